This is an optimization exercise on Yosys and OpenROAD, whose aim is a short achievable clock period and few clock cycles, not a production implementation.
Where RTL was checked, it was by simulation tests only, not by an equivalence proof against the original.
Runs are listed by start time; runs that overlapped did not see each other's results, and the first one shown may already differ from the original design.
Not every run is shown, and edits may drop behaviour that the tests do not exercise.
No functional check of the RTL was part of run 4.
Power is estimated from default activity; no workload was simulated.

[flow/design.v]
module Decoder_3_to_8
	(
	 input [2:0] select_bits,
	 input enable_bit,
	 output reg [7:0] out
	);
	always @*
		case({enable_bit, select_bits})
			4'b0000, 4'b0001, 4'b0010, 4'b0011, 4'b0100, 4'b0101, 4'b0110, 4'b0111: out = 8'h00;
			4'b1000: out = 8'h01;
			4'b1001: out = 8'h02;
			4'b1010: out = 8'h04;
			4'b1011: out = 8'h08;
			4'b1100: out = 8'h10;
			4'b1101: out = 8'h20;
			4'b1110: out = 8'h40;
			4'b1111: out = 8'h80;
		endcase
endmodule
module Decoder_4_to_16
	(
	 input [3:0] select_bits,
	 input enable_bit,
	 output reg [15:0] out
	);
	always @*
		case({enable_bit, select_bits})
			5'b00000, 5'b00001, 5'b00010, 5'b00011, 5'b00100, 5'b00101, 5'b00110,
				5'b00111, 5'b01000, 5'b01001, 5'b01010, 5'b01011, 5'b01100,
				5'b01101, 5'b01110, 5'b01111: out = 16'h0000;
			5'b10000: out = 16'h0001;
			5'b10001: out = 16'h0002;
			5'b10010: out = 16'h0004;
			5'b10011: out = 16'h0008;
			5'b10100: out = 16'h0010;
			5'b10101: out = 16'h0020;
			5'b10110: out = 16'h0040;
			5'b10111: out = 16'h0080;
			5'b11000: out = 16'h0100;
			5'b11001: out = 16'h0200;
			5'b11010: out = 16'h0400;
			5'b11011: out = 16'h0800;
			5'b11100: out = 16'h1000;
			5'b11101: out = 16'h2000;
			5'b11110: out = 16'h4000;
			5'b11111: out = 16'h8000;
		endcase
endmodule
module Mux_16(
	input [15:0] i1,
	input [15:0] i2,
	input [15:0] i3,
	input [15:0] i4,
	input [15:0] i5,
	input [15:0] i6,
	input [15:0] i7,
	input [15:0] i8,
	input [15:0] i9,
	input [15:0] i10,
	input [15:0] i11,
	input [15:0] i12,
	input [15:0] i13,
	input [15:0] i14,
	input [15:0] i15,
	input [15:0] i16,
	input [3:0] selector,
	output reg [15:0] o
	);
	always @* 
		case ({selector})
			4'h0: o = i1;
			4'h1: o = i2;
			4'h2: o = i3;
			4'h3: o = i4;
			4'h4: o = i5;
			4'h5: o = i6;
			4'h6: o = i7;
			4'h7: o = i8;
			4'h8: o = i9;
			4'h9: o = i10;
			4'ha: o = i11;
			4'hb: o = i12;
			4'hc: o = i13;
			4'hd: o = i14;
			4'he: o = i15;
			4'hf: o = i16;
		endcase
endmodule
module ALU(
	input [15:0] a,
	input [15:0] b,
	input [3:0] Imm,
	input [1:0] Alu_Control,
	output reg [15:0] Result
	);
 reg [15:0] extended_Imm;
 integer i;
 always @* 
	begin 
		extended_Imm [0]= Imm[0];
		extended_Imm [1]= Imm[1];
		extended_Imm [2]= Imm[2];
		extended_Imm [3]= Imm[3];
		for( i=4 ; i<16; i=i+1 )
			extended_Imm[i] = Imm[3];
		if( Alu_Control[0] == 0 & Alu_Control[1] == 0)
			Result = a & b;
		else if(Alu_Control[0] == 0 & Alu_Control[1] == 1)
			Result = a & extended_Imm;
		else if(Alu_Control[0] == 1 & Alu_Control[1] == 0)
			Result = a + b;
		else begin
			if(Imm[3] == 1) begin
				extended_Imm = ~extended_Imm + 1;
				Result = a - extended_Imm;
			end
			else
				Result = a + extended_Imm;
		end
	end
endmodule 
module Comparator(
		input [15:0] a,
		input [15:0] b,
		input compareSignal,
		input Clock,
		input Reset,
		output reg zf,cf
	);
	always @(posedge Clock)
		begin
			if (Reset) begin
				zf <= 1'b0;
				cf <= 1'b0;
			end
			else if (compareSignal) begin
				zf <= (a == b);
				cf <= (a < b);
			end
		end
endmodule
module Jump_Condition_Checker
	(
	 input [2:0] jump_signal,
	 input zf, cf, jumpCondCheck,
	 output reg jump_condition_result
	);
	wire [7:0] decoder_result;
	reg je, ja, jb, jbe, jae;
	Decoder_3_to_8 decoder(jump_signal, 1'b1, decoder_result);
	always @*
	begin
		je = (zf & ~cf) & decoder_result[0] & jumpCondCheck;
		ja = (~zf & ~cf) & decoder_result[1] & jumpCondCheck;
		jb = (~zf & cf) & decoder_result[2] & jumpCondCheck;
		jbe = ((~zf & cf) | (zf & ~cf)) & decoder_result[3] & jumpCondCheck;
		jae = ((~zf & ~cf) | (zf & ~cf)) & decoder_result[4] & jumpCondCheck;
		jump_condition_result = je | ja | jb | jbe | jae;
	end
endmodule
module Register_File
	(
	 input [15:0] data_to_write,
	 input regWrite,
	 input [3:0] register_to_write,
	 input [3:0] output_a_selector,
	 input [3:0] output_b_selector,
	 output reg [15:0] output_a,
	 output reg [15:0] output_b,
	 input Clock
	);
	reg [15:0] reg1, reg2, reg3, reg4, reg5, reg6, reg7, reg8, reg9, reg10, reg11,
			   reg12, reg13, reg14, reg15, reg16;
	wire [15:0] decoded_value;
	integer i;
	Decoder_4_to_16 decoder(register_to_write, 1'b1, decoded_value);
	always @(posedge Clock) begin
		if(decoded_value[0] & regWrite)
			reg1 <= data_to_write;
		else if(decoded_value[1] & regWrite)
			reg2 <= data_to_write;
		else if(decoded_value[2] & regWrite)
			reg3 <= data_to_write;
		else if(decoded_value[3] & regWrite)
			reg4 <= data_to_write;
		else if(decoded_value[4] & regWrite)
			reg5 <= data_to_write;
		else if(decoded_value[5] & regWrite)
			reg6 <= data_to_write;
		else if(decoded_value[6] & regWrite)
			reg7 <= data_to_write;
		else if(decoded_value[7] & regWrite)
			reg8 <= data_to_write;
		else if(decoded_value[8] & regWrite)
			reg9 <= data_to_write;
		else if(decoded_value[9] & regWrite)
			reg10 <= data_to_write;
		else if(decoded_value[10] & regWrite)
			reg11 <= data_to_write;
		else if(decoded_value[11] & regWrite)
			reg12 <= data_to_write;
		else if(decoded_value[12] & regWrite)
			reg13 <= data_to_write;
		else if(decoded_value[13] & regWrite)
			reg14 <= data_to_write;
		else if(decoded_value[14] & regWrite)
			reg15 <= data_to_write;
		else if(decoded_value[15] & regWrite)
			reg16 <= data_to_write;
	end
	wire [15:0] a, b;
	Mux_16 a_mux(reg1, reg2, reg3, reg4, reg5, reg6, reg7, reg8, reg9, reg10, reg11,
			   reg12, reg13, reg14, reg15, reg16, output_a_selector, a);
	Mux_16 b_mux(reg1, reg2, reg3, reg4, reg5, reg6, reg7, reg8, reg9, reg10, reg11,
			   reg12, reg13, reg14, reg15, reg16, output_b_selector, b);
	always @* begin
		output_a <= a;
		output_b <= b;
	end
endmodule
module Control_Unit(
		input [3:0] opcode,
		input Clock,
		input Reset,
		output reg pcReadsignal,
		output reg instRead,
		output reg loadData,
		output reg regWrite,
		output reg pcWrite,
		output reg changePc,
		output reg [2:0] jumpSignal,
		output reg [1:0] aluControl,
		output reg dataMemRead,
		output reg memWrite,
		output reg jumpCondCheck,
		output reg compareSignal
	);
	reg [2:0] state,stateNext;
	reg changePcReg;
	always @(state, opcode)
		begin
			pcReadsignal <= ((~state[0]) & (~state[1]) & (~state[2]));
			instRead <= (state[0] & ~state[1] & ~state[2]);
			loadData <= (~state[0] & state[1] & ~state[2] & ~opcode[2] & ~opcode[3]);
			regWrite <= (~state[0] & state[1] & ~state[2] & ~opcode[2] & ~opcode[3]) | (~state[0] & state[1] & ~state[2] & opcode[0] & ~opcode[1] & opcode[2] & ~opcode[3]);
			pcWrite <= state[2];
			changePcReg <= (state[0] & state[1] & ~state[2] & opcode[0] & opcode[1] & opcode[2] & ~opcode[3]) | (state[0] & state[1] & ~state[2] & opcode[3]);
			jumpSignal[0] <= opcode[0] ;  jumpSignal[1] <= opcode[1] ;  jumpSignal[2] <= opcode[2] ; 
			aluControl[0] <= opcode[0] ;  aluControl[1] <= opcode[1] ;
			dataMemRead <= (~state[0] & state[1] & ~state[2] & opcode[0] & ~opcode[1] & opcode[2] & ~opcode[3]);
			memWrite <= (~state[0] & state[1] & ~state[2] & ~opcode[0] & opcode[1] & opcode[2] & ~opcode[3]);
			jumpCondCheck <= opcode[3];
			compareSignal <= (~state[0] & state[1] & ~state[2] & ~opcode[0] & ~opcode[1] & opcode[2] & ~opcode[3]);
			stateNext[0] <= (~state[0] & ~state[1] & ~state[2]) | (~state[0] & state[1] & ~state[2]);
			stateNext[1] <= (state[0] & ~state[1] & ~state[2])  | (~state[0] & state[1] & ~state[2]);
			stateNext[2] <= (state[0] & state[1] & ~state[2]);
		end
	always @(posedge Clock) 
		begin
			if (Reset) begin
				state <= 3'b000;
				changePc <= 1'b0;
			end
			else begin
				state <= stateNext;
				changePc <= changePcReg;
			end
		end
endmodule
module cpu(
	input clk,
	input rst,
	output [11:0] imem_addr,
	input [15:0] imem_rdata,
	output [7:0] dmem_addr,
	output [15:0] dmem_wdata,
	output dmem_we,
	input [15:0] dmem_rdata
);
wire Clock = clk;
reg [3:0] opcode;
wire pcReadsignal;
wire instRead;
wire loadData;
wire regWrite;
wire pcWrite;
wire changePc;
wire [2:0] jumpSignal;
wire [1:0] aluControl;
wire dataMemRead;
wire memWrite;
wire jumpCondCheck;
wire compareSignal;
reg [15:0] data_to_write;
reg [3:0] register_to_write;
reg [3:0] output_a_selector;
reg [3:0] output_b_selector;
wire [15:0] output_a;
wire [15:0] output_b;
reg [15:0] alu_register1;
reg [15:0] alu_register2;
reg [3:0] alu_imm;
wire [15:0] alu_result;
reg [7:0] data_store_address;
reg [15:0] registor_to_data_memory;
wire [15:0] data_memory;
wire [15:0] instruction_memory;
wire zf, cf;
reg jump_condition_result;
wire jump_condition_result_temp;
reg [11:0] program_counter;
reg first_mux_output;
reg [11:0] second_mux_output;
Control_Unit c_u(opcode, Clock, rst, pcReadsignal, instRead, loadData, regWrite, pcWrite, changePc, 
				jumpSignal, aluControl, dataMemRead, memWrite, jumpCondCheck, compareSignal);
assign imem_addr = program_counter;
assign instruction_memory = imem_rdata;
assign dmem_addr = data_store_address;
assign dmem_wdata = registor_to_data_memory;
assign dmem_we = memWrite;
assign data_memory = dmem_rdata;
Register_File register_file(data_to_write, regWrite, register_to_write, output_a_selector, output_b_selector, output_a, output_b, Clock);
ALU alu(alu_register1, alu_register2, alu_imm, aluControl, alu_result);
Comparator comparator(output_a, output_b, compareSignal, Clock, rst, zf, cf);
Jump_Condition_Checker jump_condition_checker(jumpSignal, zf, cf, jumpCondCheck, jump_condition_result_temp);
always @* begin
	if(loadData == 0)
		data_to_write <= data_memory;
	else
		data_to_write <= alu_result;
	opcode[0] <= instruction_memory[12];
	opcode[1] <= instruction_memory[13];
	opcode[2] <= instruction_memory[14];
	opcode[3] <= instruction_memory[15];
	register_to_write[0] <= instruction_memory[8];
	register_to_write[1] <= instruction_memory[9];
	register_to_write[2] <= instruction_memory[10];
	register_to_write[3] <= instruction_memory[11];
	if(~instruction_memory[12] & instruction_memory[13] & instruction_memory[14] & ~instruction_memory[15]) begin
		output_a_selector[0] <= instruction_memory[8];
		output_a_selector[1] <= instruction_memory[9];
		output_a_selector[2] <= instruction_memory[10];
		output_a_selector[3] <= instruction_memory[11];
	end
	else begin
		output_a_selector[0] <= instruction_memory[4];
		output_a_selector[1] <= instruction_memory[5];
		output_a_selector[2] <= instruction_memory[6];
		output_a_selector[3] <= instruction_memory[7];
	end
	output_b_selector[0] <= instruction_memory[0];
	output_b_selector[1] <= instruction_memory[1];
	output_b_selector[2] <= instruction_memory[2];
	output_b_selector[3] <= instruction_memory[3];
	alu_imm[0] <= instruction_memory[0];
	alu_imm[1] <= instruction_memory[1];
	alu_imm[2] <= instruction_memory[2];
	alu_imm[3] <= instruction_memory[3];
	data_store_address[0] <= instruction_memory[0];
	data_store_address[1] <= instruction_memory[1];
	data_store_address[2] <= instruction_memory[2];
	data_store_address[3] <= instruction_memory[3];
	data_store_address[4] <= instruction_memory[4];
	data_store_address[5] <= instruction_memory[5];
	data_store_address[6] <= instruction_memory[6];
	data_store_address[7] <= instruction_memory[7];
	jump_condition_result <= jump_condition_result_temp | ~instruction_memory[15];
	registor_to_data_memory <= output_a;
	alu_register1 <= output_a;
	alu_register2 <= output_b;
	if(changePc == 1)
		first_mux_output = jump_condition_result;
	else
		first_mux_output = 0;
	if(first_mux_output == 1)
		second_mux_output = instruction_memory[11:0];
	else
		second_mux_output = 12'h001;
end
always @(posedge Clock) begin
	if(rst)
		program_counter <= 12'h000;
	else if(pcWrite == 1)
		program_counter <= second_mux_output + program_counter;
end
endmodule
[flow/run.sh]
#!/bin/bash
# synth_recipe.tcl (not shown) runs the flow's synth.tcl, then flattens the netlist and writes it again
# the make line also repeats each setting of config.mk as NAME=value (left out here)
make -C /OpenROAD-flow-scripts/flow DESIGN_CONFIG=/design/flow/config.mk WORK_HOME=/design/flow/orfs CLKGATE_MAP_FILE= SYNTH_SCRIPT=/design/flow/synth_recipe.tcl finish
[flow/config.mk]
export PLATFORM = sky130hd
export DESIGN_NAME = cpu
export DESIGN_NICKNAME = cpu
export VERILOG_FILES = /design/flow/design.v
export SDC_FILE = /design/flow/constraint.sdc
export NUM_CORES = 4
export LEC_CHECK = 0
export CAP_MARGIN = 20
export CORE_MARGIN = 2
export CORE_UTILIZATION = 40
export SLEW_MARGIN = 20
[flow/constraint.sdc]
create_clock -name core_clock -period 10.0 [get_ports {clk}]
set_input_delay 2.0000 -clock core_clock [delete_from_list [all_inputs] [get_ports {clk}]]
set_output_delay 2.0000 -clock core_clock [all_outputs]
set_load 0.01 [all_outputs]
==> results of run 1 <==
==> synth_stat cells, drive strengths merged (15+ instances only) <==
library cell,n,area (um^2)
buf,42,255
nand4,16,100
a22o,20,175
a22oi,76,571
ha,65,813
nand3,43,215
edfxtp,256,7690
mux2i,35,400
xnor2,17,149
o21ai,64,320
a21oi,90,450
nand2b,15,93.8
nor2,108,415
a31oi,20,125
inv,41,154
mux2,28,319
clkbuf,44,165
dfxtp,18,360
nand2,136,510
mux4,17,383
o21a,18,135
a221oi,25,225
nor3,49,255
==> cell usage in the layout (no fill, tap or decap), types with 11 or more instances in the layout <==
cell             Yosys  routed
edfxtp_1           256     256
nand2_1            136     136
nor2_1             104      92
a21oi_1             90      90
a22oi_1             76      76
clkdlybuf4s50_1      0      69
ha_1                65      65
o21ai_0             62      60
buf_4               10      60
nand3_1             43      43
inv_1               41      41
nor3_1              47      39
mux2i_1             31      31
clkbuf_16            0      31
mux2_2              27      27
a221oi_1            24      24
a31oi_1             20      20
a22o_1              20      20
o21a_1              18      18
dfxtp_1             18      18
mux4_2              17      17
xnor2_1             17      17
nand4_1             16      16
nand2b_1            15      15
a32oi_1             14      14
o22ai_1             14      14
nor2_2               4      12
a222oi_1            12      12
and2_1              11      11
==> path summary, 6_finish.rpt <==
| check | slack [ns] | to | cells after the start | start |
|---|---|---|---|---|
| max | 1.25 | dmem_wdata[11] | 10 | imem_rdata[13] |
| min | 0.48 | comparator.zf | 2 | comparator.zf |
| max reg2reg | 5.17 | register_file.reg14[10] | 12 | register_file.reg10[2] |
| min reg2reg | 0.48 | comparator.zf | 2 | comparator.zf |
==> cell families (layout without fill, tap and decap cells) <==
| family | after synthesis | in the layout | synth area share |
|---|---|---|---|
| DFF | 274 | 274 | 0.506 |
| muxes | 80 | 80 | 0.0693 |
| xor gates and xnor gates | 25 | 25 | 0.0138 |
| AOI/OAI and AO/OA | 438 | 438 | 0.192 |
| adders and majority gates | 68 | 68 | 0.0549 |
| buffers and inverters | 127 | 228 | 0.0361 |
| and+or+nand+nor | 429 | 429 | 0.128 |
==> stage by stage <==
step / util / setup slack [ns] / cell area (um^2) / hold slack, ns / cells
6_report: 0.468 / 1.25 / 18500 / 0.483 / 2067
5_1_grt: 0.468 / 1.24 / 18500 / 0.523 / 2067
4_1_cts: 0.468 / 1.49 / 18500 / 0.487 / 2067
3_5_place_dp: 0.441 / 1.46 / 17400 / 0.479 / 2010
3_3_place_gp: 0.441 / 1.59 / 17400 / 0.462 / 2010
2_1_floorplan: - / 3.07 / 15900 / 0.449 / 1441
==> layer usage <==
metal	vias up	track usage	wire length (um)
met2	1009	0.454	27400
met3	209	0.0678	7410
met4	4	0.146	3360
met1	6743	0.419	25800
li1	5805	-	-
met5	-	0	22
==> power breakdown <==
| group | internal [mW] | switching [mW] |
|---|---|---|
| clock | 0.725 | 0.478 |
| combinational | 0.231 | 0.381 |
| sequential | 1.27 | 0.00411 |
==> state kept, by name, indices dropped and copies added, names as in the netlist <==
register,count
register_file.reg12,16
register_file.reg7,16
c_u.changePc,1
register_file.reg3,16
register_file.reg1,16
register_file.reg4,16
register_file.reg9,16
register_file.reg16,16
register_file.reg6,16
c_u.state,3
register_file.reg10,16
comparator.zf,1
register_file.reg5,16
comparator.cf,1
register_file.reg11,16
program_counter,12
register_file.reg14,16
register_file.reg2,16
register_file.reg13,16
register_file.reg15,16
register_file.reg8,16
==> critical path: stages <==
cell and delay [ns]:
clkdlybuf4s50_1 0.46, buf_4 0.33, and4bb_4 0.48, mux2i_4 0.91, nor2_1 0.40, o2bb2ai_1 0.23
a22o_1 0.20, a2111oi_0 0.71, a21oi_1 0.39, clkdlybuf4s50_1 0.58
==> cell type report <==
cell class / count / area, um^2 / area share
sequential: 274 / 8050 / 0.436
multi-input combinational: 1040 / 7380 / 0.400
timing repair buffer: 130 / 1150 / 0.0621
clock buffer: 33 / 783 / 0.0424
tap: 525 / 657 / 0.0356
clock inverter: 24 / 297 / 0.0161
inverter: 41 / 154 / 0.00834
==> impl_metrics.ini, run 1 <==
[outcome]
run_status = no timing/DRC/antenna violations

[final_layout]
synthToLayoutAreaGrowth_pct = 16.1
share_of_cells_above_drive_strength_1 = 0.128
antenna_cells = 0
layout.filler_cells = 3626
final_nets = 1620

[sta]
maxSlewHeadroom = 0.286
timing.final.hold_violations = 0
finalSetupTns_ns = 0
fmax_mhz = 114
post-route-min-period_ns = 8.75
timing.clock.skew_ns = 0.0123
layout_worst_path_cycle_share = 0.875
grt_setup_unrepaired = no
worst_margin_pin_slew_ns = 1.05
final_number_of_setup_violating_endpoints = 0
report.final.slew_viol_count = 0

[synth]
synth_seq_area_share = 0.506
synthFlopType = edfxtp_1
postSynthNetCount = 1543
synth_seq_cells = 274
synth.yosys.warnings = 9
netlist_area_um2 = 15900
average_instance_area_after_synthesis_um2 = 11.0
number_of_distinct_library_cells_after_synthesis = 75
synthArstFlopShare = 0
synth_edf_count = 256
synth_cells = 1441

[cts]
cts_max_level = 1
post_cts_setup_buffer_count = 0
clock-sinks = 274
path_clk_slew_ns = 0.06
insertion_delay_ns = 0.57
postCtsResizedCells = 0
tritoncts.num_buffers = 31
hold_buffers_post_cts = 0
cts-root-buf = clkbuf_16
cts_buffer_depth = 3
tritoncts = yes

[critical_path]
crit_fanout = 24
cp_data_arrival_time_ns = 6.75
worst_ep_required_time_ns = 8.00
crit_path_start_kind = input pin
setup.worst_path.end_class = output pin
path_class = input pin to output pin

[routing]
routed_wire_length_per_instance_um = 30.9
drt_drc_violations_left = 0
via_count = 13800
wl_um = 64000
avgViaCountPerCell = 6.66
drt_first_iter_violations = 1925
route.antenna.remaining_nets = 0
drt-pass1-iter-count = 8

[floorplanning]
die_area_um2 = 41300
floorplan.io_pins = 71
start_util = 0.403
dieWidth_um = 203
row_count = 73
die_h_um = 203
coreArea_um2 = 39500

[place]
gp_congestion = 1.01
dp_hpwl_um = 44500
buffer_ports.inserted = 70

[pwr]
power.density_cell_area_nw_per_um2 = 167
vdd_ir_drop_max_mv = 0.135
leakage_nw = 6.32
power_mw = 3.08

[global_route]
grt.total_usage = 0.304
grt_antenna_before_repair = 2
overflow = 0
number_of_global_route_vias_before_repair = 13000
grt_start_max_net_pins = 37
grt_pass1_wl_um = 91500

[min_path]
min-delay-path-class = flop to flop

[flow_run]
drv.max_cap_violation_count = 0
Testbench counts, summed over its fixed seeds: cycles 224,953.
==> inputs of run 2 (changes only) <==
--- a/flow/design.v
+++ b/flow/design.v
@@ -277,110 +277,96 @@
 	output dmem_we,
 	input [15:0] dmem_rdata
 );
-wire Clock = clk;
-reg [3:0] opcode;
-wire pcReadsignal;
-wire instRead;
-wire loadData;
-wire regWrite;
-wire pcWrite;
-wire changePc;
-wire [2:0] jumpSignal;
-wire [1:0] aluControl;
-wire dataMemRead;
-wire memWrite;
-wire jumpCondCheck;
-wire compareSignal;
-reg [15:0] data_to_write;
-reg [3:0] register_to_write;
-reg [3:0] output_a_selector;
-reg [3:0] output_b_selector;
-wire [15:0] output_a;
-wire [15:0] output_b;
-reg [15:0] alu_register1;
-reg [15:0] alu_register2;
-reg [3:0] alu_imm;
-wire [15:0] alu_result;
-reg [7:0] data_store_address;
-reg [15:0] registor_to_data_memory;
-wire [15:0] data_memory;
-wire [15:0] instruction_memory;
-wire zf, cf;
-reg jump_condition_result;
-wire jump_condition_result_temp;
-reg [11:0] program_counter;
-reg first_mux_output;
-reg [11:0] second_mux_output;
-Control_Unit c_u(opcode, Clock, rst, pcReadsignal, instRead, loadData, regWrite, pcWrite, changePc, 
-				jumpSignal, aluControl, dataMemRead, memWrite, jumpCondCheck, compareSignal);
-assign imem_addr = program_counter;
-assign instruction_memory = imem_rdata;
-assign dmem_addr = data_store_address;
-assign dmem_wdata = registor_to_data_memory;
-assign dmem_we = memWrite;
-assign data_memory = dmem_rdata;
-Register_File register_file(data_to_write, regWrite, register_to_write, output_a_selector, output_b_selector, output_a, output_b, Clock);
-ALU alu(alu_register1, alu_register2, alu_imm, aluControl, alu_result);
-Comparator comparator(output_a, output_b, compareSignal, Clock, rst, zf, cf);
-Jump_Condition_Checker jump_condition_checker(jumpSignal, zf, cf, jumpCondCheck, jump_condition_result_temp);
-always @* begin
-	if(loadData == 0)
-		data_to_write <= data_memory;
+reg [11:0] pc;
+wire [15:0] ins = imem_rdata;
+wire [3:0] fop = ins[15:12];
+wire f_jmp = (fop == 4'h7);
+wire f_jcc = ins[15] & ~(ins[14] & (ins[13] | ins[12]));    
+wire f_pred = ins[11] | (fop == 4'hB) | (fop == 4'hC);
+wire f_pt = f_jmp | (f_jcc & f_pred);
+wire [11:0] pc_inc = pc + 12'd1;
+wire [11:0] pc_tgt = pc + ins[11:0];
+wire [11:0] f_next = f_pt ? pc_tgt : pc_inc;
+wire [11:0] f_alt = f_pt ? pc_inc : pc_tgt;
+reg        vR;
+reg        r_jcc, r_pred;
+reg        r_je, r_ja, r_jb, r_jbe, r_jae;
+reg [11:0] r_alt;
+reg [3:0]  r_asel, r_bsel, r_dsel;
+reg [7:0]  r_addr;
+reg        r_wr, r_ld, r_st, r_cmp, r_and, r_imm;
+reg [15:0] eA, eB;
+reg [3:0]  e_d;
+reg        e_wr, e_ld, e_and, e_cmp;
+reg        st_we;
+reg [7:0]  daddr;
+reg [15:0] sdata;
+reg        zf, cf;
+reg [15:0] rf [0:15];
+wire [15:0] e_alu = e_and ? (eA & eB) : (eA + eB);
+wire [15:0] e_res = e_ld ? dmem_rdata : e_alu;
+wire zf_n = (eA == eB);
+wire cf_n = (eA < eB);
+wire zf_u = e_cmp ? zf_n : zf;
+wire cf_u = e_cmp ? cf_n : cf;
+wire r_take = (r_je & zf_u) | (r_ja & ~zf_u & ~cf_u) | (r_jb & cf_u) |
+              (r_jbe & (zf_u | cf_u)) | (r_jae & ~cf_u);
+wire mispred = vR & r_jcc & (r_take ^ r_pred);
+wire fwdA = e_wr & (e_d == r_asel);
+wire fwdB = e_wr & (e_d == r_bsel);
+wire [15:0] opA = fwdA ? e_res : rf[r_asel];
+wire [15:0] opB = r_imm ? {{12{r_bsel[3]}}, r_bsel} : (fwdB ? e_res : rf[r_bsel]);
+always @(posedge clk) begin
+	if (rst)
+		pc <= 12'h000;
+	else if (mispred)
+		pc <= r_alt;
 	else
-		data_to_write <= alu_result;
-	opcode[0] <= instruction_memory[12];
-	opcode[1] <= instruction_memory[13];
-	opcode[2] <= instruction_memory[14];
-	opcode[3] <= instruction_memory[15];
-	register_to_write[0] <= instruction_memory[8];
-	register_to_write[1] <= instruction_memory[9];
-	register_to_write[2] <= instruction_memory[10];
-	register_to_write[3] <= instruction_memory[11];
-	if(~instruction_memory[12] & instruction_memory[13] & instruction_memory[14] & ~instruction_memory[15]) begin
-		output_a_selector[0] <= instruction_memory[8];
-		output_a_selector[1] <= instruction_memory[9];
-		output_a_selector[2] <= instruction_memory[10];
-		output_a_selector[3] <= instruction_memory[11];
+		pc <= f_next;
+	vR <= ~rst & ~mispred;
+	r_jcc <= f_jcc;
+	r_pred <= f_pred;
+	r_je  <= (fop == 4'h8);
+	r_ja  <= (fop == 4'h9);
+	r_jb  <= (fop == 4'hA);
+	r_jbe <= (fop == 4'hB);
+	r_jae <= (fop == 4'hC);
+	r_alt <= f_alt;
+	r_asel <= (fop == 4'h6) ? ins[11:8] : ins[7:4];
+	r_bsel <= ins[3:0];
+	r_dsel <= ins[11:8];
+	r_addr <= ins[7:0];
+	r_wr  <= ~fop[3] & ~fop[2] | (fop == 4'h5);
+	r_ld  <= (fop == 4'h5);
+	r_st  <= (fop == 4'h6);
+	r_cmp <= (fop == 4'h4);
+	r_and <= (fop == 4'h0) | (fop == 4'h2);
+	r_imm <= (fop == 4'h2) | (fop == 4'h3);
+	eA <= opA;
+	eB <= opB;
+	e_d <= r_dsel;
+	e_wr <= ~rst & vR & r_wr;
+	e_ld <= r_ld;
+	e_and <= r_and;
+	e_cmp <= ~rst & vR & r_cmp;
+	st_we <= ~rst & vR & r_st;
+	if (vR & (r_ld | r_st))
+		daddr <= r_addr;
+	if (vR & r_st)
+		sdata <= opA;
+	if (e_wr)
+		rf[e_d] <= e_res;
+	if (rst) begin
+		zf <= 1'b0;
+		cf <= 1'b0;
 	end
-	else begin
-		output_a_selector[0] <= instruction_memory[4];
-		output_a_selector[1] <= instruction_memory[5];
-		output_a_selector[2] <= instruction_memory[6];
-		output_a_selector[3] <= instruction_memory[7];
+	else if (e_cmp) begin
+		zf <= zf_n;
+		cf <= cf_n;
 	end
-	output_b_selector[0] <= instruction_memory[0];
-	output_b_selector[1] <= instruction_memory[1];
-	output_b_selector[2] <= instruction_memory[2];
-	output_b_selector[3] <= instruction_memory[3];
-	alu_imm[0] <= instruction_memory[0];
-	alu_imm[1] <= instruction_memory[1];
-	alu_imm[2] <= instruction_memory[2];
-	alu_imm[3] <= instruction_memory[3];
-	data_store_address[0] <= instruction_memory[0];
-	data_store_address[1] <= instruction_memory[1];
-	data_store_address[2] <= instruction_memory[2];
-	data_store_address[3] <= instruction_memory[3];
-	data_store_address[4] <= instruction_memory[4];
-	data_store_address[5] <= instruction_memory[5];
-	data_store_address[6] <= instruction_memory[6];
-	data_store_address[7] <= instruction_memory[7];
-	jump_condition_result <= jump_condition_result_temp | ~instruction_memory[15];
-	registor_to_data_memory <= output_a;
-	alu_register1 <= output_a;
-	alu_register2 <= output_b;
-	if(changePc == 1)
-		first_mux_output = jump_condition_result;
-	else
-		first_mux_output = 0;
-	if(first_mux_output == 1)
-		second_mux_output = instruction_memory[11:0];
-	else
-		second_mux_output = 12'h001;
-end
-always @(posedge Clock) begin
-	if(rst)
-		program_counter <= 12'h000;
-	else if(pcWrite == 1)
-		program_counter <= second_mux_output + program_counter;
 end
+assign imem_addr = pc;
+assign dmem_addr = daddr;
+assign dmem_wdata = sdata;
+assign dmem_we = st_we;
 endmodule
--- a/flow/config.mk
+++ b/flow/config.mk
@@ -5,6 +5,7 @@
 export SDC_FILE = /design/flow/constraint.sdc
 export NUM_CORES = 4
 export LEC_CHECK = 0
+export ABC_CLOCK_PERIOD_IN_PS = 2000
 export CAP_MARGIN = 20
 export CORE_MARGIN = 2
 export CORE_UTILIZATION = 40
==> impl_metrics.ini, run 2 <==
[cts]
cts_max_level = 2
postCtsResizedCells = 0
cts-root-buf = clkbuf_16
tritoncts = yes
insertion_delay_ns = 0.55
clock-sinks = 377
post_cts_setup_buffer_count = 0
cts_buffer_depth = 3
path_clk_slew_ns = 0.06
tritoncts.num_buffers = 41
hold_buffers_post_cts = 0

[critical_path]
crit_fanout = 3
worst_ep_required_time_ns = 10.41
path_class = input pin to flop
critPathMostFrequentCell = mux2i_1
crit_path_start_kind = input pin
worst_path_max_delay_cell = a2111oi_0
worst_path_largest_cell_delay_ns = 0.66
setup.worst_path.end_class = flop
crit_chain = clkdlybuf4s50_1 > ha_1 > a211oi_1 > o21ai_0 > a2111oi_0 > o31ai_1 > xnor2_1 > mux2i_1 > mux2i_1 > nor2_1
cp_data_arrival_time_ns = 4.67

[global_route]
grt_start_max_net_pins = 57
grt_pass1_wl_um = 65800
overflow = 0
grt.total_usage = 0.191
number_of_global_route_vias_before_repair = 10600
grt_antenna_before_repair = 0

[sta]
setup_slack_ns = 5.75
maxSlewHeadroom = 0.361
timing.clock.skew_ns = 0.0187
layout_worst_path_cycle_share = 0.425
worst_margin_pin_slew_ns = 0.959
fmax_mhz = 235
final_number_of_setup_violating_endpoints = 0
report.final.slew_viol_count = 0
finalSetupTns_ns = 0
post-route-min-period_ns = 4.25
timing.final.hold_violations = 0
grt_setup_unrepaired = no

[pwr]
net_sw_frac = 0.266
power.share.clock = 0.368
power.switching_mw = 1.10
power.share.combinational = 0.170
leakage_nw = 6.95
internal_power_mw = 3.05
seqPwrFrac = 0.462
vdd_ir_drop_max_mv = 0.137
power.density_cell_area_nw_per_um2 = 201

[floorplanning]
die_area_um2 = 46000
coreArea_um2 = 43900
dieWidth_um = 214
row_count = 77
floorplan.io_pins = 71
die_h_um = 214
start_util = 0.403

[routing]
routed_wire_length_per_instance_um = 23.9
route.antenna.remaining_nets = 0
avgViaCountPerCell = 5.62
via_count = 10200
wl_um = 43300
drt_first_iter_violations = 1004
drt-pass1-iter-count = 5
drt_drc_violations_left = 0

[synth]
synth_largest_type_area_fraction = 0.475
synthArstFlopShare = 0
synth.yosys.warnings = 1
netlist_top_cells_area = edfxtp_1 47%, mux4_2 20%, dfxtp_1 11%, ha_1 3.1%, mux2i_1 1.8%
synth_cells = 1091
average_instance_area_after_synthesis_um2 = 16.2
yosys-top-cells-count = 280 x edfxtp_1, 159 x mux4_2, 97 x dfxtp_1, 53 x nor2_1, 44 x ha_1
number_of_distinct_library_cells_after_synthesis = 68
synth_edf_count = 280
postSynthNetCount = 1171
synth_seq_area_share = 0.584
synthFlopType = edfxtp_1
netlist_area_um2 = 17700
yosys.cell_count.top_type = edfxtp_1
synth_seq_cells = 377
post-synth-top-area-cell = edfxtp_1

[flow_run]
drv.max_cap_violation_count = 0

[place]
buffer_ports.inserted = 70
gp_congestion = 0.868
dp_hpwl_um = 27000
placement.setup.worst_slack_ns = 4.96

[final_layout]
share_of_cells_above_drive_strength_1 = 0.277
final_common_cell = edfxtp_1
largest-register = rf
antenna_cells = 0
largest_register_ffs = 256
synthToLayoutAreaGrowth_pct = 16.7
final_nets = 1264
most_used_cells_in_the_layout_excluding_fill_and_tap_cells = 280 x edfxtp_1, 159 x mux4_2, 93 x dfxtp_1
layout.filler_cells = 3769

[min_path]
min-delay-path-class = flop to flop

[outcome]
run_status = no timing/DRC/antenna violations
run 2: cell types whose count changed in the layout (fill, tap and decap cells not counted), sizes merged, moves of 26 or more:
cell,before,now
nor2,108,53
nand3,43,8
a21oi,90,41
mux4,17,159
nand2,136,41
o21ai,64,33
dfxtp,18,97
buf,61,35
nor3,49,16
a22oi,76,0
run 2: through the flow:
| stage | hold slack, ns | utilization | instances | instance area, um^2 | power [mW] |
|---|---|---|---|---|---|
| after floorplan | 0.310 | - | 1091 | 17700 | 2.39 |
| after global placement | 0.315 | 0.439 | 1732 | 19300 | 2.64 |
| after detailed placement | 0.314 | 0.439 | 1732 | 19300 | 2.65 |
| after CTS | 0.327 | 0.470 | 1808 | 20700 | 4.18 |
| after global routing | 0.333 | 0.471 | 1809 | 20700 | 4.31 |
| final | 0.327 | 0.471 | 1809 | 20700 | 4.15 |
run 2: worst max-delay path, delay by kind of cell:
kind	cells	cell delay, ns
AOI/OAI and AO/OA	4	1.39
adders and majority gates	1	0.25
xor gates and xnor gates	1	0.24
muxes	2	0.26
buffers and inverters	1	0.50
and+or+nand+nor	1	0.05
run 2: logic make-up after synthesis:
kind of cell | count (synthesis) | share of synthesized area
adder cells (fa/ha/maj) | 46 | 0.0333
multiplexers | 214 | 0.235
AND/OR/NAND/NOR | 178 | 0.0511
XOR/XNOR | 37 | 0.0183
AO/OA/AOI/OAI | 144 | 0.0567
flip-flops | 377 | 0.584
buffers and inverters | 95 | 0.0215
run 2: worst paths after layout:
kind	start	end	slack, ns	cells past startpoint
worst max-delay path	imem_rdata[1]	pc[11]	5.75	10
worst min-delay path	r_dsel[1]	e_d[1]	0.33	0
worst max register to register	eB[0]	sdata[14]	6.45	12
worst min register to register	r_dsel[1]	e_d[1]	0.33	0
run 2: power by group through the flow:
stage          registers, mW  logic (mW)  clock network (mW)
6_report                1.92       0.704                1.53
5_1_grt                 1.93       0.773                1.61
4_1_cts                 1.92       0.705                1.56
3_5_place_dp            1.95       0.703                   0
3_3_place_gp            1.95       0.693                   0
2_1_floorplan           1.94       0.457                   0
run 2: final cells by class:
class | instances | area [um^2] | area share
sequential | 377 | 10400 | 0.501
multi-input combinational | 619 | 7080 | 0.342
clock buffer | 52 | 1170 | 0.0566
timing repair buffer | 106 | 977 | 0.0473
tap | 592 | 741 | 0.0358
clock inverter | 24 | 206 | 0.00998
inverter | 39 | 146 | 0.00708
run 2: metal layers:
metal	routed length, um	vias to the layer above	global-route usage
li1	-	4558	-
met1	18700	5242	0.259
met2	21100	297	0.320
met3	2600	74	0.0313
met4	907	0	0.0530
met5	0	-	0
Testbench counts for the RTL of run 2, summed over its fixed seeds: cycles 46,774.
==> inputs of run 3 (changes only) <==
==> flow/flow/run.sh (new file) <==
#!/bin/bash
# Standard ORFS layout, with timing repair aiming well below the 10 ns constraint.
set -euo pipefail
bash standard.sh SETUP_SLACK_MARGIN=7.5 finish > flow_make.log 2>&1
==> flow/standard.sh (new file) <==
#!/bin/bash
# synth_recipe.tcl (not shown) runs the flow's synth.tcl, then flattens the netlist and writes it again
# the make line also repeats each setting of config.mk as NAME=value (left out here)
make -C /OpenROAD-flow-scripts/flow DESIGN_CONFIG=/design/flow/config.mk WORK_HOME=/design/flow/orfs CLKGATE_MAP_FILE= SYNTH_SCRIPT=/design/flow/synth_recipe.tcl "${@:-finish}"
removed: flow/run.sh
==> impl_metrics.ini, run 3 <==
[sta]
grt_setup_unrepaired = yes
maxSlewHeadroom = 0.313
fmax_mhz = 274
report.final.slew_viol_count = 0
final_number_of_setup_violating_endpoints = 0
timing.clock.skew_ns = 0.0133
timing.final.hold_violations = 0
worst_margin_pin_slew_ns = 1.03
post-route-min-period_ns = 3.65
finalSetupTns_ns = 0
layout_worst_path_cycle_share = 0.365
whs_ns = 0.326

[synth]
synth_seq_area_share = 0.584
yosys.cell_count.top_type = edfxtp_1
average_instance_area_after_synthesis_um2 = 16.2
synth_largest_type_area_fraction = 0.475
synthArstFlopShare = 0
synthFlopType = edfxtp_1
number_of_distinct_library_cells_after_synthesis = 68
synth_cells = 1091
yosys-top-cells-count = 280 x edfxtp_1, 159 x mux4_2, 97 x dfxtp_1, 53 x nor2_1, 44 x ha_1
postSynthNetCount = 1171
synth_seq_cells = 377
netlist_top_cells_area = edfxtp_1 47%, mux4_2 20%, dfxtp_1 11%, ha_1 3.1%, mux2i_1 1.8%
synth.yosys.warnings = 1
synth_edf_count = 280
netlist_area_um2 = 17700
post-synth-top-area-cell = edfxtp_1

[global_route]
grt_antenna_before_repair = 0
grt_start_max_net_pins = 67
grt_pass1_wl_um = 70500
overflow = 0
grt.total_usage = 0.205
number_of_global_route_vias_before_repair = 11100

[routing]
drt_drc_violations_left = 0
routed_wire_length_per_instance_um = 25.0
route.antenna.remaining_nets = 0
avgViaCountPerCell = 5.68
drt-pass1-iter-count = 5
wl_um = 47600
via_count = 10800
drt_first_iter_violations = 934

[min_path]
min-delay-path-class = flop to flop
hold-path-cell-count = 0

[critical_path]
worst_path_max_delay_cell = o31a_1
crit_path_buffers_inverters = 2
critPathMostFrequentCell = o31a_1
setup.worst_path.end_class = flop
crit_chain = buf_6 > ha_4 > inv_2 > fa_2 > nor2b_2 > o31a_1 > o31a_1 > o211ai_1 > a21boi_1 > o21a_1 > o31a_1 > a211oi_2
worst_path_largest_cell_delay_ns = 0.31
cp.depth = 12
worst_path_dominant_cell_family = compound AO/OA/AOI/OAI gates
path_class = input pin to flop
crit_path_start_kind = input pin
worstRegToRegCells = 12
crit_fanout = 2
cp_data_arrival_time_ns = 4.10
worst_ep_required_time_ns = 10.45

[cts]
insertion_delay_ns = 0.54
tritoncts = yes
cts-root-buf = clkbuf_16
clock-sinks = 377
path_clk_slew_ns = 0.06
cts_max_level = 2
tritoncts.num_buffers = 39
hold_buffers_post_cts = 0
cts_buffer_depth = 3

[final_layout]
antenna_cells = 0
final_nets = 1368
largest-register = rf
share_of_cells_above_drive_strength_1 = 0.494
final_cell_count_no_fill = 1909
most_used_cells_in_the_layout_excluding_fill_and_tap_cells = 280 x edfxtp_1, 159 x mux4_2, 81 x buf_4
final_common_cell = edfxtp_1
largest_register_ffs = 256
synthToLayoutAreaGrowth_pct = 31.7

[pwr]
net_sw_frac = 0.272
power.share.combinational = 0.270
vdd_ir_drop_max_mv = 0.102
power_mw = 4.60
power.switching_mw = 1.25
power.share.clock = 0.313
power.density_cell_area_nw_per_um2 = 197
seqPwrFrac = 0.417
leakage_nw = 8.04
internal_power_mw = 3.35

[place]
buffer_ports.inserted = 70
gp_congestion = 0.834
dp_hpwl_um = 27700
dp_cells = 1722

[floorplanning]
start_util = 0.403
floorplan.io_pins = 71
die_h_um = 214
dieWidth_um = 214
die_area_um2 = 46000
row_count = 77
coreArea_um2 = 43900

[flow_run]
drv.max_cap_violation_count = 0

[outcome]
run_status = no timing/DRC/antenna violations
[run 3: changes by cell type in the layout (fill, tap and decap cells not counted), moves of 23 or more]
cell / previous run / this run
ha_1: 44 / 18
buf_4: 35 / 81
clkdlybuf4s50_1: 70 / 6
ha_4: 0 / 26
buf_2: 0 / 27
mux2_2: 24 / 1
dfxtp_1: 93 / 69
mux2_4: 0 / 23
buf_6: 0 / 45
[run 3: worst paths after layout]
path                                     from         to  slack (ns)
worst min-delay path                    r_and      e_and        0.33
worst max register to register          eB[6]  sdata[13]        7.08
worst max-delay path            imem_rdata[0]     pc[10]        6.35
worst min register to register          r_and      e_and        0.33
[run 3: layer usage]
| metal | GRT usage | routed length (um) | vias up |
|---|---|---|---|
| li1 | - | - | 4786 |
| met1 | 0.267 | 19600 | 5660 |
| met2 | 0.357 | 24300 | 318 |
| met3 | 0.0309 | 2570 | 78 |
| met4 | 0.0563 | 1170 | 0 |
| met5 | 0 | 0 | - |
[run 3: kinds of logic (layout without fill, tap and decap cells)]
| family | after synthesis | count (layout) | share of synthesized area |
|---|---|---|---|
| multiplexers | 214 | 214 | 0.235 |
| AND/OR/NAND/NOR | 178 | 178 | 0.0511 |
| XOR/XNOR | 37 | 37 | 0.0183 |
| AO/OA/AOI/OAI | 144 | 144 | 0.0567 |
| adder cells (fa/ha/maj) | 46 | 46 | 0.0333 |
| buffers and inverters | 95 | 321 | 0.0215 |
| flip-flops | 377 | 377 | 0.584 |
[run 3: metrics by stage]
step | setup slack, ns | instance area [um^2] | utilization
final | 6.35 | 23300 | 0.531
after global routing | 6.28 | 23300 | 0.531
after CTS | 6.42 | 22600 | 0.515
after detailed placement | 5.38 | 19800 | 0.451
after global placement | 5.43 | 19800 | 0.451
after floorplan | 6.05 | 18400 | -
[run 3: worst reg2reg max path, delay by kind of cell (launching register included)]
| family | cells | cell delay [ns] |
|---|---|---|
| mux | 1 | 0.34 |
| xor+xnor | 1 | 0.20 |
| simple gates | 2 | 0.44 |
| compound gates | 4 | 0.74 |
| flops | 1 | 0.33 |
| fa+ha+maj | 1 | 0.25 |
| buf+inv | 3 | 0.37 |
[run 3: layout make-up]
cell class              count  area, um^2
multi-input cells         619        8510
well taps                 592         741
fillers                  3483       20600
clock buffers              54        1140
inverters                  39         158
clock inverters            16         128
flip-flops and latches    377       10400
repair buffers            212        2240
[run 3: timing repair]
item                       in CTS  in global routing
resized for setup             416                 83
setup endpoints to repair     366                292
pin swaps                      68                 52
gates cloned                    8                  2
setup buffers                  77                 30
[run 3: power by group through the flow]
stage	registers [mW]	clock network (mW)	logic (mW)
finish	1.92	1.44	1.24
global route	1.92	1.53	1.32
CTS	1.91	1.47	1.09
detailed placement	1.96	0	0.751
global placement	1.96	0	0.739
floorplan	1.94	0	0.537
==> inputs of run 4 (changes only) <==
--- a/flow/design.v
+++ b/flow/design.v
@@ -277,6 +277,61 @@
 	output dmem_we,
 	input [15:0] dmem_rdata
 );
+function [11:0] add12;
+	input [11:0] a, b;
+	reg [11:0] g, p, p0;
+	integer i, d;
+	begin
+		g = a & b;
+		p = a ^ b;
+		p0 = p;
+		for (d = 1; d < 12; d = d * 2)
+			for (i = 11; i >= d; i = i - 1) begin
+				g[i] = g[i] | (p[i] & g[i-d]);
+				p[i] = p[i] & p[i-d];
+			end
+		add12 = p0 ^ {g[10:0], 1'b0};
+	end
+endfunction
+function [15:0] add16;
+	input [15:0] a, b;
+	reg [15:0] g, p, p0;
+	integer i, d;
+	begin
+		g = a & b;
+		p = a ^ b;
+		p0 = p;
+		for (d = 1; d < 16; d = d * 2)
+			for (i = 15; i >= d; i = i - 1) begin
+				g[i] = g[i] | (p[i] & g[i-d]);
+				p[i] = p[i] & p[i-d];
+			end
+		add16 = p0 ^ {g[14:0], 1'b0};
+	end
+endfunction
+function [11:0] inc12;
+	input [11:0] a;
+	integer i;
+	begin
+		for (i = 0; i < 12; i = i + 1)
+			inc12[i] = a[i] ^ (&(a | ~((12'd1 << i) - 12'd1)));
+	end
+endfunction
+function less16;
+	input [15:0] a, b;
+	reg [15:0] lt, eq;
+	integer i, d;
+	begin
+		lt = ~a & b;
+		eq = ~(a ^ b);
+		for (d = 1; d < 16; d = d * 2)
+			for (i = 15; i >= d; i = i - 1) begin
+				lt[i] = lt[i] | (eq[i] & lt[i-d]);
+				eq[i] = eq[i] & eq[i-d];
+			end
+		less16 = lt[15];
+	end
+endfunction
 reg [11:0] pc;
 wire [15:0] ins = imem_rdata;
 wire [3:0] fop = ins[15:12];
@@ -284,8 +339,8 @@
 wire f_jcc = ins[15] & ~(ins[14] & (ins[13] | ins[12]));    
 wire f_pred = ins[11] | (fop == 4'hB) | (fop == 4'hC);
 wire f_pt = f_jmp | (f_jcc & f_pred);
-wire [11:0] pc_inc = pc + 12'd1;
-wire [11:0] pc_tgt = pc + ins[11:0];
+wire [11:0] pc_inc = inc12(pc);
+wire [11:0] pc_tgt = add12(pc, ins[11:0]);
 wire [11:0] f_next = f_pt ? pc_tgt : pc_inc;
 wire [11:0] f_alt = f_pt ? pc_inc : pc_tgt;
 reg        vR;
@@ -303,10 +358,10 @@
 reg [15:0] sdata;
 reg        zf, cf;
 reg [15:0] rf [0:15];
-wire [15:0] e_alu = e_and ? (eA & eB) : (eA + eB);
+wire [15:0] e_alu = e_and ? (eA & eB) : add16(eA, eB);
 wire [15:0] e_res = e_ld ? dmem_rdata : e_alu;
 wire zf_n = (eA == eB);
-wire cf_n = (eA < eB);
+wire cf_n = less16(eA, eB);
 wire zf_u = e_cmp ? zf_n : zf;
 wire cf_u = e_cmp ? cf_n : cf;
 wire r_take = (r_je & zf_u) | (r_ja & ~zf_u & ~cf_u) | (r_jb & cf_u) |
==> impl_metrics.ini, run 4 <==
[flow_run]
drv.max_cap_violation_count = 0

[sta]
final_number_of_setup_violating_endpoints = 0
report.final.slew_viol_count = 0
worst_margin_pin_slew_ns = 0.946
grt_setup_unrepaired = yes
whs_ns = 0.328
setup_slack_ns = 6.38
timing.clock.skew_ns = 0.0195
fmax_mhz = 276
maxSlewHeadroom = 0.369
finalSetupTns_ns = 0
layout_worst_path_cycle_share = 0.362
post-route-min-period_ns = 3.62
timing.final.hold_violations = 0

[synth]
synthFlopType = edfxtp_1
netlist_area_um2 = 17700
synth_seq_cells = 377
synth_cells = 1108
synth_edf_count = 280
synth_seq_area_share = 0.584
number_of_distinct_library_cells_after_synthesis = 69
yosys-top-cells-count = 280 x edfxtp_1, 159 x mux4_2, 97 x dfxtp_1, 58 x nor2_1, 57 x nand2_1
synth_largest_type_area_fraction = 0.474
average_instance_area_after_synthesis_um2 = 16.0
post-synth-top-area-cell = edfxtp_1
postSynthNetCount = 1191
synth.yosys.warnings = 1
synthArstFlopShare = 0
yosys.cell_count.top_type = edfxtp_1
netlist_top_cells_area = edfxtp_1 47%, mux4_2 20%, dfxtp_1 11%, ha_1 3.3%, mux2_2 1.6%

[floorplanning]
die_h_um = 215
dieWidth_um = 215
row_count = 77
coreArea_um2 = 44000
floorplan.io_pins = 71
start_util = 0.403
die_area_um2 = 46000

[final_layout]
layout.filler_cells = 3500
final_common_cell = edfxtp_1
final_core_util = 0.526
final_cell_count_no_fill = 1932
antenna_cells = 0
post-route-cell-area_um2 = 23200
most_used_cells_in_the_layout_excluding_fill_and_tap_cells = 280 x edfxtp_1, 159 x mux4_2, 94 x buf_4
synthToLayoutAreaGrowth_pct = 30.7
share_of_cells_above_drive_strength_1 = 0.492
largest_register_ffs = 256
largest-register = rf
final_nets = 1394

[pwr]
leakage_nw = 8.06
power.density_cell_area_nw_per_um2 = 193
power_mw = 4.47
vdd_ir_drop_max_mv = 0.104

[cts]
path_clk_slew_ns = 0.06
tritoncts = yes
cts_max_level = 2
cts-root-buf = clkbuf_16
insertion_delay_ns = 0.54
clock-sinks = 377
hold_buffers_post_cts = 0
tritoncts.num_buffers = 39
cts_buffer_depth = 3

[critical_path]
setup.worst_path.end_class = flop
path_class = input pin to flop
worst_path_max_delay_cell = o41a_1
crit_fanout = 2
cp_data_arrival_time_ns = 4.09
worst_path_largest_cell_delay_ns = 0.37
crit_chain = buf_6 > ha_4 > inv_2 > fa_2 > nor2b_2 > o21ai_2 > a21boi_2 > o31a_1 > o41a_1 > mux2_4 > a31o_4 > a21oi_2
crit_path_start_kind = input pin
crit_path_buffers_inverters = 2
worst_path_dominant_cell_family = compound AO/OA/AOI/OAI gates
worst_ep_required_time_ns = 10.47

[global_route]
number_of_global_route_vias_before_repair = 11300
grt.total_usage = 0.203
grt_start_max_net_pins = 66
overflow = 0
grt_antenna_before_repair = 0
grt_pass1_wl_um = 69900

[routing]
drt_first_iter_violations = 1089
wl_um = 47600
drt-pass1-iter-count = 5
routed_wire_length_per_instance_um = 24.6
avgViaCountPerCell = 5.63
route.antenna.remaining_nets = 0
via_count = 10900
drt_drc_violations_left = 0

[outcome]
run_status = no timing/DRC/antenna violations

[place]
detailed_place.area_um2 = 19600
buffer_ports.inserted = 70
dp_cells = 1736
gp_congestion = 0.871
dp_hpwl_um = 27300
placement.setup.worst_slack_ns = 5.26

[min_path]
min-delay-path-class = flop to flop
-- run 4: cell types whose count changed in the layout (fill, tap and decap cells not counted), sizes merged, moves of 5 or more --
cell and change:
o21ai +7, inv -6, nor2b +5, a211oi -5
dlygate4sd2 +7, xnor2 -7, nor3b +6, nand2 +16
nor3 +5, a21oi +5, nor2 +5
-- run 4: routing by layer --
| metal | share of wire | track usage | up-vias | wire length [um] |
|---|---|---|---|---|
| met4 | 0.024 | 0.0662 | 0 | 1170 |
| li1 | - | - | 4818 | - |
| met3 | 0.061 | 0.0383 | 71 | 2920 |
| met1 | 0.40 | 0.256 | 5650 | 19000 |
| met5 | 0 | 0 | - | 0 |
| met2 | 0.51 | 0.355 | 338 | 24500 |
-- run 4: final cells by class --
class	instances	area, um^2	share of cell area
flip-flops and latches	377	10400	0.450
multi-input cells	641	8420	0.364
repair buffers	220	2200	0.0951
clock buffers	52	1130	0.0489
well taps	592	741	0.0320
inverters	32	128	0.00551
clock inverters	18	114	0.00491
-- run 4: final timing paths --
check	startpoint	endpoint	cells past startpoint	slack [ns]
worst max-delay path	imem_rdata[0]	pc[10]	12	6.38
worst min register to register	r_dsel[2]	e_d[2]	0	0.33
worst min-delay path	r_dsel[2]	e_d[2]	0	0.33
worst max register to register	eA[0]	sdata[14]	11	7.09
-- run 4: cells by family after synthesis --
kind of cell | Yosys count | synth area share
AO/OA/AOI/OAI | 136 | 0.0505
XOR/XNOR | 32 | 0.0158
adder cells (fa/ha/maj) | 49 | 0.0354
buffers and inverters | 92 | 0.0212
flip-flops | 377 | 0.584
multiplexers | 211 | 0.234
AND/OR/NAND/NOR | 211 | 0.0596
-- run 4: timing repair --
item | CTS | global route
gates cloned | 3 | 3
pin swaps | 64 | 39
endpoints found under the setup margin | 372 | 249
buffers inserted | 97 | 22
endpoints found under the hold margin | 0 | 0
gates resized for setup | 423 | 75
-- run 4: power breakdown --
part / switching [mW] / total, mW / internal [mW] / leakage [nW]
combinational: 0.578 / 1.15 / 0.575 / 4.10
clock: 0.586 / 1.41 / 0.822 / 0.619
sequential: 0.0409 / 1.91 / 1.87 / 3.34
==> inputs of run 5 (changes only) <==
--- a/flow/design.v
+++ b/flow/design.v
@@ -335,24 +335,14 @@
 reg [11:0] pc;
 wire [15:0] ins = imem_rdata;
 wire [3:0] fop = ins[15:12];
-wire f_jmp = (fop == 4'h7);
-wire f_jcc = ins[15] & ~(ins[14] & (ins[13] | ins[12]));    
-wire f_pred = ins[11] | (fop == 4'hB) | (fop == 4'hC);
-wire f_pt = f_jmp | (f_jcc & f_pred);
 wire [11:0] pc_inc = inc12(pc);
 wire [11:0] pc_tgt = add12(pc, ins[11:0]);
-wire [11:0] f_next = f_pt ? pc_tgt : pc_inc;
-wire [11:0] f_alt = f_pt ? pc_inc : pc_tgt;
-reg        vR;
-reg        r_jcc, r_pred;
-reg        r_je, r_ja, r_jb, r_jbe, r_jae;
-reg [11:0] r_alt;
 reg [3:0]  r_asel, r_bsel, r_dsel;
 reg [7:0]  r_addr;
 reg        r_wr, r_ld, r_st, r_cmp, r_and, r_imm;
 reg [15:0] eA, eB;
 reg [3:0]  e_d;
-reg        e_wr, e_ld, e_and, e_cmp;
+reg        e_wr, e_ld, e_and;
 reg        st_we;
 reg [7:0]  daddr;
 reg [15:0] sdata;
@@ -360,54 +350,47 @@
 reg [15:0] rf [0:15];
 wire [15:0] e_alu = e_and ? (eA & eB) : add16(eA, eB);
 wire [15:0] e_res = e_ld ? dmem_rdata : e_alu;
-wire zf_n = (eA == eB);
-wire cf_n = less16(eA, eB);
-wire zf_u = e_cmp ? zf_n : zf;
-wire cf_u = e_cmp ? cf_n : cf;
-wire r_take = (r_je & zf_u) | (r_ja & ~zf_u & ~cf_u) | (r_jb & cf_u) |
-              (r_jbe & (zf_u | cf_u)) | (r_jae & ~cf_u);
-wire mispred = vR & r_jcc & (r_take ^ r_pred);
 wire fwdA = e_wr & (e_d == r_asel);
 wire fwdB = e_wr & (e_d == r_bsel);
 wire [15:0] opA = fwdA ? e_res : rf[r_asel];
 wire [15:0] opB = r_imm ? {{12{r_bsel[3]}}, r_bsel} : (fwdB ? e_res : rf[r_bsel]);
+wire zf_r = (opA == opB);
+wire cf_r = less16(opA, opB);
+wire zf_u = r_cmp ? zf_r : zf;
+wire cf_u = r_cmp ? cf_r : cf;
+wire f_take = ((fop == 4'h7)) |
+              ((fop == 4'h8) & zf_u) |
+              ((fop == 4'h9) & ~zf_u & ~cf_u) |
+              ((fop == 4'hA) & cf_u) |
+              ((fop == 4'hB) & (zf_u | cf_u)) |
+              ((fop == 4'hC) & ~cf_u);
 always @(posedge clk) begin
 	if (rst)
 		pc <= 12'h000;
-	else if (mispred)
-		pc <= r_alt;
+	else if (f_take)
+		pc <= pc_tgt;
 	else
-		pc <= f_next;
-	vR <= ~rst & ~mispred;
-	r_jcc <= f_jcc;
-	r_pred <= f_pred;
-	r_je  <= (fop == 4'h8);
-	r_ja  <= (fop == 4'h9);
-	r_jb  <= (fop == 4'hA);
-	r_jbe <= (fop == 4'hB);
-	r_jae <= (fop == 4'hC);
-	r_alt <= f_alt;
+		pc <= pc_inc;
 	r_asel <= (fop == 4'h6) ? ins[11:8] : ins[7:4];
 	r_bsel <= ins[3:0];
 	r_dsel <= ins[11:8];
 	r_addr <= ins[7:0];
-	r_wr  <= ~fop[3] & ~fop[2] | (fop == 4'h5);
+	r_wr  <= ~rst & (~fop[3] & ~fop[2] | (fop == 4'h5));
 	r_ld  <= (fop == 4'h5);
-	r_st  <= (fop == 4'h6);
-	r_cmp <= (fop == 4'h4);
+	r_st  <= ~rst & (fop == 4'h6);
+	r_cmp <= ~rst & (fop == 4'h4);
 	r_and <= (fop == 4'h0) | (fop == 4'h2);
 	r_imm <= (fop == 4'h2) | (fop == 4'h3);
 	eA <= opA;
 	eB <= opB;
 	e_d <= r_dsel;
-	e_wr <= ~rst & vR & r_wr;
+	e_wr <= ~rst & r_wr;
 	e_ld <= r_ld;
 	e_and <= r_and;
-	e_cmp <= ~rst & vR & r_cmp;
-	st_we <= ~rst & vR & r_st;
-	if (vR & (r_ld | r_st))
+	st_we <= ~rst & r_st;
+	if (r_ld | r_st)
 		daddr <= r_addr;
-	if (vR & r_st)
+	if (r_st)
 		sdata <= opA;
 	if (e_wr)
 		rf[e_d] <= e_res;
@@ -415,9 +398,9 @@
 		zf <= 1'b0;
 		cf <= 1'b0;
 	end
-	else if (e_cmp) begin
-		zf <= zf_n;
-		cf <= cf_n;
+	else if (r_cmp) begin
+		zf <= zf_r;
+		cf <= cf_r;
 	end
 end
 assign imem_addr = pc;
==> impl_metrics.ini, run 5 <==
[routing]
route.antenna.remaining_nets = 0
routed_wire_length_per_instance_um = 25.2
avgViaCountPerCell = 5.77
via_count = 10300
drt_drc_violations_left = 0
drt-pass1-iter-count = 5
wl_um = 45100
drt_first_iter_violations = 820

[sta]
maxSlewHeadroom = 0.375
post-route-min-period_ns = 4.91
fmax_mhz = 204
grt_setup_unrepaired = yes
report.final.slew_viol_count = 0
final_number_of_setup_violating_endpoints = 0
layout_worst_path_cycle_share = 0.491
timing.clock.skew_ns = 0.0210
timing.final.hold_violations = 0
finalSetupTns_ns = 0
worst_margin_pin_slew_ns = 0.937

[final_layout]
sequential_cell_area_in_the_final_layout_um2 = 9970
multi_input_comb_area_um2 = 7390
most_used_cells_in_the_layout_excluding_fill_and_tap_cells = 280 x edfxtp_1, 155 x mux4_2, 77 x buf_4
post-route-cell-area_um2 = 21400
antenna_cells = 0
final_nets = 1304
final_common_cell = edfxtp_1
synthToLayoutAreaGrowth_pct = 26.3
layout.filler_cells = 3436
largest_register_ffs = 256
share_of_cells_above_drive_strength_1 = 0.426
largest-register = rf

[floorplanning]
row_count = 75
dieWidth_um = 210
coreArea_um2 = 41900
die_h_um = 210
floorplan.io_pins = 71
start_util = 0.405
die_area_um2 = 44000

[synth]
synth_cells = 1039
synth.yosys.warnings = 1
yosys-top-cells-count = 280 x edfxtp_1, 155 x mux4_2, 76 x dfxtp_1, 52 x a21oi_1, 48 x nand2_1
netlist_top_cells_area = edfxtp_1 50%, mux4_2 21%, dfxtp_1 9.0%, ha_1 3.5%, mux2i_1 2.3%
postSynthNetCount = 1122
post-synth-top-area-cell = edfxtp_1
synth_largest_type_area_fraction = 0.497
synthArstFlopShare = 0
synth_edf_count = 280
yosys.cell_count.top_type = edfxtp_1
synthFlopType = edfxtp_1
average_instance_area_after_synthesis_um2 = 16.3
synth_seq_area_share = 0.587
synth_seq_cells = 356
number_of_distinct_library_cells_after_synthesis = 58
netlist_area_um2 = 16900

[critical_path]
cp_data_arrival_time_ns = 5.37
ff_to_ff_setup_slack_ns = 5.09
crit_fanout = 6
path_class = flop to flop
crit_path_start_kind = flop
worst_ep_required_time_ns = 10.46
setup.worst_path.end_class = flop

[cts]
cts-root-buf = clkbuf_16
clock-sinks = 356
cts_buffer_depth = 3
tritoncts.num_buffers = 39
hold_buffers_post_cts = 0
insertion_delay_ns = 0.54
cts_max_level = 2
path_clk_slew_ns = 0.06
tritoncts = yes

[global_route]
overflow = 0
grt_start_max_net_pins = 46
grt_antenna_before_repair = 0
globalRouteMet2Util = 0.347
grt_met3_use = 0.0389
number_of_global_route_vias_before_repair = 10700
gr-usage-met1 = 0.278
globalRoute.busiestLayer = met2
grt_pass1_wl_um = 67300
grt.total_usage = 0.209

[place]
gp_congestion = 0.830
buffer_ports.inserted = 70
detailed_place.area_um2 = 18700
dp_hpwl_um = 26500

[pwr]
internal_power_mw = 3.07
leakage_nw = 7.51
power.switching_mw = 1.12
seqPwrFrac = 0.426
power.share.combinational = 0.242
net_sw_frac = 0.267
vdd_ir_drop_max_mv = 0.0870
power.density_cell_area_nw_per_um2 = 196
power.share.clock = 0.332

[min_path]
min-delay-path-class = flop to flop

[flow_run]
drv.max_cap_violation_count = 0

[outcome]
run_status = no timing/DRC/antenna violations
-- run 5: power groups by stage --
stage / clock network (mW) / logic, mW / registers, mW
finish: 1.39 / 1.01 / 1.78
global route: 1.48 / 1.08 / 1.79
CTS: 1.42 / 0.916 / 1.78
detailed placement: 0 / 0.649 / 1.82
global placement: 0 / 0.638 / 1.82
floorplan: 0 / 0.448 / 1.81
-- run 5: kinds of logic (layout without fill, tap and decap cells) --
logic type	Yosys count	count (layout)	synth area share
flip-flops	356	356	0.587
AND/OR/NAND/NOR	166	166	0.0483
AO/OA/AOI/OAI	136	136	0.0506
XOR/XNOR	31	31	0.0160
adder cells (fa/ha/maj)	49	49	0.0371
multiplexers	210	210	0.240
buffers and inverters	91	303	0.0217
-- run 5: what timing repair did --
action | in CTS | in global routing
buffers inserted | 74 | 21
pin swaps | 47 | 32
endpoints found under the setup margin | 365 | 234
gates resized for setup | 330 | 70
gates cloned | 5 | 1
-- run 5: area by class of cell --
cell class,instances,share of cell area
tap,539,0.0315
sequential,356,0.466
inverter,35,0.00843
timing repair buffer,197,0.0906
clock inverter,23,0.00907
clock buffer,48,0.0482
multi-input combinational,592,0.346
-- run 5: per-stage QoR --
step / util / power, mW / worst slack [ns] / hold WS (ns) / cells
final: 0.511 / 4.19 / 5.09 / 0.326 / 1790
after global routing: 0.511 / 4.35 / 4.86 / 0.332 / 1790
after global placement: 0.446 / 2.46 / 3.71 / 0.313 / 1618
after detailed placement: 0.447 / 2.47 / 3.59 / 0.315 / 1618
after floorplan: - / 2.25 / 5.24 / 0.310 / 1039
after CTS: 0.501 / 4.12 / 5.16 / 0.330 / 1768
-- run 5: final timing paths --
kind | startpoint | end | depth (start not counted)
max | eB[0] | pc[3] | 23
min | r_dsel[0] | e_d[0] | 0
max reg2reg | eB[0] | pc[3] | 23
min reg2reg | r_dsel[0] | e_d[0] | 0
-- run 5: per-layer routing --
metal	routed length (um)	share of wire	vias up
met2	22000	0.49	327
met5	0	0	-
met4	1420	0.032	0
met1	18600	0.41	5329
met3	2950	0.065	95
li1	-	-	4572
-- run 5: worst max-delay path: stages, from the launching register on --
cell      delay (ns)
dfxtp_2         0.33
ha_4            0.16
inv_2           0.05
fa_2            0.22
nor2b_4         0.05
o21ai_2         0.15
a21boi_2        0.09
o31a_1          0.34
o41ai_2         0.32
xnor2_1         0.10
a221o_2         0.38
a221o_1         0.38
ha_4            0.29
nand4_1         0.14
nor4_2          0.40
a222oi_1        0.17
a31oi_1         0.19
buf_4           0.16
mux2i_4         0.24
nor3_4          0.06
buf_12          0.16
buf_8           0.13
mux2_2          0.26
nor2_1          0.08
Testbench counts for the RTL of run 5, summed over its fixed seeds: cycles 45,221.
==> inputs of run 6 (changes only) <==
--- a/flow/design.v
+++ b/flow/design.v
@@ -333,67 +333,140 @@
 	end
 endfunction
 reg [11:0] pc;
-wire [15:0] ins = imem_rdata;
-wire [3:0] fop = ins[15:12];
-wire [11:0] pc_inc = inc12(pc);
-wire [11:0] pc_tgt = add12(pc, ins[11:0]);
-reg [3:0]  r_asel, r_bsel, r_dsel;
-reg [7:0]  r_addr;
-reg        r_wr, r_ld, r_st, r_cmp, r_and, r_imm;
-reg [15:0] eA, eB;
-reg [3:0]  e_d;
-reg        e_wr, e_ld, e_and;
+wire [15:0] i0 = imem_rdata;
+wire [3:0] op0 = i0[15:12];
+wire [11:0] pc1 = inc12(pc);
+wire [11:0] pc2 = inc12(pc1);
+wire [11:0] tgt0 = add12(pc, i0[11:0]);
+reg [15:0] c_ins [0:15];
+reg [7:0]  c_tag [0:15];
+reg [15:0] c_v;
+wire [15:0] i1 = c_ins[pc1[3:0]];
+wire hit1 = c_v[pc1[3:0]] & (c_tag[pc1[3:0]] == pc1[11:4]);
+wire [3:0] op1 = i1[15:12];
+wire [11:0] tgt1 = add12(pc1, i1[11:0]);
+reg [3:0]  r_asel0, r_bsel0, r_dsel0, r_asel1, r_bsel1, r_dsel1;
+reg [7:0]  r_addr0, r_addr1;
+reg        r_wr0, r_ld0, r_st0, r_cmp0, r_and0, r_imm0;
+reg        r_wr1, r_ld1, r_st1, r_cmp1, r_and1, r_imm1;
+reg [15:0] eA0, eB0, eA1, eB1;
+reg [3:0]  e_d0, e_d1;
+reg        e_wr0, e_ld0, e_and0, e_wr1, e_ld1, e_and1;
 reg        st_we;
 reg [7:0]  daddr;
 reg [15:0] sdata;
 reg        zf, cf;
 reg [15:0] rf [0:15];
-wire [15:0] e_alu = e_and ? (eA & eB) : add16(eA, eB);
-wire [15:0] e_res = e_ld ? dmem_rdata : e_alu;
-wire fwdA = e_wr & (e_d == r_asel);
-wire fwdB = e_wr & (e_d == r_bsel);
-wire [15:0] opA = fwdA ? e_res : rf[r_asel];
-wire [15:0] opB = r_imm ? {{12{r_bsel[3]}}, r_bsel} : (fwdB ? e_res : rf[r_bsel]);
-wire zf_r = (opA == opB);
-wire cf_r = less16(opA, opB);
+wire [15:0] e_res0 = e_ld0 ? dmem_rdata : (e_and0 ? (eA0 & eB0) : add16(eA0, eB0));
+wire [15:0] e_res1 = e_ld1 ? dmem_rdata : (e_and1 ? (eA1 & eB1) : add16(eA1, eB1));
+function [15:0] operand;
+	input [3:0] sel;
+	input wr0, wr1;
+	input [3:0] d0, d1;
+	input [15:0] res0, res1, regv;
+	begin
+		if (wr0 & (d0 == sel))
+			operand = res0;
+		else if (wr1 & (d1 == sel))
+			operand = res1;
+		else
+			operand = regv;
+	end
+endfunction
+wire [15:0] opA0 = operand(r_asel0, e_wr0, e_wr1, e_d0, e_d1, e_res0, e_res1, rf[r_asel0]);
+wire [15:0] opB0 = r_imm0 ? {{12{r_bsel0[3]}}, r_bsel0} :
+                   operand(r_bsel0, e_wr0, e_wr1, e_d0, e_d1, e_res0, e_res1, rf[r_bsel0]);
+wire [15:0] opA1 = operand(r_asel1, e_wr0, e_wr1, e_d0, e_d1, e_res0, e_res1, rf[r_asel1]);
+wire [15:0] opB1 = r_imm1 ? {{12{r_bsel1[3]}}, r_bsel1} :
+                   operand(r_bsel1, e_wr0, e_wr1, e_d0, e_d1, e_res0, e_res1, rf[r_bsel1]);
+wire zf_r = r_cmp1 ? (opA1 == opB1) : (opA0 == opB0);
+wire cf_r = r_cmp1 ? less16(opA1, opB1) : less16(opA0, opB0);
+wire r_cmp = r_cmp0 | r_cmp1;
 wire zf_u = r_cmp ? zf_r : zf;
 wire cf_u = r_cmp ? cf_r : cf;
-wire f_take = ((fop == 4'h7)) |
-              ((fop == 4'h8) & zf_u) |
-              ((fop == 4'h9) & ~zf_u & ~cf_u) |
-              ((fop == 4'hA) & cf_u) |
-              ((fop == 4'hB) & (zf_u | cf_u)) |
-              ((fop == 4'hC) & ~cf_u);
+wire take0 = (op0 == 4'h7) |
+             ((op0 == 4'h8) & zf_u) |
+             ((op0 == 4'h9) & ~zf_u & ~cf_u) |
+             ((op0 == 4'hA) & cf_u) |
+             ((op0 == 4'hB) & (zf_u | cf_u)) |
+             ((op0 == 4'hC) & ~cf_u);
+wire wr0 = ~op0[3] & ~op0[2] | (op0 == 4'h5);
+wire wr1 = ~op1[3] & ~op1[2] | (op1 == 4'h5);
+wire mem0 = (op0 == 4'h5) | (op0 == 4'h6);
+wire mem1 = (op1 == 4'h5) | (op1 == 4'h6);
+wire jcc1 = op1[3] & ~(op1[2] & (op1[1] | op1[0]));
+wire rda1 = ~op1[3] & (~op1[2] | ~op1[1] & ~op1[0]);         
+wire rdb1 = ~op1[3] & ~op1[1] & (~op1[2] | ~op1[0]);         
+wire rdd1 = (op1 == 4'h6);
+wire raw = wr0 & ((rda1 & (i1[7:4] == i0[11:8])) |
+                  (rdb1 & (i1[3:0] == i0[11:8])) |
+                  (rdd1 & (i1[11:8] == i0[11:8])));
+wire waw = wr0 & wr1 & (i1[11:8] == i0[11:8]);
+wire pair = hit1 & ~take0 & ~jcc1 & ~(mem0 & mem1) & ~raw & ~waw &
+            ~((op0 == 4'h4) & (op1 == 4'h4));
+wire take1 = (op1 == 4'h7);
 always @(posedge clk) begin
 	if (rst)
 		pc <= 12'h000;
-	else if (f_take)
-		pc <= pc_tgt;
+	else if (take0)
+		pc <= tgt0;
+	else if (pair & take1)
+		pc <= tgt1;
+	else if (pair)
+		pc <= pc2;
+	else
+		pc <= pc1;
+	if (rst)
+		c_v <= 16'h0000;
 	else
-		pc <= pc_inc;
-	r_asel <= (fop == 4'h6) ? ins[11:8] : ins[7:4];
-	r_bsel <= ins[3:0];
-	r_dsel <= ins[11:8];
-	r_addr <= ins[7:0];
-	r_wr  <= ~rst & (~fop[3] & ~fop[2] | (fop == 4'h5));
-	r_ld  <= (fop == 4'h5);
-	r_st  <= ~rst & (fop == 4'h6);
-	r_cmp <= ~rst & (fop == 4'h4);
-	r_and <= (fop == 4'h0) | (fop == 4'h2);
-	r_imm <= (fop == 4'h2) | (fop == 4'h3);
-	eA <= opA;
-	eB <= opB;
-	e_d <= r_dsel;
-	e_wr <= ~rst & r_wr;
-	e_ld <= r_ld;
-	e_and <= r_and;
-	st_we <= ~rst & r_st;
-	if (r_ld | r_st)
-		daddr <= r_addr;
-	if (r_st)
-		sdata <= opA;
-	if (e_wr)
-		rf[e_d] <= e_res;
+		c_v[pc[3:0]] <= 1'b1;
+	c_ins[pc[3:0]] <= i0;
+	c_tag[pc[3:0]] <= pc[11:4];
+	r_asel0 <= (op0 == 4'h6) ? i0[11:8] : i0[7:4];
+	r_bsel0 <= i0[3:0];
+	r_dsel0 <= i0[11:8];
+	r_addr0 <= i0[7:0];
+	r_wr0  <= ~rst & wr0;
+	r_ld0  <= (op0 == 4'h5);
+	r_st0  <= ~rst & (op0 == 4'h6);
+	r_cmp0 <= ~rst & (op0 == 4'h4);
+	r_and0 <= (op0 == 4'h0) | (op0 == 4'h2);
+	r_imm0 <= (op0 == 4'h2) | (op0 == 4'h3);
+	r_asel1 <= (op1 == 4'h6) ? i1[11:8] : i1[7:4];
+	r_bsel1 <= i1[3:0];
+	r_dsel1 <= i1[11:8];
+	r_addr1 <= i1[7:0];
+	r_wr1  <= ~rst & pair & wr1;
+	r_ld1  <= (op1 == 4'h5);
+	r_st1  <= ~rst & pair & (op1 == 4'h6);
+	r_cmp1 <= ~rst & pair & (op1 == 4'h4);
+	r_and1 <= (op1 == 4'h0) | (op1 == 4'h2);
+	r_imm1 <= (op1 == 4'h2) | (op1 == 4'h3);
+	eA0 <= opA0;
+	eB0 <= opB0;
+	eA1 <= opA1;
+	eB1 <= opB1;
+	e_d0 <= r_dsel0;
+	e_d1 <= r_dsel1;
+	e_wr0 <= ~rst & r_wr0;
+	e_wr1 <= ~rst & r_wr1;
+	e_ld0 <= r_ld0;
+	e_ld1 <= r_ld1;
+	e_and0 <= r_and0;
+	e_and1 <= r_and1;
+	st_we <= ~rst & (r_st0 | r_st1);
+	if (r_ld1 & r_wr1 | r_st1)
+		daddr <= r_addr1;
+	else if (r_ld0 | r_st0)
+		daddr <= r_addr0;
+	if (r_st1)
+		sdata <= opA1;
+	else if (r_st0)
+		sdata <= opA0;
+	if (e_wr0)
+		rf[e_d0] <= e_res0;
+	if (e_wr1)
+		rf[e_d1] <= e_res1;
 	if (rst) begin
 		zf <= 1'b0;
 		cf <= 1'b0;
--- a/flow/config.mk
+++ b/flow/config.mk
@@ -5,7 +5,7 @@
 export SDC_FILE = /design/flow/constraint.sdc
 export NUM_CORES = 4
 export LEC_CHECK = 0
-export ABC_CLOCK_PERIOD_IN_PS = 2000
+export ABC_CLOCK_PERIOD_IN_PS = 200
 export CAP_MARGIN = 20
 export CORE_MARGIN = 2
 export CORE_UTILIZATION = 40
==> impl_metrics.ini, run 6 <==
[outcome]
run_status = aborted with a tool error
failing_step = 5_1_grt
flow.first_error = [ERROR GRT-0232] Routing congestion too high. Check the congestion heatmap in the GUI.

[synth]
netlist_area_um2 = 44500
postSynthNetCount = 3416
synthArstFlopShare = 0
yosys.cell_count.top_type = edfxtp_1
synth_edf_count = 664
synth_largest_type_area_fraction = 0.448
average_instance_area_after_synthesis_um2 = 13.6
synth_seq_cells = 817
synth_seq_area_share = 0.517
synth.yosys.warnings = 1
yosys-top-cells-count = 664 x edfxtp_1, 408 x mux4_2, 396 x nand2_1, 370 x o21ai_0, 206 x clkbuf_1
synthFlopType = edfxtp_1
post-synth-top-area-cell = edfxtp_1
number_of_distinct_library_cells_after_synthesis = 82
synth_cells = 3280
netlist_top_cells_area = edfxtp_1 45%, mux4_2 21%, dfxtp_1 6.9%, o21ai_0 4.2%, nand2_1 3.3%

[cts]
tritoncts.num_buffers = 90
cts_buffer_depth = 3
clock-sinks = 817
cts_max_level = 3
hold_buffers_post_cts = 0
cts-root-buf = clkbuf_16

[place]
dp_hpwl_um = 92200
buffer_ports.inserted = 70
detailed_place.area_um2 = 47300
gp_congestion = 0.937

[floorplanning]
row_count = 122
dieWidth_um = 337
floorplan.io_pins = 71
start_util = 0.402
die_h_um = 337

[global_route]
grt_start_max_net_pins = 49
grt.total_usage = 0.292
overflow = 1
## run 6: what timing repair did
| item | CTS |
|---|---|
| setup endpoints to repair | 714 |
| cloned | 55 |
| pin swaps | 114 |
| setup buffers | 186 |
| endpoints found under the hold margin | 0 |
| resized for setup | 700 |
## run 6: kinds of logic after synthesis
kind of cell | count (synthesis) | share of synthesized area
flops | 817 | 0.517
simple gates | 725 | 0.0729
compound gates | 639 | 0.0826
mux | 552 | 0.246
buf+inv | 348 | 0.0324
fa+ha+maj | 102 | 0.0294
xor+xnor | 97 | 0.0191
## run 6: routing by layer
layer	GRT overflow	track usage
met4	0	0.166
met2	1	0.425
met1	0	0.398
met5	0	0
met3	0	0.0738
## run 6: how the worst max path moves through the flow
| stage | slack, ns | depth (start not counted) | startpoint | end |
|---|---|---|---|---|
| 2_1_floorplan | 4.84 | 18 | dmem_rdata[1] | pc[3] |
| 4_1_cts | 4.58 | 28 | eB1[0] | pc[9] |
| 3_5_place_dp | 2.73 | 16 | dmem_rdata[14] | pc[6] |
| 3_3_place_gp | 2.80 | 16 | dmem_rdata[14] | pc[5] |
## run 6: per-stage QoR
step                      instances  worst slack, ns  hold WS (ns)  power (mW)
after floorplan                3280             4.84         0.310        8.99
after global placement         4658             2.80         0.311        10.5
after detailed placement       4658             2.73         0.314        10.5
after CTS                      5069             4.58         0.309        16.7
## run 6: power groups by stage
stage,registers (mW),clock network (mW),logic (mW)
CTS,4.32,3.48,8.94
detailed placement,4.48,0,6.04
global placement,4.48,0,6.01
floorplan,4.24,0,4.75
Testbench counts for the RTL of run 6, summed over its fixed seeds: cycles 39,213.
==> inputs of run 7 (changes only) <==
--- a/flow/design.v
+++ b/flow/design.v
@@ -344,14 +344,18 @@
 wire [15:0] i1 = c_ins[pc1[3:0]];
 wire hit1 = c_v[pc1[3:0]] & (c_tag[pc1[3:0]] == pc1[11:4]);
 wire [3:0] op1 = i1[15:12];
-wire [11:0] tgt1 = add12(pc1, i1[11:0]);
 reg [3:0]  r_asel0, r_bsel0, r_dsel0, r_asel1, r_bsel1, r_dsel1;
 reg [7:0]  r_addr0, r_addr1;
 reg        r_wr0, r_ld0, r_st0, r_cmp0, r_and0, r_imm0;
 reg        r_wr1, r_ld1, r_st1, r_cmp1, r_and1, r_imm1;
+reg        r_jcc, r_pred;
+reg [4:0]  r_cond;
+reg [11:0] r_alt;
 reg [15:0] eA0, eB0, eA1, eB1;
 reg [3:0]  e_d0, e_d1;
 reg        e_wr0, e_ld0, e_and0, e_wr1, e_ld1, e_and1;
+reg [15:0] cA, cB;
+reg        e_cmp;
 reg        st_we;
 reg [7:0]  daddr;
 reg [15:0] sdata;
@@ -359,6 +363,10 @@
 reg [15:0] rf [0:15];
 wire [15:0] e_res0 = e_ld0 ? dmem_rdata : (e_and0 ? (eA0 & eB0) : add16(eA0, eB0));
 wire [15:0] e_res1 = e_ld1 ? dmem_rdata : (e_and1 ? (eA1 & eB1) : add16(eA1, eB1));
+wire zf_e = (cA == cB);
+wire cf_e = less16(cA, cB);
+wire zf_x = e_cmp ? zf_e : zf;
+wire cf_x = e_cmp ? cf_e : cf;
 function [15:0] operand;
 	input [3:0] sel;
 	input wr0, wr1;
@@ -373,28 +381,28 @@
 			operand = regv;
 	end
 endfunction
+function cond;
+	input [4:0] c;
+	input z, f;
+	cond = (c[0] & z) | (c[1] & ~z & ~f) | (c[2] & f) | (c[3] & (z | f)) | (c[4] & ~f);
+endfunction
 wire [15:0] opA0 = operand(r_asel0, e_wr0, e_wr1, e_d0, e_d1, e_res0, e_res1, rf[r_asel0]);
 wire [15:0] opB0 = r_imm0 ? {{12{r_bsel0[3]}}, r_bsel0} :
                    operand(r_bsel0, e_wr0, e_wr1, e_d0, e_d1, e_res0, e_res1, rf[r_bsel0]);
 wire [15:0] opA1 = operand(r_asel1, e_wr0, e_wr1, e_d0, e_d1, e_res0, e_res1, rf[r_asel1]);
 wire [15:0] opB1 = r_imm1 ? {{12{r_bsel1[3]}}, r_bsel1} :
                    operand(r_bsel1, e_wr0, e_wr1, e_d0, e_d1, e_res0, e_res1, rf[r_bsel1]);
-wire zf_r = r_cmp1 ? (opA1 == opB1) : (opA0 == opB0);
-wire cf_r = r_cmp1 ? less16(opA1, opB1) : less16(opA0, opB0);
 wire r_cmp = r_cmp0 | r_cmp1;
-wire zf_u = r_cmp ? zf_r : zf;
-wire cf_u = r_cmp ? cf_r : cf;
-wire take0 = (op0 == 4'h7) |
-             ((op0 == 4'h8) & zf_u) |
-             ((op0 == 4'h9) & ~zf_u & ~cf_u) |
-             ((op0 == 4'hA) & cf_u) |
-             ((op0 == 4'hB) & (zf_u | cf_u)) |
-             ((op0 == 4'hC) & ~cf_u);
+wire mispred = r_jcc & (cond(r_cond, zf_x, cf_x) ^ r_pred);
+wire [4:0] cond0 = {op0 == 4'hC, op0 == 4'hB, op0 == 4'hA, op0 == 4'h9, op0 == 4'h8};
+wire jcc0 = |cond0;
+wire pred0 = i0[11] | cond0[3] | cond0[4];
+wire take0 = (op0 == 4'h7) | jcc0 & pred0;
 wire wr0 = ~op0[3] & ~op0[2] | (op0 == 4'h5);
 wire wr1 = ~op1[3] & ~op1[2] | (op1 == 4'h5);
 wire mem0 = (op0 == 4'h5) | (op0 == 4'h6);
 wire mem1 = (op1 == 4'h5) | (op1 == 4'h6);
-wire jcc1 = op1[3] & ~(op1[2] & (op1[1] | op1[0]));
+wire jmp1 = op1[3] & ~(op1[2] & (op1[1] | op1[0])) | (op1 == 4'h7);    
 wire rda1 = ~op1[3] & (~op1[2] | ~op1[1] & ~op1[0]);         
 wire rdb1 = ~op1[3] & ~op1[1] & (~op1[2] | ~op1[0]);         
 wire rdd1 = (op1 == 4'h6);
@@ -402,16 +410,16 @@
                   (rdb1 & (i1[3:0] == i0[11:8])) |
                   (rdd1 & (i1[11:8] == i0[11:8])));
 wire waw = wr0 & wr1 & (i1[11:8] == i0[11:8]);
-wire pair = hit1 & ~take0 & ~jcc1 & ~(mem0 & mem1) & ~raw & ~waw &
+wire pair = hit1 & ~jcc0 & (op0 != 4'h7) & ~jmp1 & ~(mem0 & mem1) & ~raw & ~waw &
             ~((op0 == 4'h4) & (op1 == 4'h4));
-wire take1 = (op1 == 4'h7);
+wire kill = rst | mispred;
 always @(posedge clk) begin
 	if (rst)
 		pc <= 12'h000;
+	else if (mispred)
+		pc <= r_alt;
 	else if (take0)
 		pc <= tgt0;
-	else if (pair & take1)
-		pc <= tgt1;
 	else if (pair)
 		pc <= pc2;
 	else
@@ -422,24 +430,28 @@
 		c_v[pc[3:0]] <= 1'b1;
 	c_ins[pc[3:0]] <= i0;
 	c_tag[pc[3:0]] <= pc[11:4];
+	r_jcc <= ~kill & jcc0;
+	r_pred <= pred0;
+	r_cond <= cond0;
+	r_alt <= pred0 ? pc1 : tgt0;
 	r_asel0 <= (op0 == 4'h6) ? i0[11:8] : i0[7:4];
 	r_bsel0 <= i0[3:0];
 	r_dsel0 <= i0[11:8];
 	r_addr0 <= i0[7:0];
-	r_wr0  <= ~rst & wr0;
+	r_wr0  <= ~kill & wr0;
 	r_ld0  <= (op0 == 4'h5);
-	r_st0  <= ~rst & (op0 == 4'h6);
-	r_cmp0 <= ~rst & (op0 == 4'h4);
+	r_st0  <= ~kill & (op0 == 4'h6);
+	r_cmp0 <= ~kill & (op0 == 4'h4);
 	r_and0 <= (op0 == 4'h0) | (op0 == 4'h2);
 	r_imm0 <= (op0 == 4'h2) | (op0 == 4'h3);
 	r_asel1 <= (op1 == 4'h6) ? i1[11:8] : i1[7:4];
 	r_bsel1 <= i1[3:0];
 	r_dsel1 <= i1[11:8];
 	r_addr1 <= i1[7:0];
-	r_wr1  <= ~rst & pair & wr1;
+	r_wr1  <= ~kill & pair & wr1;
 	r_ld1  <= (op1 == 4'h5);
-	r_st1  <= ~rst & pair & (op1 == 4'h6);
-	r_cmp1 <= ~rst & pair & (op1 == 4'h4);
+	r_st1  <= ~kill & pair & (op1 == 4'h6);
+	r_cmp1 <= ~kill & pair & (op1 == 4'h4);
 	r_and1 <= (op1 == 4'h0) | (op1 == 4'h2);
 	r_imm1 <= (op1 == 4'h2) | (op1 == 4'h3);
 	eA0 <= opA0;
@@ -454,6 +466,11 @@
 	e_ld1 <= r_ld1;
 	e_and0 <= r_and0;
 	e_and1 <= r_and1;
+	e_cmp <= ~rst & r_cmp;
+	if (r_cmp) begin
+		cA <= r_cmp1 ? opA1 : opA0;
+		cB <= r_cmp1 ? opB1 : opB0;
+	end
 	st_we <= ~rst & (r_st0 | r_st1);
 	if (r_ld1 & r_wr1 | r_st1)
 		daddr <= r_addr1;
@@ -471,9 +488,9 @@
 		zf <= 1'b0;
 		cf <= 1'b0;
 	end
-	else if (r_cmp) begin
-		zf <= zf_r;
-		cf <= cf_r;
+	else if (e_cmp) begin
+		zf <= zf_e;
+		cf <= cf_e;
 	end
 end
 assign imem_addr = pc;
==> flow/flow/run.sh (replaced) <==
#!/bin/bash
# Standard ORFS layout (standard synthesis), with timing repair aiming well
# below the 10 ns constraint, free resizing across cell footprints, and
# port buffers of a normal drive strength.
set -euo pipefail
bash standard.sh SETUP_SLACK_MARGIN=7.5 MATCH_CELL_FOOTPRINT=0 \
  'BUFFER_PORTS_ARGS=-buffer_cell sky130_fd_sc_hd__buf_4' finish > flow_make.log 2>&1
--- a/flow/config.mk
+++ b/flow/config.mk
@@ -8,5 +8,5 @@
 export ABC_CLOCK_PERIOD_IN_PS = 200
 export CAP_MARGIN = 20
 export CORE_MARGIN = 2
-export CORE_UTILIZATION = 40
+export CORE_UTILIZATION = 30
 export SLEW_MARGIN = 20
==> impl_metrics.ini, run 7 <==
[floorplanning]
dieWidth_um = 396
coreArea_um2 = 152000
start_util = 0.303
die_area_um2 = 157000
row_count = 143
die_h_um = 396
floorplan.io_pins = 71

[sta]
whs_ns = 0.325
worst_margin_pin_slew_ns = 2.08
fmax_mhz = 255
timing.clock.skew_ns = 0.0530
timing.final.hold_violations = 0
grt_setup_unrepaired = yes
report.final.slew_viol_count = 4
finalSetupTns_ns = 0
maxSlewHeadroom = -0.393
post-route-min-period_ns = 3.93
layout_worst_path_cycle_share = 0.393
final_number_of_setup_violating_endpoints = 0

[global_route]
grt_antenna_before_repair = 10
globalRouteMet2Util = 0.329
overflow = 0
globalRoute.busiestLayer = met2
gr-usage-met1 = 0.276
grt_start_max_net_pins = 43
number_of_global_route_vias_before_repair = 33800
grt_met3_use = 0.0701
grt.total_usage = 0.220
grt_pass1_wl_um = 248000

[outcome]
failed_checks = max-capacitance violations, max-slew violations
run_status = complete, but fails checks

[synth]
synth_largest_type_area_fraction = 0.452
post-synth-top-area-cell = edfxtp_1
synth_seq_area_share = 0.527
synthFlopType = edfxtp_1
synth_cells = 3435
yosys-top-cells-count = 696 x edfxtp_1, 416 x nand2_1, 402 x mux4_2, 337 x o21ai_0, 193 x clkbuf_1
synth_seq_cells = 869
synth_edf_count = 696
postSynthNetCount = 3543
average_instance_area_after_synthesis_um2 = 13.4
netlist_top_cells_area = edfxtp_1 45%, mux4_2 20%, dfxtp_1 7.5%, o21ai_0 3.7%, nand2_1 3.4%
synthArstFlopShare = 0
yosys.cell_count.top_type = edfxtp_1
synth.yosys.warnings = 1
number_of_distinct_library_cells_after_synthesis = 87
netlist_area_um2 = 46200

[critical_path]
worstSetupEndpoint = r_cmp1
destination_of_the_worst_register_to_register_timing_path = r_cmp1
cp_data_arrival_time_ns = 4.52
path_class = input pin to flop
crit_fanout = 26
crit_path_start_kind = input pin
setup.worst_path.end_class = flop
worstRegToRegCells = 13
regToRegStartpoint = pc[0]
worst_ep_required_time_ns = 10.59
ff_to_ff_setup_slack_ns = 6.08
start_point_of_the_critical_path = imem_rdata[15]

[cts]
cts_max_level = 3
cts_buffer_depth = 3
path_clk_slew_ns = 0.06
cts-root-buf = clkbuf_16
insertion_delay_ns = 0.73
tritoncts = yes
tritoncts.num_buffers = 89
hold_buffers_post_cts = 0
clock-sinks = 869

[pwr]
leakage_nw = 20.9
power.density_cell_area_nw_per_um2 = 293
vdd_ir_drop_max_mv = 0.250

[routing]
routed_wire_length_per_instance_um = 30.8
drt_drc_violations_left = 0
route.antenna.remaining_nets = 0
via_count = 35600
wl_um = 182000
avgViaCountPerCell = 6.02
drt_first_iter_violations = 5694
drt-pass1-iter-count = 10

[place]
buffer_ports.inserted = 70
dp_hpwl_um = 92700
gp_congestion = 0.904

[min_path]
min-delay-path-class = flop to flop

[final_layout]
layout.filler_cells = 13700
share_of_cells_above_drive_strength_1 = 0.464
final_nets = 3911
final_common_cell = edfxtp_1
final_core_util = 0.403
most_used_cells_in_the_layout_excluding_fill_and_tap_cells = 696 x edfxtp_1, 402 x mux4_2, 316 x nand2_1
synthToLayoutAreaGrowth_pct = 33.0

[flow_run]
drv.max_cap_violation_count = 1
-- run 7: cell types whose count changed after synthesis, sizes merged, moves of 14 or more --
| cell | change |
|---|---|
| a21oi | +18 |
| mux4 | -17 |
| inv | +21 |
| dfxtp | +20 |
| o21ai | -32 |
| clkbuf | -14 |
| nor2 | +18 |
| ha | -27 |
| edfxtp | +32 |
| mux2i | +55 |
| nand2 | +20 |
-- run 7: cell type report --
class	instances	area [um^2]	area share
Multi-Input combinational cell	2242	24500	0.399
Sequential cell	869	24500	0.398
Timing Repair Buffer	513	6270	0.102
Tap cell	2030	2540	0.0413
Clock buffer	102	2360	0.0384
Clock inverter	66	901	0.0147
Inverter	88	403	0.00656
Antenna cell	3	7.51	0.000122
-- run 7: power breakdown --
| part | total [mW] | switching, mW | internal [mW] |
|---|---|---|---|
| combinational | 9.72 | 5.37 | 4.35 |
| clock | 3.72 | 1.58 | 2.14 |
| sequential | 4.55 | 0.209 | 4.34 |
-- run 7: worst max-delay path, cell delays in order --
cell	delay, ns
buf_6	0.21
or4b_4	0.22
nor2_1	0.05
nand3_1	0.12
o311ai_4	0.16
a2111oi_4	0.42
buf_4	0.17
nand4_1	0.08
nor4_1	0.47
nand2_1	0.20
nor4bb_2	0.39
-- run 7: how the worst min path moves through the flow --
stage,startpoint,to,depth (start not counted)
after floorplan,r_and0,e_and0,0
after global placement,r_and0,e_and0,0
after detailed placement,r_and1,e_and1,0
final,r_and1,e_and1,0
after CTS,r_and1,e_and1,0
after global routing,r_and1,e_and1,0
-- run 7: cells by family after synthesis --
group	Yosys count	synth area share
xor gates and xnor gates	91	0.0174
muxes	599	0.242
buffers and inverters	362	0.0326
and+or+nand+nor	783	0.0756
DFF	869	0.527
AOI/OAI and AO/OA	657	0.0842
adders and majority gates	74	0.0205
-- run 7: timing repair --
item                       4_1_cts  5_1_grt
pin swaps                      163      159
setup endpoints to repair      597      594
gates cloned                    68       11
resized for setup              573      380
buffers inserted               219      118
-- run 7: routing by layer --
layer | up-vias | share of wire
met5 | - | 0.00037
met4 | 10 | 0.079
met3 | 735 | 0.13
met2 | 3007 | 0.43
met1 | 17600 | 0.35
li1 | 14200 | -
-- run 7: metrics by stage --
step                area [um^2]  total power, mW  std cells  worst slack [ns]
floorplan                 47200             8.90       3435              5.82
global placement          49600             10.1       5323              4.38
detailed placement        49600             10.1       5324              4.25
CTS                       58400             16.3       5779              6.27
global route              61400             18.4       5911              6.04
finish                    61400             18.0       5913              6.07
Testbench counts for the RTL of run 7, summed over its fixed seeds: cycles 41,397.
==> inputs of run 8 (changes only) <==
--- a/flow/design.v
+++ b/flow/design.v
@@ -341,8 +341,10 @@
 reg [15:0] c_ins [0:15];
 reg [7:0]  c_tag [0:15];
 reg [15:0] c_v;
-wire [15:0] i1 = c_ins[pc1[3:0]];
-wire hit1 = c_v[pc1[3:0]] & (c_tag[pc1[3:0]] == pc1[11:4]);
+wire [3:0] c_wi = pc[3:0] - 4'd1;
+wire [7:0] pc1_hi = (&pc[3:0]) ? pc[11:4] + 8'd1 : pc[11:4];
+wire [15:0] i1 = c_ins[pc[3:0]];
+wire hit1 = c_v[pc[3:0]] & (c_tag[pc[3:0]] == pc1_hi);
 wire [3:0] op1 = i1[15:12];
 reg [3:0]  r_asel0, r_bsel0, r_dsel0, r_asel1, r_bsel1, r_dsel1;
 reg [7:0]  r_addr0, r_addr1;
@@ -427,9 +429,9 @@
 	if (rst)
 		c_v <= 16'h0000;
 	else
-		c_v[pc[3:0]] <= 1'b1;
-	c_ins[pc[3:0]] <= i0;
-	c_tag[pc[3:0]] <= pc[11:4];
+		c_v[c_wi] <= 1'b1;
+	c_ins[c_wi] <= i0;
+	c_tag[c_wi] <= pc[11:4];
 	r_jcc <= ~kill & jcc0;
 	r_pred <= pred0;
 	r_cond <= cond0;
==> impl_metrics.ini, run 8 <==
[outcome]
run_status = no timing/DRC/antenna violations

[place]
gp_congestion = 0.881
placement.setup.worst_slack_ns = 5.01
buffer_ports.inserted = 70
dp_hpwl_um = 94100

[min_path]
min_to = e_d0[0]
min-delay-path-class = flop to flop
hold-path-cell-count = 0
holdCritStartpoint = r_dsel0[0]

[critical_path]
worst_path_dominant_cell_family = compound AO/OA/AOI/OAI gates
crit_chain = buf_4 > buf_6 > clkbuf_16 > buf_4 > mux4_2 > a22o_1 > a221oi_2 > xnor2_1 > nand4_1 > nor4_4 > buf_6 > and4_4 > nand2_1 > a311o_1 > a21oi_1
path_class = flop to flop
regToRegStartpoint = pc[0]
crit_fanout = 7
worst_path_largest_cell_delay_ns = 0.49
crit_path_start_kind = flop
worst_path_max_delay_cell = mux4_2
destination_of_the_worst_register_to_register_timing_path = pc[4]
ff_to_ff_setup_slack_ns = 6.36
cp_data_arrival_time_ns = 4.29
crit_path_buffers_inverters = 5
setup.worst_path.end_class = flop
worst_ep_required_time_ns = 10.65
worstRegToRegCells = 15

[cts]
hold_buffers_post_cts = 0
tritoncts.num_buffers = 91
cts_buffer_depth = 3
cts-root-buf = clkbuf_16
insertion_delay_ns = 0.74
path_clk_slew_ns = 0.07
clock-sinks = 869
tritoncts = yes
cts_max_level = 3

[final_layout]
multi_input_comb_area_um2 = 24900
layout.filler_cells = 13500
final_common_cell = edfxtp_1
sequential_cell_area_in_the_final_layout_um2 = 24500
final_nets = 3947
share_of_cells_above_drive_strength_1 = 0.495
most_used_cells_in_the_layout_excluding_fill_and_tap_cells = 696 x edfxtp_1, 408 x mux4_2, 308 x nand2_1
synthToLayoutAreaGrowth_pct = 36.2

[floorplanning]
dieWidth_um = 396
die_area_um2 = 156000
start_util = 0.302
die_h_um = 396
coreArea_um2 = 152000
floorplan.io_pins = 71
row_count = 143

[sta]
layout_worst_path_cycle_share = 0.364
post-route-min-period_ns = 3.64
final_number_of_setup_violating_endpoints = 0
grt_setup_unrepaired = yes
fmax_mhz = 275
maxSlewHeadroom = 0.227
timing.final.hold_violations = 0
report.final.slew_viol_count = 0
setup_slack_ns = 6.36
finalSetupTns_ns = 0
timing.clock.skew_ns = 0.0651
worst_margin_pin_slew_ns = 1.16

[global_route]
grt.total_usage = 0.223
grt_antenna_before_repair = 3
grt_start_max_net_pins = 46
overflow = 0
grt_pass1_wl_um = 251000
number_of_global_route_vias_before_repair = 33700

[routing]
via_count = 36200
wl_um = 187000
drt_first_iter_violations = 5194
route.antenna.remaining_nets = 0
avgViaCountPerCell = 6.09
drt-pass1-iter-count = 8
routed_wire_length_per_instance_um = 31.5
drt_drc_violations_left = 0

[synth]
synth_seq_area_share = 0.530
synth_edf_count = 696
synthFlopType = edfxtp_1
post-synth-top-area-cell = edfxtp_1
synth.yosys.warnings = 1
yosys.cell_count.top_type = edfxtp_1
netlist_top_cells_area = edfxtp_1 45%, mux4_2 20%, dfxtp_1 7.5%, o21ai_0 3.9%, nand2_1 3.2%
synth_seq_cells = 869
synth_cells = 3365
synth_largest_type_area_fraction = 0.454
yosys-top-cells-count = 696 x edfxtp_1, 405 x mux4_2, 396 x nand2_1, 354 x o21ai_0, 208 x clkbuf_1
postSynthNetCount = 3476
number_of_distinct_library_cells_after_synthesis = 85
synthArstFlopShare = 0
average_instance_area_after_synthesis_um2 = 13.7
netlist_area_um2 = 46000

[pwr]
power.density_cell_area_nw_per_um2 = 278
power_mw = 17.4
vdd_ir_drop_max_mv = 0.249
leakage_nw = 21.6

[flow_run]
drv.max_cap_violation_count = 0
-- run 8: cell count changes after synthesis, sizes merged, moves of 12 or more --
cell / delta
clkbuf: +15
nand2: -21
inv: -12
and2: -20
o21ai: +19
a21oi: -26
mux4: +20
nand3: +15
and3: +15
mux2i: -55
-- run 8: repair_timing --
item	CTS	global route
resized for setup	632	469
buffers inserted	281	135
pin swaps	153	215
endpoints found under the setup margin	1045	970
gates cloned	68	26
-- run 8: final cells by class --
| type | instances | share of cell area |
|---|---|---|
| inverter | 76 | 0.00523 |
| sequential | 869 | 0.391 |
| clock inverter | 57 | 0.00953 |
| clock buffer | 114 | 0.0396 |
| timing repair buffer | 608 | 0.118 |
| timing repair inverter | 1 | 0.000120 |
| tap | 2030 | 0.0405 |
| multi-input combinational | 2189 | 0.397 |
| antenna | 1 | 0.0000399 |
-- run 8: cells by family after synthesis --
group | after synthesis | synth area share
DFF | 869 | 0.530
buffers and inverters | 355 | 0.0323
adders and majority gates | 77 | 0.0214
AOI/OAI and AO/OA | 641 | 0.0829
and+or+nand+nor | 774 | 0.0751
xor gates and xnor gates | 88 | 0.0168
muxes | 561 | 0.242
-- run 8: worst max-delay path by stage --
stage                              start             to  slack, ns  cells after the start
after global routing               pc[0]          pc[4]       6.32                     15
after CTS                       sdata[5]  dmem_wdata[5]       6.47                      1
after floorplan           imem_rdata[13]          pc[2]       6.12                     12
after global placement             pc[0]         pc[11]       5.09                     11
final                              pc[0]          pc[4]       6.36                     15
after detailed placement           pc[0]          pc[3]       5.01                     11
-- run 8: routing by layer --
layer  vias to the layer above  global-route usage  wire length, um
li1                      14300                   -                -
met1                     18200               0.287            66600
met2                      2977               0.339            82100
met3                       784              0.0606            24200
met4                         4               0.124            14600
met5                         -                   0               22
-- run 8: where the power goes --
group,switching (mW),internal (mW)
registers,0.209,4.39
clock network,1.59,1.94
logic,5.09,4.22
-- run 8: per-stage QoR --
stage / cells / instance area (um^2) / utilization / hold WS [ns]
2_1_floorplan: 3365 / 47400 / - / 0.310
3_3_place_gp: 5263 / 49500 / 0.326 / 0.310
3_5_place_dp: 5263 / 49500 / 0.326 / 0.312
4_1_cts: 5783 / 59100 / 0.389 / 0.324
5_1_grt: 5944 / 62600 / 0.412 / 0.322
6_report: 5945 / 62600 / 0.412 / 0.322
Testbench counts for the RTL of run 8, summed over its fixed seeds: cycles 41,397.
==> inputs of run 9 (changes only) <==
--- a/flow/design.v
+++ b/flow/design.v
@@ -337,14 +337,26 @@
 wire [3:0] op0 = i0[15:12];
 wire [11:0] pc1 = inc12(pc);
 wire [11:0] pc2 = inc12(pc1);
-wire [11:0] tgt0 = add12(pc, i0[11:0]);
-reg [15:0] c_ins [0:15];
-reg [7:0]  c_tag [0:15];
+wire [11:0] tgt0;
+adder12 u_tgt(.a(pc), .b(i0[11:0]), .s(tgt0));
+wire [15:0] tgt0_oh = 16'd1 << tgt0[3:0];
+reg [255:0] c_ins;
+reg [127:0] c_tag;
 reg [15:0] c_v;
-wire [3:0] c_wi = pc[3:0] - 4'd1;
-wire [7:0] pc1_hi = (&pc[3:0]) ? pc[11:4] + 8'd1 : pc[11:4];
-wire [15:0] i1 = c_ins[pc[3:0]];
-wire hit1 = c_v[pc[3:0]] & (c_tag[pc[3:0]] == pc1_hi);
+reg [15:0] pc_oh;
+wire [7:0] pc_hi1 = pc[11:4] + 8'd1;
+reg [15:0] i1;
+reg [15:0] c_match;
+integer j;
+always @* begin
+	i1 = 16'h0000;
+	for (j = 0; j < 16; j = j + 1) begin
+		i1 = i1 | ({16{pc_oh[j]}} & c_ins[16*j +: 16]);
+		c_match[j] = c_v[j] & (c_tag[8*j +: 8] == ((j == 15) ? pc_hi1 : pc[11:4]));
+	end
+end
+wire hit1 = |(pc_oh & c_match);
+wire [15:0] c_we = {pc_oh[0], pc_oh[15:1]};    
 wire [3:0] op1 = i1[15:12];
 reg [3:0]  r_asel0, r_bsel0, r_dsel0, r_asel1, r_bsel1, r_dsel1;
 reg [7:0]  r_addr0, r_addr1;
@@ -353,6 +365,7 @@
 reg        r_jcc, r_pred;
 reg [4:0]  r_cond;
 reg [11:0] r_alt;
+reg [15:0] r_alt_oh;
 reg [15:0] eA0, eB0, eA1, eB1;
 reg [3:0]  e_d0, e_d1;
 reg        e_wr0, e_ld0, e_and0, e_wr1, e_ld1, e_and1;
@@ -408,34 +421,48 @@
 wire rda1 = ~op1[3] & (~op1[2] | ~op1[1] & ~op1[0]);         
 wire rdb1 = ~op1[3] & ~op1[1] & (~op1[2] | ~op1[0]);         
 wire rdd1 = (op1 == 4'h6);
-wire raw = wr0 & ((rda1 & (i1[7:4] == i0[11:8])) |
-                  (rdb1 & (i1[3:0] == i0[11:8])) |
-                  (rdd1 & (i1[11:8] == i0[11:8])));
-wire waw = wr0 & wr1 & (i1[11:8] == i0[11:8]);
-wire pair = hit1 & ~jcc0 & (op0 != 4'h7) & ~jmp1 & ~(mem0 & mem1) & ~raw & ~waw &
+wire [15:0] use1 = ({16{rda1}} & (16'd1 << i1[7:4])) |
+                   ({16{rdb1}} & (16'd1 << i1[3:0])) |
+                   ({16{rdd1 | wr1}} & (16'd1 << i1[11:8]));
+wire ok1 = hit1 & ~jmp1;
+wire pair = ok1 & ~jcc0 & (op0 != 4'h7) & ~(mem0 & mem1) & ~(wr0 & use1[i0[11:8]]) &
             ~((op0 == 4'h4) & (op1 == 4'h4));
 wire kill = rst | mispred;
 always @(posedge clk) begin
 	if (rst)
 		pc <= 12'h000;
+	else if (pair & ~mispred)
+		pc <= pc2;
 	else if (mispred)
 		pc <= r_alt;
 	else if (take0)
 		pc <= tgt0;
-	else if (pair)
-		pc <= pc2;
 	else
 		pc <= pc1;
 	if (rst)
+		pc_oh <= 16'h0001;
+	else if (pair & ~mispred)
+		pc_oh <= {pc_oh[13:0], pc_oh[15:14]};
+	else if (mispred)
+		pc_oh <= r_alt_oh;
+	else if (take0)
+		pc_oh <= tgt0_oh;
+	else
+		pc_oh <= {pc_oh[14:0], pc_oh[15]};
+	for (j = 0; j < 16; j = j + 1)
+		if (c_we[j]) begin
+			c_ins[16*j +: 16] <= i0;
+			c_tag[8*j +: 8] <= pc[11:4];
+		end
+	if (rst)
 		c_v <= 16'h0000;
 	else
-		c_v[c_wi] <= 1'b1;
-	c_ins[c_wi] <= i0;
-	c_tag[c_wi] <= pc[11:4];
+		c_v <= c_v | c_we;
 	r_jcc <= ~kill & jcc0;
 	r_pred <= pred0;
 	r_cond <= cond0;
 	r_alt <= pred0 ? pc1 : tgt0;
+	r_alt_oh <= pred0 ? {pc_oh[14:0], pc_oh[15]} : tgt0_oh;
 	r_asel0 <= (op0 == 4'h6) ? i0[11:8] : i0[7:4];
 	r_bsel0 <= i0[3:0];
 	r_dsel0 <= i0[11:8];
@@ -474,14 +501,8 @@
 		cB <= r_cmp1 ? opB1 : opB0;
 	end
 	st_we <= ~rst & (r_st0 | r_st1);
-	if (r_ld1 & r_wr1 | r_st1)
-		daddr <= r_addr1;
-	else if (r_ld0 | r_st0)
-		daddr <= r_addr0;
-	if (r_st1)
-		sdata <= opA1;
-	else if (r_st0)
-		sdata <= opA0;
+	daddr <= (r_ld1 & r_wr1 | r_st1) ? r_addr1 : r_addr0;
+	sdata <= r_st1 ? opA1 : opA0;
 	if (e_wr0)
 		rf[e_d0] <= e_res0;
 	if (e_wr1)
@@ -500,3 +521,22 @@
 assign dmem_wdata = sdata;
 assign dmem_we = st_we;
 endmodule
+module adder12(
+	input [11:0] a,
+	input [11:0] b,
+	output [11:0] s
+);
+	reg [11:0] g, p, p0;
+	integer i, d;
+	always @* begin
+		g = a & b;
+		p = a ^ b;
+		p0 = p;
+		for (d = 1; d < 12; d = d * 2)
+			for (i = 11; i >= d; i = i - 1) begin
+				g[i] = g[i] | (p[i] & g[i-d]);
+				p[i] = p[i] & p[i-d];
+			end
+	end
+	assign s = p0 ^ {g[10:0], 1'b0};
+endmodule
==> flow/flow/run.sh (replaced) <==
#!/bin/bash
# Standard ORFS layout (standard synthesis), with timing repair aiming well
# below the 10 ns constraint, free resizing across cell footprints, port
# buffers of a normal drive strength, and no gate cloning (its clones were
# left with slow input nets after routing).
set -euo pipefail
bash standard.sh SETUP_SLACK_MARGIN=7.5 MATCH_CELL_FOOTPRINT=0 SKIP_GATE_CLONING=1 \
  'BUFFER_PORTS_ARGS=-buffer_cell sky130_fd_sc_hd__buf_4' finish > flow_make.log 2>&1
--- a/flow/config.mk
+++ b/flow/config.mk
@@ -6,7 +6,8 @@
 export NUM_CORES = 4
 export LEC_CHECK = 0
 export ABC_CLOCK_PERIOD_IN_PS = 200
-export CAP_MARGIN = 20
+export CAP_MARGIN = 30
 export CORE_MARGIN = 2
 export CORE_UTILIZATION = 30
-export SLEW_MARGIN = 20
+export SLEW_MARGIN = 30
+export SYNTH_HIERARCHICAL = 1
==> impl_metrics.ini, run 9 <==
[outcome]
run_status = no timing/DRC/antenna violations

[cts]
hold_buffers_post_cts = 0
cts_buffer_depth = 3
tritoncts.num_buffers = 93
cts_max_level = 3
path_clk_slew_ns = 0.07
tritoncts = yes
clock-sinks = 901
insertion_delay_ns = 0.72
cts-root-buf = clkbuf_16

[sta]
finalSetupTns_ns = 0
timing.clock.skew_ns = 0.0279
timing.final.hold_violations = 0
worst_margin_pin_slew_ns = 0.953
report.final.slew_viol_count = 0
grt_setup_unrepaired = yes
maxSlewHeadroom = 0.363
whs_ns = 0.326
post-route-min-period_ns = 3.46
layout_worst_path_cycle_share = 0.346
fmax_mhz = 289
final_number_of_setup_violating_endpoints = 0
setup_slack_ns = 6.54

[global_route]
grt_pass1_wl_um = 259000
number_of_global_route_vias_before_repair = 35500
grt.total_usage = 0.220
overflow = 0
grt_start_max_net_pins = 46
grt_antenna_before_repair = 4

[synth]
synth.yosys.warnings = 8
synth_edf_count = 672
synth_largest_type_area_fraction = 0.425
synth_cells = 3677
synth_seq_cells = 901
average_instance_area_after_synthesis_um2 = 12.9
synthFlopType = edfxtp_1
number_of_distinct_library_cells_after_synthesis = 96
yosys-top-cells-count = 672 x edfxtp_1, 349 x nand2_1, 320 x mux4_2, 275 x o21ai_0, 229 x dfxtp_1
yosys.cell_count.top_type = edfxtp_1
post-synth-top-area-cell = edfxtp_1
netlist_top_cells_area = edfxtp_1 43%, mux4_2 15%, dfxtp_1 9.7%, o21ai_0 2.9%, mux2i_1 2.8%
synthArstFlopShare = 0
postSynthNetCount = 3783
synth_seq_area_share = 0.522
netlist_area_um2 = 47500

[pwr]
leakage_nw = 22.8
vdd_ir_drop_max_mv = 0.305
power.density_cell_area_nw_per_um2 = 263

[routing]
avgViaCountPerCell = 5.95
route.antenna.remaining_nets = 0
wl_um = 188000
drt-pass1-iter-count = 8
drt_first_iter_violations = 4988
routed_wire_length_per_instance_um = 29.9
drt_drc_violations_left = 0
via_count = 37400

[critical_path]
crit_path_start_kind = flop
worstRegToRegCells = 15
worst_ep_required_time_ns = 10.59
setup.worst_path.end_class = flop
regToRegStartpoint = pc_oh[3]
crit_fanout = 7
ff_to_ff_setup_slack_ns = 6.54
cp_data_arrival_time_ns = 4.05
path_class = flop to flop
destination_of_the_worst_register_to_register_timing_path = pc_oh[0]

[floorplanning]
coreArea_um2 = 157000
die_area_um2 = 161000
floorplan.io_pins = 71
dieWidth_um = 402
die_h_um = 402
row_count = 145
start_util = 0.303

[min_path]
min-delay-path-class = flop to flop
holdCritStartpoint = r_and0
min_to = e_and0
hold-path-cell-count = 0

[final_layout]
final_common_cell = edfxtp_1
final_nets = 4252
share_of_cells_above_drive_strength_1 = 0.476
synthToLayoutAreaGrowth_pct = 36.9
layout.filler_cells = 14100
most_used_cells_in_the_layout_excluding_fill_and_tap_cells = 672 x edfxtp_1, 320 x mux4_2, 300 x buf_4

[place]
gp_congestion = 0.879
dp_hpwl_um = 95100
placement.setup.worst_slack_ns = 5.37
buffer_ports.inserted = 70

[flow_run]
drv.max_cap_violation_count = 0
==> run 9: per-module statistics from Yosys, one instance, submodules excluded <==
module   area (um^2)  cells  flops+latches  copies in the design
cpu            47000   3613            901                     1
adder12          484     64              0                     1
==> run 9: report_power, final <==
group | switching, mW | leakage [nW] | internal, mW
Clock | 1.59 | 1.52 | 2.01
Combinational | 4.78 | 13.2 | 4.08
Sequential | 0.167 | 8.08 | 4.46
Total | 6.54 | 22.8 | 10.6
==> run 9: logic make-up (layout without fill, tap and decap cells) <==
kind of cell | count (synthesis) | count (layout) | share of synthesized area
other | 0 | 1 | 0
buffers and inverters | 405 | 952 | 0.0382
XOR/XNOR | 202 | 202 | 0.0373
AO/OA/AOI/OAI | 728 | 728 | 0.104
multiplexers | 522 | 522 | 0.196
AND/OR/NAND/NOR | 846 | 846 | 0.0828
flip-flops | 901 | 901 | 0.522
adder cells (fa/ha/maj) | 73 | 73 | 0.0197
==> run 9: area by class of cell <==
class                      instances  area (um^2)  share of cell area
multi-input combinational       2371        25200               0.387
tap                             2058         2570              0.0396
timing repair buffer             692         8820               0.136
inverter                          87          359             0.00553
clock inverter                    44          448             0.00689
antenna                            1         2.50           0.0000385
clock buffer                     129         2670              0.0411
sequential                       901        24900               0.384
==> run 9: worst max path at each step <==
stage,depth (start not counted),slack [ns],from,endpoint
after global placement,13,5.38,cA[3],pc[2]
final,15,6.54,pc_oh[3],pc_oh[0]
after floorplan,13,6.17,imem_rdata[0],pc[10]
after global routing,14,6.47,pc_oh[8],pc_oh[0]
after CTS,15,6.67,cA[3],pc[11]
after detailed placement,12,5.37,cB[3],pc_oh[1]
==> run 9: critical path, cell delays in order, from the launching register on <==
cell and delay, ns:
dfxtp_4 0.38, buf_16 0.17, buf_4 0.16, a22oi_2 0.17, nand2_2 0.08, nor4_4 0.36, buf_4 0.18, o2111ai_2 0.17
o311ai_2 0.36, a211oi_1 0.11, nor3_2 0.30, buf_4 0.18, o311ai_4 0.09, buf_12 0.16, buf_12 0.13, a311o_1 0.33
==> run 9: what timing repair did <==
item / CTS / global route
gates resized for setup: 780 / 376
pin swaps: 179 / 114
buffers inserted: 372 / 140
setup endpoints to repair: 560 / 440
==> run 9: through the flow <==
step,cells,instance area [um^2],power (mW),util
6_report,6283,65000,17.1,0.415
5_1_grt,6282,65000,17.5,0.415
4_1_cts,6141,62100,15.9,0.396
3_5_place_dp,5596,51600,9.53,0.329
3_3_place_gp,5582,51300,9.46,0.327
2_1_floorplan,3677,49100,8.43,-
==> run 9: layer usage <==
layer	up-vias	routed length, um	track usage
met5	-	39	0
met4	6	14200	0.132
met3	675	21000	0.0505
met2	2606	84700	0.340
met1	18900	68300	0.281
li1	15200	-	-
Testbench counts for the RTL of run 9, summed over its fixed seeds: cycles 41,397.
==> inputs of run 10 (changes only) <==
--- a/flow/design.v
+++ b/flow/design.v
@@ -277,38 +277,6 @@
 	output dmem_we,
 	input [15:0] dmem_rdata
 );
-function [11:0] add12;
-	input [11:0] a, b;
-	reg [11:0] g, p, p0;
-	integer i, d;
-	begin
-		g = a & b;
-		p = a ^ b;
-		p0 = p;
-		for (d = 1; d < 12; d = d * 2)
-			for (i = 11; i >= d; i = i - 1) begin
-				g[i] = g[i] | (p[i] & g[i-d]);
-				p[i] = p[i] & p[i-d];
-			end
-		add12 = p0 ^ {g[10:0], 1'b0};
-	end
-endfunction
-function [15:0] add16;
-	input [15:0] a, b;
-	reg [15:0] g, p, p0;
-	integer i, d;
-	begin
-		g = a & b;
-		p = a ^ b;
-		p0 = p;
-		for (d = 1; d < 16; d = d * 2)
-			for (i = 15; i >= d; i = i - 1) begin
-				g[i] = g[i] | (p[i] & g[i-d]);
-				p[i] = p[i] & p[i-d];
-			end
-		add16 = p0 ^ {g[14:0], 1'b0};
-	end
-endfunction
 function [11:0] inc12;
 	input [11:0] a;
 	integer i;
@@ -345,18 +313,22 @@
 reg [15:0] c_v;
 reg [15:0] pc_oh;
 wire [7:0] pc_hi1 = pc[11:4] + 8'd1;
-reg [15:0] i1;
-reg [15:0] c_match;
+wire [15:0] c_we = {pc_oh[0], pc_oh[15:1]};    
+reg [15:0] i0c, i1;
+reg [15:0] c_match0, c_match1;
 integer j;
 always @* begin
+	i0c = 16'h0000;
 	i1 = 16'h0000;
 	for (j = 0; j < 16; j = j + 1) begin
+		i0c = i0c | ({16{c_we[j]}} & c_ins[16*j +: 16]);
 		i1 = i1 | ({16{pc_oh[j]}} & c_ins[16*j +: 16]);
-		c_match[j] = c_v[j] & (c_tag[8*j +: 8] == ((j == 15) ? pc_hi1 : pc[11:4]));
+		c_match0[j] = c_v[j] & (c_tag[8*j +: 8] == pc[11:4]);
+		c_match1[j] = c_v[j] & (c_tag[8*j +: 8] == ((j == 15) ? pc_hi1 : pc[11:4]));
 	end
 end
-wire hit1 = |(pc_oh & c_match);
-wire [15:0] c_we = {pc_oh[0], pc_oh[15:1]};    
+wire hit0 = |(c_we & c_match0);
+wire hit1 = |(pc_oh & c_match1);
 wire [3:0] op1 = i1[15:12];
 reg [3:0]  r_asel0, r_bsel0, r_dsel0, r_asel1, r_bsel1, r_dsel1;
 reg [7:0]  r_addr0, r_addr1;
@@ -376,8 +348,11 @@
 reg [15:0] sdata;
 reg        zf, cf;
 reg [15:0] rf [0:15];
-wire [15:0] e_res0 = e_ld0 ? dmem_rdata : (e_and0 ? (eA0 & eB0) : add16(eA0, eB0));
-wire [15:0] e_res1 = e_ld1 ? dmem_rdata : (e_and1 ? (eA1 & eB1) : add16(eA1, eB1));
+wire [15:0] sum0, sum1;
+adder16 u_add0(.a(eA0), .b(eB0), .s(sum0));
+adder16 u_add1(.a(eA1), .b(eB1), .s(sum1));
+wire [15:0] e_res0 = e_ld0 ? dmem_rdata : (e_and0 ? (eA0 & eB0) : sum0);
+wire [15:0] e_res1 = e_ld1 ? dmem_rdata : (e_and1 ? (eA1 & eB1) : sum1);
 wire zf_e = (cA == cB);
 wire cf_e = less16(cA, cB);
 wire zf_x = e_cmp ? zf_e : zf;
@@ -415,7 +390,9 @@
 wire take0 = (op0 == 4'h7) | jcc0 & pred0;
 wire wr0 = ~op0[3] & ~op0[2] | (op0 == 4'h5);
 wire wr1 = ~op1[3] & ~op1[2] | (op1 == 4'h5);
-wire mem0 = (op0 == 4'h5) | (op0 == 4'h6);
+wire [3:0] op0c = i0c[15:12];
+wire wr0c = ~op0c[3] & ~op0c[2] | (op0c == 4'h5);
+wire mem0c = (op0c == 4'h5) | (op0c == 4'h6);
 wire mem1 = (op1 == 4'h5) | (op1 == 4'h6);
 wire jmp1 = op1[3] & ~(op1[2] & (op1[1] | op1[0])) | (op1 == 4'h7);    
 wire rda1 = ~op1[3] & (~op1[2] | ~op1[1] & ~op1[0]);         
@@ -424,31 +401,24 @@
 wire [15:0] use1 = ({16{rda1}} & (16'd1 << i1[7:4])) |
                    ({16{rdb1}} & (16'd1 << i1[3:0])) |
                    ({16{rdd1 | wr1}} & (16'd1 << i1[11:8]));
-wire ok1 = hit1 & ~jmp1;
-wire pair = ok1 & ~jcc0 & (op0 != 4'h7) & ~(mem0 & mem1) & ~(wr0 & use1[i0[11:8]]) &
-            ~((op0 == 4'h4) & (op1 == 4'h4));
+wire pair = hit0 & hit1 & ~jmp1 & ~(op0c[3] & ~(op0c[2] & (op0c[1] | op0c[0]))) & (op0c != 4'h7) &
+            ~(mem0c & mem1) & ~(wr0c & use1[i0c[11:8]]) & ~((op0c == 4'h4) & (op1 == 4'h4));
 wire kill = rst | mispred;
+wire take_now = take0 & ~mispred;
+wire [11:0] pc_other = mispred ? r_alt : (pair ? pc2 : pc1);
+wire [11:0] pc_next = take_now ? tgt0 : pc_other;
+wire [15:0] pc_oh_other = mispred ? r_alt_oh :
+                          (pair ? {pc_oh[13:0], pc_oh[15:14]} : {pc_oh[14:0], pc_oh[15]});
+wire [15:0] pc_oh_next = take_now ? tgt0_oh : pc_oh_other;
 always @(posedge clk) begin
 	if (rst)
 		pc <= 12'h000;
-	else if (pair & ~mispred)
-		pc <= pc2;
-	else if (mispred)
-		pc <= r_alt;
-	else if (take0)
-		pc <= tgt0;
 	else
-		pc <= pc1;
+		pc <= pc_next;
 	if (rst)
 		pc_oh <= 16'h0001;
-	else if (pair & ~mispred)
-		pc_oh <= {pc_oh[13:0], pc_oh[15:14]};
-	else if (mispred)
-		pc_oh <= r_alt_oh;
-	else if (take0)
-		pc_oh <= tgt0_oh;
 	else
-		pc_oh <= {pc_oh[14:0], pc_oh[15]};
+		pc_oh <= pc_oh_next;
 	for (j = 0; j < 16; j = j + 1)
 		if (c_we[j]) begin
 			c_ins[16*j +: 16] <= i0;
@@ -540,3 +510,22 @@
 	end
 	assign s = p0 ^ {g[10:0], 1'b0};
 endmodule
+module adder16(
+	input [15:0] a,
+	input [15:0] b,
+	output [15:0] s
+);
+	reg [15:0] g, p, p0;
+	integer i, d;
+	always @* begin
+		g = a & b;
+		p = a ^ b;
+		p0 = p;
+		for (d = 1; d < 16; d = d * 2)
+			for (i = 15; i >= d; i = i - 1) begin
+				g[i] = g[i] | (p[i] & g[i-d]);
+				p[i] = p[i] & p[i-d];
+			end
+	end
+	assign s = p0 ^ {g[14:0], 1'b0};
+endmodule
==> impl_metrics.ini, run 10 <==
[outcome]
run_status = no timing/DRC/antenna violations

[critical_path]
crit_path_start_kind = flop
worstRegToRegCells = 16
destination_of_the_worst_register_to_register_timing_path = cB[12]
regToRegStartpoint = eB1[0]
crit_fanout = 4
worst_ep_required_time_ns = 10.45
setup.worst_path.end_class = flop
ff_to_ff_setup_slack_ns = 6.33
path_class = flop to flop
cp_data_arrival_time_ns = 4.12

[sta]
post-route-min-period_ns = 3.67
timing.final.hold_violations = 0
layout_worst_path_cycle_share = 0.367
finalSetupTns_ns = 0
worst_margin_pin_slew_ns = 0.990
maxSlewHeadroom = 0.339
timing.clock.skew_ns = 0.0412
grt_setup_unrepaired = yes
report.final.slew_viol_count = 0
fmax_mhz = 272
final_number_of_setup_violating_endpoints = 0

[global_route]
grt.total_usage = 0.221
number_of_global_route_vias_before_repair = 37100
grt_pass1_wl_um = 263000
grt_start_max_net_pins = 52
overflow = 0
gr-usage-met1 = 0.293
globalRoute.busiestLayer = met2
grt_antenna_before_repair = 6
globalRouteMet2Util = 0.335
grt_met3_use = 0.0565

[synth]
netlist_top_cells_area = edfxtp_1 42%, mux4_2 15%, dfxtp_1 9.5%, o21ai_0 3.4%, nand2_1 3.0%
combinational_family_with_the_most_area_after_synthesis = multiplexers
yosys.cell_count.top_type = edfxtp_1
synth_simple_gate_area_share = 0.0821
number_of_distinct_library_cells_after_synthesis = 88
synthArstFlopShare = 0
average_instance_area_after_synthesis_um2 = 12.6
synth_edf_count = 672
yosys-top-cells-count = 672 x edfxtp_1, 390 x nand2_1, 325 x o21ai_0, 320 x mux4_2, 229 x dfxtp_1
synth_seq_area_share = 0.513
synth.area.mux_share = 0.186
synth.yosys.warnings = 9
netlist_area_um2 = 48300
postSynthNetCount = 3924
post-synth-top-area-cell = edfxtp_1
synth_seq_cells = 901
synthFlopType = edfxtp_1
synth_largest_type_area_fraction = 0.418
synth_cells = 3820
yosys.area_share.adder = 0.0186
synth_xor_area_frac = 0.0399
post_synthesis_compound_gate_area_fraction = 0.123

[pwr]
power.density_cell_area_nw_per_um2 = 286
leakage_nw = 22.9
vdd_ir_drop_max_mv = 0.272

[min_path]
min-delay-path-class = flop to flop
holdCritStartpoint = r_ld0
min_to = e_ld0
hold-path-cell-count = 0

[cts]
insertion_delay_ns = 0.73
cts_buffer_depth = 3
clock-sinks = 901
hold_buffers_post_cts = 0
path_clk_slew_ns = 0.06
cts_max_level = 3
tritoncts = yes
cts-root-buf = clkbuf_16
tritoncts.num_buffers = 93

[final_layout]
share_of_cells_above_drive_strength_1 = 0.459
sequential_cell_area_in_the_final_layout_um2 = 25000
synthToLayoutAreaGrowth_pct = 37.9
post-route-cell-area_um2 = 66600
most_used_cells_in_the_layout_excluding_fill_and_tap_cells = 672 x edfxtp_1, 320 x mux4_2, 308 x buf_4
final_nets = 4425
final_common_cell = edfxtp_1
multi_input_comb_area_um2 = 26700
layout.filler_cells = 14200

[place]
gp_congestion = 0.909
detailed_place.area_um2 = 52700
dp_hpwl_um = 98200
buffer_ports.inserted = 70

[floorplanning]
die_h_um = 405
dieWidth_um = 405
floorplan.io_pins = 71
die_area_um2 = 164000
row_count = 147
start_util = 0.301
coreArea_um2 = 160000

[routing]
via_count = 38600
drt-pass1-iter-count = 9
drt_drc_violations_left = 0
avgViaCountPerCell = 5.89
wl_um = 190000
routed_wire_length_per_instance_um = 29.0
drt_first_iter_violations = 5764
route.antenna.remaining_nets = 0

[flow_run]
drv.max_cap_violation_count = 0
==> run 10: logic make-up after synthesis <==
group / Yosys count
fa+ha+maj: 70
simple gates: 840
buf+inv: 402
xor+xnor: 218
flops: 901
compound gates: 896
mux: 493
==> run 10: modules after synthesis, one instance, submodules excluded <==
module | times used | flip-flops and latches | cell area (um^2)
cpu | 1 | 901 | 46400
adder16 | 2 | 0 | 706
adder12 | 1 | 0 | 484
==> run 10: where the power goes <==
group	total, mW	internal (mW)	switching, mW	leakage [nW]
logic	10.7	5.24	5.44	13.4
registers	4.75	4.48	0.263	8.06
clock network	3.64	2.04	1.60	1.51
total	19.1	11.8	7.30	22.9
==> run 10: worst max-delay path by stage <==
stage	startpoint	endpoint	slack, ns	depth (start not counted)
2_1_floorplan	imem_rdata[1]	pc_oh[0]	6.23	10
3_5_place_dp	pc_oh[8]	pc_oh[0]	5.20	12
6_report	eB1[0]	cB[12]	6.33	16
3_3_place_gp	pc_oh[8]	pc_oh[0]	5.19	12
5_1_grt	eB1[0]	cB[12]	6.33	16
4_1_cts	eB1[0]	cB[10]	6.57	15
==> run 10: critical path, cell delays in order, from the launching register on <==
cell,delay (ns)
dfxtp_2,0.34
ha_4,0.18
fa_2,0.38
a21oi_4,0.21
o221ai_4,0.19
a31oi_4,0.32
buf_6,0.15
o31ai_4,0.05
xor2_1,0.14
nor2b_4,0.14
a31oi_4,0.28
o21ai_4,0.11
mux2i_1,0.22
nor2_2,0.09
a21oi_4,0.20
o21ai_2,0.11
mux2_4,0.31
==> run 10: timing repair <==
| item | in CTS | in global routing |
|---|---|---|
| endpoints found under the setup margin | 497 | 461 |
| gates resized for setup | 758 | 478 |
| setup buffers | 388 | 160 |
| pin swaps | 151 | 132 |
==> run 10: layout make-up <==
class,instances,share of cell area
Clock inverter,53,0.00975
Antenna cell,1,0.0000376
Multi-Input combinational cell,2517,0.400
Sequential cell,901,0.375
Clock buffer,120,0.0374
Timing Repair Buffer,712,0.131
Tap cell,2160,0.0406
Inverter,96,0.00558
==> run 10: metal layers <==
layer,up-vias,part of all wire
met3,630,0.12
met5,-,0.00037
met2,2768,0.44
met1,19400,0.37
li1,15800,-
met4,4,0.059
==> run 10: stage by stage <==
stage                     worst slack (ns)  total power [mW]  hold slack (ns)  std cells   util
after floorplan                       6.23              9.11            0.310       3820      -
after global placement                5.19              10.5            0.311       5822  0.327
after detailed placement              5.20              10.5            0.312       5836  0.329
after CTS                             6.57              16.6            0.326       6397  0.395
after global routing                  6.33              19.6            0.331       6559  0.416
final                                 6.33              19.1            0.325       6560  0.416
Testbench counts for the RTL of run 10, summed over its fixed seeds: cycles 41,644.
==> inputs of run 11 (changes only) <==
--- a/flow/design.v
+++ b/flow/design.v
@@ -301,6 +301,7 @@
 	end
 endfunction
 reg [11:0] pc;
+reg [11:0] pc_out_n;
 wire [15:0] i0 = imem_rdata;
 wire [3:0] op0 = i0[15:12];
 wire [11:0] pc1 = inc12(pc);
@@ -314,21 +315,44 @@
 reg [15:0] pc_oh;
 wire [7:0] pc_hi1 = pc[11:4] + 8'd1;
 wire [15:0] c_we = {pc_oh[0], pc_oh[15:1]};    
-reg [15:0] i0c, i1;
+wire [15:0] we_m1 = {pc_oh[1:0], pc_oh[15:2]};
+reg [15:0] i1, im1;
 reg [15:0] c_match0, c_match1;
 integer j;
 always @* begin
-	i0c = 16'h0000;
 	i1 = 16'h0000;
+	im1 = 16'h0000;
 	for (j = 0; j < 16; j = j + 1) begin
-		i0c = i0c | ({16{c_we[j]}} & c_ins[16*j +: 16]);
 		i1 = i1 | ({16{pc_oh[j]}} & c_ins[16*j +: 16]);
+		im1 = im1 | ({16{we_m1[j]}} & c_ins[16*j +: 16]);
 		c_match0[j] = c_v[j] & (c_tag[8*j +: 8] == pc[11:4]);
 		c_match1[j] = c_v[j] & (c_tag[8*j +: 8] == ((j == 15) ? pc_hi1 : pc[11:4]));
 	end
 end
 wire hit0 = |(c_we & c_match0);
 wire hit1 = |(pc_oh & c_match1);
+function pairable;
+	input [15:0] x, y;
+	reg [3:0] ox, oy;
+	reg wrx, wry, memx, memy, rda, rdb, rdd, u;
+	begin
+		ox = x[15:12];
+		oy = y[15:12];
+		wrx = ~ox[3] & ~ox[2] | (ox == 4'h5);
+		wry = ~oy[3] & ~oy[2] | (oy == 4'h5);
+		memx = (ox == 4'h5) | (ox == 4'h6);
+		memy = (oy == 4'h5) | (oy == 4'h6);
+		rda = ~oy[3] & (~oy[2] | ~oy[1] & ~oy[0]);         
+		rdb = ~oy[3] & ~oy[1] & (~oy[2] | ~oy[0]);         
+		rdd = (oy == 4'h6);
+		u = (rda & (y[7:4] == x[11:8])) | (rdb & (y[3:0] == x[11:8])) |
+		    ((rdd | wry) & (y[11:8] == x[11:8]));
+		pairable = ~(ox[3] & ~(ox[2] & (ox[1] | ox[0]))) & (ox != 4'h7) &    
+		           ~(oy[3] & ~(oy[2] & (oy[1] | oy[0]))) & (oy != 4'h7) &    
+		           ~(memx & memy) & ~(wrx & u) & ~((ox == 4'h4) & (oy == 4'h4));
+	end
+endfunction
+reg [15:0] c_pb;
 wire [3:0] op1 = i1[15:12];
 reg [3:0]  r_asel0, r_bsel0, r_dsel0, r_asel1, r_bsel1, r_dsel1;
 reg [7:0]  r_addr0, r_addr1;
@@ -388,21 +412,8 @@
 wire jcc0 = |cond0;
 wire pred0 = i0[11] | cond0[3] | cond0[4];
 wire take0 = (op0 == 4'h7) | jcc0 & pred0;
-wire wr0 = ~op0[3] & ~op0[2] | (op0 == 4'h5);
 wire wr1 = ~op1[3] & ~op1[2] | (op1 == 4'h5);
-wire [3:0] op0c = i0c[15:12];
-wire wr0c = ~op0c[3] & ~op0c[2] | (op0c == 4'h5);
-wire mem0c = (op0c == 4'h5) | (op0c == 4'h6);
-wire mem1 = (op1 == 4'h5) | (op1 == 4'h6);
-wire jmp1 = op1[3] & ~(op1[2] & (op1[1] | op1[0])) | (op1 == 4'h7);    
-wire rda1 = ~op1[3] & (~op1[2] | ~op1[1] & ~op1[0]);         
-wire rdb1 = ~op1[3] & ~op1[1] & (~op1[2] | ~op1[0]);         
-wire rdd1 = (op1 == 4'h6);
-wire [15:0] use1 = ({16{rda1}} & (16'd1 << i1[7:4])) |
-                   ({16{rdb1}} & (16'd1 << i1[3:0])) |
-                   ({16{rdd1 | wr1}} & (16'd1 << i1[11:8]));
-wire pair = hit0 & hit1 & ~jmp1 & ~(op0c[3] & ~(op0c[2] & (op0c[1] | op0c[0]))) & (op0c != 4'h7) &
-            ~(mem0c & mem1) & ~(wr0c & use1[i0c[11:8]]) & ~((op0c == 4'h4) & (op1 == 4'h4));
+wire pair = hit0 & hit1 & (|(c_we & c_pb));
 wire kill = rst | mispred;
 wire take_now = take0 & ~mispred;
 wire [11:0] pc_other = mispred ? r_alt : (pair ? pc2 : pc1);
@@ -416,6 +427,10 @@
 	else
 		pc <= pc_next;
 	if (rst)
+		pc_out_n <= 12'hfff;
+	else
+		pc_out_n <= ~pc_next;
+	if (rst)
 		pc_oh <= 16'h0001;
 	else
 		pc_oh <= pc_oh_next;
@@ -424,6 +439,11 @@
 			c_ins[16*j +: 16] <= i0;
 			c_tag[8*j +: 8] <= pc[11:4];
 		end
+	for (j = 0; j < 16; j = j + 1)
+		if (c_we[j])
+			c_pb[j] <= pairable(i0, i1);
+		else if (we_m1[j])
+			c_pb[j] <= pairable(im1, i0);
 	if (rst)
 		c_v <= 16'h0000;
 	else
@@ -437,7 +457,7 @@
 	r_bsel0 <= i0[3:0];
 	r_dsel0 <= i0[11:8];
 	r_addr0 <= i0[7:0];
-	r_wr0  <= ~kill & wr0;
+	r_wr0  <= ~kill & (~op0[3] & ~op0[2] | (op0 == 4'h5));
 	r_ld0  <= (op0 == 4'h5);
 	r_st0  <= ~kill & (op0 == 4'h6);
 	r_cmp0 <= ~kill & (op0 == 4'h4);
@@ -486,7 +506,7 @@
 		cf <= cf_e;
 	end
 end
-assign imem_addr = pc;
+assign imem_addr = ~pc_out_n;
 assign dmem_addr = daddr;
 assign dmem_wdata = sdata;
 assign dmem_we = st_we;
==> impl_metrics.ini, run 11 <==
[cts]
cts_max_level = 3
clock-sinks = 929
hold_buffers_post_cts = 0
cts_buffer_depth = 3
path_clk_slew_ns = 0.07
insertion_delay_ns = 0.75
cts-root-buf = clkbuf_16
tritoncts.num_buffers = 93
tritoncts = yes

[final_layout]
layout.filler_cells = 14500
synthToLayoutAreaGrowth_pct = 36.8
most_used_cells_in_the_layout_excluding_fill_and_tap_cells = 688 x edfxtp_1, 320 x mux4_2, 265 x nand2_1
final_nets = 4381
share_of_cells_above_drive_strength_1 = 0.464
final_common_cell = edfxtp_1

[synth]
netlist_top_cells_area = edfxtp_1 42%, mux4_2 15%, dfxtp_1 9.9%, o21ai_0 3.9%, nand2_1 3.3%
number_of_distinct_library_cells_after_synthesis = 85
average_instance_area_after_synthesis_um2 = 12.7
synth_seq_area_share = 0.521
synthArstFlopShare = 0
synth.yosys.warnings = 9
synthFlopType = edfxtp_1
synth_largest_type_area_fraction = 0.422
post-synth-top-area-cell = edfxtp_1
netlist_area_um2 = 48900
synth_seq_cells = 929
yosys.cell_count.top_type = edfxtp_1
postSynthNetCount = 3965
synth_edf_count = 688
yosys-top-cells-count = 688 x edfxtp_1, 431 x nand2_1, 381 x o21ai_0, 320 x mux4_2, 241 x dfxtp_1
synth_cells = 3861

[pwr]
power.density_cell_area_nw_per_um2 = 270
power_mw = 18.1
vdd_ir_drop_max_mv = 0.207
leakage_nw = 22.9

[min_path]
min-delay-path-class = flop to flop
holdCritStartpoint = r_dsel0[0]
min_to = e_d0[0]
hold-path-cell-count = 0

[routing]
routed_wire_length_per_instance_um = 29.6
route.antenna.remaining_nets = 0
drt_drc_violations_left = 0
via_count = 39100
drt-pass1-iter-count = 6
wl_um = 194000
drt_first_iter_violations = 5511
avgViaCountPerCell = 5.99

[global_route]
grt.total_usage = 0.218
grt_start_max_net_pins = 56
number_of_global_route_vias_before_repair = 37000
overflow = 0
grt_antenna_before_repair = 6
grt_pass1_wl_um = 265000

[sta]
post-route-min-period_ns = 3.51
timing.clock.skew_ns = 0.0502
fmax_mhz = 285
layout_worst_path_cycle_share = 0.351
final_number_of_setup_violating_endpoints = 0
worst_margin_pin_slew_ns = 0.867
grt_setup_unrepaired = yes
timing.final.hold_violations = 0
report.final.slew_viol_count = 0
finalSetupTns_ns = 0
maxSlewHeadroom = 0.420

[floorplanning]
floorplan.io_pins = 71
start_util = 0.301
dieWidth_um = 408
coreArea_um2 = 162000
die_h_um = 408
die_area_um2 = 166000
row_count = 148

[place]
dp_hpwl_um = 103000
gp_congestion = 0.901
buffer_ports.inserted = 70

[critical_path]
cp_data_arrival_time_ns = 4.13
destination_of_the_worst_register_to_register_timing_path = pc[6]
regToRegStartpoint = cB[15]
setup.worst_path.end_class = flop
crit_path_start_kind = flop
worstRegToRegCells = 14
crit_fanout = 7
worst_ep_required_time_ns = 10.62
path_class = flop to flop
ff_to_ff_setup_slack_ns = 6.49

[flow_run]
drv.max_cap_violation_count = 0

[outcome]
run_status = no timing/DRC/antenna violations
-- run 11: cell types whose count changed after synthesis, moves of 39 or more --
cell,change
a21oi_1,-45
inv_1,-39
mux2_2,+44
mux2i_1,-49
nand2_1,+41
o21ai_0,+56
xnor2_1,+60
xor2_1,-42
-- run 11: Yosys stat by module, one instance, submodules excluded --
module	cells inside	cell area [um^2]	copies in the design
adder12	64	484	1
adder16	87	682	2
cpu	3623	47100	1
-- run 11: area by class of cell --
| cell class | count | area (um^2) | share of cell area |
|---|---|---|---|
| antenna | 3 | 7.51 | 0.000112 |
| clock buffer | 121 | 2630 | 0.0393 |
| clock inverter | 52 | 623 | 0.00931 |
| inverter | 54 | 210 | 0.00314 |
| multi-input combinational | 2564 | 26900 | 0.401 |
| sequential | 929 | 25700 | 0.384 |
| tap | 2175 | 2720 | 0.0406 |
| timing repair buffer | 635 | 8190 | 0.122 |
-- run 11: worst max-delay path by stage --
stage                  startpoint           end  slack (ns)
floorplan           imem_rdata[0]  pc_out_n[10]        6.23
global placement    imem_rdata[0]  pc_out_n[10]        5.70
detailed placement  imem_rdata[0]  pc_out_n[10]        5.68
CTS                        eB1[0]        cB[12]        6.70
global route               cB[15]         pc[6]        6.40
finish                     cB[15]         pc[6]        6.49
-- run 11: worst max-delay path, cell delays in order, from the launching register on --
cell      delay (ns)
edfxtp_1        0.45
ha_4            0.32
nand4_1         0.20
nor4_4          0.38
buf_4           0.19
a31oi_4         0.16
a21o_1          0.25
mux2i_1         0.16
nand3_1         0.12
mux2_4          0.34
buf_6           0.12
buf_8           0.13
buf_12          0.14
buf_12          0.15
a311oi_2        0.30
-- run 11: cell families after synthesis --
kind of cell | share of synthesized area
compound gates | 0.120
xor+xnor | 0.0422
fa+ha+maj | 0.0184
buf+inv | 0.0328
flops | 0.521
mux | 0.184
simple gates | 0.0821
-- run 11: where the power goes --
part / internal, mW / total, mW / switching [mW]
combinational: 4.56 / 9.37 / 4.81
sequential: 4.66 / 4.96 / 0.304
clock: 2.12 / 3.78 / 1.66
total: 11.3 / 18.1 / 6.77
-- run 11: per-stage QoR --
step	hold slack (ns)	worst slack, ns	instance area (um^2)	std cells	util
final	0.322	6.49	67000	6533	0.412
after global routing	0.335	6.40	67000	6531	0.412
after CTS	0.323	6.70	63800	6362	0.393
after detailed placement	0.312	5.68	53400	5884	0.329
after global placement	0.311	5.70	53100	5867	0.327
after floorplan	0.310	6.23	50700	3861	-
-- run 11: metal layers --
metal  global-route usage  wire (um)
met1                0.285      72100
met2                0.328      84400
met3               0.0696      26100
met4               0.0987      11100
met5                    0         49
-- run 11: what timing repair did --
action | 4_1_cts | 5_1_grt
buffers inserted | 305 | 167
resized for setup | 867 | 442
setup endpoints to repair | 488 | 491
pin swaps | 198 | 149
Testbench counts for the RTL of run 11, summed over its fixed seeds: cycles 41,644.
==> inputs of run 12 (changes only) <==
--- a/flow/design.v
+++ b/flow/design.v
@@ -365,8 +365,7 @@
 reg [15:0] eA0, eB0, eA1, eB1;
 reg [3:0]  e_d0, e_d1;
 reg        e_wr0, e_ld0, e_and0, e_wr1, e_ld1, e_and1;
-reg [15:0] cA, cB;
-reg        e_cmp;
+reg        e_cmp, e_cmp1;
 reg        st_we;
 reg [7:0]  daddr;
 reg [15:0] sdata;
@@ -377,22 +376,32 @@
 adder16 u_add1(.a(eA1), .b(eB1), .s(sum1));
 wire [15:0] e_res0 = e_ld0 ? dmem_rdata : (e_and0 ? (eA0 & eB0) : sum0);
 wire [15:0] e_res1 = e_ld1 ? dmem_rdata : (e_and1 ? (eA1 & eB1) : sum1);
-wire zf_e = (cA == cB);
-wire cf_e = less16(cA, cB);
+wire [15:0] e_oth0 = e_ld0 ? dmem_rdata : (eA0 & eB0);
+wire [15:0] e_oth1 = e_ld1 ? dmem_rdata : (eA1 & eB1);
+wire e_add0 = ~e_ld0 & ~e_and0;
+wire e_add1 = ~e_ld1 & ~e_and1;
+wire zf_e = e_cmp1 ? (eA1 == eB1) : (eA0 == eB0);
+wire cf_e = e_cmp1 ? less16(eA1, eB1) : less16(eA0, eB0);
 wire zf_x = e_cmp ? zf_e : zf;
 wire cf_x = e_cmp ? cf_e : cf;
 function [15:0] operand;
 	input [3:0] sel;
 	input wr0, wr1;
 	input [3:0] d0, d1;
-	input [15:0] res0, res1, regv;
+	input add0, add1;
+	input [15:0] sum0, sum1, oth0, oth1, regv;
+	reg f0, f1;
+	reg [15:0] early;
 	begin
-		if (wr0 & (d0 == sel))
-			operand = res0;
-		else if (wr1 & (d1 == sel))
-			operand = res1;
+		f0 = wr0 & (d0 == sel);
+		f1 = wr1 & (d1 == sel);
+		early = f0 ? oth0 : (f1 ? oth1 : regv);
+		if (f0 & add0)
+			operand = sum0;
+		else if (~f0 & f1 & add1)
+			operand = sum1;
 		else
-			operand = regv;
+			operand = early;
 	end
 endfunction
 function cond;
@@ -400,12 +409,12 @@
 	input z, f;
 	cond = (c[0] & z) | (c[1] & ~z & ~f) | (c[2] & f) | (c[3] & (z | f)) | (c[4] & ~f);
 endfunction
-wire [15:0] opA0 = operand(r_asel0, e_wr0, e_wr1, e_d0, e_d1, e_res0, e_res1, rf[r_asel0]);
+wire [15:0] opA0 = operand(r_asel0, e_wr0, e_wr1, e_d0, e_d1, e_add0, e_add1, sum0, sum1, e_oth0, e_oth1, rf[r_asel0]);
 wire [15:0] opB0 = r_imm0 ? {{12{r_bsel0[3]}}, r_bsel0} :
-                   operand(r_bsel0, e_wr0, e_wr1, e_d0, e_d1, e_res0, e_res1, rf[r_bsel0]);
-wire [15:0] opA1 = operand(r_asel1, e_wr0, e_wr1, e_d0, e_d1, e_res0, e_res1, rf[r_asel1]);
+                   operand(r_bsel0, e_wr0, e_wr1, e_d0, e_d1, e_add0, e_add1, sum0, sum1, e_oth0, e_oth1, rf[r_bsel0]);
+wire [15:0] opA1 = operand(r_asel1, e_wr0, e_wr1, e_d0, e_d1, e_add0, e_add1, sum0, sum1, e_oth0, e_oth1, rf[r_asel1]);
 wire [15:0] opB1 = r_imm1 ? {{12{r_bsel1[3]}}, r_bsel1} :
-                   operand(r_bsel1, e_wr0, e_wr1, e_d0, e_d1, e_res0, e_res1, rf[r_bsel1]);
+                   operand(r_bsel1, e_wr0, e_wr1, e_d0, e_d1, e_add0, e_add1, sum0, sum1, e_oth0, e_oth1, rf[r_bsel1]);
 wire r_cmp = r_cmp0 | r_cmp1;
 wire mispred = r_jcc & (cond(r_cond, zf_x, cf_x) ^ r_pred);
 wire [4:0] cond0 = {op0 == 4'hC, op0 == 4'hB, op0 == 4'hA, op0 == 4'h9, op0 == 4'h8};
@@ -486,10 +495,7 @@
 	e_and0 <= r_and0;
 	e_and1 <= r_and1;
 	e_cmp <= ~rst & r_cmp;
-	if (r_cmp) begin
-		cA <= r_cmp1 ? opA1 : opA0;
-		cB <= r_cmp1 ? opB1 : opB0;
-	end
+	e_cmp1 <= r_cmp1;
 	st_we <= ~rst & (r_st0 | r_st1);
 	daddr <= (r_ld1 & r_wr1 | r_st1) ? r_addr1 : r_addr0;
 	sdata <= r_st1 ? opA1 : opA0;
==> impl_metrics.ini, run 12 <==
[synth]
synth.yosys.warnings = 9
synth_seq_area_share = 0.507
synthFlopType = edfxtp_1
yosys.cell_count.top_type = edfxtp_1
synth_cells = 3920
number_of_distinct_library_cells_after_synthesis = 78
synth_edf_count = 656
post-synth-top-area-cell = edfxtp_1
netlist_area_um2 = 48400
synthArstFlopShare = 0
yosys-top-cells-count = 656 x edfxtp_1, 472 x nand2_1, 406 x o21ai_0, 320 x mux4_2, 242 x dfxtp_1
netlist_top_cells_area = edfxtp_1 41%, mux4_2 15%, dfxtp_1 10%, o21ai_0 4.2%, nand2_1 3.7%
average_instance_area_after_synthesis_um2 = 12.3
synth_largest_type_area_fraction = 0.407
synth_seq_cells = 898
postSynthNetCount = 4072

[pwr]
power.share.clock = 0.217
power.switching_mw = 6.50
power_mw = 16.8
net_sw_frac = 0.387
internal_power_mw = 10.3
vdd_ir_drop_max_mv = 0.244
power.density_cell_area_nw_per_um2 = 264
power.share.combinational = 0.498
leakage_nw = 22.8
seqPwrFrac = 0.285

[global_route]
number_of_global_route_vias_before_repair = 35300
grt_pass1_wl_um = 245000
grt_start_max_net_pins = 57
overflow = 0
grt_antenna_before_repair = 5
grt.total_usage = 0.203

[sta]
timing.final.hold_violations = 0
fmax_mhz = 301
setup_slack_ns = 6.68
worst_margin_pin_slew_ns = 1.08
timing.clock.skew_ns = 0.0756
layout_worst_path_cycle_share = 0.332
grt_setup_unrepaired = yes
final_number_of_setup_violating_endpoints = 0
finalSetupTns_ns = 0
maxSlewHeadroom = 0.278
post-route-min-period_ns = 3.32
report.final.slew_viol_count = 0

[final_layout]
share_of_cells_above_drive_strength_1 = 0.427
synthToLayoutAreaGrowth_pct = 31.6
final_nets = 4368
layout.filler_cells = 14800
final_common_cell = edfxtp_1
multi_input_comb_area_um2 = 26100
most_used_cells_in_the_layout_excluding_fill_and_tap_cells = 656 x edfxtp_1, 320 x mux4_2, 300 x nand2_1
sequential_cell_area_in_the_final_layout_um2 = 24800

[place]
gp_congestion = 0.865
placement.setup.worst_slack_ns = 5.53
dp_hpwl_um = 94000
buffer_ports.inserted = 70

[cts]
tritoncts.num_buffers = 97
insertion_delay_ns = 0.77
path_clk_slew_ns = 0.06
cts-root-buf = clkbuf_16
cts_buffer_depth = 3
clock-sinks = 898
tritoncts = yes
cts_max_level = 3

[floorplanning]
dieWidth_um = 406
start_util = 0.302
die_h_um = 406
die_area_um2 = 165000
coreArea_um2 = 160000
row_count = 147
floorplan.io_pins = 71

[critical_path]
worstRegToRegCells = 16
path_class = input pin to flop
ff_to_ff_setup_slack_ns = 6.68
crit_fanout = 3
regToRegStartpoint = eA0[3]
cp_data_arrival_time_ns = 3.97
setup.worst_path.end_class = flop
worst_ep_required_time_ns = 10.65
crit_path_start_kind = input pin
destination_of_the_worst_register_to_register_timing_path = pc_oh[7]

[outcome]
run_status = no timing/DRC/antenna violations

[routing]
wl_um = 177000
avgViaCountPerCell = 5.84
via_count = 37700
routed_wire_length_per_instance_um = 27.5
drt_first_iter_violations = 4481
drt_drc_violations_left = 0
drt-pass1-iter-count = 5
route.antenna.remaining_nets = 0

[flow_run]
drv.max_cap_violation_count = 0

[min_path]
min_to = e_d0[2]
holdCritStartpoint = r_dsel0[2]
min-delay-path-class = flop to flop
hold-path-cell-count = 0
-- run 12: changes by cell type in the layout (fill, tap and decap cells not counted), sizes merged, moves of 16 or more --
cell	before	now
nand3	64	83
nor2b	42	12
edfxtp	688	656
a31oi	49	10
inv	63	79
xnor2	150	69
xor2	85	170
nand2	431	472
buf	624	531
mux2i	86	114
ha	67	115
mux2	82	53
-- run 12: worst max path at each step --
stage                     to      startpoint
6_report              pc[10]   imem_rdata[0]
4_1_cts        dmem_wdata[2]        sdata[2]
3_5_place_dp     pc_out_n[1]           pc[5]
3_3_place_gp         c_pb[0]  imem_rdata[15]
5_1_grt             pc_oh[7]          eA0[7]
2_1_floorplan    pc_out_n[6]   imem_rdata[0]
-- run 12: Yosys stat by module (local to each module, per instance) --
module,times used,area (um^2),flip-flops and latches,cells
adder12,1,484,0,64
adder16,2,682,0,87
cpu,1,46500,898,3682
-- run 12: per-layer routing --
metal / wire [um] / global-route usage / up-vias
li1: - / - / 15700
met1: 68800 / 0.281 / 19100
met2: 79700 / 0.309 / 2423
met3: 20800 / 0.0427 / 510
met4: 8150 / 0.0805 / 4
met5: 27 / 0 / -
-- run 12: what timing repair did --
item	in CTS	in global routing
setup endpoints to repair	414	472
hold buffers	0	0
resized for setup	669	490
pin swaps	122	180
buffers inserted	247	128
-- run 12: layout make-up --
cell class                 count  share of cell area
antenna                        1           0.0000393
clock buffer                 134              0.0427
clock inverter                49             0.00733
inverter                      73             0.00434
multi-input combinational   2608               0.409
sequential                   898               0.389
tap                         2160              0.0424
timing repair buffer         538               0.105
-- run 12: critical path, stage by stage --
cell,delay [ns]
buf_16,0.10
ha_4,0.14
inv_2,0.04
fa_2,0.35
nor2b_2,0.16
o31a_1,0.22
o21a_1,0.23
buf_4,0.15
o221ai_2,0.10
xnor2_2,0.16
nand2_2,0.09
nand2_4,0.06
o21a_1,0.17
-- run 12: logic make-up after synthesis --
logic type               Yosys count  share of synthesized area
AO/OA/AOI/OAI                    866                      0.115
XOR/XNOR                         239                     0.0433
adder cells (fa/ha/maj)          118                     0.0310
buffers and inverters            414                     0.0354
flip-flops                       898                      0.507
multiplexers                     487                      0.185
AND/OR/NAND/NOR                  898                     0.0834
-- run 12: per-stage QoR --
| step | cell area, um^2 | std cells | util | hold WS (ns) |
|---|---|---|---|---|
| after floorplan | 49900 | 3920 | - | 0.310 |
| after global placement | 52100 | 5902 | 0.325 | 0.310 |
| after detailed placement | 52200 | 5902 | 0.325 | 0.312 |
| after CTS | 60500 | 6332 | 0.377 | 0.324 |
| after global routing | 63700 | 6461 | 0.397 | 0.327 |
| final | 63700 | 6461 | 0.397 | 0.323 |
-- run 12: power by group through the flow --
stage | Combinational (mW) | Sequential, mW | Clock (mW)
3_5_place_dp | 4.84 | 4.93 | 0
2_1_floorplan | 3.91 | 4.74 | 0
4_1_cts | 6.40 | 4.80 | 3.68
6_report | 8.36 | 4.79 | 3.65
3_3_place_gp | 4.76 | 4.92 | 0
5_1_grt | 8.75 | 4.81 | 3.83
Testbench counts for the RTL of run 12, summed over its fixed seeds: cycles 41,644.
==> inputs of run 13 (changes only) <==
--- a/flow/design.v
+++ b/flow/design.v
@@ -311,19 +311,23 @@
 wire [15:0] tgt0_oh = 16'd1 << tgt0[3:0];
 reg [255:0] c_ins;
 reg [127:0] c_tag;
+reg [191:0] c_tgt;    
 reg [15:0] c_v;
 reg [15:0] pc_oh;
 wire [7:0] pc_hi1 = pc[11:4] + 8'd1;
 wire [15:0] c_we = {pc_oh[0], pc_oh[15:1]};    
 wire [15:0] we_m1 = {pc_oh[1:0], pc_oh[15:2]};
 reg [15:0] i1, im1;
+reg [11:0] tgt1;
 reg [15:0] c_match0, c_match1;
 integer j;
 always @* begin
 	i1 = 16'h0000;
 	im1 = 16'h0000;
+	tgt1 = 12'h000;
 	for (j = 0; j < 16; j = j + 1) begin
 		i1 = i1 | ({16{pc_oh[j]}} & c_ins[16*j +: 16]);
+		tgt1 = tgt1 | ({12{pc_oh[j]}} & c_tgt[12*j +: 12]);
 		im1 = im1 | ({16{we_m1[j]}} & c_ins[16*j +: 16]);
 		c_match0[j] = c_v[j] & (c_tag[8*j +: 8] == pc[11:4]);
 		c_match1[j] = c_v[j] & (c_tag[8*j +: 8] == ((j == 15) ? pc_hi1 : pc[11:4]));
@@ -348,7 +352,6 @@
 		u = (rda & (y[7:4] == x[11:8])) | (rdb & (y[3:0] == x[11:8])) |
 		    ((rdd | wry) & (y[11:8] == x[11:8]));
 		pairable = ~(ox[3] & ~(ox[2] & (ox[1] | ox[0]))) & (ox != 4'h7) &    
-		           ~(oy[3] & ~(oy[2] & (oy[1] | oy[0]))) & (oy != 4'h7) &    
 		           ~(memx & memy) & ~(wrx & u) & ~((ox == 4'h4) & (oy == 4'h4));
 	end
 endfunction
@@ -358,14 +361,18 @@
 reg [7:0]  r_addr0, r_addr1;
 reg        r_wr0, r_ld0, r_st0, r_cmp0, r_and0, r_imm0;
 reg        r_wr1, r_ld1, r_st1, r_cmp1, r_and1, r_imm1;
-reg        r_jcc, r_pred;
-reg [4:0]  r_cond;
-reg [11:0] r_alt;
-reg [15:0] r_alt_oh;
+reg        r_jcc0, r_pred0, r_jcc1, r_pred1;
+reg [4:0]  r_cond0, r_cond1;
+reg [11:0] r_alt0, r_alt1;
+reg [15:0] r_alt0_oh, r_alt1_oh;
 reg [15:0] eA0, eB0, eA1, eB1;
 reg [3:0]  e_d0, e_d1;
 reg        e_wr0, e_ld0, e_and0, e_wr1, e_ld1, e_and1;
 reg        e_cmp, e_cmp1;
+reg        e_jcc1, e_pred1;
+reg [4:0]  e_cond1;
+reg [11:0] e_alt1;
+reg [15:0] e_alt1_oh;
 reg        st_we;
 reg [7:0]  daddr;
 reg [15:0] sdata;
@@ -416,19 +423,29 @@
 wire [15:0] opB1 = r_imm1 ? {{12{r_bsel1[3]}}, r_bsel1} :
                    operand(r_bsel1, e_wr0, e_wr1, e_d0, e_d1, e_add0, e_add1, sum0, sum1, e_oth0, e_oth1, rf[r_bsel1]);
 wire r_cmp = r_cmp0 | r_cmp1;
-wire mispred = r_jcc & (cond(r_cond, zf_x, cf_x) ^ r_pred);
+wire mispred_e = e_jcc1 & (cond(e_cond1, zf_x, cf_x) ^ e_pred1);
+wire mispred_r = r_jcc0 & (cond(r_cond0, zf_x, cf_x) ^ r_pred0);
+wire mispred = mispred_e | mispred_r;
+wire [11:0] alt = mispred_e ? e_alt1 : r_alt0;
+wire [15:0] alt_oh = mispred_e ? e_alt1_oh : r_alt0_oh;
 wire [4:0] cond0 = {op0 == 4'hC, op0 == 4'hB, op0 == 4'hA, op0 == 4'h9, op0 == 4'h8};
 wire jcc0 = |cond0;
 wire pred0 = i0[11] | cond0[3] | cond0[4];
 wire take0 = (op0 == 4'h7) | jcc0 & pred0;
 wire wr1 = ~op1[3] & ~op1[2] | (op1 == 4'h5);
+wire [4:0] cond1 = {op1 == 4'hC, op1 == 4'hB, op1 == 4'hA, op1 == 4'h9, op1 == 4'h8};
+wire jcc1 = |cond1;
+wire pred1 = i1[11] | cond1[3] | cond1[4];
+wire take1 = (op1 == 4'h7) | jcc1 & pred1;
+wire [15:0] tgt1_oh = 16'd1 << tgt1[3:0];
 wire pair = hit0 & hit1 & (|(c_we & c_pb));
 wire kill = rst | mispred;
 wire take_now = take0 & ~mispred;
-wire [11:0] pc_other = mispred ? r_alt : (pair ? pc2 : pc1);
+wire [11:0] pc_other = mispred ? alt : (pair ? (take1 ? tgt1 : pc2) : pc1);
 wire [11:0] pc_next = take_now ? tgt0 : pc_other;
-wire [15:0] pc_oh_other = mispred ? r_alt_oh :
-                          (pair ? {pc_oh[13:0], pc_oh[15:14]} : {pc_oh[14:0], pc_oh[15]});
+wire [15:0] pc_oh_other = mispred ? alt_oh :
+                          (pair ? (take1 ? tgt1_oh : {pc_oh[13:0], pc_oh[15:14]}) :
+                                  {pc_oh[14:0], pc_oh[15]});
 wire [15:0] pc_oh_next = take_now ? tgt0_oh : pc_oh_other;
 always @(posedge clk) begin
 	if (rst)
@@ -447,6 +464,7 @@
 		if (c_we[j]) begin
 			c_ins[16*j +: 16] <= i0;
 			c_tag[8*j +: 8] <= pc[11:4];
+			c_tgt[12*j +: 12] <= tgt0;
 		end
 	for (j = 0; j < 16; j = j + 1)
 		if (c_we[j])
@@ -457,11 +475,16 @@
 		c_v <= 16'h0000;
 	else
 		c_v <= c_v | c_we;
-	r_jcc <= ~kill & jcc0;
-	r_pred <= pred0;
-	r_cond <= cond0;
-	r_alt <= pred0 ? pc1 : tgt0;
-	r_alt_oh <= pred0 ? {pc_oh[14:0], pc_oh[15]} : tgt0_oh;
+	r_jcc0 <= ~kill & jcc0;
+	r_pred0 <= pred0;
+	r_cond0 <= cond0;
+	r_alt0 <= pred0 ? pc1 : tgt0;
+	r_alt0_oh <= pred0 ? {pc_oh[14:0], pc_oh[15]} : tgt0_oh;
+	r_jcc1 <= ~kill & pair & jcc1;
+	r_pred1 <= pred1;
+	r_cond1 <= cond1;
+	r_alt1 <= pred1 ? pc2 : tgt1;
+	r_alt1_oh <= pred1 ? {pc_oh[13:0], pc_oh[15:14]} : tgt1_oh;
 	r_asel0 <= (op0 == 4'h6) ? i0[11:8] : i0[7:4];
 	r_bsel0 <= i0[3:0];
 	r_dsel0 <= i0[11:8];
@@ -488,15 +511,20 @@
 	eB1 <= opB1;
 	e_d0 <= r_dsel0;
 	e_d1 <= r_dsel1;
-	e_wr0 <= ~rst & r_wr0;
-	e_wr1 <= ~rst & r_wr1;
+	e_wr0 <= ~rst & ~mispred_e & r_wr0;
+	e_wr1 <= ~rst & ~mispred_e & r_wr1;
 	e_ld0 <= r_ld0;
 	e_ld1 <= r_ld1;
 	e_and0 <= r_and0;
 	e_and1 <= r_and1;
-	e_cmp <= ~rst & r_cmp;
+	e_cmp <= ~rst & ~mispred_e & r_cmp;
 	e_cmp1 <= r_cmp1;
-	st_we <= ~rst & (r_st0 | r_st1);
+	st_we <= ~rst & ~mispred_e & (r_st0 | r_st1);
+	e_jcc1 <= ~rst & ~mispred_e & r_jcc1;
+	e_pred1 <= r_pred1;
+	e_cond1 <= r_cond1;
+	e_alt1 <= r_alt1;
+	e_alt1_oh <= r_alt1_oh;
 	daddr <= (r_ld1 & r_wr1 | r_st1) ? r_addr1 : r_addr0;
 	sdata <= r_st1 ? opA1 : opA0;
 	if (e_wr0)
==> impl_metrics.ini, run 13 <==
[place]
buffer_ports.inserted = 70
dp_hpwl_um = 112000
dp_cells = 6833
placement.setup.worst_slack_ns = 5.24
gp_congestion = 0.852
detailed_place.area_um2 = 62600

[global_route]
grt_antenna_before_repair = 9
grt_pass1_wl_um = 323000
overflow = 0
grt_start_max_net_pins = 51
grt.total_usage = 0.226
number_of_global_route_vias_before_repair = 44600

[pwr]
power.share.combinational = 0.471
net_sw_frac = 0.382
internal_power_mw = 12.7
seqPwrFrac = 0.304
power.density_cell_area_nw_per_um2 = 256
leakage_nw = 28.3
power_mw = 20.6
vdd_ir_drop_max_mv = 0.261
power.share.clock = 0.225
power.switching_mw = 7.86

[critical_path]
crit_fanout = 3
destination_of_the_worst_register_to_register_timing_path = pc_oh[8]
path_class = input pin to flop
regToRegStartpoint = eA0[11]
cp_data_arrival_time_ns = 4.21
ff_to_ff_setup_slack_ns = 6.49
setup.worst_path.end_class = flop
worstRegToRegCells = 15
crit_path_start_kind = input pin
worst_ep_required_time_ns = 10.66

[sta]
maxSlewHeadroom = 0.339
finalSetupTns_ns = 0
fmax_mhz = 282
layout_worst_path_cycle_share = 0.354
final_number_of_setup_violating_endpoints = 0
setup_slack_ns = 6.46
worst_margin_pin_slew_ns = 0.991
timing.final.hold_violations = 0
grt_setup_unrepaired = yes
timing.clock.skew_ns = 0.0876
report.final.slew_viol_count = 0
post-route-min-period_ns = 3.54
whs_ns = 0.312

[cts]
insertion_delay_ns = 0.81
path_clk_slew_ns = 0.06
cts-root-buf = clkbuf_16
tritoncts = yes
cts_max_level = 3
tritoncts.num_buffers = 118
cts_buffer_depth = 3
clock-sinks = 1160
hold_buffers_post_cts = 0

[routing]
routed_wire_length_per_instance_um = 30.8
avgViaCountPerCell = 6.00
route.antenna.remaining_nets = 0
wl_um = 238000
via_count = 46400
drt-pass1-iter-count = 7
drt_first_iter_violations = 6447
drt_drc_violations_left = 0

[floorplanning]
die_area_um2 = 196000
coreArea_um2 = 192000
dieWidth_um = 443
die_h_um = 443
start_util = 0.301
floorplan.io_pins = 71
row_count = 161

[synth]
synthArstFlopShare = 0
synth_largest_type_area_fraction = 0.441
netlist_top_cells_area = edfxtp_1 44%, mux4_2 12%, dfxtp_1 11%, o21ai_0 3.6%, nand2_1 3.1%
synthFlopType = edfxtp_1
yosys.cell_count.top_type = edfxtp_1
yosys-top-cells-count = 848 x edfxtp_1, 480 x nand2_1, 418 x o21ai_0, 320 x mux4_2, 312 x dfxtp_1
synth_cells = 4508
synth.yosys.warnings = 9
post-synth-top-area-cell = edfxtp_1
average_instance_area_after_synthesis_um2 = 12.8
synth_seq_cells = 1160
netlist_area_um2 = 57800
synth_edf_count = 848
number_of_distinct_library_cells_after_synthesis = 94
postSynthNetCount = 4660
synth_seq_area_share = 0.549

[final_layout]
post-route-cell-area_um2 = 80400
final_nets = 5240
synthToLayoutAreaGrowth_pct = 39.1
share_of_cells_above_drive_strength_1 = 0.464
final_common_cell = edfxtp_1
final_core_util = 0.419
final_cell_count_no_fill = 7728
most_used_cells_in_the_layout_excluding_fill_and_tap_cells = 848 x edfxtp_1, 336 x buf_4, 320 x mux4_2

[min_path]
hold-path-cell-count = 0
min_to = e_alt1_oh[15]
min-delay-path-class = flop to flop
holdCritStartpoint = r_alt1_oh[15]

[outcome]
run_status = no timing/DRC/antenna violations

[flow_run]
drv.max_cap_violation_count = 0
[run 13: critical path, cell delays in order]
cell and delay, ns:
buf_16 0.09, ha_4 0.14, inv_2 0.04, fa_2 0.38, nor2b_2 0.19, o31a_1 0.22
o21a_1 0.24, o221ai_4 0.16, xnor2_4 0.23, nor2_1 0.08, o211ai_1 0.27, o311ai_1 0.17
[run 13: worst max-delay path by stage]
stage                             start             to
after floorplan           imem_rdata[0]    pc_out_n[8]
after global placement    imem_rdata[0]    pc_out_n[8]
after detailed placement  imem_rdata[0]    pc_out_n[8]
after CTS                  pc_out_n[11]  imem_addr[11]
after global routing             eA0[9]       pc_oh[8]
final                     imem_rdata[0]   pc_out_n[10]
[run 13: power by group through the flow]
| stage | Combinational (mW) | Sequential [mW] | Clock [mW] |
|---|---|---|---|
| 6_report | 9.68 | 6.26 | 4.62 |
| 3_5_place_dp | 5.62 | 6.43 | 0 |
| 2_1_floorplan | 4.48 | 6.18 | 0 |
| 3_3_place_gp | 5.53 | 6.42 | 0 |
| 5_1_grt | 10.1 | 6.29 | 4.82 |
| 4_1_cts | 8.41 | 6.22 | 4.63 |
[run 13: layer usage]
metal | wire length, um | global-route usage
met1 | 83800 | 0.291
met2 | 105000 | 0.340
met3 | 31900 | 0.0637
met4 | 17200 | 0.132
met5 | 17 | 0
[run 13: Yosys stat by module, one instance, submodules excluded]
module	flip-flops and latches	copies in the design	area (um^2)	cells inside
cpu	1160	1	55900	4272
adder12	0	1	484	64
adder16	0	2	706	86
[run 13: cells by family (layout without fill, tap and decap cells)]
kind of cell / count (synthesis) / after routing / synth area share
AO/OA/AOI/OAI: 1028 / 1028 / 0.115
AND/OR/NAND/NOR: 978 / 978 / 0.0770
multiplexers: 524 / 524 / 0.162
other: 0 / 9 / 0
flip-flops: 1160 / 1160 / 0.549
XOR/XNOR: 241 / 241 / 0.0367
buffers and inverters: 459 / 1144 / 0.0342
adder cells (fa/ha/maj): 118 / 118 / 0.0259
[run 13: cell type report]
class | instances | area [um^2]
fillers | 16800 | 112000
flip-flops and latches | 1160 | 32000
multi-input cells | 2889 | 29800
repair buffers | 836 | 11100
clock buffers | 161 | 3300
well taps | 2526 | 3160
clock inverters | 64 | 699
inverters | 83 | 324
diodes | 9 | 22.5
[run 13: repair_timing]
action / in CTS / in global routing
endpoints found under the hold margin: 0 / 0
buffers inserted: 544 / 117
pin swaps: 245 / 138
setup endpoints to repair: 676 / 667
resized for setup: 1152 / 552
Testbench counts for the RTL of run 13, summed over its fixed seeds: cycles 39,182.
==> inputs of run 14 (changes only) <==
--- a/flow/design.v
+++ b/flow/design.v
@@ -361,16 +361,14 @@
 reg [7:0]  r_addr0, r_addr1;
 reg        r_wr0, r_ld0, r_st0, r_cmp0, r_and0, r_imm0;
 reg        r_wr1, r_ld1, r_st1, r_cmp1, r_and1, r_imm1;
-reg        r_jcc0, r_pred0, r_jcc1, r_pred1;
-reg [4:0]  r_cond0, r_cond1;
+reg        r_jcc0, r_mz0, r_mc0, r_mn0, r_jcc1, r_mz1, r_mc1, r_mn1;
 reg [11:0] r_alt0, r_alt1;
 reg [15:0] r_alt0_oh, r_alt1_oh;
 reg [15:0] eA0, eB0, eA1, eB1;
 reg [3:0]  e_d0, e_d1;
 reg        e_wr0, e_ld0, e_and0, e_wr1, e_ld1, e_and1;
 reg        e_cmp, e_cmp1;
-reg        e_jcc1, e_pred1;
-reg [4:0]  e_cond1;
+reg        e_jcc1, e_mz1, e_mc1, e_mn1;
 reg [11:0] e_alt1;
 reg [15:0] e_alt1_oh;
 reg        st_we;
@@ -423,8 +421,8 @@
 wire [15:0] opB1 = r_imm1 ? {{12{r_bsel1[3]}}, r_bsel1} :
                    operand(r_bsel1, e_wr0, e_wr1, e_d0, e_d1, e_add0, e_add1, sum0, sum1, e_oth0, e_oth1, rf[r_bsel1]);
 wire r_cmp = r_cmp0 | r_cmp1;
-wire mispred_e = e_jcc1 & (cond(e_cond1, zf_x, cf_x) ^ e_pred1);
-wire mispred_r = r_jcc0 & (cond(r_cond0, zf_x, cf_x) ^ r_pred0);
+wire mispred_e = e_jcc1 & (zf_x ? e_mz1 : (cf_x ? e_mc1 : e_mn1));
+wire mispred_r = r_jcc0 & (zf_x ? r_mz0 : (cf_x ? r_mc0 : r_mn0));
 wire mispred = mispred_e | mispred_r;
 wire [11:0] alt = mispred_e ? e_alt1 : r_alt0;
 wire [15:0] alt_oh = mispred_e ? e_alt1_oh : r_alt0_oh;
@@ -476,13 +474,15 @@
 	else
 		c_v <= c_v | c_we;
 	r_jcc0 <= ~kill & jcc0;
-	r_pred0 <= pred0;
-	r_cond0 <= cond0;
+	r_mz0 <= cond(cond0, 1'b1, 1'b0) ^ pred0;
+	r_mc0 <= cond(cond0, 1'b0, 1'b1) ^ pred0;
+	r_mn0 <= cond(cond0, 1'b0, 1'b0) ^ pred0;
 	r_alt0 <= pred0 ? pc1 : tgt0;
 	r_alt0_oh <= pred0 ? {pc_oh[14:0], pc_oh[15]} : tgt0_oh;
 	r_jcc1 <= ~kill & pair & jcc1;
-	r_pred1 <= pred1;
-	r_cond1 <= cond1;
+	r_mz1 <= cond(cond1, 1'b1, 1'b0) ^ pred1;
+	r_mc1 <= cond(cond1, 1'b0, 1'b1) ^ pred1;
+	r_mn1 <= cond(cond1, 1'b0, 1'b0) ^ pred1;
 	r_alt1 <= pred1 ? pc2 : tgt1;
 	r_alt1_oh <= pred1 ? {pc_oh[13:0], pc_oh[15:14]} : tgt1_oh;
 	r_asel0 <= (op0 == 4'h6) ? i0[11:8] : i0[7:4];
@@ -521,8 +521,9 @@
 	e_cmp1 <= r_cmp1;
 	st_we <= ~rst & ~mispred_e & (r_st0 | r_st1);
 	e_jcc1 <= ~rst & ~mispred_e & r_jcc1;
-	e_pred1 <= r_pred1;
-	e_cond1 <= r_cond1;
+	e_mz1 <= r_mz1;
+	e_mc1 <= r_mc1;
+	e_mn1 <= r_mn1;
 	e_alt1 <= r_alt1;
 	e_alt1_oh <= r_alt1_oh;
 	daddr <= (r_ld1 & r_wr1 | r_st1) ? r_addr1 : r_addr0;
==> impl_metrics.ini, run 14 <==
[critical_path]
ff_to_ff_setup_slack_ns = 6.66
crit_chain = buf_16 > ha_4 > buf_6 > a21oi_4 > nor2b_2 > nor2_2 > xnor2_2 > buf_12 > nand2b_4 > or4_1 > a311o_1 > o21ai_1
worst_path_largest_cell_delay_ns = 0.56
path_class = input pin to flop
worst_path_max_delay_cell = or4_1
crit_path_buffers_inverters = 3
setup.worst_path.end_class = flop
cp_data_arrival_time_ns = 4.10
worst_path_dominant_cell_family = simple AND/OR/NAND/NOR gates
cp.depth = 12
crit_fanout = 4
destination_of_the_worst_register_to_register_timing_path = pc_oh[14]
crit_path_start_kind = input pin
regToRegStartpoint = eA1[15]
worst_ep_required_time_ns = 10.71
start_point_of_the_critical_path = imem_rdata[0]
worstSetupEndpoint = pc_oh[14]
worstRegToRegCells = 15

[cts]
tritoncts = yes
cts_buffer_depth = 3
clock-sinks = 1151
insertion_delay_ns = 0.80
cts_max_level = 3
path_clk_slew_ns = 0.06
tritoncts.num_buffers = 120
cts-root-buf = clkbuf_16

[floorplanning]
start_util = 0.301
row_count = 161
die_area_um2 = 196000
die_h_um = 443
floorplan.io_pins = 71
coreArea_um2 = 192000
dieWidth_um = 443

[global_route]
overflow = 0
grt.total_usage = 0.219
grt_pass1_wl_um = 313000
grt_antenna_before_repair = 2
number_of_global_route_vias_before_repair = 43400
grt_start_max_net_pins = 49

[synth]
netlist_area_um2 = 57700
yosys-top-cells-count = 848 x edfxtp_1, 451 x nand2_1, 377 x o21ai_0, 320 x mux4_2, 303 x dfxtp_1
synthArstFlopShare = 0
netlist_top_cells_area = edfxtp_1 44%, mux4_2 12%, dfxtp_1 11%, o21ai_0 3.3%, nand2_1 2.9%
yosys.cell_count.top_type = edfxtp_1
synth_cells = 4484
number_of_distinct_library_cells_after_synthesis = 92
synth_seq_cells = 1151
synth.yosys.warnings = 9
post-synth-top-area-cell = edfxtp_1
synth_largest_type_area_fraction = 0.441
synth_seq_area_share = 0.546
synthFlopType = edfxtp_1
average_instance_area_after_synthesis_um2 = 12.9
synth_edf_count = 848
postSynthNetCount = 4636

[final_layout]
synthToLayoutAreaGrowth_pct = 36.8
final_cell_count_no_fill = 7650
share_of_cells_above_drive_strength_1 = 0.451
final_nets = 5167
final_core_util = 0.411
final_common_cell = edfxtp_1
most_used_cells_in_the_layout_excluding_fill_and_tap_cells = 848 x edfxtp_1, 320 x mux4_2, 305 x buf_4
post-route-cell-area_um2 = 79000

[pwr]
leakage_nw = 27.7
power.density_cell_area_nw_per_um2 = 283
vdd_ir_drop_max_mv = 0.208
power_mw = 22.4

[routing]
drt_drc_violations_left = 0
via_count = 45400
route.antenna.remaining_nets = 0
drt_first_iter_violations = 6187
avgViaCountPerCell = 5.94
routed_wire_length_per_instance_um = 30.2
wl_um = 231000
drt-pass1-iter-count = 6

[sta]
final_number_of_setup_violating_endpoints = 0
timing.final.hold_violations = 0
fmax_mhz = 295
post-route-min-period_ns = 3.39
worst_margin_pin_slew_ns = 1.12
whs_ns = 0.316
layout_worst_path_cycle_share = 0.339
maxSlewHeadroom = 0.252
timing.clock.skew_ns = 0.0883
grt_setup_unrepaired = yes
setup_slack_ns = 6.61
report.final.slew_viol_count = 0
finalSetupTns_ns = 0

[place]
placement.setup.worst_slack_ns = 5.16
dp_hpwl_um = 114000
dp_cells = 6832
gp_congestion = 0.852
detailed_place.area_um2 = 62700
buffer_ports.inserted = 70

[outcome]
run_status = no timing/DRC/antenna violations

[min_path]
min-delay-path-class = flop to flop

[flow_run]
drv.max_cap_violation_count = 0
run 14: modules after synthesis, one instance, submodules excluded:
module / area, um^2 / flops+latches / times used
cpu: 55900 / 1151 / 1
adder16: 706 / 0 / 2
adder12: 484 / 0 / 1
run 14: how the worst min path moves through the flow:
stage / to / slack, ns / cells after the start / start
finish: e_d1[2] / 0.32 / 0 / r_dsel1[2]
global route: e_d1[2] / 0.31 / 0 / r_dsel1[2]
CTS: e_d1[1] / 0.31 / 0 / r_dsel1[1]
detailed placement: e_alt1[9] / 0.31 / 0 / r_alt1[9]
global placement: e_alt1_oh[1] / 0.31 / 0 / r_alt1_oh[1]
floorplan: e_alt1[0] / 0.31 / 0 / r_alt1[0]
run 14: kinds of logic after synthesis:
family | share of synthesized area
xor gates and xnor gates | 0.0358
muxes | 0.158
adders and majority gates | 0.0260
DFF | 0.546
buffers and inverters | 0.0337
AOI/OAI and AO/OA | 0.122
and+or+nand+nor | 0.0784
run 14: area by class of cell:
class                   instances  area (um^2)
diodes                          1         2.50
clock buffers                 172         3480
clock inverters                58          693
fillers                     16900       113000
inverters                      91          387
multi-input cells            2882        29800
flip-flops and latches       1151        31800
well taps                    2526         3160
repair buffers                769         9690
run 14: metal layers:
metal	GRT usage	up-vias	wire [um]
met5	0	-	10
met4	0.130	2	16900
met3	0.0570	919	28900
met2	0.337	3315	103000
met1	0.276	22600	82500
li1	-	18500	-
run 14: power by group:
| group | internal [mW] | switching (mW) |
|---|---|---|
| clock | 2.72 | 2.03 |
| combinational | 5.50 | 5.92 |
| sequential | 5.87 | 0.322 |
run 14: repair_timing:
action                                   CTS  global route
endpoints found under the setup margin   654           661
hold buffers                               0             0
buffers inserted                         446           141
pin swaps                                207           165
gates resized for setup                 1011           565
run 14: worst register-to-register path, stage by stage (launching register included):
cell,delay [ns]
dfxtp_2,0.34
inv_1,0.05
ha_1,0.30
nand4_1,0.16
buf_6,0.17
nor4_4,0.29
nand2_1,0.14
a31oi_4,0.17
buf_12,0.16
and2_4,0.17
a211oi_2,0.07
buf_6,0.14
buf_12,0.15
or4_1,0.54
a311o_1,0.35
o21ai_1,0.08
Testbench counts for the RTL of run 14, summed over its fixed seeds: cycles 39,182.
==> inputs of run 15 (changes only) <==
--- a/flow/config.mk
+++ b/flow/config.mk
@@ -9,5 +9,7 @@
 export CAP_MARGIN = 30
 export CORE_MARGIN = 2
 export CORE_UTILIZATION = 30
+export CTS_CLUSTER_DIAMETER = 100
+export CTS_CLUSTER_SIZE = 20
 export SLEW_MARGIN = 30
 export SYNTH_HIERARCHICAL = 1
==> impl_metrics.ini, run 15 <==
[sta]
post-route-min-period_ns = 3.45
finalSetupTns_ns = 0
timing.clock.skew_ns = 0.0399
worst_margin_pin_slew_ns = 1.08
fmax_mhz = 290
maxSlewHeadroom = 0.280
whs_ns = 0.313
layout_worst_path_cycle_share = 0.345
grt_setup_unrepaired = yes
timing.final.hold_violations = 0
report.final.slew_viol_count = 0
final_number_of_setup_violating_endpoints = 0

[pwr]
power.density_cell_area_nw_per_um2 = 268
vdd_ir_drop_max_mv = 0.226
leakage_nw = 26.9

[critical_path]
crit_path_start_kind = input pin
worst_ep_required_time_ns = 10.65
crit_chain = buf_16 > ha_4 > inv_2 > fa_2 > xnor2_4 > buf_8 > nor2_4 > nand2_2 > or3_1 > a311o_1 > o21ai_1
cp_data_arrival_time_ns = 4.10
worst_path_dominant_cell_family = simple AND/OR/NAND/NOR gates
crit_path_buffers_inverters = 3
worst_path_largest_cell_delay_ns = 0.40
crit_fanout = 4
path_class = input pin to flop
setup.worst_path.end_class = flop
worst_path_max_delay_cell = fa_2

[global_route]
grt.total_usage = 0.216
grt_pass1_wl_um = 309000
number_of_global_route_vias_before_repair = 42500
grt_start_max_net_pins = 49
grt_antenna_before_repair = 4
overflow = 0

[synth]
yosys.cell_count.top_type = edfxtp_1
postSynthNetCount = 4636
combinational_family_with_the_most_area_after_synthesis = multiplexers
synth.area.mux_share = 0.158
synth.yosys.warnings = 9
netlist_area_um2 = 57700
synth_seq_area_share = 0.546
synth_xor_area_frac = 0.0358
post-synth-top-area-cell = edfxtp_1
number_of_distinct_library_cells_after_synthesis = 92
yosys.area_share.adder = 0.0260
post_synthesis_compound_gate_area_fraction = 0.122
synth_simple_gate_area_share = 0.0784
synth_seq_cells = 1151
yosys-top-cells-count = 848 x edfxtp_1, 451 x nand2_1, 377 x o21ai_0, 320 x mux4_2, 303 x dfxtp_1
synthFlopType = edfxtp_1
synth_edf_count = 848
netlist_top_cells_area = edfxtp_1 44%, mux4_2 12%, dfxtp_1 11%, o21ai_0 3.3%, nand2_1 2.9%
synth_largest_type_area_fraction = 0.441
synth_cells = 4484
synthArstFlopShare = 0
average_instance_area_after_synthesis_um2 = 12.9

[place]
gp_congestion = 0.852
buffer_ports.inserted = 70
dp_hpwl_um = 114000

[floorplanning]
floorplan.io_pins = 71
row_count = 161
start_util = 0.301
die_h_um = 443
coreArea_um2 = 192000
dieWidth_um = 443
die_area_um2 = 196000

[cts]
hold_buffers_post_cts = 0
clock-sinks = 1151
path_clk_slew_ns = 0.09
insertion_delay_ns = 0.73
cts_max_level = 3
tritoncts = yes
cts-root-buf = clkbuf_16
cts_buffer_depth = 3
tritoncts.num_buffers = 69

[final_layout]
final_nets = 5161
synthToLayoutAreaGrowth_pct = 34.2
most_used_cells_in_the_layout_excluding_fill_and_tap_cells = 848 x edfxtp_1, 349 x buf_4, 320 x mux4_2
share_of_cells_above_drive_strength_1 = 0.445
final_common_cell = edfxtp_1

[routing]
avgViaCountPerCell = 5.93
wl_um = 228000
drt_drc_violations_left = 0
route.antenna.remaining_nets = 0
drt-pass1-iter-count = 6
routed_wire_length_per_instance_um = 30.1
via_count = 45000
drt_first_iter_violations = 5671

[min_path]
min-delay-path-class = flop to flop

[outcome]
run_status = no timing/DRC/antenna violations

[flow_run]
drv.max_cap_violation_count = 0
[run 15: final timing paths]
kind / startpoint / endpoint / slack [ns] / cells after the start
worst min-delay path: r_dsel1[0] / e_d1[0] / 0.31 / 0
worst min register to register: r_dsel1[0] / e_d1[0] / 0.31 / 0
worst max-delay path: imem_rdata[0] / pc_oh[9] / 6.55 / 11
worst max register to register: pc[4] / pc_oh[1] / 6.69 / 16
[run 15: routing by layer]
layer / vias to the layer above / global-route usage / part of all wire
met2: 3216 / 0.335 / 0.45
li1: 18500 / - / -
met3: 786 / 0.0526 / 0.12
met5: - / 0 / 0.000057
met4: 2 / 0.118 / 0.068
met1: 22600 / 0.277 / 0.36
[run 15: cell families (layout without fill, tap and decap cells)]
logic type | count (synthesis) | count (layout)
flops | 1151 | 1151
compound gates | 1048 | 1048
simple gates | 977 | 977
mux | 504 | 504
buf+inv | 451 | 1032
xor+xnor | 235 | 235
fa+ha+maj | 118 | 118
other cells | 0 | 3
[run 15: cell type report]
cell class	instances	area, um^2
Clock inverter	9	153
Clock buffer	118	1950
Inverter	91	392
Multi-Input combinational cell	2882	30000
Timing Repair Buffer	814	10000
Tap cell	2526	3160
Antenna cell	3	7.51
Fill cell	17100	114000
Sequential cell	1151	31800
[run 15: metrics by stage]
stage	util	std cells	setup slack [ns]	area, um^2	power (mW)
global route	0.404	7592	6.51	77500	21.4
CTS	0.380	7380	6.69	73000	18.5
global placement	0.326	6828	5.28	62600	12.1
finish	0.404	7594	6.55	77500	20.7
floorplan	-	4484	5.93	59600	10.7
detailed placement	0.327	6832	5.16	62700	12.2
[run 15: report_power, final]
group	switching, mW	total (mW)	internal [mW]
Combinational	5.89	11.5	5.57
Clock	1.72	3.09	1.37
Sequential	0.321	6.18	5.86
Total	7.93	20.7	12.8
[run 15: modules after synthesis, one instance, submodules excluded]
module	cells inside	flip-flops and latches	copies in the design	cell area [um^2]
adder12	64	0	1	484
adder16	86	0	2	706
cpu	4248	1151	1	55900
[run 15: repair_timing]
item	CTS	global route
gates cloned	0	0
pin swaps	205	203
setup endpoints to repair	643	656
setup buffers	421	211
endpoints found under the hold margin	0	0
resized for setup	983	618
==> inputs of run 16 (changes only) <==
--- a/flow/config.mk
+++ b/flow/config.mk
@@ -8,7 +8,7 @@
 export ABC_CLOCK_PERIOD_IN_PS = 200
 export CAP_MARGIN = 30
 export CORE_MARGIN = 2
-export CORE_UTILIZATION = 30
+export CORE_UTILIZATION = 34
 export CTS_CLUSTER_DIAMETER = 100
 export CTS_CLUSTER_SIZE = 20
 export SLEW_MARGIN = 30
==> impl_metrics.ini, run 16 <==
[critical_path]
worst_path_largest_cell_delay_ns = 0.36
crit_chain = buf_16 > ha_4 > inv_2 > fa_2 > buf_6 > xnor2_4 > buf_6 > buf_6 > buf_8 > nand2b_4 > nor2_4 > a221oi_2 > nor3_1
cp_data_arrival_time_ns = 4.11
critPathMostFrequentCell = buf_6
worst_path_max_delay_cell = fa_2
crit_path_start_kind = input pin
crit_fanout = 7
setup.worst_path.end_class = flop
path_class = input pin to flop
worst_ep_required_time_ns = 10.60

[cts]
hold_buffers_post_cts = 0
cts_max_level = 3
insertion_delay_ns = 0.75
clock-sinks = 1151
cts_buffer_depth = 3
tritoncts.num_buffers = 68
path_clk_slew_ns = 0.09
cts-root-buf = clkbuf_16
tritoncts = yes

[pwr]
power.share.clock = 0.150
power.share.combinational = 0.547
power.density_cell_area_nw_per_um2 = 267
seqPwrFrac = 0.303
vdd_ir_drop_max_mv = 0.204
power.switching_mw = 7.87
power_mw = 20.5
net_sw_frac = 0.384
internal_power_mw = 12.7
leakage_nw = 26.9

[sta]
setup_slack_ns = 6.49
report.final.slew_viol_count = 0
worst_margin_pin_slew_ns = 0.821
finalSetupTns_ns = 0
timing.clock.skew_ns = 0.0762
maxSlewHeadroom = 0.451
layout_worst_path_cycle_share = 0.351
final_number_of_setup_violating_endpoints = 0
fmax_mhz = 285
grt_setup_unrepaired = yes
post-route-min-period_ns = 3.51
timing.final.hold_violations = 0

[synth]
synth_edf_count = 848
post-synth-top-area-cell = edfxtp_1
number_of_distinct_library_cells_after_synthesis = 92
netlist_top_cells_area = edfxtp_1 44%, mux4_2 12%, dfxtp_1 11%, o21ai_0 3.3%, nand2_1 2.9%
netlist_area_um2 = 57700
synth_cells = 4484
average_instance_area_after_synthesis_um2 = 12.9
synth.yosys.warnings = 9
synth_seq_area_share = 0.546
synthFlopType = edfxtp_1
yosys.cell_count.top_type = edfxtp_1
synthArstFlopShare = 0
synth_seq_cells = 1151
postSynthNetCount = 4636
yosys-top-cells-count = 848 x edfxtp_1, 451 x nand2_1, 377 x o21ai_0, 320 x mux4_2, 303 x dfxtp_1
synth_largest_type_area_fraction = 0.441

[global_route]
grt.total_usage = 0.250
grt_start_max_net_pins = 54
overflow = 0
number_of_global_route_vias_before_repair = 43000
grt_antenna_before_repair = 6
grt_pass1_wl_um = 313000

[outcome]
run_status = no timing/DRC/antenna violations

[place]
dp_hpwl_um = 116000
gp_congestion = 0.892
detailed_place.area_um2 = 62300
buffer_ports.inserted = 70
placement.setup.worst_slack_ns = 5.25

[routing]
met2_length_um = 102000
drt_first_iter_violations = 6315
via_count = 45200
route.antenna.remaining_nets = 0
route.top_layer_used = met5
routed_wire_length_per_instance_um = 31.5
routed-wl-met3_um = 27600
wirelength_met1_um = 84400
wl_um = 229000
avgViaCountPerCell = 6.20
drt_drc_violations_left = 0
drt-pass1-iter-count = 6

[floorplanning]
dieWidth_um = 416
coreArea_um2 = 169000
row_count = 151
die_h_um = 416
floorplan.io_pins = 71
start_util = 0.342
die_area_um2 = 173000

[final_layout]
final_common_cell = edfxtp_1
share_of_cells_above_drive_strength_1 = 0.435
post-route-cell-area_um2 = 76900
multi_input_comb_area_um2 = 29500
most_used_cells_in_the_layout_excluding_fill_and_tap_cells = 848 x edfxtp_1, 338 x buf_4, 320 x mux4_2
final_nets = 5159
synthToLayoutAreaGrowth_pct = 33.1
final_core_util = 0.454
layout.filler_cells = 14300
sequential_cell_area_in_the_final_layout_um2 = 31800

[min_path]
min-delay-path-class = flop to flop

[flow_run]
drv.max_cap_violation_count = 0
run 16: worst paths after layout:
path / end / slack [ns] / depth (start not counted) / from
min reg2reg: e_ld0 / 0.27 / 0 / r_ld0
max reg2reg: pc_out_n[10] / 6.67 / 10 / eA1[4]
max: pc_oh[2] / 6.49 / 13 / imem_rdata[0]
min: e_ld0 / 0.27 / 0 / r_ld0
run 16: critical path: cells and delay by family:
kind,cells,cell delay (ns)
AOI/OAI and AO/OA,1,0.31
xor gates and xnor gates,1,0.28
adders and majority gates,2,0.48
buffers and inverters,6,0.67
and+or+nand+nor,3,0.36
run 16: kinds of logic (layout without fill, tap and decap cells):
kind of cell | count (synthesis) | after routing | share of synthesized area
other | 0 | 6 | 0
XOR/XNOR | 235 | 235 | 0.0358
AO/OA/AOI/OAI | 1048 | 1048 | 0.122
AND/OR/NAND/NOR | 977 | 977 | 0.0784
buffers and inverters | 451 | 1030 | 0.0337
multiplexers | 504 | 504 | 0.158
adder cells (fa/ha/maj) | 118 | 118 | 0.0260
flip-flops | 1151 | 1151 | 0.546
run 16: routing by layer:
layer	GRT usage	vias to the layer above
met4	0.135	4
met3	0.0655	818
met1	0.322	22600
met2	0.383	3289
met5	0.00222	-
li1	-	18400
run 16: power by group through the flow:
stage	sequential (mW)	combinational [mW]	clock [mW]
after floorplan	6.15	4.52	0
after detailed placement	6.38	5.78	0
after CTS	6.22	9.15	3.09
final	6.22	11.2	3.08
after global placement	6.38	5.70	0
after global routing	6.25	11.7	3.25
run 16: area by class of cell:
cell class / count / share of cell area
antenna: 6 / 0.000195
clock buffer: 112 / 0.0244
clock inverter: 14 / 0.00301
inverter: 91 / 0.00506
multi-input combinational: 2882 / 0.384
sequential: 1151 / 0.414
tap: 2218 / 0.0361
timing repair buffer: 813 / 0.133
run 16: Yosys stat by module (local to each module, per instance):
| module | times used | cells inside |
|---|---|---|
| cpu | 1 | 4248 |
| adder16 | 2 | 86 |
| adder12 | 1 | 64 |
run 16: repair_timing:
action | CTS | global route
setup endpoints to repair | 630 | 672
resized for setup | 1074 | 470
endpoints found under the hold margin | 0 | 0
pin swaps | 218 | 145
buffers inserted | 474 | 158
run 16: metrics by stage:
step,cells,hold WS [ns]
floorplan,4484,0.310
global placement,6519,0.310
detailed placement,6523,0.312
CTS,7123,0.282
global route,7287,0.296
finish,7287,0.272
==> inputs of run 17 (changes only) <==
--- a/flow/design.v
+++ b/flow/design.v
@@ -308,7 +308,8 @@
 wire [11:0] pc2 = inc12(pc1);
 wire [11:0] tgt0;
 adder12 u_tgt(.a(pc), .b(i0[11:0]), .s(tgt0));
-wire [15:0] tgt0_oh = 16'd1 << tgt0[3:0];
+wire [31:0] tgt0_rot = {pc_oh, pc_oh} << i0[3:0];
+wire [15:0] tgt0_oh = tgt0_rot[31:16];
 reg [255:0] c_ins;
 reg [127:0] c_tag;
 reg [191:0] c_tgt;    
--- a/flow/config.mk
+++ b/flow/config.mk
@@ -8,7 +8,7 @@
 export ABC_CLOCK_PERIOD_IN_PS = 200
 export CAP_MARGIN = 30
 export CORE_MARGIN = 2
-export CORE_UTILIZATION = 34
+export CORE_UTILIZATION = 30
 export CTS_CLUSTER_DIAMETER = 100
 export CTS_CLUSTER_SIZE = 20
 export SLEW_MARGIN = 30
==> impl_metrics.ini, run 17 <==
[floorplanning]
dieWidth_um = 445
die_area_um2 = 198000
start_util = 0.303
floorplan.io_pins = 71
die_h_um = 445
row_count = 161
coreArea_um2 = 193000

[cts]
tritoncts = yes
clock-sinks = 1151
cts_buffer_depth = 3
insertion_delay_ns = 0.73
cts_max_level = 3
path_clk_slew_ns = 0.09
cts-root-buf = clkbuf_16
tritoncts.num_buffers = 67

[critical_path]
destination_of_the_worst_register_to_register_timing_path = pc[9]
worst_path_max_delay_cell = ha_1
crit_path_buffers_inverters = 1
setup.worst_path.end_class = flop
crit_chain = buf_8 > ha_1 > nand3_1 > nand3_1 > o221ai_4 > xnor2_4 > a2111o_1 > and3_1
regToRegStartpoint = eA1[10]
critPathMostFrequentCell = nand3_1
worst_path_largest_cell_delay_ns = 0.53
start_point_of_the_critical_path = imem_rdata[8]
crit_path_start_kind = input pin
worstRegToRegCells = 14
crit_fanout = 23
ff_to_ff_setup_slack_ns = 6.62
cp_data_arrival_time_ns = 4.05
path_class = input pin to flop
worst_ep_required_time_ns = 10.62
worst_path_dominant_cell_family = simple AND/OR/NAND/NOR gates

[final_layout]
layout.filler_cells = 17400
final_common_cell = edfxtp_1
synthToLayoutAreaGrowth_pct = 31.8
final_core_util = 0.399
share_of_cells_above_drive_strength_1 = 0.421
final_nets = 5169
most_used_cells_in_the_layout_excluding_fill_and_tap_cells = 848 x edfxtp_1, 342 x buf_4, 336 x mux4_2

[pwr]
power.density_cell_area_nw_per_um2 = 245
leakage_nw = 26.8
vdd_ir_drop_max_mv = 0.231

[routing]
drt_first_iter_violations = 6399
wl_um = 227000
routed_wire_length_per_instance_um = 29.9
route.antenna.remaining_nets = 0
avgViaCountPerCell = 5.99
drt_drc_violations_left = 0
drt-pass1-iter-count = 6
via_count = 45500

[global_route]
grt.total_usage = 0.219
grt_antenna_before_repair = 6
grt_pass1_wl_um = 316000
number_of_global_route_vias_before_repair = 43200
overflow = 0
grt_start_max_net_pins = 53

[synth]
synthFlopType = edfxtp_1
yosys-top-cells-count = 848 x edfxtp_1, 466 x nand2_1, 425 x o21ai_0, 336 x mux4_2, 303 x dfxtp_1
synth_seq_cells = 1151
netlist_top_cells_area = edfxtp_1 44%, mux4_2 13%, dfxtp_1 10%, o21ai_0 3.6%, nand2_1 3.0%
post-synth-top-area-cell = edfxtp_1
synth_seq_area_share = 0.540
average_instance_area_after_synthesis_um2 = 12.8
number_of_distinct_library_cells_after_synthesis = 95
synth_edf_count = 848
synth.yosys.warnings = 9
synthArstFlopShare = 0
synth_largest_type_area_fraction = 0.436
synth_cells = 4553
yosys.cell_count.top_type = edfxtp_1
postSynthNetCount = 4705
netlist_area_um2 = 58400

[sta]
grt_setup_unrepaired = yes
worst_margin_pin_slew_ns = 1.01
finalSetupTns_ns = 0
fmax_mhz = 292
timing.clock.skew_ns = 0.0362
layout_worst_path_cycle_share = 0.343
timing.final.hold_violations = 0
maxSlewHeadroom = 0.330
post-route-min-period_ns = 3.43
final_number_of_setup_violating_endpoints = 0
report.final.slew_viol_count = 0

[place]
gp_congestion = 0.880
buffer_ports.inserted = 70
dp_hpwl_um = 112000

[min_path]
min-delay-path-class = flop to flop
holdCritStartpoint = r_ld0
hold-path-cell-count = 0
min_to = e_ld0

[outcome]
run_status = no timing/DRC/antenna violations

[flow_run]
drv.max_cap_violation_count = 0
==> run 17: worst max path at each step <==
| stage | end | cells after the start | slack (ns) |
|---|---|---|---|
| global placement | pc_out_n[9] | 9 | 5.00 |
| floorplan | pc[10] | 10 | 5.96 |
| finish | pc[10] | 8 | 6.57 |
| CTS | imem_addr[9] | 2 | 6.70 |
| global route | pc[10] | 8 | 6.52 |
| detailed placement | pc_out_n[6] | 11 | 5.12 |
==> run 17: per-layer routing <==
metal  wire length [um]  track usage  part of all wire  up-vias
li1                   -            -                 -    18600
met1              85200        0.290              0.37    23000
met2             100000        0.333              0.44     3228
met3              29000       0.0572              0.13      730
met4              13000        0.106             0.057        2
met5                 13            0          0.000057        -
==> run 17: per-module statistics from Yosys (local to each module, per instance) <==
| module | area, um^2 | cells inside |
|---|---|---|
| adder12 | 484 | 64 |
| adder16 | 706 | 86 |
| cpu | 56500 | 4317 |
==> run 17: power breakdown <==
group	switching [mW]	leakage [nW]	internal, mW	total, mW
clock	1.71	0.981	1.33	3.04
sequential	0.346	10.4	5.87	6.21
combinational	5.02	15.5	4.60	9.62
==> run 17: final cells by class <==
class	instances	area (um^2)	area share
sequential	1151	31800	0.413
antenna	2	5.00	0.0000650
multi-input combinational	2962	30200	0.392
tap	2526	3160	0.0411
timing repair buffer	749	9380	0.122
clock buffer	114	1850	0.0241
clock inverter	10	209	0.00272
inverter	86	379	0.00493
==> run 17: stage by stage <==
step / area [um^2] / hold slack, ns / worst slack, ns / total power, mW / instances
finish: 77000 / 0.313 / 6.57 / 18.9 / 7600
global route: 76900 / 0.318 / 6.52 / 19.5 / 7599
CTS: 74200 / 0.312 / 6.70 / 17.5 / 7482
detailed placement: 63600 / 0.312 / 5.12 / 11.9 / 6911
global placement: 63500 / 0.310 / 5.00 / 11.8 / 6907
floorplan: 60500 / 0.310 / 5.96 / 10.6 / 4553
==> run 17: kinds of logic after synthesis <==
group           after synthesis  share of synthesized area
xor+xnor                    243                     0.0365
fa+ha+maj                   118                     0.0257
mux                         554                      0.169
simple gates                984                     0.0780
flops                      1151                      0.540
buf+inv                     440                     0.0305
compound gates             1063                      0.120
==> run 17: timing repair <==
action	in CTS	in global routing
resized for setup	954	393
pin swaps	198	136
hold buffers	0	0
buffers inserted	447	116
setup endpoints to repair	645	640
Testbench counts for the RTL of run 17, summed over its fixed seeds: cycles 39,182.
==> inputs of run 18 (changes only) <==
--- a/flow/config.mk
+++ b/flow/config.mk
@@ -9,7 +9,5 @@
 export CAP_MARGIN = 30
 export CORE_MARGIN = 2
 export CORE_UTILIZATION = 30
-export CTS_CLUSTER_DIAMETER = 100
-export CTS_CLUSTER_SIZE = 20
 export SLEW_MARGIN = 30
 export SYNTH_HIERARCHICAL = 1
==> impl_metrics.ini, run 18 <==
[place]
buffer_ports.inserted = 70
detailed_place.area_um2 = 63600
dp_hpwl_um = 112000
placement.setup.worst_slack_ns = 5.12
dp_cells = 6911
gp_congestion = 0.880

[cts]
insertion_delay_ns = 0.80
cts_max_level = 3
cts_buffer_depth = 3
path_clk_slew_ns = 0.07
tritoncts.num_buffers = 112
clock-sinks = 1151
cts-root-buf = clkbuf_16
tritoncts = yes

[sta]
worst_margin_pin_slew_ns = 1.02
final_number_of_setup_violating_endpoints = 0
fmax_mhz = 294
whs_ns = 0.325
timing.clock.skew_ns = 0.0626
timing.final.hold_violations = 0
maxSlewHeadroom = 0.323
finalSetupTns_ns = 0
setup_slack_ns = 6.59
grt_setup_unrepaired = yes
report.final.slew_viol_count = 0
layout_worst_path_cycle_share = 0.341
post-route-min-period_ns = 3.41

[floorplanning]
row_count = 161
die_h_um = 445
start_util = 0.303
dieWidth_um = 445
die_area_um2 = 198000
floorplan.io_pins = 71
coreArea_um2 = 193000

[routing]
drt_first_iter_violations = 6432
routed_wire_length_per_instance_um = 29.9
route.antenna.remaining_nets = 0
drt-pass1-iter-count = 5
wl_um = 231000
via_count = 46300
avgViaCountPerCell = 5.99
drt_drc_violations_left = 0

[final_layout]
share_of_cells_above_drive_strength_1 = 0.443
most_used_cells_in_the_layout_excluding_fill_and_tap_cells = 848 x edfxtp_1, 336 x mux4_2, 335 x buf_4
sequential_cell_area_in_the_final_layout_um2 = 31800
layout.filler_cells = 17200
final_cell_count_no_fill = 7722
final_common_cell = edfxtp_1
synthToLayoutAreaGrowth_pct = 36.0
multi_input_comb_area_um2 = 30500
final_nets = 5247
post-route-cell-area_um2 = 79400
final_core_util = 0.412

[synth]
synth_largest_type_area_fraction = 0.436
yosys.cell_count.top_type = edfxtp_1
synth.yosys.warnings = 9
netlist_top_cells_area = edfxtp_1 44%, mux4_2 13%, dfxtp_1 10%, o21ai_0 3.6%, nand2_1 3.0%
postSynthNetCount = 4705
number_of_distinct_library_cells_after_synthesis = 95
synth_seq_cells = 1151
synth_cells = 4553
post-synth-top-area-cell = edfxtp_1
yosys-top-cells-count = 848 x edfxtp_1, 466 x nand2_1, 425 x o21ai_0, 336 x mux4_2, 303 x dfxtp_1
synth_seq_area_share = 0.540
average_instance_area_after_synthesis_um2 = 12.8
synthFlopType = edfxtp_1
synthArstFlopShare = 0
netlist_area_um2 = 58400
synth_edf_count = 848

[critical_path]
crit_path_start_kind = input pin
worst_ep_required_time_ns = 10.69
ff_to_ff_setup_slack_ns = 6.66
worst_path_max_delay_cell = a2111o_1
destination_of_the_worst_register_to_register_timing_path = pc_out_n[6]
setup.worst_path.end_class = flop
crit_chain = buf_16 > ha_4 > nor2b_2 > o31a_1 > o21a_4 > o221ai_4 > xnor2_4 > a2111o_1 > and3_1
worstRegToRegCells = 16
regToRegStartpoint = eA1[11]
path_class = input pin to flop
worst_path_largest_cell_delay_ns = 0.43
crit_fanout = 19
cp_data_arrival_time_ns = 4.10

[global_route]
grt_start_max_net_pins = 54
grt.total_usage = 0.219
overflow = 0
grt_antenna_before_repair = 3
number_of_global_route_vias_before_repair = 43500
grt_pass1_wl_um = 315000

[pwr]
vdd_ir_drop_max_mv = 0.246
power.density_cell_area_nw_per_um2 = 259
power_mw = 20.5
leakage_nw = 28.0

[min_path]
hold-path-cell-count = 0
holdCritStartpoint = r_ld0
min-delay-path-class = flop to flop
min_to = e_ld0

[flow_run]
drv.max_cap_violation_count = 0

[outcome]
run_status = no timing/DRC/antenna violations
## run 18: cell counts after synthesis
Identical to the previous run, type by type.
## run 18: repair_timing
action	CTS	global route
setup endpoints to repair	636	626
hold buffers	0	0
gates resized for setup	957	501
pin swaps	174	199
setup buffers	418	178
## run 18: layout make-up
cell class	count	area share
flip-flops and latches	1151	0.400
multi-input cells	2962	0.384
repair buffers	782	0.125
well taps	2526	0.0398
clock buffers	155	0.0393
clock inverters	58	0.00729
inverters	86	0.00480
diodes	2	0.0000630
## run 18: cells by family after synthesis
group	after synthesis	synth area share
AO/OA/AOI/OAI	1063	0.120
adder cells (fa/ha/maj)	118	0.0257
AND/OR/NAND/NOR	984	0.0780
XOR/XNOR	243	0.0365
buffers and inverters	440	0.0305
multiplexers	554	0.169
flip-flops	1151	0.540
## run 18: where the power goes
group / internal [mW] / switching (mW) / leakage, nW
sequential: 5.88 / 0.345 / 10.4
combinational: 4.82 / 5.15 / 15.8
clock: 2.36 / 1.98 / 1.81
total: 13.1 / 7.48 / 28.0
## run 18: worst max path at each step
stage                             start            to  slack (ns)
final                     imem_rdata[2]        pc[10]        6.59
after global routing      imem_rdata[2]        pc[10]        6.61
after CTS                   pc_out_n[9]  imem_addr[9]        6.61
after detailed placement  imem_rdata[0]   pc_out_n[6]        5.12
after global placement    imem_rdata[2]   pc_out_n[9]        5.00
after floorplan           imem_rdata[0]        pc[10]        5.96
## run 18: modules after synthesis, one instance, submodules excluded
module / area (um^2) / cells / flip-flops and latches
adder16: 706 / 86 / 0
cpu: 56500 / 4317 / 1151
adder12: 484 / 64 / 0
## run 18: per-layer routing
metal,global-route usage,share of wire,vias to the layer above
li1,-,-,18800
met1,0.288,0.37,23200
met2,0.331,0.43,3382
met3,0.0613,0.13,880
met4,0.106,0.065,0
met5,0,0,-
## run 18: worst max-delay path, delay by kind of cell
kind,cells,cell delay [ns]
AO/OA/AOI/OAI,4,1.22
AND/OR/NAND/NOR,2,0.31
adder cells (fa/ha/maj),1,0.24
buffers and inverters,1,0.16
XOR/XNOR,1,0.13

what the ideal ports hide:
No port has a modelled driver above. Below, the same layouts with a new extraction and two added sets of constraints. Step 1, drivers: a clkbuf_16 drives clk and a buf_2 each remaining input, both assumed. Step 2 moves the port delays by t, midway between the first and last clock arrival at a register: inputs arrive t later, outputs are due t later. That takes back most of the time a late clock gives input paths. Slacks: ideal / step 1 / step 2; pairs: ideal / step 1.
| run | t, ns | setup slack, ns | worst setup path at the end | slew at the worst register clock pin (ns) |
|---|---|---|---|---|
| run 1 | 0.621 | 1.252 / 1.230 / 1.230 | input to output | 0.07 / 0.07 |
| run 2 | 0.606 | 5.745 / 5.779 / 5.173 | input to register | 0.06 / 0.06 |
| run 3 | 0.587 | 6.352 / 6.376 / 5.789 | input to register | 0.06 / 0.06 |
| run 4 | 0.587 | 6.380 / 6.403 / 5.819 | input to register | 0.07 / 0.07 |
| run 5 | 0.587 | 5.094 / 5.094 / 4.580 | input to register | 0.06 / 0.06 |
| run 7 | 0.775 | 6.073 / 6.041 / 5.266 | input to register | 0.07 / 0.07 |
| run 8 | 0.786 | 6.362 / 6.359 / 5.630 | input to register | 0.07 / 0.07 |
| run 9 | 0.776 | 6.536 / 6.536 / 5.790 | input to register | 0.07 / 0.07 |
| run 10 | 0.770 | 6.329 / 6.329 / 5.981 | input to register | 0.07 / 0.07 |
| run 11 | 0.798 | 6.490 / 6.490 / 5.802 | input to register | 0.08 / 0.08 |
| run 12 | 0.798 | 6.677 / 6.621 / 5.865 | input to register | 0.08 / 0.08 |
| run 13 | 0.858 | 6.459 / 6.464 / 5.606 | input to register | 0.07 / 0.07 |
| run 14 | 0.847 | 6.607 / 6.561 / 5.783 | input to register | 0.08 / 0.08 |
| run 15 | 0.788 | 6.549 / 6.528 / 5.740 | input to register | 0.10 / 0.10 |
| run 16 | 0.799 | 6.488 / 6.367 / 5.568 | input to register | 0.10 / 0.10 |
| run 17 | 0.796 | 6.570 / 6.576 / 5.780 | input to register | 0.10 / 0.10 |
| run 18 | 0.857 | 6.593 / 6.558 / 5.731 | input to register | 0.07 / 0.07 |
The setup slack of run 16, which loses most, moves by -0.121 ns with the drivers and by -0.920 ns with both steps.
